Background: an optimization exercise with open tools, aiming at small area, a short achievable clock period and few clock cycles per item. Do not read the settings as production practice. In this exercise RTL edits were held to simulation tests only and were not proved equivalent to the original. Order is by start time. A run may have started before the one above it ended, and the first run may already hold edits. Some runs may be left out. An edit can pass the tests and still lose a function that they never use. No activity file was given, so power comes from the tool's default toggle rates.

**config.mk**
```make
export PLATFORM = sky130hd
export DESIGN_NAME = alu32
export DESIGN_NICKNAME = alu32
export VERILOG_FILES = /design/flow/design.v
export SDC_FILE = /design/flow/constraint.sdc
export NUM_CORES = 4
export LEC_CHECK = 0
export CAP_MARGIN = 20
export CORE_MARGIN = 2
export CORE_UTILIZATION = 40
export SLEW_MARGIN = 20
```
**constraint.sdc**
```tcl
create_clock -name core_clock -period 24.0 [get_ports {clk}]
set_input_delay 4.8000 -clock core_clock [delete_from_list [all_inputs] [get_ports {clk}]]
set_output_delay 4.8000 -clock core_clock [all_outputs]
set_load 0.01 [all_outputs]
```
**design.v**
```verilog
module half_adder(sum, carry_out, a, b);
	input a, b;
	output sum, carry_out;
	xor sum_of_digits(sum, a, b);
	and carry_of_sum(carry_out, a, b);
endmodule
module full_adder(sum, carry_out, a, b, carry_in);
	input a, b, carry_in;
	output sum, carry_out;
	wire temp_sum, first_carry_out, second_carry_out;
	half_adder first_sum(temp_sum, first_carry_out, a, b);
	half_adder second_sum(sum, second_carry_out, temp_sum, carry_in);
	or final_carry_out(carry_out, second_carry_out, first_carry_out);
endmodule
module four_bit_cla(
input [3:0] a, b,
input carry_in,
output [3:0] sum,
output carry_out
);
	wire [3:0] g, p, c;
	wire c1, c2, c3, c_out_wire;
	and g0(g[0], a[0], b[0]);
	and g1(g[1], a[1], b[1]);
	and g2(g[2], a[2], b[2]);
	and g3(g[3], a[3], b[3]);
	or p0(p[0], a[0], b[0]);
	or p1(p[1], a[1], b[1]);
	or p2(p[2], a[2], b[2]);
	or p3(p[3], a[3], b[3]);
	and c0(c[0], carry_in, 1'b1);  
	and pc0(c1, p[0], c[0]);
	or c_out1(c[1], g[0], c1);
	and pc1(c2, p[1], c[1]);
	or c_out2(c[2], g[1], c2);
	and pc2(c3, p[2], c[2]);
	or c_out3(c[3], g[2], c3);
	and pc3(c_out_wire, p[3], c[3]);
	or c_out4(carry_out, g[3], c_out_wire);
	full_adder fa0(sum[0], , a[0], b[0], c[0]);
	full_adder fa1(sum[1], , a[1], b[1], c[1]);
	full_adder fa2(sum[2], , a[2], b[2], c[2]);
	full_adder fa3(sum[3], , a[3], b[3], c[3]);
endmodule
module thirty_two_bit_cla(
input [31:0] a, b,
input carry_in,
output [31:0] sum,
output carry_out
);
	wire [7:0] carry_signals;
	four_bit_cla cla0(a[3:0], b[3:0], carry_in, sum[3:0], carry_signals[0]);
	four_bit_cla cla1(a[7:4], b[7:4], carry_signals[0], sum[7:4], carry_signals[1]);
	four_bit_cla cla2(a[11:8], b[11:8], carry_signals[1], sum[11:8], carry_signals[2]);
	four_bit_cla cla3(a[15:12], b[15:12], carry_signals[2], sum[15:12], carry_signals[3]);
	four_bit_cla cla4(a[19:16], b[19:16], carry_signals[3], sum[19:16], carry_signals[4]);
	four_bit_cla cla5(a[23:20], b[23:20], carry_signals[4], sum[23:20], carry_signals[5]);
	four_bit_cla cla6(a[27:24], b[27:24], carry_signals[5], sum[27:24], carry_signals[6]);
	four_bit_cla cla7(a[31:28], b[31:28], carry_signals[6], sum[31:28], carry_out);
endmodule
module myAnd(
output [31:0] R,
input [31:0] A,
input [31:0] B
);
	and (R[0],A[0],B[0]);
	and (R[1],A[1],B[1]);
	and (R[2],A[2],B[2]);
	and (R[3],A[3],B[3]);
	and (R[4],A[4],B[4]);
	and (R[5],A[5],B[5]);
	and (R[6],A[6],B[6]);
	and (R[7],A[7],B[7]);
	and (R[8],A[8],B[8]);
	and (R[9],A[9],B[9]);
	and (R[10],A[10],B[10]);
	and (R[11],A[11],B[11]);
	and (R[12],A[12],B[12]);
	and (R[13],A[13],B[13]);
	and (R[14],A[14],B[14]);
	and (R[15],A[15],B[15]);
	and (R[16],A[16],B[16]);
	and (R[17],A[17],B[17]);
	and (R[18],A[18],B[18]);
	and (R[19],A[19],B[19]);
	and (R[20],A[20],B[20]);
	and (R[21],A[21],B[21]);
	and (R[22],A[22],B[22]);
	and (R[23],A[23],B[23]);
	and (R[24],A[24],B[24]);
	and (R[25],A[25],B[25]);
	and (R[26],A[26],B[26]);
	and (R[27],A[27],B[27]);
	and (R[28],A[28],B[28]);
	and (R[29],A[29],B[29]);
	and (R[30],A[30],B[30]);
	and (R[31],A[31],B[31]);
endmodule
module myOr(
output [31:0] R,
input [31:0] A,
input [31:0] B
);
	or (R[0],A[0],B[0]);
	or (R[1],A[1],B[1]);
	or (R[2],A[2],B[2]);
	or (R[3],A[3],B[3]);
	or (R[4],A[4],B[4]);
	or (R[5],A[5],B[5]);
	or (R[6],A[6],B[6]);
	or (R[7],A[7],B[7]);
	or (R[8],A[8],B[8]);
	or (R[9],A[9],B[9]);
	or (R[10],A[10],B[10]);
	or (R[11],A[11],B[11]);
	or (R[12],A[12],B[12]);
	or (R[13],A[13],B[13]);
	or (R[14],A[14],B[14]);
	or (R[15],A[15],B[15]);
	or (R[16],A[16],B[16]);
	or (R[17],A[17],B[17]);
	or (R[18],A[18],B[18]);
	or (R[19],A[19],B[19]);
	or (R[20],A[20],B[20]);
	or (R[21],A[21],B[21]);
	or (R[22],A[22],B[22]);
	or (R[23],A[23],B[23]);
	or (R[24],A[24],B[24]);
	or (R[25],A[25],B[25]);
	or (R[26],A[26],B[26]);
	or (R[27],A[27],B[27]);
	or (R[28],A[28],B[28]);
	or (R[29],A[29],B[29]);
	or (R[30],A[30],B[30]);
	or (R[31],A[31],B[31]);
endmodule
module myXor(
output [31:0] R,
input [31:0] A,
input [31:0] B
);
	xor (R[0],A[0],B[0]);
	xor (R[1],A[1],B[1]);
	xor (R[2],A[2],B[2]);
	xor (R[3],A[3],B[3]);
	xor (R[4],A[4],B[4]);
	xor (R[5],A[5],B[5]);
	xor (R[6],A[6],B[6]);
	xor (R[7],A[7],B[7]);
	xor (R[8],A[8],B[8]);
	xor (R[9],A[9],B[9]);
	xor (R[10],A[10],B[10]);
	xor (R[11],A[11],B[11]);
	xor (R[12],A[12],B[12]);
	xor (R[13],A[13],B[13]);
	xor (R[14],A[14],B[14]);
	xor (R[15],A[15],B[15]);
	xor (R[16],A[16],B[16]);
	xor (R[17],A[17],B[17]);
	xor (R[18],A[18],B[18]);
	xor (R[19],A[19],B[19]);
	xor (R[20],A[20],B[20]);
	xor (R[21],A[21],B[21]);
	xor (R[22],A[22],B[22]);
	xor (R[23],A[23],B[23]);
	xor (R[24],A[24],B[24]);
	xor (R[25],A[25],B[25]);
	xor (R[26],A[26],B[26]);
	xor (R[27],A[27],B[27]);
	xor (R[28],A[28],B[28]);
	xor (R[29],A[29],B[29]);
	xor (R[30],A[30],B[30]);
	xor (R[31],A[31],B[31]);
endmodule
module myNor(
output [31:0] R,
input [31:0] A,
input [31:0] B);
	wire [31:0]wOr;
	myOr s0(wOr, A, B);
	not s1(R[0],wOr[0]);
	not s2(R[1],wOr[1]);
	not s3(R[2],wOr[2]);
	not s4(R[3],wOr[3]);
	not s5(R[4],wOr[4]);
	not s6(R[5],wOr[5]);
	not s7(R[6],wOr[6]);
	not s8(R[7],wOr[7]);
	not s9(R[8],wOr[8]);
	not s10(R[9],wOr[9]);
	not s11(R[10],wOr[10]);
	not s12(R[11],wOr[11]);
	not s13(R[12],wOr[12]);
	not s14(R[13],wOr[13]);
	not s15(R[14],wOr[14]);
	not s16(R[15],wOr[15]);
	not s17(R[16],wOr[16]);
	not s18(R[17],wOr[17]);
	not s19(R[18],wOr[18]);
	not s20(R[19],wOr[19]);
	not s21(R[20],wOr[20]);
	not s22(R[21],wOr[21]);
	not s23(R[22],wOr[22]);
	not s24(R[23],wOr[23]);
	not s25(R[24],wOr[24]);
	not s26(R[25],wOr[25]);
	not s27(R[26],wOr[26]);
	not s28(R[27],wOr[27]);
	not s29(R[28],wOr[28]);
	not s30(R[29],wOr[29]);
	not s31(R[30],wOr[30]);
	not s32(R[31],wOr[31]);
endmodule
module setLessThan (
output [31:0]F,
input	[31:0]A,
input	[31:0]B);
	wire [31:0]res;
	wire c;
	thirty_two_bit_cla s0(A,~B, 1'b1, res, c);
	buf s1(F[0],res[31]);
	buf s2(F[1],0);
	buf s3(F[2],0);
	buf s4(F[3],0);
	buf s5(F[4],0);
	buf s6(F[5],0);
	buf s7(F[6],0);
	buf s8(F[7],0);
	buf s9(F[8],0);
	buf s10(F[9],0);
	buf s11(F[10],0);
	buf s12(F[11],0);
	buf s13(F[12],0);
	buf s14(F[13],0);
	buf s15(F[14],0);
	buf s16(F[15],0);
	buf s17(F[16],0);
	buf s18(F[17],0);
	buf s19(F[18],0);
	buf s20(F[19],0);
	buf s21(F[20],0);
	buf s22(F[21],0);
	buf s23(F[22],0);
	buf s24(F[23],0);
	buf s25(F[24],0);
	buf s26(F[25],0);
	buf s27(F[26],0);
	buf s28(F[27],0);
	buf s29(F[28],0);
	buf s30(F[29],0);
	buf s31(F[30],0);
	buf s32(F[31],0);
endmodule
module mod_cu(
input clk,        
input reset,      
input start,      
input comp,       
output reg ld_temp,  
output reg sub,      
output reg done      
);
	parameter 	S_IDLE = 2'b00,
					S_SUBTRACT = 2'b01,
					S_DONE = 2'b10;
	reg [1:0] current_state;
	reg [1:0] next_state;
	always @(posedge clk or posedge reset) begin
		if (reset) begin
			current_state <= S_IDLE;
		end else begin
			current_state <= next_state;
		end
	end
	always @(*) begin
		ld_temp = 1'b0;
		sub = 1'b0;
		done = 1'b0;
		case (current_state)
			S_IDLE: begin
				if (start) begin
					ld_temp = 1'b1;
					next_state = S_SUBTRACT;
				end else begin
					next_state = S_IDLE;
				end
			end
			S_SUBTRACT: begin
				if (!comp) begin
					sub = 1'b0;
					next_state = S_DONE;
				end else begin
				sub = 1'b1;
				next_state = S_SUBTRACT;   
				end
			end
			S_DONE: begin
				done = 1'b1;
				if(!start) begin
					next_state = S_IDLE;   
				end else begin
					next_state = S_DONE;
				end
			end
			default: begin
				next_state = S_IDLE;
			end
		endcase
	end
endmodule
module mod_dp(
input clk,       
input reset,      
input [31:0] A,   
input [31:0] B,   
input ld_temp,    
input sub,        
output reg [31:0] TEMP,  
output comp       
);
	always @(posedge clk or posedge reset) begin
		if (reset) begin
			TEMP <= 0;
		end else if (ld_temp) begin
			TEMP <= A;   
		end else if (sub) begin
			TEMP <= TEMP - B;   
		end
	end
	assign comp = (TEMP >= B);
endmodule
module myMod(
input clk,    
input reset,    
input start,    
input [31:0] A, 
input [31:0] B, 
output [31:0] result, 
output done           
);
wire ld_temp, sub, comp;
mod_cu control_unit(
    .clk(clk),
    .reset(reset),
    .start(start),
    .comp(comp),
    .ld_temp(ld_temp),
    .sub(sub),
    .done(done)
);
mod_dp datapath(
    .clk(clk),
    .reset(reset),
    .A(A),
    .B(B),
    .ld_temp(ld_temp),
    .sub(sub),
    .TEMP(result),
    .comp(comp)
);
endmodule
module mux2x1 (
input [31:0]D0,
input [31:0]D1,
input S,
output [31:0]F);
	wire [31:0]wAnd1;
	wire [31:0]wAnd2;
	wire sNot;
	not n0(sNot, S);
	and a0(wAnd1[0], sNot, D0[0]);
	and a32(wAnd2[0], S, D1[0]);
	or o0(F[0],wAnd1[0],wAnd2[0]);
	and a1(wAnd1[1], sNot, D0[1]);
	and a33(wAnd2[1], S, D1[1]);
	or o1(F[1],wAnd1[1],wAnd2[1]);
	and a2(wAnd1[2], sNot, D0[2]);
	and a34(wAnd2[2], S, D1[2]);
	or o2(F[2],wAnd1[2],wAnd2[2]);
	and a3(wAnd1[3], sNot, D0[3]);
	and a35(wAnd2[3], S, D1[3]);
	or o3(F[3],wAnd1[3],wAnd2[3]);
	and a4(wAnd1[4], sNot, D0[4]);
	and a36(wAnd2[4], S, D1[4]);
	or o4(F[4],wAnd1[4],wAnd2[4]);
	and a5(wAnd1[5], sNot, D0[5]);
	and a37(wAnd2[5], S, D1[5]);
	or o5(F[5],wAnd1[5],wAnd2[5]);
	and a6(wAnd1[6], sNot, D0[6]);
	and a38(wAnd2[6], S, D1[6]);
	or o6(F[6],wAnd1[6],wAnd2[6]);
	and a7(wAnd1[7], sNot, D0[7]);
	and a39(wAnd2[7], S, D1[7]);
	or o7(F[7],wAnd1[7],wAnd2[7]);
	and a8(wAnd1[8], sNot, D0[8]);
	and a40(wAnd2[8], S, D1[8]);
	or o8(F[8],wAnd1[8],wAnd2[8]);
	and a9(wAnd1[9], sNot, D0[9]);
	and a41(wAnd2[9], S, D1[9]);
	or o9(F[9],wAnd1[9],wAnd2[9]);
	and a10(wAnd1[10], sNot, D0[10]);
	and a42(wAnd2[10], S, D1[10]);
	or o10(F[10],wAnd1[10],wAnd2[10]);
	and a11(wAnd1[11], sNot, D0[11]);
	and a43(wAnd2[11], S, D1[11]);
	or o11(F[11],wAnd1[11],wAnd2[11]);
	and a12(wAnd1[12], sNot, D0[12]);
	and a44(wAnd2[12], S, D1[12]);
	or o12(F[12],wAnd1[12],wAnd2[12]);
	and a13(wAnd1[13], sNot, D0[13]);
	and a45(wAnd2[13], S, D1[13]);
	or o13(F[13],wAnd1[13],wAnd2[13]);
	and a14(wAnd1[14], sNot, D0[14]);
	and a46(wAnd2[14], S, D1[14]);
	or o14(F[14],wAnd1[14],wAnd2[14]);
	and a15(wAnd1[15], sNot, D0[15]);
	and a47(wAnd2[15], S, D1[15]);
	or o15(F[15],wAnd1[15],wAnd2[15]);
	and a16(wAnd1[16], sNot, D0[16]);
	and a48(wAnd2[16], S, D1[16]);
	or o16(F[16],wAnd1[16],wAnd2[16]);
	and a17(wAnd1[17], sNot, D0[17]);
	and a49(wAnd2[17], S, D1[17]);
	or o17(F[17],wAnd1[17],wAnd2[17]);
	and a18(wAnd1[18], sNot, D0[18]);
	and a50(wAnd2[18], S, D1[18]);
	or o18(F[18],wAnd1[18],wAnd2[18]);
	and a19(wAnd1[19], sNot, D0[19]);
	and a51(wAnd2[19], S, D1[19]);
	or o19(F[19],wAnd1[19],wAnd2[19]);
	and a20(wAnd1[20], sNot, D0[20]);
	and a52(wAnd2[20], S, D1[20]);
	or o20(F[20],wAnd1[20],wAnd2[20]);
	and a21(wAnd1[21], sNot, D0[21]);
	and a53(wAnd2[21], S, D1[21]);
	or o21(F[21],wAnd1[21],wAnd2[21]);
	and a22(wAnd1[22], sNot, D0[22]);
	and a54(wAnd2[22], S, D1[22]);
	or o22(F[22],wAnd1[22],wAnd2[22]);
	and a23(wAnd1[23], sNot, D0[23]);
	and a55(wAnd2[23], S, D1[23]);
	or o23(F[23],wAnd1[23],wAnd2[23]);
	and a24(wAnd1[24], sNot, D0[24]);
	and a56(wAnd2[24], S, D1[24]);
	or o24(F[24],wAnd1[24],wAnd2[24]);
	and a25(wAnd1[25], sNot, D0[25]);
	and a57(wAnd2[25], S, D1[25]);
	or o25(F[25],wAnd1[25],wAnd2[25]);
	and a26(wAnd1[26], sNot, D0[26]);
	and a58(wAnd2[26], S, D1[26]);
	or o26(F[26],wAnd1[26],wAnd2[26]);
	and a27(wAnd1[27], sNot, D0[27]);
	and a59(wAnd2[27], S, D1[27]);
	or o27(F[27],wAnd1[27],wAnd2[27]);
	and a28(wAnd1[28], sNot, D0[28]);
	and a60(wAnd2[28], S, D1[28]);
	or o28(F[28],wAnd1[28],wAnd2[28]);
	and a29(wAnd1[29], sNot, D0[29]);
	and a61(wAnd2[29], S, D1[29]);
	or o29(F[29],wAnd1[29],wAnd2[29]);
	and a30(wAnd1[30], sNot, D0[30]);
	and a62(wAnd2[30], S, D1[30]);
	or o30(F[30],wAnd1[30],wAnd2[30]);
	and a31(wAnd1[31], sNot, D0[31]);
	and a63(wAnd2[31], S, D1[31]);
	or o31(F[31],wAnd1[31],wAnd2[31]);
endmodule
module mux8x1 (
input [31:0] D0,
input [31:0] D1,
input [31:0] D2,
input [31:0] D3,
input [31:0] D4,
input [31:0] D5,
input [31:0] D6,
input [31:0] D7,
input [2:0]S,
output [31:0] F);
	wire [31:0]W1;
	wire [31:0]W2;
	wire [31:0]W3;
	wire [31:0]W4;
	wire [31:0]W5;
	wire [31:0]W6;
	mux2x1 m1(D0,D1,S[2],W1);
	mux2x1 m2(D2,D3,S[2],W2);
	mux2x1 m3(D4,D5,S[2],W3);
	mux2x1 m4(D6,D7,S[2],W4);
	mux2x1 m5(W1,W2,S[1],W5);
	mux2x1 m6(W3,W4,S[1],W6);
	mux2x1 m7(W5,W6,S[0],F);
endmodule
module alu32 (
input clk, 
input reset,
input start,
input [31:0] A,
input [31:0] B, 
input [2:0] S,
output done,
output [31:0] R
);
	localparam AND = 3'b000;
	localparam OR = 3'b001;
	localparam XOR = 3'b010;
	localparam NOR = 3'b011;
	localparam SLT = 3'b100;
	localparam ADD  = 3'b101;
	localparam SUB = 3'b110;
	localparam MOD = 3'b111;
	wire [31:0] wAnd;
	wire [31:0] wOr;
	wire [31:0] wXor;
	wire [31:0] wNor;
	wire [31:0] wSlt;
	wire [31:0] wCLA_Add;
	wire [31:0] wCLA_Sub;
	wire [31:0] wMod;  
	wire carry_out;
	wire wCarry_out;
	wire wCarry_out_sub;
	wire [31:0] notB = ~B;
	myAnd s1(wAnd, A, B);
	myOr s2(wOr, A, B);
	myXor s3(wXor, A, B);
	myNor s4(wNor, A, B);
	setLessThan s5(wSlt, A, B);
	thirty_two_bit_cla s6(A, B, 1'b0, wCLA_Add, wCarry_out);  
	thirty_two_bit_cla s7(A, notB, 1'b1, wCLA_Sub, wCarry_out_sub);  
	myMod s8(clk,reset,start,A,B,wMod,done);
	mux8x1 sf(wAnd,wSlt,wXor,wCLA_Sub,wOr,wCLA_Add,wNor,wMod,S,R);
endmodule
```
**run.sh**
```bash
#!/bin/bash
# synth_recipe.tcl (not shown) runs the flow's synth.tcl, then flattens the netlist and writes it again
# the make line also repeats each setting of config.mk as NAME=value (left out here)
make -C /OpenROAD-flow-scripts/flow DESIGN_CONFIG=/design/flow/config.mk WORK_HOME=/design/flow/orfs CLKGATE_MAP_FILE= SYNTH_SCRIPT=/design/flow/synth_recipe.tcl finish
```
==> flow_summary.json, run 1 <==
{
  "io_buffer_count": 102,
  "rows": 50,
  "grt_use_total": 0.1888,
  "maxCapViolCount": 0,
  "dpl_cell_area_mm2": 0.008662,
  "cts_buffer_depth": 2,
  "htreeDepth": 2,
  "ys_seq_area_frac": 0.1134,
  "cp_common_cell": "fa_1",
  "peakVddDrop_mv": 0.03488,
  "drcViolationCount": 0,
  "die-area_mm2": 0.01987,
  "drt-total-wl_um": 18060,
  "grt-ovfl-total": 0,
  "grt_max_degree": 65,
  "diodes": 0,
  "period_needed_ps": 23360,
  "cts_hold_buf": 0,
  "p_per_area_mw_per_mm2": 75.37,
  "first_pass_iters": 4,
  "place_hpwl_um": 14170,
  "core-area_mm2": 0.01858,
  "cp.required_ps": 19200,
  "finalClockSkew_ps": 3.504,
  "tightest_slew_ps": 891.8,
  "cp_top_family": "adder cells",
  "synth_top_flop_cell": "dfrtp_1",
  "grt_pass1_vias": 6347,
  "nNetsFinal": 1189,
  "syn_inst": 890,
  "slew_violations": 0,
  "clk_latency_ps": 280,
  "cts_made_buffers": 5,
  "fmax_ghz": 0.04281,
  "stdcell_area_mm2": 0.008800,
  "hold_viol_final": 0,
  "post_drt_wl_per_cell_um": 15.12,
  "cp-end-kind": "output port",
  "maxSlewHeadroom": 0.4054,
  "syn-cell-area_mm2": 0.007505,
  "worstPathMaxFanout": 3,
  "worst_path_max_delay_cell": "clkdlybuf4s50_1",
  "postCtsSetupBuffers": 0,
  "worst_setup_path_start_kind": "input port",
  "layout-drive-gt1-share": 0.03850,
  "vias": 6428,
  "synth_top_area_cell": "fa_1",
  "cts_tree": "done",
  "final_core_util": 0.4736,
  "timing.setup.tns_ps": 0,
  "antenna_found_initial": 0,
  "crit_type": "input port to output port",
  "synthTopCellsByArea": "fa_1 16%, ha_1 16%, dfrtp_1 11%, mux2i_1 8.7%, xnor2_1 5.4%",
  "synth-seq-cells": 34,
  "start_util": 0.4039,
  "rsz0062_at_grt": "false",
  "grt_pass1_wl_um": 31420,
  "slowest_delay_ps": 510,
  "antenna_left": 0,
  "chipWidth_um": 141.0,
  "arrival_ps": 18560,
  "yosys_warnings": 2,
  "outcome": "timing/DRC/antenna clean",
  "place_congestion": 0.9089,
  "avgViaCountPerCell": 5.379,
  "place_ws_ps": 364.4,
  "clockRootBuffer": "clkbuf_16",
  "yosys-top-cells-count": "97 x ha_1, 79 x nand2_1, 78 x inv_1, 74 x a21oi_1, 65 x mux2i_1",
  "io-pin-count": 103,
  "synth_nets": 1118,
  "setup_violations": 0,
  "synth-edff-count": 0,
  "drtIter0Drc": 395,
  "cp.buffers_inverters": 3,
  "finalCritPeriodShare": 0.9734,
  "clock-sinks": 34,
  "hold_class": "flop to flop",
  "async_flop_share": 1.000,
  "area_growth_pct": 17.26,
  "leakagePower_nw": 4.003,
  "cts_resized": 0,
  "clk_pin_slew_worst_paths_ps": 50,
  "synth_top_area_share": 0.1627,
  "synth.most_common_cell": "ha_1",
  "yosysUniqueCellTypes": 69,
  "avgSynthCellArea_um2": 8.432,
  "die_y_um": 141.0,
  "fin_ws_ps": 638.5
}
## power by group
part | internal [mW] | switching (mW)
Sequential | 0.0864 | 0.0236
Combinational | 0.216 | 0.275
Clock | 0.0380 | 0.0237
## per-layer routing
layer,track usage,up-vias,part of all wire
met2,0.3140,96,0.47
met5,0,-,0
met1,0.2761,3055,0.50
met4,0.02211,0,0.0052
li1,-,3269,-
met3,0.01664,8,0.028
## cell families after synthesis
| group | after synthesis | share of synthesized area |
|---|---|---|
| buffers and inverters | 126 | 0.06819 |
| DFF | 34 | 0.1134 |
| adders and majority gates | 158 | 0.3244 |
| and+or+nand+nor | 192 | 0.1152 |
| xor gates and xnor gates | 62 | 0.07236 |
| muxes | 67 | 0.08970 |
| AOI/OAI and AO/OA | 251 | 0.2167 |
## registers in the layout (all words and copies together) (netlist names)
signal / cells
s8.datapath.TEMP: 32
s8.control_unit.current_state: 2
## tightest hold or removal path, stage by stage (launching register included)
cell	delay [ps]
dfrtp_1	370
nand2_1	60
o221ai_1	60
## per-stage QoR
| step | hold slack, ps | power, mW | std cells |
|---|---|---|---|
| global placement | 504.5 | 0.5998 | 1188 |
| CTS | 523.6 | 0.6673 | 1195 |
| global route | 544.2 | 0.7363 | 1195 |
| floorplan | 480.0 | 0.4763 | 890 |
| finish | 522.1 | 0.6632 | 1195 |
| detailed placement | 510.5 | 0.6004 | 1188 |
## cell type report
| type | instances | area [um^2] |
|---|---|---|
| clock buffer | 7 | 132.6 |
| tap | 234 | 292.8 |
| sequential | 34 | 850.8 |
| multi-input combinational | 730 | 6145 |
| fill | 1845 | 9781 |
| inverter | 78 | 292.8 |
| timing repair buffer | 112 | 1086 |
## cells in the final DEF (no fill, tap or decap), types with 46 or more instances in the layout
cell / n
a21oi_1: 74
clkdlybuf4s50_1: 98
nand2_1: 79
nor2_1: 57
fa_1: 60
ha_1: 97
inv_1: 78
xnor2_1: 46
mux2i_1: 65
o21ai_0: 51
## path summary, 6_finish.rpt
check | to | depth (start not counted) | slack [ps] | from
setup reg to reg | s8.datapath.TEMP[24] | 11 | 20830 | s8.datapath.TEMP[0]
hold reg to reg | s8.datapath.TEMP[19] | 2 | 520 | s8.datapath.TEMP[19]
setup / recovery | R[31] | 38 | 640 | A[0]
hold / removal | s8.datapath.TEMP[19] | 2 | 520 | s8.datapath.TEMP[19]
max in group asynchronous | s8.datapath.TEMP[14] | 3 | 18740 | reset
min in group asynchronous | s8.datapath.TEMP[10] | 3 | 4920 | reset
Testbench counts, summed over its fixed seeds: cycles 874,027, mods 1,200.
==> run 2: changes to the inputs <==
==> design.v (replaced) <==
module alu32 #(
  parameter K = 2      
) (
input clk,
input reset,
input start,
input [31:0] A,
input [31:0] B,
input [2:0] S,
output done,
output [31:0] R
);
  localparam G  = (32 + K - 1) / K;   
  localparam GW = (G > 16) ? 5 : (G > 8) ? 4 : (G > 4) ? 3 : (G > 2) ? 2 : 1;
  wire        sub = ~S[0];
  wire [31:0] bx  = B ^ {32{sub}};
  wire [31:0] sum = A + bx + {31'd0, sub};
  function [4:0] msb;   
    input [31:0] x;
    integer n;
    begin
      msb = 0;
      for (n = 0; n < 32; n = n + 1) if (x[n]) msb = n;
    end
  endfunction
  wire [4:0] la = msb(A);
  wire [4:0] lb = msb(B);
  wire [5:0] df = {1'b0, la} - {1'b0, lb};
  wire [GW-1:0] gs = df[5] ? {GW{1'b0}} : df[4:0] / K;
  reg          busy;     
  reg          done_r;
  reg          hold_r;   
  reg [GW-1:0] g;
  reg [31:0]   rem;
  wire          first = ~busy & ~done_r;
  wire [GW-1:0] gc    = first ? gs : g;
  wire [K*G-1:0] a_ext = {{(K*G-32){1'b0}}, A};
  wire [K-1:0]  chunk = a_ext >> (K * gc);
  wire [K*G-1:0] a_sh = a_ext >> (K * gs);
  wire [31+K:0] x_in  = first ? {{K{1'b0}}, a_sh[31:0]} : {rem, chunk};
  reg [32:0] x;
  reg [32:0] d;
  reg [31:0] y;
  integer j;
  always @* begin
    y = x_in[31+K:K];
    for (j = K - 1; j >= 0; j = j - 1) begin
      x = {y, x_in[j]};
      d = x - {1'b0, B};
      y = d[32] ? x[31:0] : d[31:0];
    end
  end
  always @(posedge clk or posedge reset) begin
    if (reset) begin
      busy <= 1'b0; done_r <= 1'b0; hold_r <= 1'b0; g <= 0;
    end else if (!start) begin
      busy <= 1'b0; done_r <= 1'b0;
    end else if (!done_r) begin
      g <= gc - 1'b1;
      hold_r <= first & (gs == 0);
      if (gc <= 1) begin busy <= 1'b0; done_r <= 1'b1; end
      else busy <= 1'b1;
    end
  end
  always @(posedge clk) begin
    if (start && !done_r) rem <= y;
  end
  wire [31:0] modr = hold_r ? rem : y;
  assign done = done_r;
  reg [31:0] r;
  always @* begin
    case (S)
      3'b000: r = A & B;
      3'b001: r = A | B;
      3'b010: r = A ^ B;
      3'b011: r = ~(A | B);
      3'b100: r = {31'd0, sum[31]};
      3'b101: r = sum;
      3'b110: r = sum;
      default: r = modr;
    endcase
  end
  assign R = r;
endmodule
==> run 2 against run 1 <==
- highest routed layer unchanged
- maximum frequency rose by 1.3%
- cell area rose by 62%
- die area rose by 67%
- register-to-register slack got worse by 6800 ps
- count of clock-buffer cells in the layout fell by 2
==> flow_summary.json, run 2 <==
{
  "nNetsFinal": 1975,
  "tightest_slew_ps": 1114,
  "rsz0062_at_grt": "false",
  "io-pin-count": 103,
  "synth_compound_area_frac": 0.3234,
  "grt_use_total": 0.3236,
  "synth_top_area_share": 0.1610,
  "worstPathMaxFanout": 25,
  "syn_inst": 1682,
  "worst_path_max_delay_cell": "a221oi_1",
  "synthTopCellsByArea": "ha_1 16%, xnor2_1 7.7%, edfxtp_1 7.6%, mux2i_1 6.7%, a21oi_1 4.7%",
  "die-area_mm2": 0.03311,
  "area_growth_pct": 12.65,
  "synth_xor_xnor_area_share": 0.1036,
  "stdcell_area_mm2": 0.01427,
  "grt_pass1_vias": 13032,
  "synth_mux_area_frac": 0.09323,
  "start_util": 0.4035,
  "synth_top_family_by_area": "compound AO/OA/AOI/OAI gates",
  "dpl_cell_area_mm2": 0.01408,
  "vias": 13842,
  "cp.buffers_inverters": 6,
  "synth_nets": 1919,
  "avgViaCountPerCell": 6.465,
  "finalClockSkew_ps": 15.13,
  "synth-simple-area-share": 0.1576,
  "finalCritPeriodShare": 0.9607,
  "synth_top_area_cell": "ha_1",
  "post_drt_wl_per_cell_um": 25.48,
  "place_ws_ps": 974.7,
  "timing.setup.tns_ps": 0,
  "diodes": 0,
  "reg_top3": "rem x32, g x4",
  "maxCapViolCount": 0,
  "async_flop_share": 0.1795,
  "grt-ovfl-total": 0,
  "antenna_found_initial": 0,
  "clk_pin_slew_worst_paths_ps": 70,
  "largest-register": "rem",
  "cp-end-kind": "output port",
  "place_congestion": 1.070,
  "place_hpwl_um": 43470,
  "cts_made_buffers": 5,
  "n_fill_cell": 3194,
  "synth_top_flop_cell": "edfxtp_1",
  "synthAdderAreaFrac": 0.1673,
  "clock-sinks": 39,
  "slew_violations": 0,
  "drcViolationCount": 0,
  "chipWidth_um": 182.0,
  "drtIter0Drc": 1568,
  "first_pass_iters": 9,
  "clk_latency_ps": 320,
  "cp_common_cell": "a21o_1",
  "crit_type": "input port to output port",
  "worst_setup_path_start_kind": "input port",
  "period_needed_ps": 23060,
  "final_core_util": 0.4546,
  "outcome": "timing/DRC/antenna clean",
  "final_cell_mix": "163 x ha_1, 146 x nor2_1, 125 x inv_1, 119 x a21oi_1, 117 x nand2_1",
  "largest_reg_flops": 32,
  "htreeDepth": 2,
  "synth.most_common_cell": "ha_1",
  "yosys-top-cells-count": "163 x ha_1, 147 x nor2_1, 125 x inv_1, 119 x a21oi_1, 118 x nand2_1",
  "core-area_mm2": 0.03139,
  "syn-cell-area_mm2": 0.01267,
  "yosys_warnings": 1,
  "antenna_left": 0,
  "layout_commonest_cell": "ha_1",
  "cp_top_family": "compound AO/OA/AOI/OAI gates",
  "synth-edff-count": 32,
  "fin_ws_ps": 944.3,
  "fmax_ghz": 0.04337,
  "layout-drive-gt1-share": 0.05750,
  "arrival_ps": 18260,
  "yosysUniqueCellTypes": 93,
  "ys_seq_area_frac": 0.08968,
  "grt_pass1_wl_um": 81880,
  "hold_class": "flop to flop",
  "maxSlewHeadroom": 0.2380,
  "slowest_delay_ps": 600,
  "cts_tree": "done",
  "die_y_um": 182.0,
  "drt-total-wl_um": 54560,
  "setup_violations": 0,
  "cts_buffer_depth": 2,
  "hold_viol_final": 0,
  "synth-seq-cells": 39,
  "clockRootBuffer": "clkbuf_16",
  "cp.required_ps": 19200,
  "avgSynthCellArea_um2": 7.532,
  "rows": 65,
  "grt_max_degree": 62,
  "io_buffer_count": 102
}
-- run 2: logic make-up after synthesis --
| logic type | count (synthesis) |
|---|---|
| simple gates | 428 |
| compound gates | 580 |
| flops | 39 |
| buf+inv | 210 |
| mux | 109 |
| fa+ha+maj | 167 |
| xor+xnor | 149 |
-- run 2: final timing paths --
path	from	end	slack, ps	cells past startpoint
worst max-delay path	B[5]	R[26]	940	47
worst min-delay path	g[1]	g[1]	590	2
worst max register to register	done_r	rem[29]	13990	31
worst min register to register	g[1]	g[1]	590	2
max in group asynchronous	reset	hold_r	18860	2
min in group asynchronous	reset	busy	4800	2
-- run 2: what timing repair did --
action	4_1_cts	5_1_grt
hold buffers	0	0
buffers inserted	0	2
gates resized for setup	0	4
setup endpoints to repair	0	21
-- run 2: cell type report --
type                            count  area [um^2]  share of cell area
Inverter                          129        484.2             0.03393
Clock buffer                        5        125.1            0.008767
Clock inverter                      3        38.79            0.002718
Multi-Input combinational cell   1433        10760              0.7540
Timing Repair Buffer              130         1224             0.08574
Sequential cell                    39         1136             0.07961
Tap cell                          402        503.0             0.03524
-- run 2: layer usage --
metal,part of all wire,track usage,vias up
met1,0.41,0.4147,6512
li1,-,-,6414
met3,0.078,0.04232,161
met5,0,0,-
met4,0.062,0.1690,0
met2,0.45,0.5315,755
-- run 2: metrics by stage --
stage               hold slack (ps)  cells
floorplan                     500.7   1682
global placement              556.7   2131
detailed placement            565.7   2131
CTS                           582.8   2139
global route                  640.6   2141
finish                        588.2   2141
-- run 2: tightest hold or removal path, delay by kind of cell, from the launching register on --
kind	cells	cell delay, ps
compound gates	1	70
simple gates	1	60
flops	1	430
Testbench counts for the RTL of run 2, summed over its fixed seeds: cycles 4,225, mods 1,200.
Power of run 2 is not shown: the default activity estimate is doubtful for this run.
==> run 3: changes to the inputs <==
==> design.v (replaced) <==
module alu_logic (
input  [31:0] A,
input  [31:0] B,
input  [2:0]  S,
output [31:0] sum,
output [31:0] lres
);
  wire        sub = S[2] & ~S[0];
  wire [31:0] bx  = B ^ {32{sub}};
  wire [31:0] g0  = A & bx;
  wire [31:0] p0  = A ^ bx;
  reg  [31:0] G, P;
  integer l, i;
  always @* begin
    G = g0; P = p0;
    G[0] = g0[0] | (p0[0] & sub);
    for (l = 0; l < 5; l = l + 1)
      for (i = 0; i < 32; i = i + 1)
        if ((i >> l) & 1) begin
          G[i] = G[i] | (P[i] & G[((i >> l) << l) - 1]);
          P[i] = P[i] & P[((i >> l) << l) - 1];
        end
  end
  wire [31:0] c  = {G[30:0], sub};
  wire [31:0] s  = p0 ^ c;
  wire        slt = (S[1:0] == 2'b00);
  assign sum = slt ? {31'd0, s[31]} : s;
  wire [31:0] o = p0 | g0;
  assign lres = S[1] ? (S[0] ? ~o : p0) : (S[0] ? o : g0);
endmodule
module mod_step (
input  [31:0] r,
input         a,
input  [31:0] b,
output [31:0] y
);
  wire [32:0] x = {r, a};
  wire [32:0] nb = {1'b1, ~b};
  wire [32:0] g0 = x & nb;
  wire [32:0] p0 = x ^ nb;
  reg  [32:0] G, P;
  integer l, i;
  always @* begin
    G = g0; P = p0;
    G[0] = g0[0] | p0[0];
    for (l = 0; l < 6; l = l + 1)
      for (i = 0; i < 33; i = i + 1)
        if ((i >> l) & 1) begin
          G[i] = G[i] | (P[i] & G[((i >> l) << l) - 1]);
          P[i] = P[i] & P[((i >> l) << l) - 1];
        end
  end
  wire [32:0] c = {G[31:0], 1'b1};
  wire nob = G[32];    
  wire [31:0] d = p0[31:0] ^ c[31:0];
  assign y = nob ? d : x[31:0];
endmodule
module alu32 #(
  parameter K = 2      
) (
input clk,
input reset,
input start,
input [31:0] A,
input [31:0] B,
input [2:0] S,
output done,
output [31:0] R
);
  localparam G  = (32 + K - 1) / K;   
  localparam GW = (G > 16) ? 5 : (G > 8) ? 4 : (G > 4) ? 3 : (G > 2) ? 2 : 1;
  wire [31:0] sum;
  wire [31:0] lres;
  alu_logic u_alu (.A(A), .B(B), .S(S), .sum(sum), .lres(lres));
  function [4:0] msb;   
    input [31:0] x;
    integer n;
    begin
      msb = 0;
      for (n = 0; n < 32; n = n + 1) if (x[n]) msb = n;
    end
  endfunction
  wire [4:0] la = msb(A);
  wire [4:0] lb = msb(B);
  wire [5:0] df = {1'b0, la} - {1'b0, lb};
  wire [4:0] dq = df[4:0] / K;
  wire [GW-1:0] gs = df[5] ? 0 : dq[GW-1:0];
  reg          busy;
  reg          done_r;
  reg [GW-1:0] g;
  reg [31:0]   rem;
  wire          first = ~busy & ~done_r;
  wire [GW-1:0] gc    = first ? gs : g;
  wire [K*G-1:0] a_ext = {{(K*G-32){1'b0}}, A};
  wire [K*G-1:0] a_sh  = a_ext >> (K * gc);
  wire [31+K:0] x_in   = {first ? {{K{1'b0}}, a_sh[31:K]} : rem, a_sh[K-1:0]};
  wire [31:0] yy [0:K];
  assign yy[K] = x_in[31+K:K];
  genvar j;
  generate for (j = K - 1; j >= 0; j = j - 1) begin : st
    mod_step u (.r(yy[j+1]), .a(x_in[j]), .b(B), .y(yy[j]));
  end endgenerate
  wire [31:0] y = yy[0];
  always @(posedge clk or posedge reset) begin
    if (reset) begin
      busy <= 1'b0; done_r <= 1'b0; g <= 0;
    end else if (!start) begin
      busy <= 1'b0; done_r <= 1'b0;
    end else if (!done_r) begin
      g <= gc - 1'b1;
      if (gc == 0) begin busy <= 1'b0; done_r <= 1'b1; end
      else busy <= 1'b1;
    end
  end
  always @(posedge clk) begin
    if (start && !done_r) rem <= y;
  end
  assign done = done_r;
  assign R = (S == 3'b111) ? rem : (S[2] ? sum : lres);
endmodule
==> run 3 against run 2 <==
- critical endpoint is now rem[16]
- non-clock buffer count is 10 lower
- worst setup slack better by 5000 ps
- register-to-register slack worse by 1100 ps
- clock skew is 8.3 ps lower
- critical path depth is 2 lower
- utilization is 0.26 points higher
- still clean on timing, DRC and antenna
==> flow_summary.json, run 3 <==
{
  "final_cell_mix": "136 x inv_1, 131 x ha_1, 126 x a21oi_1, 113 x nor2_1, 103 x o21ai_0",
  "n_fill_cell": 2863,
  "area_growth_pct": 13.07,
  "clk_pin_slew_worst_paths_ps": 60,
  "layout_commonest_cell": "inv_1",
  "start_util": 0.4044,
  "synth_top_flop_cell": "edfxtp_1",
  "synth-seq-cells": 38,
  "setup_violations": 0,
  "final-seq-area_mm2": 0.001111,
  "hold_class": "flop to flop",
  "diodes": 0,
  "period_needed_ps": 18020,
  "synth-edff-count": 32,
  "nNetsFinal": 1775,
  "slew_violations": 0,
  "largest_reg_flops": 32,
  "drtIter0Drc": 1391,
  "clock-sinks": 38,
  "place_congestion": 0.9984,
  "synthTopCellsByArea": "ha_1 15%, edfxtp_1 8.6%, a21oi_1 5.6%, xnor2_1 5.5%, o21ai_0 4.7%",
  "htreeDepth": 2,
  "avgViaCountPerCell": 6.148,
  "chipWidth_um": 171.1,
  "clockRootBuffer": "clkbuf_16",
  "worst_setup_path_start_kind": "input port",
  "rsz0062_at_grt": "false",
  "cp_common_cell": "a21o_1",
  "syn-cell-area_mm2": 0.01117,
  "grt_pass1_wl_um": 65940,
  "grt_max_degree": 87,
  "async_flop_share": 0.1579,
  "largest-register": "rem",
  "die_y_um": 171.1,
  "synth_nets": 1723,
  "fmax_ghz": 0.05549,
  "avgSynthCellArea_um2": 7.418,
  "synth_top_area_share": 0.1467,
  "timing.setup.tns_ps": 0,
  "maxCapViolCount": 0,
  "crit_type": "input port to flop",
  "cts_hold_buf": 0,
  "yosys_warnings": 3,
  "ys_seq_area_frac": 0.09945,
  "syn_inst": 1506,
  "io_buffer_count": 102,
  "synth.most_common_cell": "inv_1",
  "place_hpwl_um": 34970,
  "finalCritPeriodShare": 0.7509,
  "outcome": "timing/DRC/antenna clean",
  "arrival_ps": 18070,
  "vias": 11908,
  "clk_latency_ps": 290,
  "dp.cells": 1929,
  "rows": 61,
  "fin_cells": 1937,
  "drcViolationCount": 0,
  "antenna_left": 0,
  "synth_top_area_cell": "ha_1",
  "regToRegSetupSlack_ps": 12880,
  "maxSlewHeadroom": 0.3879,
  "post_drt_wl_per_cell_um": 22.59,
  "cts_tree": "done",
  "hold_viol_final": 0,
  "reg_top3": "rem x32, g x4",
  "postCtsSetupBuffers": 0,
  "finalClockSkew_ps": 6.880,
  "tightest_slew_ps": 918.2,
  "yosys-top-cells-count": "136 x inv_1, 131 x ha_1, 126 x a21oi_1, 115 x nor2_1, 104 x o21ai_0",
  "cts_buffer_depth": 2,
  "grt-ovfl-total": 0,
  "layout-drive-gt1-share": 0.06094,
  "cts_made_buffers": 5,
  "grt_use_total": 0.2930,
  "multi_input_area_mm2": 0.009244,
  "cp-end-kind": "flop",
  "worst_path_max_delay_cell": "a2111oi_1",
  "die-area_mm2": 0.02928,
  "cp.required_ps": 24050,
  "worstPathMaxFanout": 38,
  "first_pass_iters": 6,
  "io-pin-count": 103,
  "drt-total-wl_um": 43770,
  "yosysUniqueCellTypes": 86,
  "slowest_delay_ps": 770,
  "core-area_mm2": 0.02763,
  "cts_resized": 0,
  "antenna_found_initial": 0,
  "grt_pass1_vias": 11016
}
## run 3: changes by cell type after synthesis, moves of 11 or more
cell | previous run | this run
inv_1 | 125 | 136
fa_1 | 4 | 16
mux2_2 | 17 | 31
nor2_1 | 147 | 115
nand2_1 | 118 | 102
mux2i_1 | 85 | 46
ha_1 | 163 | 131
a221oi_1 | 30 | 4
xnor2_1 | 111 | 70
o21a_1 | 17 | 45
a211oi_1 | 42 | 25
## run 3: critical path: cells and delay by family
family	cells	cell delay (ps)
AO/OA/AOI/OAI	29	8390
XOR/XNOR	1	240
adder cells (fa/ha/maj)	3	1090
buffers and inverters	4	1310
AND/OR/NAND/NOR	8	2150
## run 3: final timing paths
kind                         from      end  depth (start not counted)
max                          A[5]  rem[16]                         45
min                          g[0]     g[0]                          2
max reg2reg                done_r  rem[16]                         34
min reg2reg                  g[0]     g[0]                          2
max in group asynchronous   reset     g[3]                          2
min in group asynchronous   reset     busy                          2
## run 3: cell families (layout without fill, tap and decap cells)
kind of cell	Yosys count	after routing	synth area share
AO/OA/AOI/OAI	530	530	0.3192
XOR/XNOR	105	105	0.08232
adder cells (fa/ha/maj)	147	147	0.1754
buffers and inverters	214	267	0.07436
flip-flops	38	38	0.09945
multiplexers	85	85	0.08657
AND/OR/NAND/NOR	387	387	0.1627
## run 3: metal layers
| layer | part of all wire | vias to the layer above | routed length, um | GRT usage |
|---|---|---|---|---|
| li1 | - | 5621 | - | - |
| met1 | 0.45 | 5664 | 19900 | 0.4305 |
| met2 | 0.43 | 541 | 18630 | 0.4439 |
| met3 | 0.080 | 82 | 3493 | 0.02359 |
| met4 | 0.040 | 0 | 1740 | 0.1094 |
| met5 | 0 | - | 0 | 0 |
## run 3: area by class of cell
class                      instances  share of cell area
multi-input combinational       1254              0.7318
timing repair buffer             120             0.09033
sequential                        38             0.08796
inverter                         139             0.04150
tap                              378             0.03744
clock buffer                       6             0.01020
clock inverter                     2           0.0007924
## run 3: per-stage QoR
stage                     hold slack, ps    util  setup WS, ps  area (um^2)
after floorplan                    449.2       -          8907        11170
after global placement             489.0  0.4522          6030        12490
after detailed placement           492.2  0.4522          5885        12490
after CTS                          505.4  0.4572          6164        12630
after global routing               528.6  0.4572          5038        12630
final                              506.2  0.4572          5979        12630
Testbench counts for the RTL of run 3, summed over its fixed seeds: cycles 5,118, mods 1,200.
Power of run 3 is not shown: the default activity estimate is doubtful for this run.
==> run 4: changes to the inputs <==
--- a/config.mk
+++ b/config.mk
@@ -7,5 +7,6 @@
 export LEC_CHECK = 0
+export ABC_AREA = 1
 export CAP_MARGIN = 20
 export CORE_MARGIN = 2
-export CORE_UTILIZATION = 40
+export CORE_UTILIZATION = 55
 export SLEW_MARGIN = 20
==> run 4 against run 3 <==
- worst setup slack gained 460 ps
- count of clock-buffer cells in the layout shrank 1
- highest routed layer unchanged
- critical path depth grew 61
- hold slack lost 20 ps
- still clean on timing, DRC and antenna
- non-clock buffer count shrank 5
- die area shrank 31%
- clock skew shrank 1.5 ps
==> flow_summary.json, run 4 <==
{
  "outcome": "timing/DRC/antenna clean",
  "period_needed_ps": 17560,
  "first_pass_iters": 5,
  "synthTopCellsByArea": "nand2_1 19%, ha_1 16%, nand3_1 13%, edfxtp_1 9.1%, inv_1 7.5%",
  "slew_violations": 0,
  "layout-drive-gt1-share": 0.04862,
  "postCtsSetupBuffers": 0,
  "place_congestion": 0.9754,
  "io-pin-count": 103,
  "cp.buffers_inverters": 11,
  "final_cell_mix": "519 x nand2_1, 264 x nand3_1, 209 x inv_1, 131 x ha_1, 101 x clkdlybuf4s50_1",
  "finalClockSkew_ps": 5.399,
  "cp.depth": 106,
  "cp_common_cell": "nand2_1",
  "syn-cell-area_mm2": 0.01053,
  "regToRegSetupSlack_ps": 12700,
  "finalCritPeriodShare": 0.7316,
  "cp_top_family": "simple AND/OR/NAND/NOR gates",
  "rows": 50,
  "cts_made_buffers": 5,
  "rsz0062_at_grt": "false",
  "nNetsFinal": 2026,
  "die_y_um": 142.3,
  "crit_start": "B[2]",
  "ys_seq_area_frac": 0.1056,
  "drtIter0Drc": 1079,
  "place_hpwl_um": 27800,
  "core-area_mm2": 0.01877,
  "drt-total-wl_um": 34990,
  "htreeDepth": 2,
  "worst_setup_path_start_kind": "input port",
  "cts_tree": "done",
  "largest_reg_flops": 32,
  "worstPathMaxFanout": 39,
  "die-area_mm2": 0.02026,
  "r2r_cells": 74,
  "async_flop_share": 0.1579,
  "grt_pass1_vias": 10489,
  "worstReg2RegEnd": "rem[17]",
  "grt_max_degree": 85,
  "antenna_left": 0,
  "hold_viol_final": 0,
  "grt_pass1_wl_um": 55300,
  "area_growth_pct": 11.23,
  "synth_top_flop_cell": "edfxtp_1",
  "fmax_ghz": 0.05696,
  "cts_hold_buf": 0,
  "grt-ovfl-total": 0,
  "synth.most_common_cell": "nand2_1",
  "synth_nets": 1977,
  "avgViaCountPerCell": 5.820,
  "dp.cells": 2036,
  "maxCapViolCount": 0,
  "yosysUniqueCellTypes": 49,
  "vias": 11896,
  "worst_path_max_delay_cell": "clkdlybuf4s50_1",
  "clk_pin_slew_worst_paths_ps": 60,
  "diodes": 0,
  "fin_cells": 2044,
  "post_drt_wl_per_cell_um": 17.12,
  "setup_violations": 0,
  "synth-edff-count": 32,
  "tightest_slew_ps": 1090,
  "largest-register": "rem",
  "final-seq-area_mm2": 0.001111,
  "multi_input_area_mm2": 0.008224,
  "clockRootBuffer": "clkbuf_16",
  "clk_latency_ps": 290,
  "arrival_ps": 17580,
  "yosys_warnings": 3,
  "antenna_found_initial": 0,
  "avgSynthCellArea_um2": 5.981,
  "cts_resized": 0,
  "grt_use_total": 0.3459,
  "syn_inst": 1760,
  "clock-sinks": 38,
  "chipWidth_um": 142.3,
  "cp.required_ps": 24020,
  "drcViolationCount": 0,
  "reg_top3": "rem x32, g x4",
  "hold_class": "flop to flop",
  "yosys-top-cells-count": "519 x nand2_1, 264 x nand3_1, 210 x inv_1, 131 x ha_1, 96 x o21ai_0",
  "r2r-start": "done_r",
  "endpoint": "rem[17]",
  "crit_type": "input port to flop",
  "io_buffer_count": 102,
  "layout_commonest_cell": "nand2_1",
  "n_fill_cell": 1933,
  "synth-seq-cells": 38,
  "timing.setup.tns_ps": 0,
  "min_from": "g[2]",
  "slowest_delay_ps": 540,
  "cts_buffer_depth": 2,
  "start_util": 0.5609,
  "synth_top_area_cell": "nand2_1",
  "maxSlewHeadroom": 0.2704,
  "synth_top_area_share": 0.1851,
  "cp-end-kind": "flop"
}
[run 4: cell types whose count changed after synthesis, sizes merged, moves of 30 or more]
cell | previous run | this run
a21o | 39 | 4
mux2i | 47 | 0
nor3 | 34 | 4
nand2 | 103 | 540
xnor2 | 70 | 18
o21a | 45 | 1
a21oi | 126 | 70
mux2 | 33 | 0
nand3 | 35 | 266
inv | 138 | 217
[run 4: layout make-up]
cell class / count / share of cell area
Timing Repair Buffer: 115 / 0.09511
Inverter: 221 / 0.07096
Multi-Input combinational cell: 1428 / 0.7024
Tap cell: 234 / 0.02501
Clock buffer: 5 / 0.01069
Sequential cell: 38 / 0.09489
Clock inverter: 3 / 0.0009617
[run 4: worst reg2reg max path, delay by kind of cell, from the launching register on]
family          cells  cell delay, ps
buf+inv            11            2720
simple gates       45            5070
fa+ha+maj           3            1000
flops               1             430
compound gates     15            1850
[run 4: how the worst min path moves through the flow]
stage,slack [ps],end,cells after the start
floorplan,450,g[2],2
global placement,460,g[2],2
detailed placement,470,g[2],2
CTS,480,g[2],2
global route,530,g[2],2
finish,490,g[2],2
[run 4: through the flow]
stage	setup slack (ps)	cell area (um^2)	hold WS, ps	utilization
3_3_place_gp	6584	11570	463.9	0.6166
4_1_cts	6531	11710	482.8	0.6239
2_1_floorplan	9741	10530	449.3	-
6_report	6442	11710	486.5	0.6239
5_1_grt	4993	11710	525.1	0.6239
3_5_place_dp	6252	11570	466.5	0.6166
[run 4: layer usage]
metal / track usage / wire (um) / vias up
li1: - / - / 5883
met1: 0.5282 / 16590 / 5481
met2: 0.5195 / 14470 / 493
met3: 0.04341 / 3342 / 39
met4: 0.07191 / 582 / 0
met5: 0 / 0 / -
[run 4: kinds of logic (layout without fill, tap and decap cells)]
group / after synthesis / count (layout) / share of synthesized area
AO/OA/AOI/OAI: 260 / 260 / 0.1429
XOR/XNOR: 75 / 75 / 0.06240
adder cells (fa/ha/maj): 147 / 147 / 0.1861
buffers and inverters: 294 / 344 / 0.1143
flip-flops: 38 / 38 / 0.1056
AND/OR/NAND/NOR: 946 / 946 / 0.3887
Power of run 4 is not shown: the default activity estimate is doubtful for this run.
==> run 5: changes to the inputs <==
--- a/design.v
+++ b/design.v
@@ -29,2 +29,34 @@
   assign lres = S[1] ? (S[0] ? ~o : p0) : (S[0] ? o : g0);
+endmodule
+module mod_msb (
+input  [31:0] x,
+output [4:0]  m
+);
+  wire [15:0] v1, p1;
+  wire [7:0]  v2;
+  wire [15:0] p2;
+  wire [3:0]  v3;
+  wire [11:0] p3;
+  wire [1:0]  v4;
+  wire [7:0]  p4;
+  genvar i;
+  generate
+    for (i = 0; i < 16; i = i + 1) begin : l1
+      assign v1[i] = x[2*i+1] | x[2*i];
+      assign p1[i] = x[2*i+1];
+    end
+    for (i = 0; i < 8; i = i + 1) begin : l2
+      assign v2[i] = v1[2*i+1] | v1[2*i];
+      assign p2[2*i+1:2*i] = {v1[2*i+1], v1[2*i+1] ? p1[2*i+1] : p1[2*i]};
+    end
+    for (i = 0; i < 4; i = i + 1) begin : l3
+      assign v3[i] = v2[2*i+1] | v2[2*i];
+      assign p3[3*i+2:3*i] = {v2[2*i+1], v2[2*i+1] ? p2[4*i+3:4*i+2] : p2[4*i+1:4*i]};
+    end
+    for (i = 0; i < 2; i = i + 1) begin : l4
+      assign v4[i] = v3[2*i+1] | v3[2*i];
+      assign p4[4*i+3:4*i] = {v3[2*i+1], v3[2*i+1] ? p3[6*i+5:6*i+3] : p3[6*i+2:6*i]};
+    end
+  endgenerate
+  assign m = {v4[1], v4[1] ? p4[7:4] : p4[3:0]};
 endmodule
@@ -74,12 +106,5 @@
   alu_logic u_alu (.A(A), .B(B), .S(S), .sum(sum), .lres(lres));
-  function [4:0] msb;   
-    input [31:0] x;
-    integer n;
-    begin
-      msb = 0;
-      for (n = 0; n < 32; n = n + 1) if (x[n]) msb = n;
-    end
-  endfunction
-  wire [4:0] la = msb(A);
-  wire [4:0] lb = msb(B);
+  wire [4:0] la, lb;
+  mod_msb ua (.x(A), .m(la));
+  mod_msb ub (.x(B), .m(lb));
   wire [5:0] df = {1'b0, la} - {1'b0, lb};
--- a/config.mk
+++ b/config.mk
@@ -7,6 +7,5 @@
 export LEC_CHECK = 0
-export ABC_AREA = 1
 export CAP_MARGIN = 20
 export CORE_MARGIN = 2
-export CORE_UTILIZATION = 55
+export CORE_UTILIZATION = 40
 export SLEW_MARGIN = 20
==> run 5 against run 4 <==
- via count decreased by 4.4%
- worst setup slack improved by 3.2 ps
- area after synthesis rose by 1.9%
- register-to-register slack improved by 160 ps
- sequential share of layout area decreased by 0.39 points
- die area grew 39%
- cell count decreased by 11%
- cell area is 4.3% higher
- critical endpoint is now rem[1]
==> flow_summary.json, run 5 <==
{
  "outcome": "timing/DRC/antenna clean",
  "grt_use_total": 0.2778,
  "setup_violations": 0,
  "maxCapViolCount": 0,
  "postCtsSetupBuffers": 0,
  "hold_viol_final": 0,
  "final_core_util": 0.4660,
  "synth.most_common_cell": "inv_1",
  "fin_ws_ps": 6446,
  "crit_type": "input port to flop",
  "cts_tree": "done",
  "yosys-top-cells-count": "136 x inv_1, 131 x ha_1, 113 x a21oi_1, 111 x nand2_1, 107 x nor2_1",
  "drtIter0Drc": 1352,
  "first_pass_iters": 8,
  "finalCritPeriodShare": 0.7314,
  "core-area_mm2": 0.02621,
  "post_drt_wl_per_cell_um": 21.94,
  "diodes": 0,
  "grt_pass1_vias": 10671,
  "synth_nets": 1654,
  "start_util": 0.4092,
  "io-pin-count": 103,
  "cp.buffers_inverters": 6,
  "synth_top_area_cell": "ha_1",
  "synth_top_family_by_area": "compound AO/OA/AOI/OAI gates",
  "cp_top_family": "compound AO/OA/AOI/OAI gates",
  "place_congestion": 1.076,
  "worst_path_max_delay_cell": "a2111oi_0",
  "cp.required_ps": 24130,
  "layout_commonest_cell": "inv_1",
  "period_needed_ps": 17550,
  "io_buffer_count": 102,
  "synth_top_area_share": 0.1529,
  "syn_inst": 1437,
  "place_ws_ps": 6498,
  "avgSynthCellArea_um2": 7.462,
  "drcViolationCount": 0,
  "place_hpwl_um": 32290,
  "regToRegSetupSlack_ps": 12860,
  "r2r_cells": 36,
  "finalClockSkew_ps": 4.592,
  "yosys_warnings": 3,
  "drt-total-wl_um": 40080,
  "grt_max_degree": 90,
  "cp-end-kind": "flop",
  "synthTopCellsByArea": "ha_1 15%, edfxtp_1 9.0%, xnor2_1 5.6%, a21oi_1 5.3%, inv_1 4.8%",
  "avgViaCountPerCell": 6.227,
  "nNetsFinal": 1708,
  "clock-sinks": 38,
  "crit_start": "B[4]",
  "clk_latency_ps": 290,
  "final_cell_mix": "135 x inv_1, 131 x ha_1, 113 x a21oi_1, 111 x nand2_1, 107 x nor2_1",
  "synth-seq-cells": 38,
  "tightest_slew_ps": 1108,
  "clockRootBuffer": "clkbuf_16",
  "htreeDepth": 2,
  "ys_seq_area_frac": 0.1036,
  "grt_pass1_wl_um": 61280,
  "worstPathMaxFanout": 28,
  "layout-drive-gt1-share": 0.06836,
  "cts_made_buffers": 5,
  "fmax_ghz": 0.05697,
  "synth-edff-count": 32,
  "worstReg2RegEnd": "rem[1]",
  "arrival_ps": 17690,
  "chipWidth_um": 167.7,
  "synth_top_flop_cell": "edfxtp_1",
  "maxSlewHeadroom": 0.2567,
  "r2r-start": "done_r",
  "syn-cell-area_mm2": 0.01072,
  "synth_xor_xnor_area_share": 0.08086,
  "largest-register": "rem",
  "hold_class": "flop to flop",
  "cts_resized": 0,
  "slowest_delay_ps": 880,
  "reg_top3": "rem x32, g x4",
  "synth-simple-area-share": 0.1599,
  "antenna_found_initial": 0,
  "slew_violations": 0,
  "die-area_mm2": 0.02813,
  "async_flop_share": 0.1579,
  "cts_hold_buf": 0,
  "rsz0062_at_grt": "false",
  "cts_buffer_depth": 2,
  "vias": 11377,
  "yosysUniqueCellTypes": 83,
  "grt-ovfl-total": 0,
  "worst_setup_path_start_kind": "input port",
  "endpoint": "rem[1]",
  "area_growth_pct": 13.89,
  "timing.setup.tns_ps": 0,
  "synthAdderAreaFrac": 0.1827,
  "cp.depth": 44,
  "largest_reg_flops": 32,
  "synth_compound_area_frac": 0.3205,
  "rows": 59,
  "antenna_left": 0,
  "synth_mux_area_frac": 0.07736,
  "die_y_um": 167.7,
  "clk_pin_slew_worst_paths_ps": 60
}
-- run 5: changes by cell type after synthesis, sizes merged, moves of 41 or more --
cell,before,now
a21oi,70,114
o21a,1,42
nand3,266,12
nand2,540,111
xnor2,18,69
inv,217,136
-- run 5: logic make-up (layout without fill, tap and decap cells) --
family                     after synthesis  after routing
buffers and inverters                  210            265
adders and majority gates              147            147
DFF                                     38             38
and+or+nand+nor                        359            359
xor gates and xnor gates                99             99
muxes                                   78             78
AOI/OAI and AO/OA                      506            506
-- run 5: cell type report --
| type | count | area (um^2) |
|---|---|---|
| sequential | 38 | 1111 |
| clock buffer | 8 | 188.9 |
| tap | 335 | 419.2 |
| fill | 2627 | 13990 |
| inverter | 136 | 510.5 |
| multi-input combinational | 1189 | 8833 |
| timing repair buffer | 121 | 1149 |
-- run 5: worst reg2reg max path: cells and delay by family (launching register included) --
kind,cells,cell delay [ps]
AOI/OAI and AO/OA,22,6430
buffers and inverters,4,1190
adders and majority gates,2,590
muxes,1,230
and+or+nand+nor,7,2110
DFF,1,430
-- run 5: how the worst min path moves through the flow --
stage / startpoint / to / slack [ps] / cells after the start
final: g[3] / g[3] / 530 / 2
after global routing: g[0] / g[0] / 550 / 1
after CTS: g[3] / g[3] / 530 / 2
after detailed placement: g[3] / g[3] / 510 / 2
after global placement: g[3] / g[3] / 510 / 2
after floorplan: g[3] / g[3] / 470 / 2
-- run 5: metrics by stage --
stage / instance area, um^2 / std cells / hold WS, ps
6_report: 12210 / 1827 / 528.0
3_5_place_dp: 12020 / 1819 / 513.7
4_1_cts: 12210 / 1827 / 526.7
2_1_floorplan: 10720 / 1437 / 472.4
3_3_place_gp: 12020 / 1819 / 506.2
5_1_grt: 12210 / 1827 / 551.2
-- run 5: layer usage --
| layer | share of wire | global-route usage | wire, um | up-vias |
|---|---|---|---|---|
| li1 | - | - | - | 5363 |
| met3 | 0.086 | 0.04136 | 3459 | 105 |
| met2 | 0.43 | 0.4283 | 17190 | 541 |
| met4 | 0.040 | 0.1047 | 1615 | 0 |
| met1 | 0.44 | 0.3915 | 17820 | 5368 |
| met5 | 0 | 0 | 0 | - |
Testbench counts for the RTL of run 5, summed over its fixed seeds: cycles 5,118, mods 1,200.
Power of run 5 is not shown: the default activity estimate is doubtful for this run.
==> run 6: changes to the inputs <==
--- a/design.v
+++ b/design.v
@@ -110,23 +110,17 @@
   wire [5:0] df = {1'b0, la} - {1'b0, lb};
-  wire [4:0] dq = df[4:0] / K;
-  wire [GW-1:0] gs = df[5] ? 0 : dq[GW-1:0];
+  wire [4:0] gs = df[5] ? 5'd0 : ((df[4:0] + 5'd1) >> 1) | {df[4:0] == 5'd31, 4'd0};
   reg          busy;
   reg          done_r;
-  reg [GW-1:0] g;
+  reg [4:0]    g;
   reg [31:0]   rem;
-  wire          first = ~busy & ~done_r;
-  wire [GW-1:0] gc    = first ? gs : g;
-  wire [K*G-1:0] a_ext = {{(K*G-32){1'b0}}, A};
-  wire [K*G-1:0] a_sh  = a_ext >> (K * gc);
-  wire [31+K:0] x_in   = {first ? {{K{1'b0}}, a_sh[31:K]} : rem, a_sh[K-1:0]};
-  wire [31:0] yy [0:K];
-  assign yy[K] = x_in[31+K:K];
-  genvar j;
-  generate for (j = K - 1; j >= 0; j = j - 1) begin : st
-    mod_step u (.r(yy[j+1]), .a(x_in[j]), .b(B), .y(yy[j]));
-  end endgenerate
-  wire [31:0] y = yy[0];
+  wire        first = ~busy & ~done_r;
+  wire [4:0]  gc    = first ? gs : g;
+  wire [65:0] a_sh  = {32'd0, A, 2'b00} >> {gc, 1'b0};
+  reg  [1:0]  c_r;     
+  wire [31:0] y1, y;
+  mod_step u1 (.r(rem), .a(c_r[1]), .b(B), .y(y1));
+  mod_step u2 (.r(first ? {1'b0, a_sh[33:3]} : y1), .a(first ? a_sh[2] : c_r[0]), .b(B), .y(y));
   always @(posedge clk or posedge reset) begin
     if (reset) begin
-      busy <= 1'b0; done_r <= 1'b0; g <= 0;
+      busy <= 1'b0; done_r <= 1'b0; g <= 5'd0;
     end else if (!start) begin
@@ -134,4 +128,4 @@
     end else if (!done_r) begin
-      g <= gc - 1'b1;
-      if (gc == 0) begin busy <= 1'b0; done_r <= 1'b1; end
+      g <= gc - 5'd1;
+      if (gc == 5'd0) begin busy <= 1'b0; done_r <= 1'b1; end
       else busy <= 1'b1;
@@ -140,3 +134,6 @@
   always @(posedge clk) begin
-    if (start && !done_r) rem <= y;
+    if (start && !done_r) begin
+      rem <= y;
+      c_r <= a_sh[1:0];
+    end
   end
--- a/config.mk
+++ b/config.mk
@@ -7,5 +7,6 @@
 export LEC_CHECK = 0
+export ABC_AREA = 1
 export CAP_MARGIN = 20
 export CORE_MARGIN = 2
-export CORE_UTILIZATION = 40
+export CORE_UTILIZATION = 55
 export SLEW_MARGIN = 20
==> run 6 against run 5 <==
- non-clock buffer count fell by 7
- register-to-register slack gained 4600 ps
- first-iteration DRC count up 7.1%
- maximum frequency is 19% higher
- clock skew is 1.7 ps higher
- still clean
- synthesized cell count increased by 41%
- utilization grew 15 points
- cell count grew 29%
- worst setup slack improved by 2800 ps
==> flow_summary.json, run 6 <==
{
  "die_y_um": 150.1,
  "synth-seq-cells": 41,
  "period_needed_ps": 14780,
  "fmax_ghz": 0.06766,
  "n_fill_cell": 2185,
  "cts_made_buffers": 5,
  "arrival_ps": 9980,
  "crit_type": "input port to output port",
  "yosys_warnings": 3,
  "clock-sinks": 41,
  "syn-cell-area_mm2": 0.01174,
  "async_flop_share": 0.1707,
  "cp.required_ps": 19200,
  "antenna_left": 0,
  "area_growth_pct": 10.58,
  "grt_pass1_wl_um": 65200,
  "die-area_mm2": 0.02254,
  "finalClockSkew_ps": 6.289,
  "io-pin-count": 103,
  "synth-edff-count": 34,
  "yosys-top-cells-count": "619 x nand2_1, 304 x nand3_1, 250 x inv_1, 148 x nor2_1, 134 x ha_1",
  "clockRootBuffer": "clkbuf_16",
  "maxSlewHeadroom": 0.3699,
  "io_buffer_count": 102,
  "core-area_mm2": 0.02102,
  "clk_pin_slew_worst_paths_ps": 70,
  "maxCapViolCount": 0,
  "post_drt_wl_per_cell_um": 18.03,
  "cts_tree": "done",
  "first_pass_iters": 6,
  "clk_latency_ps": 300,
  "cp-end-kind": "output port",
  "place_congestion": 0.9925,
  "grt-ovfl-total": 0,
  "diodes": 0,
  "cts_buffer_depth": 2,
  "setup_violations": 0,
  "synth_top_area_cell": "nand2_1",
  "outcome": "timing/DRC/antenna clean",
  "cts_resized": 0,
  "largest_reg_flops": 32,
  "synth_top_area_share": 0.1978,
  "largest-register": "rem",
  "yosysUniqueCellTypes": 52,
  "vias": 13770,
  "worst_setup_path_start_kind": "input port",
  "tightest_slew_ps": 943.8,
  "avgViaCountPerCell": 5.850,
  "grt_use_total": 0.3701,
  "synthTopCellsByArea": "nand2_1 20%, ha_1 14%, nand3_1 13%, edfxtp_1 8.7%, inv_1 8.0%",
  "hold_class": "flop to flop",
  "final_cell_mix": "619 x nand2_1, 304 x nand3_1, 250 x inv_1, 145 x nor2_1, 134 x ha_1",
  "syn_inst": 2031,
  "drt-total-wl_um": 42450,
  "drtIter0Drc": 1448,
  "timing.setup.tns_ps": 0,
  "reg_top3": "rem x32, g x5, c_r x2",
  "synth.most_common_cell": "nand2_1",
  "htreeDepth": 2,
  "cts_hold_buf": 0,
  "layout-drive-gt1-share": 0.03127,
  "grt_pass1_vias": 12153,
  "finalCritPeriodShare": 0.6158,
  "avgSynthCellArea_um2": 5.782,
  "postCtsSetupBuffers": 0,
  "multi_input_area_mm2": 0.009205,
  "rsz0062_at_grt": "false",
  "start_util": 0.5587,
  "place_hpwl_um": 33390,
  "antenna_found_initial": 0,
  "grt_max_degree": 86,
  "hold_viol_final": 0,
  "synth_nets": 2251,
  "layout_commonest_cell": "nand2_1",
  "slew_violations": 0,
  "chipWidth_um": 150.1,
  "synth_top_flop_cell": "edfxtp_1",
  "rows": 53,
  "drcViolationCount": 0,
  "final-seq-area_mm2": 0.001196,
  "worstPathMaxFanout": 35,
  "nNetsFinal": 2298,
  "ys_seq_area_frac": 0.1019
}
[run 6: cell count changes after synthesis, sizes merged, moves of 22 or more]
| cell | delta |
|---|---|
| o21a | -41 |
| nor2b | -22 |
| mux2 | -39 |
| inv | +127 |
| mux2i | -39 |
| a211oi | -22 |
| nand2 | +513 |
| xnor2 | -56 |
| clkbuf | -27 |
| nand3 | +293 |
| buf | +27 |
| nor2 | +50 |
[run 6: stage by stage]
stage / worst slack (ps) / cells / hold slack, ps / instance area, um^2 / utilization
finish: 9221 / 2354 / 490.2 / 12990 / 0.6178
global route: 8873 / 2354 / 515.8 / 12990 / 0.6178
CTS: 9267 / 2354 / 491.7 / 12990 / 0.6178
detailed placement: 9252 / 2346 / 475.0 / 12840 / 0.6107
global placement: 9420 / 2346 / 467.1 / 12840 / 0.6107
floorplan: 11140 / 2031 / 453.4 / 11740 / -
[run 6: critical path, cell delays in order]
cell and delay, ps:
clkdlybuf4s50_1 510, inv_2 310, nor2_4 620, buf_4 390, xor2_1 220, inv_1 100
fa_1 450, nand2_1 90, nand2_1 50, o21ai_0 110, inv_1 120, nand2_1 80
nand2_1 130, nand3_1 100, nand2_1 320, inv_1 190, fa_1 420, o311ai_0 340
clkdlybuf4s50_1 600
[run 6: kinds of logic after synthesis]
group | after synthesis | synth area share
AND/OR/NAND/NOR | 1133 | 0.4110
buffers and inverters | 337 | 0.1158
AO/OA/AOI/OAI | 307 | 0.1543
adder cells (fa/ha/maj) | 150 | 0.1700
XOR/XNOR | 63 | 0.04698
flip-flops | 41 | 0.1019
[run 6: worst paths after layout]
| kind | to | depth (start not counted) | start | slack (ps) |
|---|---|---|---|---|
| setup / recovery | R[16] | 19 | S[2] | 9220 |
| hold / removal | g[0] | 2 | g[0] | 490 |
| setup reg to reg | rem[1] | 29 | done_r | 17490 |
| hold reg to reg | g[0] | 2 | g[0] | 490 |
| max in group asynchronous | g[2] | 2 | reset | 18920 |
| min in group asynchronous | busy | 2 | reset | 4800 |
[run 6: final cells by class]
type / instances / area share
clock inverter: 3 / 0.001734
timing repair buffer: 114 / 0.08517
sequential: 41 / 0.09211
inverter: 263 / 0.07602
multi-input combinational: 1653 / 0.7088
tap: 275 / 0.02650
clock buffer: 5 / 0.009635
[run 6: metal layers]
layer  up-vias  share of wire  global-route usage
met5         -              0                   0
met4         0          0.029              0.1198
met3        82           0.11             0.06121
met2       635           0.41              0.5390
met1      6279           0.44              0.5517
li1       6774              -                   -
Testbench counts for the RTL of run 6, summed over its fixed seeds: cycles 5,650, mods 1,200.
Power of run 6 is not shown: the default activity estimate is doubtful for this run.
==> run 7: changes to the inputs <==
==> flow/run.sh (new file) <==
#!/bin/bash
# The standard layout, with the port buffers that it inserts on every input
# and output made plain buf_2 cells instead of the resizer's default choice.
set -euo pipefail
export BUFFER_PORTS_ARGS="-buffer_cell sky130_fd_sc_hd__buf_2"
bash standard.sh > standard_flow.log 2>&1
==> standard.sh (new file) <==
#!/bin/bash
# synth_recipe.tcl (not shown) runs the flow's synth.tcl, then flattens the netlist and writes it again
# the make line also repeats each setting of config.mk as NAME=value (left out here)
make -C /OpenROAD-flow-scripts/flow DESIGN_CONFIG=/design/flow/config.mk WORK_HOME=/design/flow/orfs CLKGATE_MAP_FILE= SYNTH_SCRIPT=/design/flow/synth_recipe.tcl "${@:-finish}"
removed: run.sh
==> run 7 against run 6 <==
- still clean on timing, DRC and antenna
- cell count is essentially flat
- sequential cell count unchanged
- die area stayed put
- critical path type unchanged
==> flow_summary.json, run 7 <==
{
  "slew_violations": 0,
  "r2r-start": "done_r",
  "dpl_cell_area_mm2": 0.01233,
  "area_growth_pct": 6.414,
  "first_pass_iters": 7,
  "cts_resized": 0,
  "cts_buffer_depth": 2,
  "wl_met1_um": 18720,
  "synth_nets": 2251,
  "synth-edff-count": 34,
  "drtIter0Drc": 1256,
  "largest_reg_flops": 32,
  "largest-register": "rem",
  "top_layer_used": "met4",
  "regToRegSetupSlack_ps": 17310,
  "synth_top_area_cell": "nand2_1",
  "die-area_mm2": 0.02254,
  "maxCapViolCount": 0,
  "synth-seq-cells": 41,
  "place_hpwl_um": 33630,
  "async_flop_share": 0.1707,
  "clockRootBuffer": "clkbuf_16",
  "fmax_ghz": 0.07425,
  "syn-cell-area_mm2": 0.01174,
  "cts_tree": "done",
  "vias": 13737,
  "synth_top_flop_cell": "edfxtp_1",
  "rsz0062_at_grt": "false",
  "outcome": "timing/DRC/antenna clean",
  "die_y_um": 150.1,
  "grt_use_total": 0.3688,
  "dr_wl_met3_um": 5301,
  "cp.required_ps": 19200,
  "drcViolationCount": 0,
  "synthTopCellsByArea": "nand2_1 20%, ha_1 14%, nand3_1 13%, edfxtp_1 8.7%, inv_1 8.0%",
  "crit_type": "input port to output port",
  "whs_path_depth": 2,
  "layout_commonest_cell": "nand2_1",
  "r2r_cells": 29,
  "worstReg2RegEnd": "rem[4]",
  "grt-ovfl-total": 0,
  "grt_max_degree": 86,
  "cts_hold_buf": 0,
  "holdWs_ps": 496.1,
  "clock-sinks": 41,
  "rows": 53,
  "timing.setup.tns_ps": 0,
  "yosysUniqueCellTypes": 52,
  "worst_setup_path_start_kind": "input port",
  "yosys_warnings": 3,
  "clk_pin_slew_worst_paths_ps": 70,
  "syn_inst": 2031,
  "yosys-top-cells-count": "619 x nand2_1, 304 x nand3_1, 250 x inv_1, 148 x nor2_1, 134 x ha_1",
  "wl_met2_um": 17810,
  "crit_start": "S[0]",
  "antenna_found_initial": 0,
  "ys_seq_area_frac": 0.1019,
  "cp-end-kind": "output port",
  "arrival_ps": 8670,
  "finalClockSkew_ps": 9.657,
  "hold_viol_final": 0,
  "reg_top3": "rem x32, g x5, c_r x2",
  "place_congestion": 0.9961,
  "io_buffer_count": 102,
  "avgViaCountPerCell": 5.838,
  "avgSynthCellArea_um2": 5.782,
  "maxSlewHeadroom": 0.3881,
  "clk_latency_ps": 300,
  "stdcell_area_mm2": 0.01250,
  "place_ws_ps": 10630,
  "grt_pass1_vias": 12174,
  "endpoint": "R[17]",
  "chipWidth_um": 150.1,
  "period_needed_ps": 13470,
  "setup_violations": 0,
  "fin_ws_ps": 10530,
  "grt_pass1_wl_um": 65030,
  "worstPathMaxFanout": 85,
  "postCtsSetupBuffers": 0,
  "finalCritPeriodShare": 0.5612,
  "io-pin-count": 103,
  "start_util": 0.5587,
  "drt-total-wl_um": 42590,
  "post_drt_wl_per_cell_um": 18.10,
  "hold_class": "flop to flop",
  "htreeDepth": 2,
  "antenna_left": 0,
  "tightest_slew_ps": 916.5,
  "n_fill_cell": 2193,
  "synth_top_area_share": 0.1978,
  "final_cell_mix": "619 x nand2_1, 304 x nand3_1, 250 x inv_1, 145 x nor2_1, 134 x ha_1",
  "synth.most_common_cell": "nand2_1",
  "nNetsFinal": 2297,
  "core-area_mm2": 0.02102,
  "layout-drive-gt1-share": 0.07940,
  "diodes": 0,
  "cts_made_buffers": 5
}
-- run 7: cell counts after synthesis --
Identical to the previous run, type by type.
-- run 7: kinds of logic (layout without fill, tap and decap cells) --
family / count (synthesis) / in the layout / synth area share
adder cells (fa/ha/maj): 150 / 150 / 0.1700
AO/OA/AOI/OAI: 307 / 307 / 0.1543
flip-flops: 41 / 41 / 0.1019
buffers and inverters: 337 / 384 / 0.1158
XOR/XNOR: 63 / 63 / 0.04698
AND/OR/NAND/NOR: 1133 / 1133 / 0.4110
-- run 7: worst min-delay path by stage --
stage / from / to / slack [ps]
6_report: g[0] / g[0] / 500
5_1_grt: g[0] / g[0] / 520
4_1_cts: g[0] / g[0] / 500
3_5_place_dp: g[0] / g[0] / 480
3_3_place_gp: g[0] / g[0] / 470
2_1_floorplan: g[0] / g[0] / 450
-- run 7: layout make-up --
type,instances,area [um^2],area share
Clock buffer,5,125.1,0.01001
Multi-Input combinational cell,1653,9205,0.7366
Sequential cell,41,1196,0.09571
Tap cell,275,344.1,0.02753
Clock inverter,3,46.29,0.003704
Timing Repair Buffer,113,593.1,0.04746
Inverter,263,987.2,0.07899
-- run 7: stage by stage --
stage / util / instances
6_report: 0.5945 / 2353
5_1_grt: 0.5945 / 2353
4_1_cts: 0.5945 / 2353
3_5_place_dp: 0.5863 / 2345
3_3_place_gp: 0.5863 / 2345
2_1_floorplan: - / 2031
-- run 7: routing by layer --
metal	global-route usage	vias to the layer above
li1	-	6784
met1	0.5426	6212
met2	0.5564	685
met3	0.07394	56
met4	0.07736	0
met5	0	-
-- run 7: worst max-delay path, cell delays in order --
cell and delay (ps):
buf_2 100, buf_4 340, nor2_4 470, buf_4 440, xor2_1 150, ha_1 340, inv_1 80, nor3_1 310
nand3_1 120, nand2_1 400, inv_1 130, fa_1 400, xnor2_1 150, a21oi_1 80, a21oi_1 150, buf_2 150
Power of run 7 is not shown: the default activity estimate is doubtful for this run.
==> run 8: changes to the inputs <==
==> flow/run.sh (replaced) <==
#!/bin/bash
# The standard layout, with plain buf_2 port buffers, and timing repair
# aiming past the period.
set -euo pipefail
export BUFFER_PORTS_ARGS="-buffer_cell sky130_fd_sc_hd__buf_2"
export SETUP_SLACK_MARGIN=11.5
bash standard.sh > standard_flow.log 2>&1
==> run 8 against run 7 <==
- hold slack lost 3.4 ps
- routed wire length grew 6.2%
- register-to-register slack improved by 560 ps
- critical path type unchanged
- count of clock-buffer cells in the layout is 1 higher
- sequential share of layout area fell by 0.48 points
- sequential cell count unchanged
- die area is the same
- area after synthesis is the same
- global-route usage grew 0.92 points
- still clean on timing, DRC and antenna
- worst setup slack better by 1100 ps
==> flow_summary.json, run 8 <==
{
  "outcome": "timing/DRC/antenna clean",
  "synth.most_common_cell": "nand2_1",
  "yosys_warnings": 3,
  "slowest_delay_ps": 420,
  "timing.setup.tns_ps": 0,
  "worstReg2RegEnd": "rem[20]",
  "cp.required_ps": 19200,
  "chipWidth_um": 150.1,
  "die_y_um": 150.1,
  "clk_pin_slew_worst_paths_ps": 70,
  "wl_met2_um": 19200,
  "r2r-start": "done_r",
  "setup_violations": 0,
  "nNetsFinal": 2326,
  "vias": 14116,
  "ys_seq_area_frac": 0.1019,
  "dr_wl_met3_um": 6045,
  "grt_max_degree": 49,
  "layout_commonest_cell": "nand2_1",
  "final_cell_mix": "611 x nand2_1, 303 x nand3_1, 246 x inv_1, 140 x nor2_1, 129 x ha_1",
  "cp_top_family": "buffers and inverters",
  "grt-ovfl-total": 0,
  "cts_hold_buf": 0,
  "io-pin-count": 103,
  "reg_top3": "rem x32, g x5, c_r x2",
  "hold_class": "flop to flop",
  "clockRootBuffer": "clkbuf_16",
  "finalClockSkew_ps": 13.33,
  "place_congestion": 1.012,
  "synthTopCellsByArea": "nand2_1 20%, ha_1 14%, nand3_1 13%, edfxtp_1 8.7%, inv_1 8.0%",
  "synth-seq-cells": 41,
  "area_growth_pct": 12.07,
  "cp-end-kind": "output port",
  "layout-drive-gt1-share": 0.1139,
  "synth_top_area_share": 0.1978,
  "cp_common_cell": "buf_6",
  "synth_top_flop_cell": "edfxtp_1",
  "arrival_ps": 7610,
  "place_hpwl_um": 33970,
  "worstPathCellList": "buf_6 -> buf_12 -> nor2_4 -> buf_6 -> buf_6 -> xor2_2 -> inv_1 -> ha_1 -> a21oi_2 -> nor2_2 -> nor3_2 -> nand2_2 -> nand3_2 -> nand2_4 -> inv_4 -> fa_2 -> o311ai_2 -> buf_2",
  "drcViolationCount": 0,
  "yosys-top-cells-count": "619 x nand2_1, 304 x nand3_1, 250 x inv_1, 148 x nor2_1, 134 x ha_1",
  "tightest_slew_ps": 921.4,
  "io_buffer_count": 102,
  "start_util": 0.5587,
  "cp.buffers_inverters": 7,
  "wl_met1_um": 18870,
  "cp.depth": 18,
  "regToRegSetupSlack_ps": 17870,
  "grt_use_total": 0.3780,
  "syn_inst": 2031,
  "clk_latency_ps": 300,
  "synth_top_area_cell": "nand2_1",
  "post_drt_wl_per_cell_um": 18.99,
  "period_needed_ps": 12410,
  "yosysUniqueCellTypes": 52,
  "worst_path_max_delay_cell": "fa_2",
  "cts_buffer_depth": 2,
  "rsz0062_at_grt": "false",
  "async_flop_share": 0.1707,
  "largest-register": "rem",
  "largest_reg_flops": 32,
  "maxCapViolCount": 0,
  "synth-edff-count": 34,
  "drtIter0Drc": 1361,
  "crit_type": "input port to output port",
  "worst_setup_path_start_kind": "input port",
  "core-area_mm2": 0.02102,
  "hold_viol_final": 0,
  "cts_tree": "done",
  "top_layer_used": "met4",
  "antenna_found_initial": 0,
  "diodes": 0,
  "grt_pass1_wl_um": 66100,
  "slew_violations": 0,
  "die-area_mm2": 0.02254,
  "rows": 53,
  "htreeDepth": 2,
  "r2r_cells": 24,
  "syn-cell-area_mm2": 0.01174,
  "drt-total-wl_um": 45240,
  "fmax_ghz": 0.08056,
  "crit_start": "S[0]",
  "cts_made_buffers": 5,
  "finalCritPeriodShare": 0.5172,
  "endpoint": "R[16]",
  "synth_nets": 2251,
  "avgSynthCellArea_um2": 5.782,
  "grt_pass1_vias": 12270,
  "maxSlewHeadroom": 0.3848,
  "first_pass_iters": 6,
  "worstPathMaxFanout": 5,
  "avgViaCountPerCell": 5.926,
  "antenna_left": 0,
  "clock-sinks": 41
}
run 8: cell count changes in the layout (fill, tap and decap cells not counted), sizes merged:
cell      delta
clkinvlp     -1
buf         +24
bufbuf       +1
nor2         +1
clkbuf       +3
clkinv       +1
run 8: per-layer routing:
metal | vias to the layer above | GRT usage
li1 | 6841 | -
met1 | 6409 | 0.5410
met2 | 786 | 0.5616
met3 | 80 | 0.1009
met4 | 0 | 0.09670
met5 | - | 0
run 8: worst min-delay path by stage:
stage               startpoint    to  slack (ps)  depth (start not counted)
floorplan                 g[0]  g[0]         450                          2
global placement          g[0]  g[0]         480                          2
detailed placement        g[1]  g[1]         480                          2
CTS                       g[1]  g[1]         500                          2
finish                    g[1]  g[1]         490                          2
global route              g[0]  g[0]         530                          2
run 8: final cells by class:
| type | instances | area, um^2 |
|---|---|---|
| clock buffers | 6 | 128.9 |
| clock inverters | 2 | 38.79 |
| fillers | 2137 | 7860 |
| inverters | 263 | 1007 |
| multi-input cells | 1654 | 9513 |
| flip-flops and latches | 41 | 1196 |
| well taps | 275 | 344.1 |
| repair buffers | 140 | 924.6 |
| repair inverters | 1 | 8.758 |
run 8: per-stage QoR:
| step | worst slack [ps] | std cells | instance area [um^2] | hold slack [ps] | util |
|---|---|---|---|---|---|
| after global routing | 11430 | 2382 | 13160 | 525.2 | 0.6261 |
| after CTS | 11500 | 2363 | 12720 | 500.6 | 0.6053 |
| after detailed placement | 10630 | 2344 | 12330 | 484.3 | 0.5863 |
| after global placement | 10730 | 2344 | 12330 | 475.1 | 0.5863 |
| final | 11590 | 2382 | 13160 | 492.7 | 0.6261 |
| after floorplan | 11510 | 2031 | 11760 | 453.4 | - |
run 8: cells by family (layout without fill, tap and decap cells):
group | Yosys count | count (layout) | synth area share
xor gates and xnor gates | 63 | 63 | 0.04698
buffers and inverters | 337 | 412 | 0.1158
DFF | 41 | 41 | 0.1019
and+or+nand+nor | 1133 | 1134 | 0.4110
AOI/OAI and AO/OA | 307 | 307 | 0.1543
adders and majority gates | 150 | 150 | 0.1700
run 8: tightest hold or removal path, stage by stage, from the launching register on:
cell     delay, ps
dfrtp_1        340
nand2_1         50
o21ai_0         60
run 8: timing repair:
| item | in CTS | in global routing |
|---|---|---|
| pin swaps | 3 | 17 |
| buffers inserted | 10 | 15 |
| hold endpoints to repair | 0 | 0 |
| endpoints found under the setup margin | 57 | 53 |
| gates cloned | 1 | 4 |
| gates resized for setup | 26 | 56 |
Power of run 8 is not shown: the default activity estimate is doubtful for this run.
==> run 9: changes to the inputs <==
--- a/design.v
+++ b/design.v
@@ -16,8 +16,12 @@
     G[0] = g0[0] | (p0[0] & sub);
-    for (l = 0; l < 5; l = l + 1)
-      for (i = 0; i < 32; i = i + 1)
-        if ((i >> l) & 1) begin
-          G[i] = G[i] | (P[i] & G[((i >> l) << l) - 1]);
-          P[i] = P[i] & P[((i >> l) << l) - 1];
-        end
+    for (l = 1; l < 32; l = l * 2)
+      for (i = 2*l - 1; i < 32; i = i + 2*l) begin
+        G[i] = G[i] | (P[i] & G[i-l]);
+        P[i] = P[i] & P[i-l];
+      end
+    for (l = 16; l >= 1; l = l / 2)
+      for (i = 3*l - 1; i < 32; i = i + 2*l) begin
+        G[i] = G[i] | (P[i] & G[i-l]);
+        P[i] = P[i] & P[i-l];
+      end
   end
@@ -77,8 +81,12 @@
     G[0] = g0[0] | p0[0];
-    for (l = 0; l < 6; l = l + 1)
-      for (i = 0; i < 33; i = i + 1)
-        if ((i >> l) & 1) begin
-          G[i] = G[i] | (P[i] & G[((i >> l) << l) - 1]);
-          P[i] = P[i] & P[((i >> l) << l) - 1];
-        end
+    for (l = 1; l < 33; l = l * 2)
+      for (i = 2*l - 1; i < 33; i = i + 2*l) begin
+        G[i] = G[i] | (P[i] & G[i-l]);
+        P[i] = P[i] & P[i-l];
+      end
+    for (l = 16; l >= 1; l = l / 2)
+      for (i = 3*l - 1; i < 33; i = i + 2*l) begin
+        G[i] = G[i] | (P[i] & G[i-l]);
+        P[i] = P[i] & P[i-l];
+      end
   end
==> run 9 against run 8 <==
- area after synthesis fell by 4.8%
- cell count shrank 13%
- clock skew fell by 5.3 ps
- sequential cell count is the same
- sequential share of layout area increased by 0.32 points
- non-clock buffer count grew 4
- synthesized cell count is 16% lower
- via count decreased by 13%
- register-to-register slack got worse by 110 ps
- first-iteration DRC count down 12%
- die area is 4.6% lower
- maximum frequency down 2.9%
==> flow_summary.json, run 9 <==
{
  "period_needed_ps": 12790,
  "worstPathCellList": "buf_8 -> buf_12 -> nor2_4 -> buf_12 -> buf_12 -> xor2_4 -> ha_4 -> buf_6 -> inv_2 -> nor4_2 -> nand2_1 -> nand2_2 -> nand2_2 -> nand2_4 -> nand3_2 -> nand2_2 -> nand2_2 -> nand2_2 -> a21boi_2 -> fa_2 -> xnor2_4 -> o311ai_2 -> a31oi_1 -> buf_2",
  "min_from": "g[0]",
  "rsz0062_at_grt": "true",
  "core-area_mm2": 0.02010,
  "drt-total-wl_um": 40570,
  "synth_mux_area_frac": 0,
  "layout-drive-gt1-share": 0.1652,
  "fin_cells": 2062,
  "cp-end-kind": "output port",
  "worst_setup_path_start_kind": "input port",
  "crit_type": "input port to output port",
  "finalClockSkew_ps": 8.059,
  "n_fill_cell": 1877,
  "synth.most_common_cell": "nand2_1",
  "syn_inst": 1710,
  "cp_common_cell": "nand2_2",
  "clockRootBuffer": "clkbuf_16",
  "dp.cells": 2018,
  "largest-register": "rem",
  "chipWidth_um": 146.6,
  "synth_nets": 1963,
  "synthAdderAreaFrac": 0.2376,
  "maxSlewHeadroom": 0.3122,
  "clk_pin_slew_worst_paths_ps": 70,
  "synth_top_family_by_area": "simple AND/OR/NAND/NOR gates",
  "antenna_left": 0,
  "grt_pass1_vias": 11363,
  "diodes": 0,
  "async_flop_share": 0.1707,
  "first_pass_iters": 5,
  "post_drt_wl_per_cell_um": 19.67,
  "place_ws_ps": 9879,
  "slowest_delay_ps": 400,
  "synth_compound_area_frac": 0.1640,
  "htreeDepth": 2,
  "grt-ovfl-total": 0,
  "drtIter0Drc": 1199,
  "cts_tree": "done",
  "slew_violations": 0,
  "fmax_ghz": 0.07819,
  "hold_viol_final": 0,
  "io_buffer_count": 102,
  "grt_max_degree": 49,
  "start_util": 0.5564,
  "ys_seq_area_frac": 0.1069,
  "yosys_warnings": 3,
  "fin_ws_ps": 11210,
  "crit_start": "S[0]",
  "reg_top3": "rem x32, g x5, c_r x2",
  "synth_top_area_cell": "ha_1",
  "avgSynthCellArea_um2": 6.541,
  "syn-cell-area_mm2": 0.01119,
  "holdWs_ps": 492.4,
  "worst_path_max_delay_cell": "fa_2",
  "timing.setup.tns_ps": 0,
  "arrival_ps": 7990,
  "place_hpwl_um": 30970,
  "synth-seq-cells": 41,
  "hold_class": "flop to flop",
  "layout_commonest_cell": "nand2_1",
  "synthTopCellsByArea": "ha_1 15%, nand2_1 15%, nand3_1 11%, edfxtp_1 9.1%, fa_1 8.8%",
  "setup_violations": 0,
  "largest_reg_flops": 32,
  "drcViolationCount": 0,
  "area_growth_pct": 13.67,
  "worstPathMaxFanout": 6,
  "io-pin-count": 103,
  "maxCapViolCount": 0,
  "synth_top_area_share": 0.1499,
  "cts_buffer_depth": 2,
  "r2r-start": "done_r",
  "die-area_mm2": 0.02149,
  "rows": 52,
  "cts_made_buffers": 5,
  "outcome": "timing/DRC/antenna clean",
  "grt_use_total": 0.3711,
  "clock-sinks": 41,
  "synth-simple-area-share": 0.3209,
  "nNetsFinal": 2044,
  "tightest_slew_ps": 1029,
  "synth_top_flop_cell": "edfxtp_1",
  "antenna_found_initial": 0,
  "yosysUniqueCellTypes": 58,
  "final_cell_mix": "432 x nand2_1, 234 x nand3_1, 198 x inv_1, 130 x ha_1, 100 x buf_2",
  "synth-edff-count": 34,
  "avgViaCountPerCell": 5.939,
  "cp.required_ps": 19200,
  "place_congestion": 0.9929,
  "final-seq-area_mm2": 0.001196,
  "finalCritPeriodShare": 0.5329,
  "multi_input_area_mm2": 0.009183,
  "die_y_um": 146.6,
  "vias": 12246,
  "grt_pass1_wl_um": 62760,
  "yosys-top-cells-count": "441 x nand2_1, 236 x nand3_1, 201 x inv_1, 134 x ha_1, 86 x nor2_1",
  "clk_latency_ps": 300,
  "cts_hold_buf": 0,
  "synth_xor_xnor_area_share": 0.06029
}
[run 9: changes by cell type in the layout (fill, tap and decap cells not counted), moves of 8 or more]
cell,change
nand2_1,-179
nand3_1,-69
fa_2,+8
fa_1,+25
a21oi_1,-26
o211ai_2,+8
nor2_1,-59
o21ai_0,-18
inv_1,-48
[run 9: path summary, 6_finish.rpt]
path                            endpoint  slack [ps]  cells past startpoint
worst max-delay path                R[0]       11210                     24
worst min-delay path                g[0]         490                      2
worst max register to register   rem[31]       17760                     31
worst min register to register      g[0]         490                      2
max in group asynchronous           g[2]       19310                      2
min in group asynchronous         done_r        4450                      2
[run 9: final cells by class]
type,instances,share of cell area
timing repair inverter,1,0.0006888
clock buffer,8,0.01151
inverter,221,0.06701
sequential,41,0.09408
multi-input combinational,1377,0.7222
tap,270,0.02657
timing repair buffer,144,0.07794
[run 9: timing repair]
item | in CTS | in global routing
resized for setup | 50 | 42
pin swaps | 38 | 34
setup endpoints to repair | 32 | 56
cloned | 4 | 1
endpoints found under the hold margin | 0 | 0
setup buffers | 25 | 6
[run 9: worst max-delay path: cells and delay by family]
kind            cells  cell delay [ps]
compound gates      3              410
xor+xnor            2              250
fa+ha+maj           2              690
buf+inv             7              750
simple gates       10             1060
[run 9: logic make-up after synthesis]
family / Yosys count
AND/OR/NAND/NOR: 824
buffers and inverters: 293
AO/OA/AOI/OAI: 292
adder cells (fa/ha/maj): 183
XOR/XNOR: 77
flip-flops: 41
[run 9: layer usage]
| layer | part of all wire | up-vias | global-route usage |
|---|---|---|---|
| met5 | 0 | - | 0 |
| met2 | 0.43 | 631 | 0.5566 |
| met1 | 0.44 | 5704 | 0.5500 |
| met3 | 0.11 | 69 | 0.06688 |
| met4 | 0.023 | 0 | 0.09417 |
| li1 | - | 5842 | - |
[run 9: through the flow]
| step | util | cell area, um^2 |
|---|---|---|
| global placement | 0.5835 | 11730 |
| detailed placement | 0.5835 | 11730 |
| finish | 0.6324 | 12710 |
| floorplan | - | 11220 |
| CTS | 0.6179 | 12420 |
| global route | 0.6324 | 12710 |
Testbench counts for the RTL of run 9, summed over its fixed seeds: cycles 5,650, mods 1,200.
Power of run 9 is not shown: the default activity estimate is doubtful for this run.
==> run 10: changes to the inputs <==
--- a/config.mk
+++ b/config.mk
@@ -7,3 +7,3 @@
 export LEC_CHECK = 0
-export ABC_AREA = 1
+export ABC_AREA = 0
 export CAP_MARGIN = 20
==> run 10 against run 9 <==
- synthesized cell count decreased by 16%
- utilization rose by 3.8 points
- sequential cell count unchanged
- worst setup slack lost 830 ps
- die area fell by 0.53%
- via count is 6.1% lower
- cell count fell by 12%
- first-iteration DRC count is 1.1% higher
- area after synthesis is 0.55% lower
- routed wire length increased by 3.6%
- cell area increased by 5.7%
- highest routed layer unchanged
==> flow_summary.json, run 10 <==
{
  "outcome": "timing/DRC/antenna clean",
  "grt_max_degree": 70,
  "tightest_slew_ps": 958.0,
  "drtIter0Drc": 1212,
  "cp.buffers_inverters": 5,
  "synth_nets": 1683,
  "layout-drive-gt1-share": 0.2386,
  "post_drt_wl_per_cell_um": 23.28,
  "yosysUniqueCellTypes": 83,
  "worstPathCellList": "buf_12 -> buf_16 -> nand2b_4 -> buf_12 -> xnor2_2 -> inv_2 -> ha_4 -> nand4_1 -> or2_4 -> o31ai_4 -> a221o_1 -> a211oi_2 -> or2_4 -> o41ai_4 -> o41ai_2 -> fa_2 -> xor2_2 -> nor3_2 -> a221oi_1 -> a21oi_1 -> buf_2",
  "rsz0062_at_grt": "true",
  "synth_top_area_share": 0.1507,
  "hold_class": "flop to flop",
  "timing.setup.tns_ps": 0,
  "holdWs_ps": 482.2,
  "cp_top_family": "compound AO/OA/AOI/OAI gates",
  "worst_setup_path_start_kind": "input port",
  "largest_reg_flops": 32,
  "synth_top_area_cell": "ha_1",
  "clk_pin_slew_worst_paths_ps": 80,
  "async_flop_share": 0.1707,
  "synthTopCellsByArea": "ha_1 15%, edfxtp_1 9.2%, fa_1 8.8%, o21ai_0 5.7%, xnor2_1 5.7%",
  "core-area_mm2": 0.02004,
  "synth.most_common_cell": "inv_1",
  "period_needed_ps": 13620,
  "setup_violations": 0,
  "crit_type": "input port to output port",
  "nNetsFinal": 1786,
  "slew_violations": 0,
  "busiest_layer": "met2",
  "first_pass_iters": 6,
  "grtUsageMet1": 0.5269,
  "io-pin-count": 103,
  "cts_tree": "done",
  "drt-total-wl_um": 42010,
  "largest-register": "rem",
  "finalClockSkew_ps": 12.80,
  "final_cell_mix": "152 x inv_1, 121 x ha_1, 109 x o21ai_0, 105 x nand2_1, 98 x buf_2",
  "cts_buffer_depth": 2,
  "worstPathMaxFanout": 5,
  "rows": 52,
  "antenna_left": 0,
  "worst_path_max_delay_cell": "fa_2",
  "htreeDepth": 2,
  "place_congestion": 1.018,
  "use_met2": 0.5833,
  "ys_seq_area_frac": 0.1075,
  "area_growth_pct": 20.84,
  "synth-edff-count": 34,
  "slowest_delay_ps": 370,
  "yosys_warnings": 3,
  "finalCritPeriodShare": 0.5676,
  "grt-ovfl-total": 0,
  "avgSynthCellArea_um2": 7.779,
  "grt_pass1_wl_um": 62530,
  "fmax_ghz": 0.07341,
  "layout_commonest_cell": "inv_1",
  "chipWidth_um": 146.2,
  "hold_viol_final": 0,
  "syn_inst": 1430,
  "antenna_found_initial": 1,
  "synth_top_flop_cell": "edfxtp_1",
  "grt_pass1_vias": 10653,
  "drcViolationCount": 0,
  "maxSlewHeadroom": 0.3613,
  "arrival_ps": 8820,
  "place_hpwl_um": 31310,
  "cp.required_ps": 19200,
  "start_util": 0.5551,
  "syn-cell-area_mm2": 0.01112,
  "synth-seq-cells": 41,
  "grtUsageMet3": 0.08375,
  "maxCapViolCount": 0,
  "cts_made_buffers": 5,
  "avgViaCountPerCell": 6.373,
  "die_y_um": 146.2,
  "grt_use_total": 0.3792,
  "vias": 11503,
  "clock-sinks": 41,
  "yosys-top-cells-count": "159 x inv_1, 134 x ha_1, 126 x o21ai_0, 119 x a21oi_1, 105 x nand2_1",
  "io_buffer_count": 102,
  "clk_latency_ps": 300,
  "reg_top3": "rem x32, g x5, c_r x2",
  "die-area_mm2": 0.02138,
  "cp-end-kind": "output port",
  "clockRootBuffer": "clkbuf_16"
}
## run 10: changes by cell type in the layout (fill, tap and decap cells not counted), sizes merged, moves of 39 or more
cell / delta
a21oi: +42
inv: -60
mux2i: +60
nand2: -350
nand3: -226
o21ai: +39
xnor2: +51
xor2: -42
## run 10: worst paths after layout
check / start / end / slack, ps / depth (start not counted)
max in group asynchronous: reset / g[3] / 19310 / 2
min: g[4] / g[4] / 480 / 2
max: S[0] / R[0] / 10380 / 21
min in group asynchronous: reset / g[4] / 4430 / 2
max reg2reg: c_r[1] / rem[5] / 17100 / 24
min reg2reg: g[4] / g[4] / 480 / 2
## run 10: stage by stage
stage / utilization / cells / setup slack [ps] / area [um^2]
finish: 0.6708 / 1805 / 10380 / 13440
global route: 0.6707 / 1804 / 10240 / 13440
CTS: 0.6443 / 1779 / 10400 / 12910
detailed placement: 0.5972 / 1738 / 9004 / 11970
global placement: 0.5972 / 1738 / 9107 / 11970
floorplan: - / 1430 / 10730 / 11460
## run 10: kinds of logic after synthesis
| kind of cell | after synthesis | synth area share |
|---|---|---|
| AOI/OAI and AO/OA | 481 | 0.2831 |
| and+or+nand+nor | 316 | 0.1325 |
| buffers and inverters | 236 | 0.08795 |
| adders and majority gates | 183 | 0.2389 |
| xor gates and xnor gates | 87 | 0.06973 |
| muxes | 86 | 0.08031 |
| DFF | 41 | 0.1075 |
## run 10: routing by layer
| metal | vias to the layer above | wire [um] |
|---|---|---|
| met5 | - | 0 |
| met4 | 0 | 1600 |
| met3 | 114 | 4667 |
| met2 | 617 | 18510 |
| met1 | 5431 | 17240 |
| li1 | 5341 | - |
## run 10: what timing repair did
item                                    CTS  global route
endpoints found under the setup margin   63            56
hold buffers                              0             0
gates resized for setup                  74            65
pin swaps                                45            40
gates cloned                              9             1
buffers inserted                         24            24
## run 10: final cells by class
cell class | instances | area, um^2
multi-input combinational | 1156 | 9834
fill | 1750 | 6596
timing repair buffer | 168 | 1267
sequential | 41 | 1196
inverter | 160 | 609.3
tap | 270 | 337.8
clock buffer | 5 | 125.1
clock inverter | 3 | 65.06
timing repair inverter | 1 | 5.005
antenna | 1 | 2.502
## run 10: worst min-delay path: cells and delay by family (launching register included)
kind / cells / cell delay (ps)
AOI/OAI and AO/OA: 1 / 60
DFF: 1 / 340
and+or+nand+nor: 1 / 50
Power of run 10 is not shown: the default activity estimate is doubtful for this run.
==> run 11: changes to the inputs <==
--- a/design.v
+++ b/design.v
@@ -16,12 +16,8 @@
     G[0] = g0[0] | (p0[0] & sub);
-    for (l = 1; l < 32; l = l * 2)
-      for (i = 2*l - 1; i < 32; i = i + 2*l) begin
-        G[i] = G[i] | (P[i] & G[i-l]);
-        P[i] = P[i] & P[i-l];
-      end
-    for (l = 16; l >= 1; l = l / 2)
-      for (i = 3*l - 1; i < 32; i = i + 2*l) begin
-        G[i] = G[i] | (P[i] & G[i-l]);
-        P[i] = P[i] & P[i-l];
-      end
+    for (l = 0; l < 5; l = l + 1)
+      for (i = 0; i < 32; i = i + 1)
+        if ((i >> l) & 1) begin
+          G[i] = G[i] | (P[i] & G[((i >> l) << l) - 1]);
+          P[i] = P[i] & P[((i >> l) << l) - 1];
+        end
   end
@@ -132,3 +128,3 @@
     if (reset) begin
-      busy <= 1'b0; done_r <= 1'b0; g <= 5'd0;
+      busy <= 1'b0; done_r <= 1'b0;
     end else if (!start) begin
@@ -136,3 +132,2 @@
     end else if (!done_r) begin
-      g <= gc - 5'd1;
       if (gc == 5'd0) begin busy <= 1'b0; done_r <= 1'b1; end
@@ -142,6 +137,5 @@
   always @(posedge clk) begin
-    if (start && !done_r) begin
-      rem <= y;
-      c_r <= a_sh[1:0];
-    end
+    g   <= gc - 5'd1;
+    c_r <= a_sh[1:0];
+    if (start && !done_r) rem <= y;
   end
--- a/config.mk
+++ b/config.mk
@@ -7,3 +7,3 @@
 export LEC_CHECK = 0
-export ABC_AREA = 0
+export ABC_AREA = 1
 export CAP_MARGIN = 20
==> run 11 against run 10 <==
- still clean on timing, DRC and antenna
- worst setup slack improved by 1100 ps
- utilization is 3.5 points lower
- synthesized cell count grew 28%
- routed wire length down 0.94%
- non-clock buffer count decreased by 26
- maximum frequency rose by 9.1%
- count of clock-buffer cells in the layout up 3
- critical path depth fell by 2
- critical path type unchanged
- highest routed layer unchanged
==> flow_summary.json, run 11 <==
{
  "final-seq-area_mm2": 0.001151,
  "grt_pass1_vias": 11429,
  "io_buffer_count": 102,
  "finalClockSkew_ps": 7.712,
  "largest_reg_flops": 32,
  "htreeDepth": 2,
  "whs_path_depth": 2,
  "first_pass_iters": 7,
  "drcViolationCount": 0,
  "slowest_delay_ps": 360,
  "vias": 12922,
  "maxCapViolCount": 0,
  "reg_top3": "rem x32, g x5, c_r x2",
  "layout-drive-gt1-share": 0.1363,
  "cts_buffer_depth": 2,
  "avgSynthCellArea_um2": 6.261,
  "io-pin-count": 103,
  "timing.setup.tns_ps": 0,
  "avgViaCountPerCell": 5.914,
  "whs_endpoint": "busy",
  "dpl_cell_area_mm2": 0.01197,
  "clk_pin_slew_worst_paths_ps": 70,
  "place_congestion": 1.006,
  "grt_max_degree": 51,
  "layout_commonest_cell": "nand2_1",
  "yosysUniqueCellTypes": 60,
  "fmax_ghz": 0.08009,
  "ys_seq_area_frac": 0.1002,
  "cp-end-kind": "output port",
  "area_growth_pct": 12.68,
  "tightest_slew_ps": 955.2,
  "largest-register": "rem",
  "clk_latency_ps": 300,
  "grt-ovfl-total": 0,
  "finalCritPeriodShare": 0.5202,
  "min_from": "busy",
  "final_cell_mix": "518 x nand2_1, 281 x nand3_1, 219 x inv_1, 132 x ha_1, 100 x buf_2",
  "synth_top_flop_cell": "edfxtp_1",
  "r2r_cells": 27,
  "synth-edff-count": 32,
  "die-area_mm2": 0.02206,
  "r2r-start": "done_r",
  "worst_path_max_delay_cell": "fa_2",
  "cts_made_buffers": 5,
  "worstReg2RegEnd": "rem[30]",
  "drt-total-wl_um": 41620,
  "cp.required_ps": 19200,
  "synthTopCellsByArea": "nand2_1 17%, ha_1 15%, nand3_1 12%, edfxtp_1 8.4%, inv_1 7.4%",
  "cts_tree": "done",
  "synth_top_area_share": 0.1709,
  "antenna_left": 0,
  "hold_viol_final": 0,
  "yosys_warnings": 3,
  "worst_setup_path_start_kind": "input port",
  "die_y_um": 148.5,
  "multi_input_area_mm2": 0.009380,
  "stdcell_area_mm2": 0.01294,
  "cp_common_cell": "buf_12",
  "period_needed_ps": 12490,
  "regToRegSetupSlack_ps": 18180,
  "arrival_ps": 7690,
  "clock-sinks": 41,
  "post_drt_wl_per_cell_um": 19.05,
  "worstPathCellList": "buf_12 -> buf_12 -> nor2_4 -> buf_12 -> buf_4 -> xor2_2 -> ha_4 -> nand2_2 -> nor3_4 -> inv_2 -> nor4_4 -> nand2_4 -> nand2_4 -> inv_2 -> fa_2 -> xnor2_2 -> a21oi_1 -> a22oi_1 -> buf_2",
  "rows": 52,
  "n_fill_cell": 2036,
  "outcome": "timing/DRC/antenna clean",
  "synth_top_area_cell": "nand2_1",
  "syn-cell-area_mm2": 0.01149,
  "drtIter0Drc": 1315,
  "clockRootBuffer": "clkbuf_16",
  "setup_violations": 0,
  "nNetsFinal": 2156,
  "rsz0062_at_grt": "true",
  "hold_class": "flop to flop",
  "maxSlewHeadroom": 0.3608,
  "chipWidth_um": 148.5,
  "worstPathMaxFanout": 4,
  "yosys-top-cells-count": "523 x nand2_1, 282 x nand3_1, 225 x inv_1, 134 x ha_1, 85 x nor2_1",
  "antenna_found_initial": 0,
  "grt_pass1_wl_um": 63020,
  "synth_nets": 2077,
  "slew_violations": 0,
  "synth.most_common_cell": "nand2_1",
  "synth-seq-cells": 41,
  "async_flop_share": 0.04878,
  "grt_use_total": 0.3685,
  "diodes": 0,
  "place_hpwl_um": 31300,
  "syn_inst": 1835,
  "core-area_mm2": 0.02036,
  "crit_type": "input port to output port",
  "start_util": 0.5641
}
## run 11: routing by layer
| metal | GRT usage | routed length [um] | vias to the layer above | part of all wire |
|---|---|---|---|---|
| met2 | 0.5581 | 17740 | 639 | 0.43 |
| met5 | 0 | 0 | - | 0 |
| met1 | 0.5333 | 18270 | 5989 | 0.44 |
| li1 | - | - | 6220 | - |
| met4 | 0.1124 | 1335 | 0 | 0.032 |
| met3 | 0.06687 | 4271 | 74 | 0.10 |
## run 11: layout make-up
class / count / share of cell area
Inverter: 236 / 0.07037
Clock buffer: 8 / 0.01131
Timing Repair Buffer: 142 / 0.07800
Timing Repair inverter: 1 / 0.0006766
Multi-Input combinational cell: 1487 / 0.7246
Tap cell: 270 / 0.02610
Sequential cell: 41 / 0.08892
## run 11: worst max path at each step
stage,from,to,cells past startpoint
finish,S[0],R[17],19
global route,S[0],R[17],19
CTS,S[0],R[16],18
detailed placement,S[2],R[16],20
global placement,S[2],R[16],20
floorplan,S[0],R[16],19
## run 11: through the flow
step,utilization,hold WS [ps],setup WS (ps),cells
5_1_grt,0.6357,578.4,11410,2185
4_1_cts,0.6176,533.2,11500,2172
3_5_place_dp,0.5880,523.3,10270,2142
3_3_place_gp,0.5880,516.5,10340,2142
6_report,0.6357,536.9,11510,2185
2_1_floorplan,-,499.9,11540,1835
## run 11: critical path, delay by kind of cell
family,cells,cell delay (ps)
AOI/OAI and AO/OA,2,270
xor gates and xnor gates,2,230
adders and majority gates,2,670
buffers and inverters,7,770
and+or+nand+nor,6,920
## run 11: cell families (layout without fill, tap and decap cells)
group / count (synthesis) / in the layout / synth area share
AND/OR/NAND/NOR: 953 / 953 / 0.3652
buffers and inverters: 307 / 387 / 0.1156
AO/OA/AOI/OAI: 294 / 294 / 0.1551
adder cells (fa/ha/maj): 172 / 172 / 0.2122
XOR/XNOR: 68 / 68 / 0.05184
flip-flops: 41 / 41 / 0.1002
## run 11: repair_timing
action                     4_1_cts  5_1_grt
gates resized for setup         33       50
cloned                           6        0
buffers inserted                16       13
hold buffers                     0        0
pin swaps                       12       23
setup endpoints to repair       63       49
Testbench counts for the RTL of run 11, summed over its fixed seeds: cycles 5,650, mods 1,200.
Power of run 11 is not shown: the default activity estimate is doubtful for this run.
==> run 12: changes to the inputs <==
--- a/config.mk
+++ b/config.mk
@@ -11,2 +11,3 @@
 export CORE_UTILIZATION = 55
+export CTS_BUF_LIST = sky130_fd_sc_hd__clkbuf_4 sky130_fd_sc_hd__clkbuf_8
 export SLEW_MARGIN = 20
==> run 12 against run 11 <==
- still clean on timing, DRC and antenna
- cell area hardly changed
- count of clock-buffer cells in the layout stayed put
- utilization hardly changed
- clock skew rose by 4.5 ps
- global-route usage fell by 0.085 points
- worst setup slack improved by 40 ps
- hold slack improved by 3.3 ps
- non-clock buffer count up 1
- first-iteration DRC count decreased by 6.8%
- maximum frequency increased by 0.32%
- critical endpoint is now R[16]
==> flow_summary.json, run 12 <==
{
  "syn_inst": 1835,
  "cts_buffer_depth": 2,
  "die_y_um": 148.5,
  "io_buffer_count": 102,
  "avgViaCountPerCell": 5.900,
  "finalClockSkew_ps": 12.22,
  "clk_latency_ps": 320,
  "largest-register": "rem",
  "r2r-start": "done_r",
  "synthTopCellsByArea": "nand2_1 17%, ha_1 15%, nand3_1 12%, edfxtp_1 8.4%, inv_1 7.4%",
  "drcViolationCount": 0,
  "crit_type": "input port to output port",
  "cp-end-kind": "output port",
  "antenna_left": 0,
  "first_pass_iters": 6,
  "place_ws_ps": 10270,
  "ys_seq_area_frac": 0.1002,
  "hold_class": "flop to flop",
  "synth-seq-cells": 41,
  "avgSynthCellArea_um2": 6.261,
  "yosys_warnings": 3,
  "cts_made_buffers": 5,
  "syn-cell-area_mm2": 0.01149,
  "diodes": 0,
  "clockRootBuffer": "clkbuf_8",
  "clock-sinks": 41,
  "async_flop_share": 0.04878,
  "grt_pass1_wl_um": 63020,
  "worstPathMaxFanout": 4,
  "drtIter0Drc": 1226,
  "grt_use_total": 0.3676,
  "finalCritPeriodShare": 0.5186,
  "core-area_mm2": 0.02036,
  "layout_commonest_cell": "nand2_1",
  "hold_viol_final": 0,
  "arrival_ps": 7650,
  "synth_top_area_share": 0.1709,
  "synth_top_area_cell": "nand2_1",
  "yosys-top-cells-count": "523 x nand2_1, 282 x nand3_1, 225 x inv_1, 134 x ha_1, 85 x nor2_1",
  "timing.setup.tns_ps": 0,
  "nNetsFinal": 2157,
  "grt_max_degree": 51,
  "maxCapViolCount": 0,
  "cts_hold_buf": 0,
  "die-area_mm2": 0.02206,
  "start_util": 0.5641,
  "setup_violations": 0,
  "drt-total-wl_um": 41550,
  "maxSlewHeadroom": 0.3627,
  "antenna_found_initial": 0,
  "reg_top3": "rem x32, g x5, c_r x2",
  "period_needed_ps": 12450,
  "synth_nets": 2077,
  "place_congestion": 1.006,
  "clk_pin_slew_worst_paths_ps": 90,
  "cp.required_ps": 19200,
  "final_cell_mix": "518 x nand2_1, 282 x nand3_1, 219 x inv_1, 130 x ha_1, 100 x buf_2",
  "cts_tree": "done",
  "area_growth_pct": 12.66,
  "worst_setup_path_start_kind": "input port",
  "synth-edff-count": 32,
  "largest_reg_flops": 32,
  "place_hpwl_um": 31300,
  "slew_violations": 0,
  "synth.most_common_cell": "nand2_1",
  "outcome": "timing/DRC/antenna clean",
  "whs_endpoint": "busy",
  "tightest_slew_ps": 953.8,
  "grt_pass1_vias": 11450,
  "io-pin-count": 103,
  "rsz0062_at_grt": "true",
  "synth_top_flop_cell": "edfxtp_1",
  "rows": 52,
  "chipWidth_um": 148.5,
  "post_drt_wl_per_cell_um": 19.01,
  "grt-ovfl-total": 0,
  "min_from": "busy",
  "layout-drive-gt1-share": 0.1388,
  "fin_ws_ps": 11550,
  "fmax_ghz": 0.08035,
  "r2r_cells": 26,
  "regToRegSetupSlack_ps": 18150,
  "whs_path_depth": 2,
  "vias": 12897,
  "worstReg2RegEnd": "rem[31]",
  "htreeDepth": 2,
  "yosysUniqueCellTypes": 60
}
## run 12: cell count changes in the layout (fill, tap and decap cells not counted), moves of 2 or more
cell | previous run | this run
ha_4 | 2 | 4
clkbuf_8 | 1 | 6
clkbuf_16 | 5 | 0
clkbuf_4 | 0 | 2
ha_1 | 132 | 130
clkbuf_1 | 2 | 0
## run 12: worst max path at each step
stage / startpoint / to / slack (ps) / cells after the start
final: S[0] / R[16] / 11550 / 21
after global routing: S[0] / R[16] / 11440 / 18
after CTS: S[0] / R[16] / 11470 / 21
after detailed placement: S[2] / R[16] / 10270 / 20
after global placement: S[2] / R[16] / 10340 / 20
after floorplan: S[0] / R[16] / 11540 / 19
## run 12: cells by family after synthesis
kind of cell             share of synthesized area
adder cells (fa/ha/maj)                     0.2122
AND/OR/NAND/NOR                             0.3652
AO/OA/AOI/OAI                               0.1551
buffers and inverters                       0.1156
flip-flops                                  0.1002
XOR/XNOR                                   0.05184
## run 12: layout make-up
cell class              instances  area [um^2]
repair buffers                143         1017
multi-input cells            1487         9417
fillers                      2033         7422
clock buffers                   8        97.59
flip-flops and latches         41         1151
repair inverters                1        8.758
well taps                     270        337.8
inverters                     236        913.4
## run 12: metrics by stage
| step | utilization | cells | hold WS (ps) | cell area, um^2 |
|---|---|---|---|---|
| after floorplan | - | 1835 | 499.9 | 11520 |
| after CTS | 0.6151 | 2172 | 536.9 | 12530 |
| final | 0.6355 | 2186 | 540.2 | 12940 |
| after detailed placement | 0.5880 | 2142 | 523.3 | 11970 |
| after global placement | 0.5880 | 2142 | 516.5 | 11970 |
| after global routing | 0.6355 | 2186 | 582.5 | 12940 |
## run 12: repair_timing
item	in CTS	in global routing
gates cloned	6	0
endpoints found under the setup margin	63	49
setup buffers	16	14
gates resized for setup	33	54
pin swaps	14	21
## run 12: per-layer routing
metal,global-route usage,share of wire,vias up
met4,0.1138,0.033,0
li1,-,-,6219
met3,0.06503,0.11,75
met5,0,0,-
met2,0.5579,0.42,672
met1,0.5316,0.44,5931
## run 12: critical path: stages
cell and delay, ps:
buf_12 100, buf_12 120, nor2_4 150, buf_12 150
buf_12 110, xor2_4 160, inv_2 60, fa_2 380
nand2_2 60, nand2_1 60, o21ai_2 70, o21ai_2 90
nand2_2 100, nand2_4 70, nand2_4 80, nand2_4 50
inv_2 60, fa_2 420, or2_4 250, a31oi_4 120
buf_2 150
Power of run 12 is not shown: the default activity estimate is doubtful for this run.
==> run 13: changes to the inputs <==
--- a/flow/run.sh
+++ b/flow/run.sh
@@ -5,3 +5,3 @@
 export BUFFER_PORTS_ARGS="-buffer_cell sky130_fd_sc_hd__buf_2"
-export SETUP_SLACK_MARGIN=11.5
+export SETUP_SLACK_MARGIN=12.2
 bash standard.sh > standard_flow.log 2>&1
--- a/config.mk
+++ b/config.mk
@@ -11,3 +11,2 @@
 export CORE_UTILIZATION = 55
-export CTS_BUF_LIST = sky130_fd_sc_hd__clkbuf_4 sky130_fd_sc_hd__clkbuf_8
 export SLEW_MARGIN = 20
==> run 13 against run 12 <==
- cell count rose by 1.3%
- synthesized cell count did not move
- routed wire length rose by 5.2%
- non-clock buffer count rose by 22
- first-iteration DRC count rose by 20%
- critical endpoint unchanged
- highest routed layer unchanged
==> flow_summary.json, run 13 <==
{
  "outcome": "timing/DRC/antenna clean",
  "min_from": "busy",
  "diodes": 0,
  "grt_pass1_vias": 11808,
  "setup_violations": 0,
  "whs_path_depth": 2,
  "fin_ws_ps": 11530,
  "rsz0062_at_grt": "true",
  "htreeDepth": 2,
  "grt_max_degree": 51,
  "first_pass_iters": 9,
  "start_util": 0.5641,
  "synth_top_flop_cell": "edfxtp_1",
  "tightest_slew_ps": 793.6,
  "hold_viol_final": 0,
  "drtIter0Drc": 1470,
  "antenna_left": 0,
  "multi_input_area_mm2": 0.009718,
  "arrival_ps": 7670,
  "place_ws_ps": 10130,
  "vias": 13356,
  "final_cell_mix": "504 x nand2_1, 278 x nand3_1, 213 x inv_1, 129 x ha_1, 98 x buf_2",
  "drt-total-wl_um": 43720,
  "yosysUniqueCellTypes": 60,
  "async_flop_share": 0.04878,
  "final-seq-area_mm2": 0.001151,
  "cp.required_ps": 19200,
  "worstReg2RegEnd": "rem[31]",
  "largest_reg_flops": 32,
  "clk_pin_slew_worst_paths_ps": 60,
  "synth-seq-cells": 41,
  "slew_violations": 0,
  "cp-end-kind": "output port",
  "holdWs_ps": 528.4,
  "crit_type": "input port to output port",
  "cts_buffer_depth": 2,
  "r2r-start": "done_r",
  "io_buffer_count": 102,
  "ys_seq_area_frac": 0.1002,
  "worstPathMaxFanout": 5,
  "timing.setup.tns_ps": 0,
  "whs_endpoint": "busy",
  "clockRootBuffer": "clkbuf_16",
  "maxSlewHeadroom": 0.4691,
  "grt_use_total": 0.3744,
  "yosys-top-cells-count": "523 x nand2_1, 282 x nand3_1, 225 x inv_1, 134 x ha_1, 85 x nor2_1",
  "hold_class": "flop to flop",
  "cts_made_buffers": 5,
  "grt-ovfl-total": 0,
  "clk_latency_ps": 300,
  "post_drt_wl_per_cell_um": 19.74,
  "layout-drive-gt1-share": 0.1784,
  "cts_hold_buf": 0,
  "die_y_um": 148.5,
  "place_congestion": 1.017,
  "largest-register": "rem",
  "worst_setup_path_start_kind": "input port",
  "io-pin-count": 103,
  "r2r_cells": 30,
  "synth-edff-count": 32,
  "avgSynthCellArea_um2": 6.261,
  "synth.most_common_cell": "nand2_1",
  "synth_top_area_cell": "nand2_1",
  "yosys_warnings": 3,
  "grt_pass1_wl_um": 64530,
  "die-area_mm2": 0.02206,
  "area_growth_pct": 17.27,
  "synthTopCellsByArea": "nand2_1 17%, ha_1 15%, nand3_1 12%, edfxtp_1 8.4%, inv_1 7.4%",
  "finalCritPeriodShare": 0.5195,
  "clock-sinks": 41,
  "avgViaCountPerCell": 6.030,
  "n_fill_cell": 1942,
  "syn-cell-area_mm2": 0.01149,
  "period_needed_ps": 12470,
  "cts_tree": "done",
  "place_hpwl_um": 31270,
  "reg_top3": "rem x32, g x5, c_r x2",
  "synth_nets": 2077,
  "syn_inst": 1835,
  "regToRegSetupSlack_ps": 18420,
  "fmax_ghz": 0.08021,
  "nNetsFinal": 2186,
  "layout_commonest_cell": "nand2_1",
  "maxCapViolCount": 0,
  "finalClockSkew_ps": 10.49,
  "drcViolationCount": 0,
  "synth_top_area_share": 0.1709,
  "antenna_found_initial": 1,
  "core-area_mm2": 0.02036,
  "rows": 52,
  "chipWidth_um": 148.5
}
-- run 13: cell counts after synthesis --
No cell type changed its count.
-- run 13: kinds of logic after synthesis --
kind of cell               synth area share
and+or+nand+nor                      0.3652
buffers and inverters                0.1156
DFF                                  0.1002
adders and majority gates            0.2122
AOI/OAI and AO/OA                    0.1551
xor gates and xnor gates            0.05184
-- run 13: routing by layer --
layer  track usage  wire length, um  vias up
met5             0                0        -
met4        0.1181             1437        0
met3       0.06012             5630      101
met2        0.5641            18590      851
met1        0.5474            18060     6101
li1              -                -     6303
-- run 13: worst max path at each step --
| stage | from | endpoint | cells past startpoint |
|---|---|---|---|
| floorplan | S[0] | R[16] | 19 |
| finish | S[0] | R[16] | 21 |
| detailed placement | S[2] | R[16] | 20 |
| global route | S[0] | R[16] | 21 |
| global placement | S[2] | R[16] | 20 |
| CTS | S[0] | R[16] | 18 |
-- run 13: worst max-delay path, cell delays in order --
cell,delay (ps)
buf_8,100
buf_12,120
nor2_4,220
buf_6,160
buf_16,130
xor2_4,160
inv_2,70
ha_1,200
nor2_1,140
nand2_1,90
o21ai_2,80
o21ai_2,100
nand2_2,90
nand2_4,80
nand2_4,80
nand2_4,50
inv_2,50
fa_2,420
or2_4,250
a31oi_4,130
buf_6,120
-- run 13: area by class of cell --
class / count / share of cell area
Sequential cell: 41 / 0.08544
Timing Repair inverter: 1 / 0.0006501
Multi-Input combinational cell: 1494 / 0.7213
Clock buffer: 7 / 0.009844
Tap cell: 270 / 0.02507
Inverter: 236 / 0.06891
Clock inverter: 1 / 0.0003715
Timing Repair Buffer: 165 / 0.08841
-- run 13: through the flow --
| stage | utilization | cells | instance area, um^2 |
|---|---|---|---|
| 4_1_cts | 0.6274 | 2181 | 12780 |
| 5_1_grt | 0.6616 | 2215 | 13470 |
| 3_3_place_gp | 0.5914 | 2143 | 12040 |
| 2_1_floorplan | - | 1835 | 11610 |
| 6_report | 0.6616 | 2215 | 13470 |
| 3_5_place_dp | 0.5914 | 2143 | 12040 |
-- run 13: repair_timing --
action | CTS | global route
gates cloned | 6 | 7
pin swaps | 27 | 43
gates resized for setup | 56 | 89
endpoints found under the setup margin | 64 | 64
setup buffers | 24 | 27
Power of run 13 is not shown: the default activity estimate is doubtful for this run.
==> run 14: changes to the inputs <==
--- a/design.v
+++ b/design.v
@@ -13,2 +13,3 @@
   integer l, i;
+  reg [31:0] G2, P2;
   always @* begin
@@ -16,8 +17,11 @@
     G[0] = g0[0] | (p0[0] & sub);
-    for (l = 0; l < 5; l = l + 1)
+    for (l = 1; l < 32; l = l * 2) begin
+      G2 = G; P2 = P;
       for (i = 0; i < 32; i = i + 1)
-        if ((i >> l) & 1) begin
-          G[i] = G[i] | (P[i] & G[((i >> l) << l) - 1]);
-          P[i] = P[i] & P[((i >> l) << l) - 1];
+        if (i >= l) begin
+          G2[i] = G[i] | (P[i] & G[i-l]);
+          P2[i] = P[i] & P[i-l];
         end
+      G = G2; P = P2;
+    end
   end
==> run 14 against run 13 <==
- critical path depth fell by 5
- sequential share of layout area fell by 0.67 points
- global-route usage rose by 4.3 points
- cell count rose by 4.9%
- first-iteration DRC count rose by 15%
- non-clock buffer count rose by 1
- utilization rose by 3.6 points
- area after synthesis rose by 2.1%
- critical path type unchanged
- critical endpoint is now R[24]
==> flow_summary.json, run 14 <==
{
  "outcome": "timing/DRC/antenna clean",
  "maxSlewHeadroom": 0.3907,
  "fin_ws_ps": 12080,
  "yosys-top-cells-count": "540 x nand2_1, 243 x inv_1, 236 x nand3_1, 134 x ha_1, 128 x o21ai_0",
  "nNetsFinal": 2285,
  "final_cell_mix": "501 x nand2_1, 227 x nand3_1, 226 x inv_1, 103 x o21ai_0, 100 x buf_2",
  "syn-cell-area_mm2": 0.01173,
  "chipWidth_um": 150.1,
  "synth-seq-cells": 41,
  "grt-ovfl-total": 0,
  "reg_top3": "rem x32, g x5, c_r x2",
  "synth.most_common_cell": "nand2_1",
  "synthAdderAreaFrac": 0.2009,
  "fmax_ghz": 0.08390,
  "period_needed_ps": 11920,
  "antenna_found_initial": 1,
  "n_fill_cell": 1870,
  "die_y_um": 150.1,
  "cp.required_ps": 19200,
  "antenna_left": 0,
  "place_ws_ps": 10670,
  "drt-total-wl_um": 48780,
  "die-area_mm2": 0.02252,
  "worstPathCellList": "buf_16 -> nand2_8 -> xor2_4 -> ha_4 -> nand2_4 -> nor2_4 -> inv_2 -> nor3_4 -> nand4_1 -> nand3_1 -> nand2_1 -> nand3_1 -> nand2_1 -> nand2_1 -> nand2_1 -> buf_2",
  "cts_made_buffers": 5,
  "regToRegSetupSlack_ps": 17990,
  "cts_tree": "done",
  "largest-register": "rem",
  "synth-simple-area-share": 0.3490,
  "synth_mux_area_frac": 0,
  "cp_common_cell": "nand2_1",
  "grt_pass1_wl_um": 72080,
  "layout_commonest_cell": "nand2_1",
  "rows": 53,
  "rsz0062_at_grt": "true",
  "grt_max_degree": 76,
  "finalCritPeriodShare": 0.4966,
  "synth_nets": 2174,
  "largest_reg_flops": 32,
  "arrival_ps": 7120,
  "setup_violations": 0,
  "yosysUniqueCellTypes": 58,
  "clock-sinks": 41,
  "dp.cells": 2253,
  "synthTopCellsByArea": "nand2_1 17%, ha_1 14%, nand3_1 10%, edfxtp_1 8.2%, inv_1 7.8%",
  "vias": 14545,
  "grt_pass1_vias": 13208,
  "cp.buffers_inverters": 3,
  "first_pass_iters": 6,
  "avgViaCountPerCell": 6.261,
  "timing.setup.tns_ps": 0,
  "area_growth_pct": 24.55,
  "cts_buffer_depth": 2,
  "ys_seq_area_frac": 0.09811,
  "core-area_mm2": 0.02096,
  "place_congestion": 1.073,
  "hold_class": "flop to flop",
  "cp_top_family": "simple AND/OR/NAND/NOR gates",
  "avgSynthCellArea_um2": 6.060,
  "slew_violations": 0,
  "layout-drive-gt1-share": 0.2192,
  "synth_top_family_by_area": "simple AND/OR/NAND/NOR gates",
  "clk_latency_ps": 300,
  "clockRootBuffer": "clkbuf_16",
  "diodes": 0,
  "drtIter0Drc": 1688,
  "crit_type": "input port to output port",
  "cp-end-kind": "output port",
  "io_buffer_count": 102,
  "synth_top_flop_cell": "edfxtp_1",
  "async_flop_share": 0.04878,
  "drcViolationCount": 0,
  "tightest_slew_ps": 911.7,
  "post_drt_wl_per_cell_um": 21.00,
  "synth_top_area_cell": "nand2_1",
  "io-pin-count": 103,
  "hold_viol_final": 0,
  "synth-edff-count": 32,
  "worstPathMaxFanout": 14,
  "final_core_util": 0.6973,
  "htreeDepth": 2,
  "synth_compound_area_frac": 0.1877,
  "worst_setup_path_start_kind": "input port",
  "syn_inst": 1936,
  "worst_path_max_delay_cell": "ha_4",
  "finalClockSkew_ps": 4.753,
  "yosys_warnings": 3,
  "slowest_delay_ps": 330,
  "maxCapViolCount": 0,
  "start_util": 0.5599,
  "synth_xor_xnor_area_share": 0.05002,
  "synth_top_area_share": 0.1728,
  "fin_cells": 2323,
  "grt_use_total": 0.4176,
  "clk_pin_slew_worst_paths_ps": 60,
  "place_hpwl_um": 36390
}
## run 14: changes by cell type after synthesis, sizes merged, moves of 4 or more
cell / delta
nand2: +6
nor4: +4
fa: -4
a21oi: +26
nand3: -47
inv: +21
nor2: +27
o21ai: +37
nand4: +7
o211ai: +8
o21a: +6
nor3: +8
## run 14: per-stage QoR
| stage | hold slack, ps | instance area [um^2] |
|---|---|---|
| floorplan | 493.5 | 11740 |
| detailed placement | 523.5 | 12290 |
| CTS | 532.4 | 13940 |
| global route | 575.6 | 14610 |
| global placement | 508.3 | 12290 |
| finish | 530.8 | 14610 |
## run 14: cell families (layout without fill, tap and decap cells)
kind of cell             after synthesis  in the layout
AO/OA/AOI/OAI                        374            374
XOR/XNOR                              67             67
flip-flops                            41             41
AND/OR/NAND/NOR                      961            967
buffers and inverters                325            431
adder cells (fa/ha/maj)              168            168
## run 14: repair_timing
item,CTS,global route
hold buffers,0,0
gates cloned,6,2
gates resized for setup,241,114
setup endpoints to repair,64,56
hold endpoints to repair,0,0
pin swaps,66,70
buffers inserted,37,17
## run 14: cell type report
cell class	count	area, um^2	share of cell area
clock inverter	1	5.005	0.0003425
tap	275	344.1	0.02355
sequential	41	1151	0.07877
timing repair inverter	2	13.76	0.0009419
timing repair buffer	166	1069	0.07312
clock buffer	7	153.9	0.01053
inverter	255	999.7	0.06841
multi-input combinational	1576	10880	0.7443
## run 14: final timing paths
kind                       cells after the start       to  startpoint
min in group asynchronous                      2     busy       reset
max in group asynchronous                      2   done_r       reset
min                                            2     busy        busy
max                                           16    R[24]        S[2]
min reg2reg                                    2     busy        busy
max reg2reg                                   35  rem[31]      c_r[1]
## run 14: worst min-delay path, cell delays in order (launching register included)
cell	delay, ps
dfrtp_1	370
nand2_1	60
a21oi_1	60
## run 14: metal layers
metal,GRT usage,vias to the layer above,part of all wire
li1,-,6672,-
met1,0.5737,6690,0.39
met2,0.6416,962,0.43
met3,0.05762,219,0.12
met4,0.2071,2,0.061
met5,0,-,0.00025
Testbench counts for the RTL of run 14, summed over its fixed seeds: cycles 5,650, mods 1,200.
Power of run 14 is not shown: the default activity estimate is doubtful for this run.
==> run 15: changes to the inputs <==
--- a/design.v
+++ b/design.v
@@ -13,3 +13,2 @@
   integer l, i;
-  reg [31:0] G2, P2;
   always @* begin
@@ -17,11 +16,8 @@
     G[0] = g0[0] | (p0[0] & sub);
-    for (l = 1; l < 32; l = l * 2) begin
-      G2 = G; P2 = P;
+    for (l = 0; l < 5; l = l + 1)
       for (i = 0; i < 32; i = i + 1)
-        if (i >= l) begin
-          G2[i] = G[i] | (P[i] & G[i-l]);
-          P2[i] = P[i] & P[i-l];
+        if ((i >> l) & 1) begin
+          G[i] = G[i] | (P[i] & G[((i >> l) << l) - 1]);
+          P[i] = P[i] & P[((i >> l) << l) - 1];
         end
-      G = G2; P = P2;
-    end
   end
@@ -34,33 +30,8 @@
 endmodule
-module mod_msb (
-input  [31:0] x,
-output [4:0]  m
-);
-  wire [15:0] v1, p1;
-  wire [7:0]  v2;
-  wire [15:0] p2;
-  wire [3:0]  v3;
-  wire [11:0] p3;
-  wire [1:0]  v4;
-  wire [7:0]  p4;
-  genvar i;
-  generate
-    for (i = 0; i < 16; i = i + 1) begin : l1
-      assign v1[i] = x[2*i+1] | x[2*i];
-      assign p1[i] = x[2*i+1];
-    end
-    for (i = 0; i < 8; i = i + 1) begin : l2
-      assign v2[i] = v1[2*i+1] | v1[2*i];
-      assign p2[2*i+1:2*i] = {v1[2*i+1], v1[2*i+1] ? p1[2*i+1] : p1[2*i]};
-    end
-    for (i = 0; i < 4; i = i + 1) begin : l3
-      assign v3[i] = v2[2*i+1] | v2[2*i];
-      assign p3[3*i+2:3*i] = {v2[2*i+1], v2[2*i+1] ? p2[4*i+3:4*i+2] : p2[4*i+1:4*i]};
-    end
-    for (i = 0; i < 2; i = i + 1) begin : l4
-      assign v4[i] = v3[2*i+1] | v3[2*i];
-      assign p4[4*i+3:4*i] = {v3[2*i+1], v3[2*i+1] ? p3[6*i+5:6*i+3] : p3[6*i+2:6*i]};
-    end
-  endgenerate
-  assign m = {v4[1], v4[1] ? p4[7:4] : p4[3:0]};
+module mod_msb (input [31:0] x, output reg [4:0] m);
+  integer n;
+  always @* begin
+    m = 0;
+    for (n = 0; n < 32; n = n + 1) if (x[n]) m = n;
+  end
 endmodule
--- a/flow/run.sh
+++ b/flow/run.sh
@@ -5,3 +5,3 @@
 export BUFFER_PORTS_ARGS="-buffer_cell sky130_fd_sc_hd__buf_2"
-export SETUP_SLACK_MARGIN=12.2
+export SETUP_SLACK_MARGIN=11.5
 bash standard.sh > standard_flow.log 2>&1
--- a/config.mk
+++ b/config.mk
@@ -11,2 +11,3 @@
 export CORE_UTILIZATION = 55
+export CTS_BUF_LIST = sky130_fd_sc_hd__clkbuf_4 sky130_fd_sc_hd__clkbuf_8
 export SLEW_MARGIN = 20
==> run 15 against run 14 <==
- global-route usage decreased by 4.7 points
- sequential cell count unchanged
- maximum frequency decreased by 8.0%
- cell area decreased by 13%
- sequential share of layout area increased by 1.1 points
- synthesized cell count decreased by 13%
- critical endpoint is now R[0]
- largest cell class unchanged
==> flow_summary.json, run 15 <==
{
  "post_drt_wl_per_cell_um": 18.99,
  "die_y_um": 142.5,
  "synth_top_flop_cell": "edfxtp_1",
  "period_needed_ps": 12960,
  "worstPathMaxFanout": 7,
  "htreeDepth": 2,
  "core-area_mm2": 0.01877,
  "syn-cell-area_mm2": 0.01056,
  "whs_path_depth": 2,
  "fmax_ghz": 0.07719,
  "final_cell_mix": "412 x nand2_1, 214 x inv_1, 135 x o21ai_0, 132 x ha_1, 101 x nand3_1",
  "place_hpwl_um": 28560,
  "clock-sinks": 41,
  "maxCapViolCount": 0,
  "maxSlewHeadroom": 0.5289,
  "tightest_slew_ps": 706.7,
  "chipWidth_um": 142.5,
  "layout_commonest_cell": "nand2_1",
  "avgViaCountPerCell": 5.960,
  "clk_latency_ps": 320,
  "synth_top_area_cell": "ha_1",
  "arrival_ps": 8160,
  "io-pin-count": 103,
  "drcViolationCount": 0,
  "yosys-top-cells-count": "431 x nand2_1, 219 x inv_1, 167 x o21ai_0, 135 x ha_1, 110 x nand3_1",
  "worst_setup_path_start_kind": "input port",
  "first_pass_iters": 6,
  "cts_tree": "done",
  "io_buffer_count": 102,
  "setup_violations": 0,
  "cts_made_buffers": 5,
  "yosys_warnings": 4,
  "grt_pass1_vias": 10882,
  "reg_top3": "rem x32, g x5, c_r x2",
  "regToRegSetupSlack_ps": 17780,
  "finalClockSkew_ps": 14.04,
  "largest_reg_flops": 32,
  "antenna_left": 0,
  "async_flop_share": 0.04878,
  "diodes": 0,
  "clk_pin_slew_worst_paths_ps": 100,
  "nNetsFinal": 2058,
  "outcome": "timing/DRC/antenna clean",
  "cp.required_ps": 19200,
  "synth_top_area_share": 0.1600,
  "synth_nets": 1920,
  "synth-edff-count": 32,
  "antenna_found_initial": 0,
  "r2r_cells": 34,
  "start_util": 0.5624,
  "area_growth_pct": 20.93,
  "finalCritPeriodShare": 0.5398,
  "grt_use_total": 0.3702,
  "grt_max_degree": 60,
  "cp_common_cell": "nand2_2",
  "syn_inst": 1677,
  "grt_pass1_wl_um": 58740,
  "cp-end-kind": "output port",
  "place_congestion": 1.005,
  "cts_buffer_depth": 2,
  "cp_top_family": "simple AND/OR/NAND/NOR gates",
  "synth.most_common_cell": "nand2_1",
  "slowest_delay_ps": 330,
  "drt-total-wl_um": 38940,
  "clockRootBuffer": "clkbuf_8",
  "vias": 12217,
  "hold_viol_final": 0,
  "whs_endpoint": "busy",
  "worst_path_max_delay_cell": "ha_1",
  "yosysUniqueCellTypes": 56,
  "grt-ovfl-total": 0,
  "hold_class": "flop to flop",
  "rows": 50,
  "layout-drive-gt1-share": 0.1828,
  "drtIter0Drc": 1239,
  "synth-seq-cells": 41,
  "ys_seq_area_frac": 0.1091,
  "die-area_mm2": 0.02031,
  "worstReg2RegEnd": "rem[8]",
  "cp.buffers_inverters": 7,
  "n_fill_cell": 1692,
  "rsz0062_at_grt": "true",
  "min_from": "busy",
  "largest-register": "rem",
  "crit_type": "input port to output port",
  "slew_violations": 0,
  "avgSynthCellArea_um2": 6.294,
  "r2r-start": "rem[0]",
  "timing.setup.tns_ps": 0,
  "synthTopCellsByArea": "ha_1 16%, nand2_1 15%, edfxtp_1 9.1%, o21ai_0 7.9%, inv_1 7.8%"
}
-- run 15: through the flow --
stage	cells	util	cell area (um^2)	hold slack (ps)	setup slack [ps]
final	2050	0.6801	12760	562.6	11040
after global routing	2050	0.6801	12760	596.5	10880
after CTS	2009	0.6391	11990	566.9	11180
after detailed placement	1956	0.5966	11200	553.5	9826
after global placement	1956	0.5966	11200	527.2	9938
after floorplan	1677	-	10630	514.1	11350
-- run 15: what timing repair did --
action                                 CTS  global route
gates cloned                             7             7
hold buffers                             0             0
pin swaps                               21            43
resized for setup                       63           113
setup buffers                           38            34
endpoints found under the hold margin    0             0
setup endpoints to repair               63            55
-- run 15: worst max-delay path by stage --
stage               startpoint     to  slack [ps]  cells past startpoint
floorplan                 S[0]  R[16]       11350                     21
global placement          S[2]  R[16]        9940                     24
detailed placement        S[2]  R[16]        9830                     24
CTS                       S[0]  R[16]       11180                     24
global route              S[0]   R[0]       10880                     28
finish                    S[0]   R[0]       11040                     28
-- run 15: final cells by class --
type                            count  area, um^2  share of cell area
Tap cell                          234       292.8             0.02294
Sequential cell                    41        1151             0.09018
Clock inverter                      2       15.01            0.001176
Timing Repair Buffer              195        1535              0.1203
Timing Repair inverter              4       32.53            0.002549
Multi-Input combinational cell   1339        8755              0.6858
Clock buffer                        6       76.32            0.005979
Inverter                          229       907.1             0.07106
-- run 15: cells by family after synthesis --
group                      share of synthesized area
xor gates and xnor gates                     0.05891
buffers and inverters                         0.1110
muxes                                       0.005690
adders and majority gates                     0.2321
and+or+nand+nor                               0.2709
AOI/OAI and AO/OA                             0.2124
DFF                                           0.1091
-- run 15: worst min-delay path: cells and delay by family (launching register included) --
kind | cells | cell delay [ps]
AO/OA/AOI/OAI | 1 | 60
flip-flops | 1 | 410
AND/OR/NAND/NOR | 1 | 60
-- run 15: layer usage --
layer / track usage / share of wire / routed length, um / vias up
met5: 0 / 0 / 0 / -
met4: 0.09171 / 0.023 / 899 / 0
met3: 0.05485 / 0.11 / 4422 / 72
met2: 0.5660 / 0.44 / 16990 / 680
met1: 0.5463 / 0.43 / 16620 / 5643
li1: - / - / - / 5822
Testbench counts for the RTL of run 15, summed over its fixed seeds: cycles 5,650, mods 1,200.
Power of run 15 is not shown: the default activity estimate is doubtful for this run.
==> run 16: changes to the inputs <==
--- a/design.v
+++ b/design.v
@@ -30,8 +30,33 @@
 endmodule
-module mod_msb (input [31:0] x, output reg [4:0] m);
-  integer n;
-  always @* begin
-    m = 0;
-    for (n = 0; n < 32; n = n + 1) if (x[n]) m = n;
-  end
+module mod_msb (
+input  [31:0] x,
+output [4:0]  m
+);
+  wire [15:0] v1, p1;
+  wire [7:0]  v2;
+  wire [15:0] p2;
+  wire [3:0]  v3;
+  wire [11:0] p3;
+  wire [1:0]  v4;
+  wire [7:0]  p4;
+  genvar i;
+  generate
+    for (i = 0; i < 16; i = i + 1) begin : l1
+      assign v1[i] = x[2*i+1] | x[2*i];
+      assign p1[i] = x[2*i+1];
+    end
+    for (i = 0; i < 8; i = i + 1) begin : l2
+      assign v2[i] = v1[2*i+1] | v1[2*i];
+      assign p2[2*i+1:2*i] = {v1[2*i+1], v1[2*i+1] ? p1[2*i+1] : p1[2*i]};
+    end
+    for (i = 0; i < 4; i = i + 1) begin : l3
+      assign v3[i] = v2[2*i+1] | v2[2*i];
+      assign p3[3*i+2:3*i] = {v2[2*i+1], v2[2*i+1] ? p2[4*i+3:4*i+2] : p2[4*i+1:4*i]};
+    end
+    for (i = 0; i < 2; i = i + 1) begin : l4
+      assign v4[i] = v3[2*i+1] | v3[2*i];
+      assign p4[4*i+3:4*i] = {v3[2*i+1], v3[2*i+1] ? p3[6*i+5:6*i+3] : p3[6*i+2:6*i]};
+    end
+  endgenerate
+  assign m = {v4[1], v4[1] ? p4[7:4] : p4[3:0]};
 endmodule
--- a/flow/run.sh
+++ b/flow/run.sh
@@ -5,3 +5,3 @@
 export BUFFER_PORTS_ARGS="-buffer_cell sky130_fd_sc_hd__buf_2"
-export SETUP_SLACK_MARGIN=11.5
+export SETUP_SLACK_MARGIN=11.0
 bash standard.sh > standard_flow.log 2>&1
==> run 16 against run 15 <==
- still clean
- hold slack lost 23 ps
- routed wire length grew 4.8%
- maximum frequency grew 1.1%
- register-to-register slack improved by 170 ps
- non-clock buffer count is 66 lower
- sequential cell count unchanged
- count of clock-buffer cells in the layout grew 1
- synthesized cell count rose by 9.4%
- die area rose by 8.6%
- sequential share of layout area up 0.21 points
- critical path depth fell by 9
==> flow_summary.json, run 16 <==
{
  "largest-register": "rem",
  "largest_reg_flops": 32,
  "place_ws_ps": 10440,
  "place_hpwl_um": 31560,
  "htreeDepth": 2,
  "tightest_slew_ps": 954.5,
  "final-seq-area_mm2": 0.001151,
  "grt_pass1_wl_um": 62130,
  "reg_top3": "rem x32, g x5, c_r x2",
  "hold_class": "flop to flop",
  "core-area_mm2": 0.02036,
  "slowest_delay_ps": 430,
  "io_buffer_count": 102,
  "final_cell_mix": "520 x nand2_1, 282 x nand3_1, 225 x inv_1, 134 x ha_1, 101 x buf_2",
  "chipWidth_um": 148.5,
  "avgViaCountPerCell": 5.892,
  "antenna_left": 0,
  "worst_setup_path_start_kind": "input port",
  "yosys_warnings": 3,
  "post_drt_wl_per_cell_um": 18.79,
  "finalClockSkew_ps": 10.46,
  "synth.most_common_cell": "nand2_1",
  "grt_max_degree": 86,
  "area_growth_pct": 8.561,
  "syn_inst": 1835,
  "syn-cell-area_mm2": 0.01149,
  "drt-total-wl_um": 40790,
  "clk_pin_slew_worst_paths_ps": 100,
  "cts_tree": "done",
  "fmax_ghz": 0.07801,
  "die_y_um": 148.5,
  "n_fill_cell": 2026,
  "yosysUniqueCellTypes": 60,
  "whs_path_depth": 2,
  "finalCritPeriodShare": 0.5341,
  "rows": 52,
  "cp-end-kind": "output port",
  "first_pass_iters": 8,
  "clock-sinks": 41,
  "diodes": 0,
  "worst_path_max_delay_cell": "fa_1",
  "layout-drive-gt1-share": 0.1120,
  "synth_top_flop_cell": "edfxtp_1",
  "drtIter0Drc": 1358,
  "cp.required_ps": 19200,
  "async_flop_share": 0.04878,
  "place_congestion": 0.9669,
  "synth_nets": 2077,
  "nNetsFinal": 2142,
  "synth-edff-count": 32,
  "layout_commonest_cell": "nand2_1",
  "slew_violations": 0,
  "worstPathCellList": "buf_2 -> clkinvlp_4 -> buf_12 -> nor2_4 -> buf_12 -> buf_12 -> xor2_1 -> ha_1 -> nand2_2 -> nor3_4 -> inv_1 -> nor4_2 -> nand2_2 -> nand2_8 -> inv_1 -> fa_1 -> or2_2 -> a31oi_1 -> buf_2",
  "synth-seq-cells": 41,
  "holdWs_ps": 539.1,
  "drcViolationCount": 0,
  "rsz0062_at_grt": "false",
  "io-pin-count": 103,
  "outcome": "timing/DRC/antenna clean",
  "grt_use_total": 0.3591,
  "arrival_ps": 8020,
  "maxCapViolCount": 0,
  "clk_latency_ps": 320,
  "crit_type": "input port to output port",
  "worstPathMaxFanout": 6,
  "synth_top_area_share": 0.1709,
  "start_util": 0.5641,
  "die-area_mm2": 0.02206,
  "synthTopCellsByArea": "nand2_1 17%, ha_1 15%, nand3_1 12%, edfxtp_1 8.4%, inv_1 7.4%",
  "final_core_util": 0.6124,
  "cts_buffer_depth": 2,
  "maxSlewHeadroom": 0.3622,
  "synth_top_area_cell": "nand2_1",
  "cts_made_buffers": 5,
  "fin_ws_ps": 11180,
  "r2r_cells": 32,
  "grt_pass1_vias": 11406,
  "yosys-top-cells-count": "523 x nand2_1, 282 x nand3_1, 225 x inv_1, 134 x ha_1, 85 x nor2_1",
  "ys_seq_area_frac": 0.1002,
  "multi_input_area_mm2": 0.009115,
  "antenna_found_initial": 0,
  "avgSynthCellArea_um2": 6.261,
  "vias": 12791,
  "timing.setup.tns_ps": 0,
  "cp_common_cell": "buf_12",
  "hold_viol_final": 0,
  "period_needed_ps": 12820,
  "clockRootBuffer": "clkbuf_8",
  "setup_violations": 0,
  "grt-ovfl-total": 0
}
==> run 16: cell types whose count changed after synthesis, moves of 9 or more <==
cell / delta
nand3_1: +172
o21ai_1: -42
nor2_1: -15
xor2_1: -15
a21o_1: +9
clkbuf_1: -17
buf_6: +13
o21ai_0: -83
nand2_1: +92
xnor2_1: +12
==> run 16: layer usage <==
| metal | track usage | wire (um) | part of all wire |
|---|---|---|---|
| met1 | 0.5480 | 18620 | 0.46 |
| met2 | 0.5414 | 17460 | 0.43 |
| met3 | 0.03742 | 3886 | 0.095 |
| met4 | 0.08619 | 823 | 0.020 |
| met5 | 0 | 0 | 0 |
==> run 16: critical path: cells and delay by family <==
family	cells	cell delay (ps)
adder cells (fa/ha/maj)	2	820
buffers and inverters	8	910
AO/OA/AOI/OAI	1	170
XOR/XNOR	1	80
AND/OR/NAND/NOR	7	1240
==> run 16: timing repair <==
item / 4_1_cts / 5_1_grt
setup buffers: 5 / 9
gates resized for setup: 8 / 25
hold buffers: 0 / 0
pin swaps: 1 / 11
setup endpoints to repair: 19 / 42
cloned: 1 / 4
==> run 16: final cells by class <==
| class | count | area share |
|---|---|---|
| well taps | 270 | 0.02709 |
| multi-input cells | 1487 | 0.7308 |
| flip-flops and latches | 41 | 0.09229 |
| clock inverters | 1 | 0.0006019 |
| repair buffers | 129 | 0.07002 |
| clock buffers | 7 | 0.007223 |
| inverters | 236 | 0.07193 |
==> run 16: cells by family after synthesis <==
| group | Yosys count | synth area share |
|---|---|---|
| xor gates and xnor gates | 68 | 0.05184 |
| buffers and inverters | 307 | 0.1156 |
| AOI/OAI and AO/OA | 294 | 0.1551 |
| adders and majority gates | 172 | 0.2122 |
| DFF | 41 | 0.1002 |
| and+or+nand+nor | 953 | 0.3652 |
==> run 16: through the flow <==
step | area, um^2 | instances
floorplan | 11490 | 1835
global placement | 11970 | 2144
detailed placement | 11970 | 2144
CTS | 12180 | 2158
global route | 12470 | 2171
finish | 12470 | 2171
==> run 16: worst paths after layout <==
check	from	to	slack, ps
worst max register to register	done_r	rem[31]	17950
max in group asynchronous	reset	done_r	19580
worst max-delay path	S[2]	R[16]	11180
worst min-delay path	busy	busy	540
min in group asynchronous	reset	busy	4310
worst min register to register	busy	busy	540
Testbench counts for the RTL of run 16, summed over its fixed seeds: cycles 5,650, mods 1,200.
Power of run 16 is not shown: the default activity estimate is doubtful for this run.
==> run 17: changes to the inputs <==
--- a/flow/run.sh
+++ b/flow/run.sh
@@ -5,3 +5,3 @@
 export BUFFER_PORTS_ARGS="-buffer_cell sky130_fd_sc_hd__buf_2"
-export SETUP_SLACK_MARGIN=11.0
+export SETUP_SLACK_MARGIN=11.5
 bash standard.sh > standard_flow.log 2>&1
--- a/config.mk
+++ b/config.mk
@@ -12,2 +12,3 @@
 export CTS_BUF_LIST = sky130_fd_sc_hd__clkbuf_4 sky130_fd_sc_hd__clkbuf_8
+export PLACE_DENSITY = 0.75
 export SLEW_MARGIN = 20
==> run 17 against run 16 <==
- still clean
- worst setup slack better by 280 ps
- first-iteration DRC count up 11%
- cell count about the same
- area after synthesis unchanged
- non-clock buffer count down 2
- critical path depth down 1
- sequential share of layout area down 0.074 points
- register-to-register slack better by 190 ps
- routed wire length down 2.7%
==> flow_summary.json, run 17 <==
{
  "worstPathCellList": "buf_12 -> clkinv_8 -> nor2_4 -> buf_12 -> buf_6 -> xor2_2 -> ha_1 -> nand2_2 -> nor3_4 -> inv_2 -> nor4_4 -> nand2_4 -> nand2_4 -> inv_2 -> fa_2 -> or2_4 -> a31oi_4 -> buf_2",
  "worst_path_max_delay_cell": "fa_2",
  "synth-seq-cells": 41,
  "slowest_delay_ps": 440,
  "final_cell_mix": "518 x nand2_1, 282 x nand3_1, 221 x inv_1, 134 x ha_1, 100 x buf_2",
  "avgSynthCellArea_um2": 6.261,
  "synth-edff-count": 32,
  "largest-register": "rem",
  "synthTopCellsByArea": "nand2_1 17%, ha_1 15%, nand3_1 12%, edfxtp_1 8.4%, inv_1 7.4%",
  "worstReg2RegEnd": "rem[27]",
  "io-pin-count": 103,
  "synth_top_area_share": 0.1709,
  "start_util": 0.5641,
  "multi_input_area_mm2": 0.009248,
  "io_buffer_count": 102,
  "clk_pin_slew_worst_paths_ps": 90,
  "avgViaCountPerCell": 5.920,
  "n_fill_cell": 1905,
  "die-area_mm2": 0.02206,
  "syn-cell-area_mm2": 0.01149,
  "grt_pass1_wl_um": 61210,
  "rsz0062_at_grt": "true",
  "setup_violations": 0,
  "diodes": 0,
  "die_y_um": 148.5,
  "ys_seq_area_frac": 0.1002,
  "grt_pass1_vias": 11383,
  "reg_top3": "rem x32, g x5, c_r x2",
  "cts_buffer_depth": 2,
  "hold_class": "flop to flop",
  "r2r_cells": 24,
  "hold_viol_final": 0,
  "clk_latency_ps": 310,
  "worst_setup_path_start_kind": "input port",
  "finalClockSkew_ps": 4.564,
  "crit_type": "input port to output port",
  "maxCapViolCount": 0,
  "syn_inst": 1835,
  "timing.setup.tns_ps": 0,
  "layout_commonest_cell": "nand2_1",
  "final-seq-area_mm2": 0.001151,
  "outcome": "timing/DRC/antenna clean",
  "min_from": "busy",
  "drtIter0Drc": 1512,
  "drt-total-wl_um": 39700,
  "r2r-start": "done_r",
  "antenna_found_initial": 0,
  "layout-drive-gt1-share": 0.1232,
  "synth.most_common_cell": "nand2_1",
  "drcViolationCount": 0,
  "yosys-top-cells-count": "523 x nand2_1, 282 x nand3_1, 225 x inv_1, 134 x ha_1, 85 x nor2_1",
  "crit_start": "S[2]",
  "synth_top_flop_cell": "edfxtp_1",
  "synth_xor_xnor_area_share": 0.05184,
  "regToRegSetupSlack_ps": 18140,
  "synth-simple-area-share": 0.3652,
  "first_pass_iters": 8,
  "synth_top_family_by_area": "simple AND/OR/NAND/NOR gates",
  "async_flop_share": 0.04878,
  "cts_tree": "done",
  "post_drt_wl_per_cell_um": 18.30,
  "period_needed_ps": 12540,
  "fmax_ghz": 0.07973,
  "place_hpwl_um": 30700,
  "place_ws_ps": 10090,
  "yosysUniqueCellTypes": 60,
  "vias": 12847,
  "maxSlewHeadroom": 0.3183,
  "yosys_warnings": 3,
  "htreeDepth": 2,
  "tightest_slew_ps": 1023,
  "synth_nets": 2077,
  "synthAdderAreaFrac": 0.2122,
  "nNetsFinal": 2141,
  "synth_mux_area_frac": 0,
  "fin_ws_ps": 11460,
  "finalCritPeriodShare": 0.5226,
  "chipWidth_um": 148.5,
  "whs_path_depth": 2,
  "cp-end-kind": "output port",
  "grt_use_total": 0.3521,
  "clock-sinks": 41,
  "core-area_mm2": 0.02036,
  "grt-ovfl-total": 0,
  "antenna_left": 0,
  "rows": 52,
  "arrival_ps": 7740,
  "synth_compound_area_frac": 0.1551,
  "worstPathMaxFanout": 4,
  "cts_hold_buf": 0,
  "place_congestion": 1.022,
  "cp.required_ps": 19200,
  "synth_top_area_cell": "nand2_1",
  "whs_endpoint": "busy",
  "largest_reg_flops": 32,
  "grt_max_degree": 84,
  "area_growth_pct": 9.442,
  "slew_violations": 0,
  "clockRootBuffer": "clkbuf_8",
  "cts_made_buffers": 5
}
-- run 17: final cells by class --
type | count | share of cell area
timing repair buffer | 127 | 0.06210
clock inverter | 3 | 0.005175
tap | 270 | 0.02687
multi-input combinational | 1487 | 0.7355
timing repair inverter | 1 | 0.0006966
sequential | 41 | 0.09155
clock buffer | 5 | 0.005473
inverter | 236 | 0.07264
-- run 17: timing repair --
item | in CTS | in global routing
resized for setup | 13 | 53
setup endpoints to repair | 63 | 55
buffers inserted | 6 | 11
pin swaps | 1 | 22
gates cloned | 2 | 1
-- run 17: worst max-delay path, delay by kind of cell --
kind                     cells  cell delay, ps
AND/OR/NAND/NOR              7            1290
adder cells (fa/ha/maj)      2             780
buffers and inverters        7             670
XOR/XNOR                     1              60
AO/OA/AOI/OAI                1             110
-- run 17: logic make-up after synthesis --
kind of cell,Yosys count
buffers and inverters,307
xor gates and xnor gates,68
AOI/OAI and AO/OA,294
and+or+nand+nor,953
adders and majority gates,172
DFF,41
-- run 17: metal layers --
metal / GRT usage / vias to the layer above / wire (um)
met5: 0 / - / 0
met1: 0.5098 / 5888 / 16970
li1: - / 6203 / -
met3: 0.06411 / 57 / 4646
met2: 0.5424 / 699 / 17190
met4: 0.08667 / 0 / 897
-- run 17: how the worst max path moves through the flow --
stage | to
after floorplan | R[16]
after global placement | R[16]
after detailed placement | R[16]
after CTS | R[16]
after global routing | R[17]
final | R[16]
-- run 17: stage by stage --
stage	util	hold WS [ps]	cell area, um^2	cells
after floorplan	-	499.9	11520	1835
after global placement	0.5880	513.9	11970	2142
after detailed placement	0.5880	519.8	11970	2142
after CTS	0.6012	532.3	12240	2158
after global routing	0.6174	582.3	12570	2170
final	0.6174	529.4	12570	2170
Power of run 17 is not shown: the default activity estimate is doubtful for this run.
==> run 18: changes to the inputs <==
--- a/design.v
+++ b/design.v
@@ -7,3 +7,3 @@
 );
-  wire        sub = S[2] & ~S[0];
+  wire        sub = ~S[0];    
   wire [31:0] bx  = B ^ {32{sub}};
@@ -28,3 +28,3 @@
   wire [31:0] o = p0 | g0;
-  assign lres = S[1] ? (S[0] ? ~o : p0) : (S[0] ? o : g0);
+  assign lres = S[1] ? (S[0] ? ~o : ~p0) : (S[0] ? o : A & ~g0);
 endmodule
@@ -93,5 +93,3 @@
 endmodule
-module alu32 #(
-  parameter K = 2      
-) (
+module alu32 (
 input clk,
@@ -105,4 +103,2 @@
 );
-  localparam G  = (32 + K - 1) / K;   
-  localparam GW = (G > 16) ? 5 : (G > 8) ? 4 : (G > 4) ? 3 : (G > 2) ? 2 : 1;
   wire [31:0] sum;
==> flow/run.sh (replaced) <==
#!/bin/bash
set -euo pipefail
export BUFFER_PORTS_ARGS="-buffer_cell sky130_fd_sc_hd__buf_2"
export SETUP_SLACK_MARGIN=11.5
bash standard.sh > standard_flow.log 2>&1
--- a/config.mk
+++ b/config.mk
@@ -12,3 +12,2 @@
 export CTS_BUF_LIST = sky130_fd_sc_hd__clkbuf_4 sky130_fd_sc_hd__clkbuf_8
-export PLACE_DENSITY = 0.75
 export SLEW_MARGIN = 20
==> run 18 against run 17 <==
- still clean on timing, DRC and antenna
- utilization decreased by 1.5 points
- area after synthesis is 0.66% lower
- count of clock-buffer cells in the layout up 1
- via count down 0.51%
- sequential share of layout area increased by 0.26 points
- cell count rose by 0.83%
- hold slack got worse by 6.1 ps
- global-route usage rose by 0.26 points
- non-clock buffer count fell by 8
- worst setup slack improved by 250 ps
==> flow_summary.json, run 18 <==
{
  "finalCritPeriodShare": 0.5120,
  "post_drt_wl_per_cell_um": 18.29,
  "clock-sinks": 41,
  "crit_type": "input port to output port",
  "arrival_ps": 7490,
  "die_y_um": 148.0,
  "synth-seq-cells": 41,
  "clk_pin_slew_worst_paths_ps": 100,
  "synth_top_area_share": 0.1500,
  "layout_commonest_cell": "nand2_1",
  "yosys-top-cells-count": "456 x nand2_1, 247 x inv_1, 229 x nand3_1, 164 x nor2_1, 151 x a21oi_1",
  "largest_reg_flops": 32,
  "grt_use_total": 0.3547,
  "slowest_delay_ps": 550,
  "ys_seq_area_frac": 0.1009,
  "clk_latency_ps": 320,
  "layout-drive-gt1-share": 0.1064,
  "largest-register": "rem",
  "hold_viol_final": 0,
  "setup_violations": 0,
  "syn_inst": 1863,
  "async_flop_share": 0.04878,
  "start_util": 0.5622,
  "vias": 12781,
  "io-pin-count": 103,
  "antenna_found_initial": 0,
  "htreeDepth": 2,
  "drtIter0Drc": 1275,
  "rows": 52,
  "cp.required_ps": 19200,
  "outcome": "timing/DRC/antenna clean",
  "worst_path_max_delay_cell": "fa_2",
  "synth-edff-count": 32,
  "core-area_mm2": 0.02030,
  "reg_top3": "rem x32, g x5, c_r x2",
  "tightest_slew_ps": 1021,
  "syn-cell-area_mm2": 0.01141,
  "grt_pass1_vias": 11301,
  "place_ws_ps": 10970,
  "avgSynthCellArea_um2": 6.126,
  "cts_buffer_depth": 2,
  "place_congestion": 0.9817,
  "first_pass_iters": 5,
  "slew_violations": 0,
  "yosys_warnings": 3,
  "cp.buffers_inverters": 4,
  "cp_common_cell": "nand3_1",
  "diodes": 0,
  "synthTopCellsByArea": "nand2_1 15%, ha_1 14%, nand3_1 10%, edfxtp_1 8.4%, inv_1 8.1%",
  "period_needed_ps": 12290,
  "cp_top_family": "simple AND/OR/NAND/NOR gates",
  "final_cell_mix": "454 x nand2_1, 247 x inv_1, 229 x nand3_1, 161 x nor2_1, 151 x a21oi_1",
  "maxSlewHeadroom": 0.3178,
  "drt-total-wl_um": 40010,
  "avgViaCountPerCell": 5.841,
  "regToRegSetupSlack_ps": 17900,
  "holdWs_ps": 523.3,
  "grt-ovfl-total": 0,
  "grt_pass1_wl_um": 61200,
  "fin_ws_ps": 11710,
  "maxCapViolCount": 0,
  "cts_made_buffers": 5,
  "yosysUniqueCellTypes": 58,
  "place_hpwl_um": 31120,
  "synth.most_common_cell": "nand2_1",
  "synth_top_area_cell": "nand2_1",
  "fmax_ghz": 0.08138,
  "synth_nets": 2102,
  "worst_setup_path_start_kind": "input port",
  "cts_tree": "done",
  "antenna_left": 0,
  "io_buffer_count": 102,
  "nNetsFinal": 2156,
  "hold_class": "flop to flop",
  "clockRootBuffer": "clkbuf_8",
  "worstPathCellList": "buf_6 -> buf_12 -> nand2_1 -> inv_1 -> nor2_1 -> ha_1 -> or2_2 -> nand3_1 -> o211ai_1 -> nand3_1 -> nand2_4 -> fa_2 -> a22oi_1 -> o21ai_0 -> buf_2",
  "cp-end-kind": "output port",
  "rsz0062_at_grt": "true",
  "grt_max_degree": 78,
  "finalClockSkew_ps": 6.503,
  "chipWidth_um": 148.0,
  "die-area_mm2": 0.02192,
  "area_growth_pct": 7.083,
  "timing.setup.tns_ps": 0,
  "drcViolationCount": 0,
  "synth_top_flop_cell": "edfxtp_1",
  "worstPathMaxFanout": 10,
  "n_fill_cell": 2080
}
==> run 18: cell type report <==
type,instances,area (um^2),area share
Clock inverter,2,12.51,0.001024
Tap cell,270,337.8,0.02764
Multi-Input combinational cell,1490,8917,0.7297
Sequential cell,41,1151,0.09419
Timing Repair Buffer,119,725.7,0.05938
Clock buffer,6,82.58,0.006757
Inverter,260,993.5,0.08129
==> run 18: what timing repair did <==
item / CTS / global route
setup buffers: 0 / 3
setup endpoints to repair: 28 / 44
gates resized for setup: 5 / 15
cloned: 0 / 5
hold buffers: 0 / 0
pin swaps: 0 / 4
==> run 18: worst paths after layout <==
check | cells after the start | endpoint | from
max | 15 | R[16] | S[0]
min | 2 | busy | busy
max reg2reg | 25 | rem[11] | done_r
min reg2reg | 2 | busy | busy
max in group asynchronous | 2 | busy | reset
min in group asynchronous | 2 | done_r | reset
==> run 18: logic make-up (layout without fill, tap and decap cells) <==
group	Yosys count	count (layout)	synth area share
XOR/XNOR	37	37	0.02840
adder cells (fa/ha/maj)	169	169	0.2103
flip-flops	41	41	0.1009
AO/OA/AOI/OAI	374	374	0.1949
AND/OR/NAND/NOR	909	910	0.3415
buffers and inverters	333	387	0.1240
==> run 18: per-stage QoR <==
stage          instance area (um^2)  utilization  cells
2_1_floorplan                 11410            -   1863
3_3_place_gp                  11920       0.5872   2172
3_5_place_dp                  11920       0.5872   2172
4_1_cts                       12030       0.5928   2180
5_1_grt                       12220       0.6020   2188
6_report                      12220       0.6020   2188
==> run 18: per-layer routing <==
layer | up-vias | wire length (um) | track usage
li1 | 6268 | - | -
met1 | 5921 | 18200 | 0.5337
met2 | 534 | 17020 | 0.5373
met3 | 58 | 3998 | 0.04877
met4 | 0 | 793 | 0.07952
met5 | - | 0 | 0
==> run 18: worst register-to-register path, stage by stage (launching register included) <==
cell and delay (ps):
dfrtp_1 450, or2_1 130, buf_4 400, inv_2 410, and2_4 330, a21oi_4 740
nand3_1 230, nand3_1 170, nand3_1 240, nand2_1 140, inv_1 50, ha_1 310
nand3_1 90, nand3_1 150, nand2_1 70, nand2_1 130, inv_2 70, o21ai_2 250
nand2_1 100, nand2_1 210, a21oi_1 110, nand2_1 70, buf_4 360, clkinv_4 390
nand3_1 190, nand2_1 80
Testbench counts for the RTL of run 18, summed over its fixed seeds: cycles 5,650, mods 1,200.
Power of run 18 is not shown: the default activity estimate is doubtful for this run.
==> run 19: changes to the inputs <==
--- a/config.mk
+++ b/config.mk
@@ -12,2 +12,3 @@
 export CTS_BUF_LIST = sky130_fd_sc_hd__clkbuf_4 sky130_fd_sc_hd__clkbuf_8
+export PLACE_DENSITY = 0.75
 export SLEW_MARGIN = 20
==> run 19 against run 18 <==
- highest routed layer unchanged
- still clean
- first-iteration DRC count increased by 1.0%
- global-route usage is 0.23 points lower
- worst setup slack worse by 51 ps
==> flow_summary.json, run 19 <==
{
  "outcome": "timing/DRC/antenna clean",
  "synth_nets": 2102,
  "clk_pin_slew_worst_paths_ps": 100,
  "largest-register": "rem",
  "setup_violations": 0,
  "antenna_left": 0,
  "cts_made_buffers": 5,
  "synth_top_family_by_area": "simple AND/OR/NAND/NOR gates",
  "first_pass_iters": 5,
  "period_needed_ps": 12340,
  "finalCritPeriodShare": 0.5141,
  "yosysUniqueCellTypes": 58,
  "multi_input_area_mm2": 0.008904,
  "core-area_mm2": 0.02030,
  "io-pin-count": 103,
  "avgSynthCellArea_um2": 6.126,
  "grt_pass1_wl_um": 61170,
  "antenna_found_initial": 0,
  "avgViaCountPerCell": 5.848,
  "worst_setup_path_start_kind": "input port",
  "final_cell_mix": "454 x nand2_1, 247 x inv_1, 229 x nand3_1, 160 x nor2_1, 149 x a21oi_1",
  "worstPathMaxFanout": 19,
  "die_y_um": 148.0,
  "stdcell_area_mm2": 0.01227,
  "n_fill_cell": 2014,
  "diodes": 0,
  "maxCapViolCount": 0,
  "syn-cell-area_mm2": 0.01141,
  "final-seq-area_mm2": 0.001151,
  "grt_max_degree": 44,
  "drcViolationCount": 0,
  "drtIter0Drc": 1288,
  "crit_type": "input port to output port",
  "arrival_ps": 7540,
  "post_drt_wl_per_cell_um": 17.87,
  "cts_hold_buf": 0,
  "cp.required_ps": 19200,
  "synth_compound_area_frac": 0.1949,
  "grt-ovfl-total": 0,
  "synth_top_area_cell": "nand2_1",
  "rsz0062_at_grt": "true",
  "grt_pass1_vias": 11446,
  "yosys_warnings": 3,
  "cts_tree": "done",
  "io_buffer_count": 102,
  "synth_xor_xnor_area_share": 0.02840,
  "largest_reg_flops": 32,
  "synth_top_area_share": 0.1500,
  "synth-seq-cells": 41,
  "ys_seq_area_frac": 0.1009,
  "synth-edff-count": 32,
  "synth.most_common_cell": "nand2_1",
  "nNetsFinal": 2155,
  "die-area_mm2": 0.02192,
  "grt_use_total": 0.3523,
  "fmax_ghz": 0.08104,
  "synthTopCellsByArea": "nand2_1 15%, ha_1 14%, nand3_1 10%, edfxtp_1 8.4%, inv_1 8.1%",
  "synth_top_flop_cell": "edfxtp_1",
  "clock-sinks": 41,
  "layout-drive-gt1-share": 0.1085,
  "layout_commonest_cell": "nand2_1",
  "drt-total-wl_um": 39080,
  "clk_latency_ps": 330,
  "area_growth_pct": 7.554,
  "place_congestion": 1.022,
  "cp-end-kind": "output port",
  "hold_viol_final": 0,
  "chipWidth_um": 148.0,
  "fin_ws_ps": 11660,
  "maxSlewHeadroom": 0.3853,
  "clockRootBuffer": "clkbuf_8",
  "slew_violations": 0,
  "dpl_cell_area_mm2": 0.01192,
  "reg_top3": "rem x32, g x5, c_r x2",
  "synth-simple-area-share": 0.3415,
  "synth_mux_area_frac": 0,
  "place_ws_ps": 10640,
  "cts_buffer_depth": 2,
  "hold_class": "flop to flop",
  "vias": 12790,
  "start_util": 0.5622,
  "timing.setup.tns_ps": 0,
  "tightest_slew_ps": 921.0,
  "rows": 52,
  "syn_inst": 1863,
  "async_flop_share": 0.04878,
  "htreeDepth": 2,
  "synthAdderAreaFrac": 0.2103,
  "place_hpwl_um": 30360,
  "yosys-top-cells-count": "456 x nand2_1, 247 x inv_1, 229 x nand3_1, 164 x nor2_1, 151 x a21oi_1",
  "finalClockSkew_ps": 11.75
}
## run 19: area by class of cell
class | instances | area share
clock buffers | 5 | 0.005607
clock inverters | 3 | 0.003772
inverters | 260 | 0.08053
multi-input cells | 1489 | 0.7254
flip-flops and latches | 41 | 0.09378
well taps | 270 | 0.02752
repair buffers | 119 | 0.06340
## run 19: cell families (layout without fill, tap and decap cells)
| group | count (synthesis) | after routing |
|---|---|---|
| flops | 41 | 41 |
| simple gates | 909 | 909 |
| fa+ha+maj | 169 | 169 |
| compound gates | 374 | 374 |
| buf+inv | 333 | 387 |
| xor+xnor | 37 | 37 |
## run 19: routing by layer
metal	global-route usage	up-vias	part of all wire
met4	0.08810	0	0.021
met2	0.5299	657	0.43
li1	-	6273	-
met5	0	-	0
met1	0.5127	5800	0.42
met3	0.07685	60	0.13
## run 19: through the flow
stage,utilization,hold slack [ps],std cells
CTS,0.6013,526.4,2185
finish,0.6047,530.8,2187
global route,0.6047,556.5,2187
floorplan,-,493.5,1863
detailed placement,0.5873,512.7,2173
global placement,0.5873,505.1,2173
## run 19: repair_timing
item / 4_1_cts / 5_1_grt
pin swaps: 2 / 3
resized for setup: 12 / 13
setup endpoints to repair: 27 / 22
cloned: 4 / 0
setup buffers: 0 / 2
## run 19: worst max-delay path, cell delays in order
cell and delay, ps:
buf_4 140, bufbuf_16 300, nand2_1 70, inv_1 50
nor2_2 160, inv_1 70, fa_2 340, nand2_1 80
nand2_1 70, nand3_1 90, o211ai_1 180, nand3_1 180
nand2_4 90, fa_2 540, a22oi_1 70, o21ai_1 140
buf_2 150
## run 19: worst paths after layout
kind / cells past startpoint / start / slack (ps) / end
setup / recovery: 17 / S[0] / 11660 / R[16]
hold / removal: 2 / busy / 530 / busy
setup reg to reg: 28 / done_r / 18060 / rem[31]
hold reg to reg: 2 / busy / 530 / busy
max in group asynchronous: 2 / reset / 19590 / busy
min in group asynchronous: 2 / reset / 4300 / done_r
Power of run 19 is not shown: the default activity estimate is doubtful for this run.
==> run 20: changes to the inputs <==
==> flow/run.sh (replaced) <==
#!/bin/bash
set -euo pipefail
export BUFFER_PORTS_ARGS="-buffer_cell sky130_fd_sc_hd__buf_2"
export SETUP_SLACK_MARGIN=11.0
bash standard.sh > standard_flow.log 2>&1
==> run 20 against run 19 <==
- non-clock buffer count is 5 lower
- count of clock-buffer cells in the layout is the same
- sequential share of layout area rose by 0.14 points
- sequential cell count stayed put
- cell area shrank 1.5%
- utilization down 0.92 points
- hold slack lost 1.3 ps
- clock skew rose by 1.0 ps
- critical path depth rose by 1
- maximum frequency fell by 3.8%
- routed wire length is 1.4% lower
- critical path type unchanged
- critical endpoint is now R[17]
- highest routed layer unchanged
==> flow_summary.json, run 20 <==
{
  "outcome": "timing/DRC/antenna clean",
  "die_y_um": 148.0,
  "synth_top_area_share": 0.1500,
  "start_util": 0.5622,
  "n_fill_cell": 2040,
  "clk_pin_slew_worst_paths_ps": 100,
  "setup_violations": 0,
  "grt-ovfl-total": 0,
  "final_cell_mix": "455 x nand2_1, 247 x inv_1, 229 x nand3_1, 163 x nor2_1, 151 x a21oi_1",
  "vias": 12767,
  "worstPathMaxFanout": 54,
  "postCtsSetupBuffers": 0,
  "cts_tree": "done",
  "grt_use_total": 0.3442,
  "grt_pass1_vias": 11320,
  "drcViolationCount": 0,
  "syn_inst": 1863,
  "synth-seq-cells": 41,
  "largest-register": "rem",
  "avgSynthCellArea_um2": 6.126,
  "timing.setup.tns_ps": 0,
  "hold_viol_final": 0,
  "ys_seq_area_frac": 0.1009,
  "core-area_mm2": 0.02030,
  "antenna_found_initial": 0,
  "cp.required_ps": 19200,
  "layout_commonest_cell": "nand2_1",
  "maxCapViolCount": 0,
  "grt_max_degree": 78,
  "yosys-top-cells-count": "456 x nand2_1, 247 x inv_1, 229 x nand3_1, 164 x nor2_1, 151 x a21oi_1",
  "post_drt_wl_per_cell_um": 17.66,
  "rows": 52,
  "first_pass_iters": 8,
  "htreeDepth": 2,
  "layout-drive-gt1-share": 0.1015,
  "slew_violations": 0,
  "cts_hold_buf": 0,
  "tightest_slew_ps": 937.6,
  "cp-end-kind": "output port",
  "io-pin-count": 103,
  "place_congestion": 1.022,
  "cts_made_buffers": 5,
  "nNetsFinal": 2150,
  "clk_latency_ps": 320,
  "crit_type": "input port to output port",
  "rsz0062_at_grt": "false",
  "synth_top_area_cell": "nand2_1",
  "holdWs_ps": 529.4,
  "clock-sinks": 41,
  "synth-edff-count": 32,
  "cts_buffer_depth": 2,
  "yosysUniqueCellTypes": 58,
  "io_buffer_count": 102,
  "synth_nets": 2102,
  "drtIter0Drc": 1325,
  "clockRootBuffer": "clkbuf_8",
  "drt-total-wl_um": 38530,
  "worst_setup_path_start_kind": "input port",
  "synthTopCellsByArea": "nand2_1 15%, ha_1 14%, nand3_1 10%, edfxtp_1 8.4%, inv_1 8.1%",
  "diodes": 0,
  "fmax_ghz": 0.07794,
  "hold_class": "flop to flop",
  "reg_top3": "rem x32, g x5, c_r x2",
  "arrival_ps": 8030,
  "finalCritPeriodShare": 0.5346,
  "synth_top_flop_cell": "edfxtp_1",
  "largest_reg_flops": 32,
  "async_flop_share": 0.04878,
  "finalClockSkew_ps": 12.79,
  "maxSlewHeadroom": 0.3735,
  "place_hpwl_um": 30360,
  "antenna_left": 0,
  "yosys_warnings": 3,
  "area_growth_pct": 5.920,
  "syn-cell-area_mm2": 0.01141,
  "avgViaCountPerCell": 5.851,
  "period_needed_ps": 12830,
  "grt_pass1_wl_um": 59950,
  "die-area_mm2": 0.02192,
  "chipWidth_um": 148.0,
  "synth.most_common_cell": "nand2_1"
}
==> run 20: cell count changes in the layout (fill, tap and decap cells not counted), sizes merged <==
cell / change
bufbuf: -4
buf: -2
clkbuf: +1
==> run 20: through the flow <==
stage | cell area (um^2) | setup WS, ps | utilization | cells
5_1_grt | 12090 | 11010 | 0.5955 | 2182
3_3_place_gp | 11920 | 10710 | 0.5873 | 2173
4_1_cts | 12050 | 11130 | 0.5937 | 2181
6_report | 12090 | 11170 | 0.5955 | 2182
3_5_place_dp | 11920 | 10640 | 0.5873 | 2173
2_1_floorplan | 11410 | 11750 | - | 1863
==> run 20: area by class of cell <==
class	instances	area, um^2	share of cell area
multi-input cells	1489	8857	0.7327
flip-flops and latches	41	1151	0.09523
inverters	260	984.7	0.08146
repair buffers	114	641.9	0.05310
well taps	270	337.8	0.02795
clock buffers	5	68.82	0.005693
clock inverters	3	46.29	0.003830
==> run 20: cell families (layout without fill, tap and decap cells) <==
logic type,Yosys count,after routing,synth area share
flops,41,41,0.1009
compound gates,374,374,0.1949
simple gates,909,909,0.3415
xor+xnor,37,37,0.02840
fa+ha+maj,169,169,0.2103
buf+inv,333,382,0.1240
==> run 20: worst max-delay path: stages <==
cell and delay, ps:
buf_2 190, buf_16 230, clkinv_1 100, buf_6 230, o21ai_0 200, inv_1 80, fa_1 410, nand2_1 80
nand2_1 70, nand3_1 100, o211ai_1 190, nand3_1 140, nand2_2 170, fa_1 450, xor2_1 140, a21oi_1 70
a22oi_1 180, buf_2 160
==> run 20: timing repair <==
item	CTS	global route
resized for setup	4	2
endpoints found under the setup margin	11	2
gates cloned	0	1
==> run 20: final timing paths <==
| check | start | to | slack (ps) | cells past startpoint |
|---|---|---|---|---|
| min in group asynchronous | reset | busy | 4300 | 2 |
| max in group asynchronous | reset | busy | 19590 | 2 |
| max reg2reg | done_r | rem[31] | 17910 | 30 |
| max | S[0] | R[17] | 11170 | 18 |
| min reg2reg | busy | busy | 530 | 2 |
| min | busy | busy | 530 | 2 |
==> run 20: metal layers <==
layer	GRT usage	part of all wire	vias to the layer above
li1	-	-	6256
met1	0.5109	0.44	5816
met2	0.5190	0.42	633
met3	0.06111	0.12	62
met4	0.07952	0.022	0
met5	0	0	-
Power of run 20 is not shown: the default activity estimate is doubtful for this run.
==> run 21: changes to the inputs <==
==> flow/run.sh (replaced) <==
#!/bin/bash
set -euo pipefail
export BUFFER_PORTS_ARGS="-buffer_cell sky130_fd_sc_hd__buf_2"
export SETUP_SLACK_MARGIN=11.8
bash standard.sh > standard_flow.log 2>&1
--- a/config.mk
+++ b/config.mk
@@ -12,3 +12,2 @@
 export CTS_BUF_LIST = sky130_fd_sc_hd__clkbuf_4 sky130_fd_sc_hd__clkbuf_8
-export PLACE_DENSITY = 0.75
 export SLEW_MARGIN = 20
==> run 21 against run 20 <==
- still clean
- count of clock-buffer cells in the layout grew 2
- routed wire length up 9.3%
- hold slack worse by 10 ps
- via count increased by 2.2%
- area after synthesis unchanged
- maximum frequency increased by 5.4%
- cell area up 6.6%
- global-route usage rose by 2.6 points
- die area unchanged
- clock skew down 3.3 ps
- highest routed layer unchanged
==> flow_summary.json, run 21 <==
{
  "finalCritPeriodShare": 0.5074,
  "drt-total-wl_um": 42110,
  "hold_class": "flop to flop",
  "yosys-top-cells-count": "456 x nand2_1, 247 x inv_1, 229 x nand3_1, 164 x nor2_1, 151 x a21oi_1",
  "htreeDepth": 2,
  "layout-drive-gt1-share": 0.1531,
  "slowest_delay_ps": 410,
  "die_y_um": 148.0,
  "slew_violations": 0,
  "place_ws_ps": 10630,
  "arrival_ps": 7380,
  "yosys_warnings": 3,
  "synth_nets": 2102,
  "grt-ovfl-total": 0,
  "start_util": 0.5622,
  "io-pin-count": 103,
  "clock-sinks": 41,
  "place_congestion": 0.9729,
  "first_pass_iters": 5,
  "core-area_mm2": 0.02030,
  "drtIter0Drc": 1198,
  "outcome": "timing/DRC/antenna clean",
  "synth_top_area_cell": "nand2_1",
  "finalClockSkew_ps": 9.466,
  "synth-seq-cells": 41,
  "regToRegSetupSlack_ps": 18180,
  "largest_reg_flops": 32,
  "io_buffer_count": 102,
  "layout_commonest_cell": "nand2_1",
  "rows": 52,
  "cts_made_buffers": 5,
  "period_needed_ps": 12180,
  "worstPathCellList": "buf_12 -> buf_12 -> inv_4 -> buf_12 -> o21ai_2 -> inv_1 -> fa_2 -> nand2_2 -> nand2_2 -> nand3_2 -> o211ai_1 -> buf_4 -> nand3_2 -> nand2_4 -> fa_1 -> xor2_1 -> a21oi_1 -> a22oi_1 -> buf_2",
  "cts_hold_buf": 0,
  "diodes": 0,
  "synth_top_area_share": 0.1500,
  "min_from": "busy",
  "antenna_left": 0,
  "cp.required_ps": 19200,
  "worstPathMaxFanout": 14,
  "whs_path_depth": 2,
  "async_flop_share": 0.04878,
  "cts_tree": "done",
  "cp_top_family": "buffers and inverters",
  "final_cell_mix": "442 x nand2_1, 245 x inv_1, 226 x nand3_1, 144 x a21oi_1, 140 x nor2_1",
  "synth.most_common_cell": "nand2_1",
  "yosysUniqueCellTypes": 58,
  "avgViaCountPerCell": 5.889,
  "dpl_cell_area_mm2": 0.01192,
  "cp_common_cell": "buf_12",
  "r2r-start": "done_r",
  "area_growth_pct": 12.86,
  "synth-edff-count": 32,
  "syn_inst": 1863,
  "cts_buffer_depth": 2,
  "grt_max_degree": 48,
  "chipWidth_um": 148.0,
  "vias": 13050,
  "cp-end-kind": "output port",
  "grt_pass1_wl_um": 63400,
  "largest-register": "rem",
  "worst_path_max_delay_cell": "fa_1",
  "maxCapViolCount": 0,
  "clk_pin_slew_worst_paths_ps": 80,
  "synth_top_flop_cell": "edfxtp_1",
  "whs_endpoint": "busy",
  "rsz0062_at_grt": "true",
  "syn-cell-area_mm2": 0.01141,
  "drcViolationCount": 0,
  "synthTopCellsByArea": "nand2_1 15%, ha_1 14%, nand3_1 10%, edfxtp_1 8.4%, inv_1 8.1%",
  "cp.buffers_inverters": 7,
  "ys_seq_area_frac": 0.1009,
  "place_hpwl_um": 31640,
  "final_core_util": 0.6345,
  "nNetsFinal": 2184,
  "grt_use_total": 0.3701,
  "clockRootBuffer": "clkbuf_8",
  "avgSynthCellArea_um2": 6.126,
  "fin_ws_ps": 11820,
  "worstReg2RegEnd": "rem[11]",
  "tightest_slew_ps": 950.6,
  "antenna_found_initial": 0,
  "post_drt_wl_per_cell_um": 19.00,
  "clk_latency_ps": 320,
  "worst_setup_path_start_kind": "input port",
  "grt_pass1_vias": 11730,
  "maxSlewHeadroom": 0.3662,
  "setup_violations": 0,
  "hold_viol_final": 0,
  "fmax_ghz": 0.08211,
  "timing.setup.tns_ps": 0,
  "die-area_mm2": 0.02192,
  "r2r_cells": 27,
  "crit_type": "input port to output port",
  "reg_top3": "rem x32, g x5, c_r x2",
  "stdcell_area_mm2": 0.01288
}
==> run 21: metal layers <==
metal | up-vias | routed length (um) | track usage
met3 | 72 | 4746 | 0.07809
met2 | 598 | 17920 | 0.5514
li1 | 6337 | - | -
met1 | 6043 | 18400 | 0.5378
met4 | 0 | 1041 | 0.1081
met5 | - | 0 | 0
==> run 21: final cells by class <==
class                      instances  area, um^2
tap                              270       337.8
clock buffer                       7       90.09
fill                            2006        7420
inverter                         260        1005
timing repair buffer             144       999.7
clock inverter                     1       30.03
multi-input combinational       1493        9266
sequential                        41        1151
==> run 21: logic make-up (layout without fill, tap and decap cells) <==
family | count (synthesis) | in the layout | share of synthesized area
AOI/OAI and AO/OA | 374 | 375 | 0.1949
xor gates and xnor gates | 37 | 37 | 0.02840
adders and majority gates | 169 | 169 | 0.2103
buffers and inverters | 333 | 412 | 0.1240
DFF | 41 | 41 | 0.1009
and+or+nand+nor | 909 | 912 | 0.3415
==> run 21: what timing repair did <==
action                                 4_1_cts  5_1_grt
pin swaps                                    9       27
setup endpoints to repair                   63       56
resized for setup                           25       90
endpoints found under the hold margin        0        0
buffers inserted                            13       13
cloned                                       5        4
==> run 21: per-stage QoR <==
step | hold slack, ps | cells
6_report | 519.0 | 2216
5_1_grt | 539.6 | 2216
4_1_cts | 521.9 | 2199
3_5_place_dp | 509.9 | 2173
3_3_place_gp | 507.7 | 2173
2_1_floorplan | 493.5 | 1863
==> run 21: worst max-delay path by stage <==
stage	startpoint	to	cells past startpoint	slack, ps
6_report	S[0]	R[17]	19	11820
5_1_grt	S[0]	R[17]	19	11730
4_1_cts	S[0]	R[17]	19	11790
3_5_place_dp	S[0]	R[17]	18	10630
3_3_place_gp	S[0]	R[17]	18	10690
2_1_floorplan	S[0]	R[17]	16	11830
==> run 21: worst reg2reg max path, stage by stage (launching register included) <==
cell and delay, ps:
dfrtp_1 430, or2_1 220, buf_4 280, inv_2 540
nor2_1 240, a21oi_4 500, nand3_1 230, nand3_1 120
nand3_1 80, nand2_1 160, inv_1 70, ha_1 180
inv_1 70, fa_1 210, nand3_1 80, nand3_1 150
nand2_1 70, nand2_1 120, inv_2 70, o21ai_2 280
nand2_1 90, nand2_1 220, a21oi_1 110, nand2_1 70
buf_4 340, clkinv_4 360, nand3_1 210, nand2_1 100
Power of run 21 is not shown: the default activity estimate is doubtful for this run.
==> run 22: changes to the inputs <==
==> flow/run.sh (replaced) <==
#!/bin/bash
set -euo pipefail
export BUFFER_PORTS_ARGS="-buffer_cell sky130_fd_sc_hd__buf_2"
export SETUP_SLACK_MARGIN=11.5
bash standard.sh > standard_flow.log 2>&1
--- a/config.mk
+++ b/config.mk
@@ -10,3 +10,3 @@
 export CORE_MARGIN = 2
-export CORE_UTILIZATION = 55
+export CORE_UTILIZATION = 62
 export CTS_BUF_LIST = sky130_fd_sc_hd__clkbuf_4 sky130_fd_sc_hd__clkbuf_8
==> run 22 against run 21 <==
- still clean
- cell area fell by 5.0%
- sequential cell count did not move
- first-iteration DRC count rose by 18%
- routed wire length fell by 4.8%
- hold slack improved by 13 ps
- largest cell class unchanged
- clock skew fell by 2.7 ps
- highest routed layer unchanged
- critical endpoint is now R[16]
- register-to-register slack got worse by 190 ps
- utilization rose by 4.4 points
==> flow_summary.json, run 22 <==
{
  "cp_common_cell": "nor2_1",
  "reg_top3": "rem x32, g x5, c_r x2",
  "worstPathCellList": "clkbuf_4 -> clkbuf_16 -> nor2_1 -> nor2_1 -> ha_1 -> nand2_1 -> nor2_1 -> nand3_1 -> o211ai_1 -> nand3_1 -> nand2_4 -> fa_2 -> a22oi_1 -> o21ai_1 -> buf_2",
  "worstPathMaxFanout": 10,
  "dpl_cell_area_mm2": 0.01187,
  "core-area_mm2": 0.01802,
  "diodes": 0,
  "synth_top_area_share": 0.1500,
  "clock-sinks": 41,
  "cp_top_family": "simple AND/OR/NAND/NOR gates",
  "place_congestion": 1.032,
  "synth_nets": 2102,
  "synth.most_common_cell": "nand2_1",
  "io-pin-count": 103,
  "finalCritPeriodShare": 0.5148,
  "chipWidth_um": 139.7,
  "cts_tree": "done",
  "largest_reg_flops": 32,
  "clk_latency_ps": 320,
  "outcome": "timing/DRC/antenna clean",
  "yosys_warnings": 3,
  "synth_mux_area_frac": 0,
  "timing.setup.tns_ps": 0,
  "period_needed_ps": 12350,
  "area_growth_pct": 7.214,
  "avgViaCountPerCell": 6.046,
  "syn_inst": 1863,
  "layout_commonest_cell": "nand2_1",
  "htreeDepth": 2,
  "synth_top_family_by_area": "simple AND/OR/NAND/NOR gates",
  "hold_class": "flop to flop",
  "grt_use_total": 0.3952,
  "worst_path_max_delay_cell": "fa_2",
  "async_flop_share": 0.04878,
  "drt-total-wl_um": 40100,
  "ys_seq_area_frac": 0.1009,
  "tightest_slew_ps": 926.8,
  "avgSynthCellArea_um2": 6.126,
  "rows": 49,
  "hold_viol_final": 0,
  "synth-seq-cells": 41,
  "grt_pass1_wl_um": 61510,
  "clk_pin_slew_worst_paths_ps": 80,
  "worst_setup_path_start_kind": "input port",
  "fmax_ghz": 0.08094,
  "clockRootBuffer": "clkbuf_8",
  "first_pass_iters": 6,
  "place_hpwl_um": 30540,
  "cts_buffer_depth": 2,
  "grt-ovfl-total": 0,
  "grt_max_degree": 54,
  "nNetsFinal": 2165,
  "final_core_util": 0.6788,
  "syn-cell-area_mm2": 0.01141,
  "cp.required_ps": 19200,
  "maxSlewHeadroom": 0.3807,
  "cts_made_buffers": 5,
  "die_y_um": 139.7,
  "finalClockSkew_ps": 6.762,
  "synth-simple-area-share": 0.3415,
  "post_drt_wl_per_cell_um": 18.60,
  "crit_type": "input port to output port",
  "yosysUniqueCellTypes": 58,
  "synth-edff-count": 32,
  "antenna_found_initial": 0,
  "maxCapViolCount": 0,
  "antenna_left": 0,
  "slew_violations": 0,
  "vias": 13035,
  "final_cell_mix": "454 x nand2_1, 247 x inv_1, 229 x nand3_1, 158 x nor2_1, 151 x a21oi_1",
  "drtIter0Drc": 1416,
  "holdWs_ps": 532.4,
  "n_fill_cell": 1760,
  "layout-drive-gt1-share": 0.1131,
  "final-seq-area_mm2": 0.001151,
  "io_buffer_count": 102,
  "cp.buffers_inverters": 3,
  "arrival_ps": 7550,
  "drcViolationCount": 0,
  "die-area_mm2": 0.01951,
  "stdcell_area_mm2": 0.01224,
  "synth_xor_xnor_area_share": 0.02840,
  "rsz0062_at_grt": "false",
  "setup_violations": 0,
  "synthAdderAreaFrac": 0.2103,
  "start_util": 0.6331,
  "synth_compound_area_frac": 0.1949,
  "synth_top_flop_cell": "edfxtp_1",
  "yosys-top-cells-count": "456 x nand2_1, 247 x inv_1, 229 x nand3_1, 164 x nor2_1, 151 x a21oi_1",
  "cp-end-kind": "output port",
  "grt_pass1_vias": 11621,
  "largest-register": "rem",
  "slowest_delay_ps": 450,
  "synth_top_area_cell": "nand2_1",
  "multi_input_area_mm2": 0.008924,
  "synthTopCellsByArea": "nand2_1 15%, ha_1 14%, nand3_1 10%, edfxtp_1 8.4%, inv_1 8.1%"
}
run 22: kinds of logic (layout without fill, tap and decap cells):
logic type	after synthesis	after routing
and+or+nand+nor	909	911
adders and majority gates	169	169
DFF	41	41
AOI/OAI and AO/OA	374	374
buffers and inverters	333	395
xor gates and xnor gates	37	37
run 22: what timing repair did:
| action | 4_1_cts | 5_1_grt |
|---|---|---|
| pin swaps | 0 | 7 |
| setup endpoints to repair | 20 | 43 |
| gates resized for setup | 4 | 21 |
| hold buffers | 0 | 0 |
| cloned | 1 | 4 |
| buffers inserted | 0 | 11 |
run 22: path summary, 6_finish.rpt:
| kind | to | slack [ps] | start | depth (start not counted) |
|---|---|---|---|---|
| setup / recovery | R[16] | 11650 | S[0] | 15 |
| hold / removal | busy | 530 | busy | 2 |
| setup reg to reg | rem[31] | 17990 | done_r | 27 |
| hold reg to reg | busy | 530 | busy | 2 |
| max in group asynchronous | busy | 19580 | reset | 2 |
| min in group asynchronous | done_r | 4310 | reset | 2 |
run 22: layer usage:
layer / up-vias / wire [um] / track usage
met5: - / 0 / 0
met4: 0 / 969 / 0.1068
met3: 70 / 5453 / 0.09498
met2: 758 / 17060 / 0.5967
met1: 5918 / 16610 / 0.5658
li1: 6289 / - / -
run 22: final cells by class:
type | count | area share
multi-input cells | 1491 | 0.7293
flip-flops and latches | 41 | 0.09408
inverters | 260 | 0.08099
repair buffers | 127 | 0.06422
well taps | 229 | 0.02342
clock buffers | 7 | 0.007363
clock inverters | 1 | 0.0006136
run 22: tightest hold or removal path, stage by stage (launching register included):
cell	delay (ps)
dfrtp_1	380
nand2_1	50
a21oi_1	60
run 22: stage by stage:
stage	std cells	worst slack, ps
final	2156	11650
after CTS	2141	11520
after detailed placement	2132	10930
after global routing	2156	11490
after global placement	2132	11020
after floorplan	1863	11750
Power of run 22 is not shown: the default activity estimate is doubtful for this run.

==> afterwards: timing with drivers on the ports <==
No port has a modelled driver above. Below, the same layouts with a new extraction and two added sets of constraints. Step 1, drivers: a clkbuf_16 drives clk and a buf_2 each remaining input, both assumed. Step 2 also shifts input and output timing later by t, the mid clock arrival at the registers, as if the neighbouring blocks saw the same clock. Three values: no drivers, after step 1, after step 2; two values: the first two.
run | t, ns | setup WS [ns] | hold slack, ns
run 1 | 0.322 | 0.638 / 0.612 / 0.612 | 0.522 / 0.522 / 0.522
run 2 | 0.361 | 0.944 / 0.916 / 0.916 | 0.588 / 0.588 / 0.588
run 3 | 0.324 | 5.979 / 5.988 / 5.665 | 0.506 / 0.506 / 0.506
run 4 | 0.325 | 6.442 / 6.459 / 6.134 | 0.487 / 0.487 / 0.487
run 5 | 0.327 | 6.446 / 6.457 / 6.131 | 0.528 / 0.528 / 0.528
run 6 | 0.335 | 9.221 / 9.197 / 9.197 | 0.490 / 0.490 / 0.490
run 7 | 0.330 | 10.531 / 10.512 / 10.512 | 0.496 / 0.496 / 0.496
run 8 | 0.335 | 11.587 / 11.554 / 11.554 | 0.493 / 0.493 / 0.493
run 9 | 0.335 | 11.211 / 11.164 / 11.164 | 0.492 / 0.492 / 0.492
run 10 | 0.343 | 10.378 / 10.325 / 10.325 | 0.482 / 0.482 / 0.482
run 11 | 0.339 | 11.514 / 11.461 / 11.461 | 0.537 / 0.537 / 0.537
run 12 | 0.352 | 11.555 / 11.501 / 11.501 | 0.540 / 0.540 / 0.540
run 13 | 0.342 | 11.532 / 11.489 / 11.489 | 0.528 / 0.528 / 0.528
run 14 | 0.333 | 12.081 / 11.993 / 11.993 | 0.531 / 0.531 / 0.531
run 15 | 0.355 | 11.045 / 11.005 / 11.005 | 0.563 / 0.563 / 0.563
run 16 | 0.351 | 11.181 / 11.158 / 11.158 | 0.539 / 0.539 / 0.539
run 17 | 0.345 | 11.458 / 11.389 / 11.389 | 0.529 / 0.529 / 0.529
run 18 | 0.355 | 11.712 / 11.681 / 11.681 | 0.523 / 0.523 / 0.523
run 19 | 0.357 | 11.661 / 11.638 / 11.638 | 0.531 / 0.531 / 0.531
run 20 | 0.353 | 11.170 / 11.146 / 11.146 | 0.529 / 0.529 / 0.529
run 21 | 0.353 | 11.822 / 11.752 / 11.752 | 0.519 / 0.519 / 0.519
run 22 | 0.347 | 11.646 / 11.624 / 11.624 | 0.532 / 0.532 / 0.532
After both steps setup and hold are still met in every run listed. For run 5, which loses most, drivers alone change the setup slack by +0.011 ns; drivers and shift together by -0.315 ns.
